What follows belongs to an exercise in optimizing a design on an open flow for small area and a short achievable clock period; a production flow would make more cautious choices. At most, simulation tests tie the RTL to the original design; equivalence was not proved. The runs stand in the order in which they began. Some may have run side by side, so a run need not build on the results above it, and the first need not be the original design. The series may have gaps, and a smaller design here may also do less where the tests do not look. Function not checked in runs 2 and 3: the RTL went through the layout flow alone. Power and IR drop assume default switching activity.

<file path="design/flow/config.mk">
export PLATFORM = sky130hd
export DESIGN_NAME = processor
export DESIGN_NICKNAME = processor
export VERILOG_FILES = /design/flow/design.v
export SDC_FILE = /design/flow/constraint.sdc
export NUM_CORES = 4
export LEC_CHECK = 0
export CAP_MARGIN = 20
export CORE_MARGIN = 2
export CORE_UTILIZATION = 40
export SLEW_MARGIN = 20
</file>
<file path="design/flow/constraint.sdc">
create_clock -name core_clock -period 12.0 [get_ports {clk}]
set_input_delay 2.4000 -clock core_clock [delete_from_list [all_inputs] [get_ports {clk}]]
set_output_delay 2.4000 -clock core_clock [all_outputs]
set_load 0.01 [all_outputs]
</file>
<file path="design/flow/design.v">
module alu32(input [31:0] SrcA, SrcB, input [3:0] ALUControl, output reg [31:0] ALUResult, output zero);
	reg c;
	always @ (*) begin
		c = 0;
		ALUResult = 32'b0;
		case (ALUControl)
			4'b0010: ALUResult = SrcA + SrcB;
			4'b0110: ALUResult = SrcA - SrcB;
			4'b0000: ALUResult = SrcA & SrcB;
			4'b0001: ALUResult = SrcA | SrcB;
			4'b0011: ALUResult = SrcA ^ SrcB;
			4'b0111: ALUResult = (SrcA[31] != SrcB[31]) ? SrcA[31] : (SrcA < SrcB);
			4'b1010: ALUResult = SrcB << SrcA;
			4'b1011: ALUResult = SrcB >> SrcA;
			4'b1100: ALUResult = ($signed(SrcB) >>> (SrcA));
			4'b1000: begin
				ALUResult[7:0] = SrcA[7:0] + SrcB[7:0];
				ALUResult[15:8] = SrcA[15:8] + SrcB[15:8];
				ALUResult[23:16] = SrcA[23:16] + SrcB[23:16];
				ALUResult[31:24] = SrcA[31:24] + SrcB[31:24];
			end
			4'b1001: begin		
				c = 0;
				{c, ALUResult[7:0]} = SrcA[7:0] + SrcB[7:0];
				if(c == 1) ALUResult[7:0] = 8'b11111111;
				c = 0;
				{c, ALUResult[15:8]} = SrcA[15:8] + SrcB[15:8];
				if(c == 1) ALUResult[15:8] = 8'b11111111;
				c = 0;
				{c, ALUResult[23:16]} = SrcA[23:16] + SrcB[23:16];
				if(c == 1) ALUResult[23:16] = 8'b11111111;
				c = 0;
				{c, ALUResult[31:24]} = SrcA[31:24] + SrcB[31:24];
				if(c == 1) ALUResult[31:24] = 8'b11111111;
			end
		endcase
	end
		assign zero = ALUResult ? 0 : 1;
endmodule
module branchEnable(input zero, branch, output PCSrcBeq);
	assign PCSrcBeq = (zero && branch) ? 1 : 0;
endmodule
module controlUnit(input [5:0] Opcode, funct, input [4:0] shamt, 
				   output RegWrite, RegDst, ALUSrc, Branch, MemWrite, MemToReg, PCSrcJal, PCSrcJr, PCSrcJ, output [3:0] ALUControl);
	wire [1:0] tmp;
	mainDecoder mainDec(Opcode, RegWrite, RegDst, ALUSrc, Branch, MemWrite, MemToReg, PCSrcJal, PCSrcJr, PCSrcJ, tmp); 
	ALUOpDecoder aluDec(tmp, funct, shamt, ALUControl);
endmodule
module mainDecoder(input [5:0] Opcode, output reg RegWrite, RegDst, ALUSrc, Branch, MemWrite, MemToReg, PCSrcJal, PCSrcJr, PCSrcJ, output reg [1:0] ALUOp);
	always @ (*) begin
		{RegWrite, RegDst, ALUSrc, ALUOp, Branch, MemWrite, MemToReg, PCSrcJal, PCSrcJr, PCSrcJ} = 11'b0;
		case (Opcode)
			6'b000000: {RegWrite, RegDst, ALUSrc, ALUOp, Branch, MemWrite, MemToReg, PCSrcJal, PCSrcJr, PCSrcJ} = 11'b11010000000;
			6'b100011: {RegWrite, RegDst, ALUSrc, ALUOp, Branch, MemWrite, MemToReg, PCSrcJal, PCSrcJr, PCSrcJ} = 11'b10100001000;
			6'b101011: {RegWrite, RegDst, ALUSrc, ALUOp, Branch, MemWrite, MemToReg, PCSrcJal, PCSrcJr, PCSrcJ} = 11'b00100010000;
			6'b000100: {RegWrite, RegDst, ALUSrc, ALUOp, Branch, MemWrite, MemToReg, PCSrcJal, PCSrcJr, PCSrcJ} = 11'b00001100000;
			6'b001000: {RegWrite, RegDst, ALUSrc, ALUOp, Branch, MemWrite, MemToReg, PCSrcJal, PCSrcJr, PCSrcJ} = 11'b10100000000;
			6'b000011: {RegWrite, RegDst, ALUSrc, ALUOp, Branch, MemWrite, MemToReg, PCSrcJal, PCSrcJr, PCSrcJ} = 11'b10000000100;
			6'b000010: {RegWrite, RegDst, ALUSrc, ALUOp, Branch, MemWrite, MemToReg, PCSrcJal, PCSrcJr, PCSrcJ} = 11'b00000000001;
			6'b000111: {RegWrite, RegDst, ALUSrc, ALUOp, Branch, MemWrite, MemToReg, PCSrcJal, PCSrcJr, PCSrcJ} = 11'b00000000010;
			6'b011111: {RegWrite, RegDst, ALUSrc, ALUOp, Branch, MemWrite, MemToReg, PCSrcJal, PCSrcJr, PCSrcJ} = 11'b11011000000;
		endcase
	end
endmodule
module ALUOpDecoder(input [1:0] ALUOp, input [5:0] funct, input [4:0] shamt, output reg [3:0] ALUControl);
	always @ (*) begin
		ALUControl = 4'b0010;
		case (ALUOp)
			0: ALUControl = 4'b0010;
			1: ALUControl = 4'b0110;
			2: begin
				case (funct)
					6'b100000: ALUControl = 4'b0010;
					6'b100010: ALUControl = 4'b0110;
					6'b100100: ALUControl = 4'b0000;
					6'b100101: ALUControl = 4'b0001;
					6'b101010: ALUControl = 4'b0111;
					6'b000100: ALUControl = 4'b1010;
					6'b000110: if(shamt == 0) ALUControl = 4'b1011;
					6'b000111: if(shamt == 0) ALUControl = 4'b1100;
				endcase
			   end
			3: begin
				if(shamt == 5'b00000 && funct == 6'b010000)
					ALUControl = 4'b1000;
				if(shamt == 5'b00100 && funct == 6'b010000)
					ALUControl = 4'b1001;
			   end
		endcase
	end
endmodule
module expander16_32(input [15:0] a, output [31:0] b);
	assign b = { {16{a[15]}}, a };
endmodule
module multiply4(input [31:0] in, output [31:0] out);
	assign out = in * 4;	
endmodule
module mux_2_1_5 (input [4:0] d0, d1, input select, output reg [4:0] y);
	always@ (*) begin
		if(select) y = d1;
		else y = d0;
	end
endmodule
module mux_2_1 (input [31:0] d0, d1, input select, output reg [31:0] y);
	always@ (*) begin
		if(select) y = d1;
		else y = d0;
	end
endmodule
module programCounter(input [31:0] PC, beqValue, jalValue, jrValue, input reset, clk, beq, jal, jr, j, output reg [31:0] newPC);
	always @ (posedge clk) begin
		if(reset)
			newPC <= 0;
		else if(beq)
			newPC <= beqValue;
		else if(jal || j)
			newPC <= jalValue;
		else if(jr)
			newPC <= jrValue;
		else 
			newPC <= PC + 4;
	end
endmodule
module regFile(input [4:0] A1, A2, A3, input CLK, WE3, input [31:0] WD3, output reg [31:0] RD1, RD2);
	reg [31:0] rf[31:0];
	always @ (*) begin
		RD1 = (A1 == 5'd0) ? 32'b0 : rf[A1];
		RD2 = (A2 == 5'd0) ? 32'b0 : rf[A2];
	end
	always @ (posedge CLK) begin
		if(WE3) begin
			if(A3 != 0)
				rf[A3] <= WD3;
		end
	end
endmodule
module processor( input         clk, reset,
                  output [31:0] PC,
                  input  [31:0] instruction,
                  output        WE,
                  output [31:0] address_to_mem,
                  output [31:0] data_to_mem,
                  input  [31:0] data_from_mem
                );
    wire RegWrite, RegDst, ALUSrc, Branch, MemWrite, MemToReg, PCSrcJal, PCSrcJr, PCSrcJ, zero, BranchEQ;
	wire [3:0] ALUControl;
	wire [4:0] A3, writeReg, wire31;
	wire [31:0] AluOut, expandedInst, expInstMult4, RD1, RD2, PCBranch, SrcB, Result, WD3, nextPC;
	controlUnit controlUnit(instruction[31:26], instruction[5:0], instruction[10:6], RegWrite, RegDst, ALUSrc, Branch, MemWrite, MemToReg, PCSrcJal, PCSrcJr, PCSrcJ, ALUControl);
	programCounter pCounter(PC, PCBranch, {PC[31:28], instruction[25:0], 2'b00},	RD1, reset, clk, BranchEQ, PCSrcJal, PCSrcJr, PCSrcJ, PC);
	regFile regFile(instruction[25:21], instruction[20:16], A3, clk, RegWrite, WD3, RD1, RD2);
	expander16_32 expander16_32(instruction[15:0], expandedInst);
	mux_2_1_5 regDest(instruction[20:16], instruction[15:11], RegDst, writeReg);
	mux_2_1 aluSrc(RD2, expandedInst, ALUSrc, SrcB);
	mux_2_1 memToReg(AluOut, data_from_mem, MemToReg, Result);
	alu32 alu32(RD1, SrcB, ALUControl, AluOut, zero);
	assign data_to_mem = RD2;
	assign address_to_mem = AluOut;
	assign WE = MemWrite;
	assign PCBranch = PC + 4 + expInstMult4;
	assign wire31 = 31;
	assign nextPC = PC + 4;
	branchEnable branchEnable(zero, Branch, BranchEQ);
	multiply4 mult4(expandedInst, expInstMult4);
	mux_2_1_5 a3Mux(writeReg, wire31, PCSrcJal, A3);
	mux_2_1 wd3Mux(Result, nextPC, PCSrcJal, WD3);
endmodule
</file>
<file path="design/flow/run.sh">
#!/bin/bash
# synth_recipe.tcl (not shown) runs the flow's synth.tcl, then flattens the netlist and writes it again
# the make line also repeats each setting of config.mk as NAME=value (left out here)
make -C /OpenROAD-flow-scripts/flow DESIGN_CONFIG=/design/flow/config.mk WORK_HOME=/design/flow/orfs CLKGATE_MAP_FILE= SYNTH_SCRIPT=/design/flow/synth_recipe.tcl finish
</file>
==> results of run 1 <==
==> area by class of cell <==
cell class | instances | share of cell area, %
Multi-Input combinational cell | 3342 | 40.6
Clock inverter | 76 | 1.21
Antenna cell | 4 | 0.0138
Clock buffer | 129 | 3.91
Inverter | 130 | 0.671
Sequential cell | 1056 | 43.1
Timing Repair Buffer | 577 | 6.94
Tap cell | 2058 | 3.54
==> cell usage in the layout (no fill, tap or decap), types with 84 or more instances in the layout <==
cell type,n
a21oi_1,161
a22oi_1,222
buf_4,392
clkbuf_16,111
clkdlybuf4s50_1,151
edfxtp_1,1024
ha_1,128
inv_1,122
mux2_2,84
mux2i_1,306
mux4_2,349
nand2_1,295
nand3_1,116
nor2_1,238
o21ai_0,177
==> synth_stat cells, types with 50 or more instances <==
library cell	instances
a221oi_1	54
and3_1	54
inv_1	122
a21oi_1	179
nand2_1	298
o21ai_0	192
nor3_1	87
buf_2	95
edfxtp_1	1024
a22oi_1	222
mux2i_1	306
nand3_1	117
nor2_1	274
a31oi_1	50
xnor2_1	59
o211ai_1	54
a211oi_1	51
mux4_2	349
mux2_2	84
ha_1	128
clkbuf_1	164
==> registers in the layout (all words and copies together) (netlist names) <==
register and count:
pCounter.newPC 32, regFile.rf 1024
==> worst reg2reg max path: cells and delay by family (launching register included) <==
kind	cells	cell delay (ns)
flip-flops	1	0.38
AO/OA/AOI/OAI	10	2.65
multiplexers	3	1.05
adder cells (fa/ha/maj)	1	0.43
AND/OR/NAND/NOR	9	2.17
buffers and inverters	6	1.17
==> logic make-up after synthesis <==
| group | synth area share (%) |
|---|---|
| AOI/OAI and AO/OA | 13.9 |
| and+or+nand+nor | 8.76 |
| DFF | 50.0 |
| muxes | 19.2 |
| buffers and inverters | 4.13 |
| adders and majority gates | 2.74 |
| xor gates and xnor gates | 1.31 |
| other | 0.00597 |
==> how the worst min path moves through the flow <==
| stage | start | end | slack (ns) | cells after the start |
|---|---|---|---|---|
| 2_1_floorplan | pCounter.newPC[0] | pCounter.newPC[0] | 0.56 | 2 |
| 3_3_place_gp | pCounter.newPC[31] | pCounter.newPC[31] | 0.60 | 2 |
| 3_5_place_dp | pCounter.newPC[31] | pCounter.newPC[31] | 0.60 | 2 |
| 4_1_cts | pCounter.newPC[31] | pCounter.newPC[31] | 0.62 | 2 |
| 5_1_grt | pCounter.newPC[31] | pCounter.newPC[31] | 0.63 | 2 |
| 6_report | pCounter.newPC[31] | pCounter.newPC[31] | 0.62 | 2 |
==> per-stage QoR <==
step	util (%)	hold slack (ns)	area [µm²]	power [µW]	setup slack, ns
final	46.6	0.615	72800	11700	0.299
after global routing	46.6	0.634	72800	12000	0.0120
after CTS	46.6	0.618	72700	11600	0.0319
after detailed placement	44.2	0.604	68900	8110	0.0605
after global placement	44.1	0.604	68900	8120	0.0798
after floorplan	-	0.557	62900	6410	1.43
==> per-layer routing <==
layer	wire length, µm	up-vias	GRT usage [%]	share of wire (%)
met5	89	-	0	0.030
met4	24800	12	25.3	8.3
met3	32300	910	8.27	11
met2	134000	3642	56.3	45
met1	107000	25800	45.1	36
li1	-	20300	-	-
==> power by group through the flow <==
stage	Clock, µW	Combinational, µW	Sequential (µW)
after CTS	3600	3400	4640
after global placement	0	3400	4720
final	3580	3520	4640
after detailed placement	0	3390	4720
after floorplan	0	1670	4740
after global routing	3740	3640	4650
==> repair_timing <==
item,in CTS,in global routing
setup endpoints to repair,0,4
buffers inserted,0,3
resized for setup,0,7
==> impl_metrics.py, run 1 <==
metrics = {
    "routing": {
        "drtIter0Drc": 7456,
        "antenna_left": 0,
        "vias": 50700,
        "drt_first_pass_iters": 6,
        "finalWirelength_um": 298000,
        "drcViolationCount": 0,
        "post_drt_wl_per_cell_um": 40.5,
        "viasPerCell": 6.88,
    },
    "sta": {
        "max_freq_ghz": 0.0855,
        "final.setup_skew_ns": 0.0790,
        "slew_headroom_pct": 16.9,
        "fin_crit_ns": 11.70,
        "finalCritPeriodShare_pct": 97.5,
        "finalSetupViolCount": 0,
        "slew_violations": 0,
        "rsz0062_at_grt": "false",
        "setup-tns-final_ns": 0,
        "tightestPinTransition_ns": 1.25,
        "hold_violations": 0,
    },
    "setup_path": {
        "startpoint": "instruction[19]",
        "cp-start-kind": "input pin",
        "worstPathRequired_ns": 9.60,
        "crit_type": "input pin to output port",
        "end_kind": "output port",
        "crit_arrival_ns": 9.30,
        "slowest_delay_ns": 0.75,
        "worstSetupEndpoint": "address_to_mem[30]",
        "r2r_cells": 29,
        "reg2reg_from": "regFile.rf[15][2]",
        "worst-path-max-fanout": 17,
        "cp.depth": 24,
        "r2r-end": "pCounter.newPC[22]",
        "critPathTopFamily": "compound AO/OA/AOI/OAI gates",
        "r2r_slack_ns": 4.03,
        "crit_chain": "buf_2 > or3_2 > o221ai_1 > a211oi_1 > o31a_1 > inv_1 > ha_1 > inv_1 > fa_1 > nand2b_1 > a221oi_2 > o311ai_0 > buf_4 > a32oi_1 > o211ai_1 > a2111oi_1 > nor3_1 > nor4_1 > o31a_1 > o41ai_2 > o31ai_1 > xor2_1 > o221ai_1 > clkdlybuf4s50_1",
        "cp_slowest_cell": "or3_2",
        "path_buf_inv": 5,
    },
    "final_layout": {
        "fin_cells": 7372,
        "syn_to_final_growth_pct": 15.9,
        "fin_nets": 5418,
        "multi_input_area_um2": 29500,
        "regArea_um2": 31400,
        "nFillCells": 13900,
        "drive_gt1_share_pct": 23.0,
    },
    "cts": {
        "insertion_delay_ns": 0.77,
        "cts_made_buffers": 111,
        "htreeDepth": 3,
        "clockBufferDepth": 3,
        "path_clk_slew_ns": 0.06,
        "cts.sinks": 1056,
        "hold_buffers": 0,
        "cts_root_buffer": "clkbuf_16",
        "tritoncts": "yes",
    },
    "placed_design": {
        "io_buffers": 162,
        "dpl.hpwl_um": 209000,
        "gp_congestion": 1.05,
        "numPlacedInstances": 7159,
    },
    "run": {
        "maxCapViolCount": 0,
    },
    "global_route": {
        "grt_pass1_wl_um": 405000,
        "grt_start_max_net_pins": 83,
        "grt_pass1_vias": 48700,
        "grtUsageTotal_pct": 36.3,
        "overflow": 0,
        "grt_antenna_before_repair": 11,
    },
    "floorplanning": {
        "initial_core_util_pct": 40.2,
        "design.die.area_um2": 160000,
        "die_x_um": 400,
        "coreArea_um2": 156000,
        "ios": 163,
        "rows": 145,
        "die_h_um": 400,
    },
    "status": {
        "status": "complete, no violations",
    },
    "yosys": {
        "syn_avg_cell_area_um2": 12.9,
        "synth_cell_type_count": 114,
        "yosys.area.top_type_share_pct": 49.0,
        "ys_warn_count": 7,
        "netlist_area_um2": 62800,
        "synthCells": 4867,
        "synth_top_cells_by_area": "edfxtp_1 49%, mux4_2 13%, mux2i_1 4.9%",
        "ys_seq_elements": 1056,
        "async_reset_ff_share_pct": 0,
        "ys_seq_area_share_pct": 50.0,
        "yosys.area.top_type": "edfxtp_1",
        "synth_edf_count": 1024,
        "ys.flop_type": "edfxtp_1",
    },
    "power": {
        "p_comb_share_pct": 30.0,
        "power_switching_uw": 4010,
        "vdd_ir_drop_max_uv": 125,
        "p_leak_uw": 0.0253,
        "p_clk_share_pct": 30.5,
        "intPower_uw": 7740,
        "seq_power_share_pct": 39.5,
        "switching_share_pct": 34.1,
        "power_density_nw_per_um2": 161,
    },
    "hold_path": {
        "min_path_type": "flop to flop",
    },
}
==> inputs of run 2 (changes only) <==
==> design/flow/design.v (replaced) <==
module processor( input         clk, reset,
                  output [31:0] PC,
                  input  [31:0] instruction,
                  output        WE,
                  output [31:0] address_to_mem,
                  output [31:0] data_to_mem,
                  input  [31:0] data_from_mem
                );
    wire [5:0]  op  = instruction[31:26];
    wire [5:0]  fn  = instruction[5:0];
    wire [4:0]  rs  = instruction[25:21];
    wire [4:0]  rt  = instruction[20:16];
    wire [4:0]  rd  = instruction[15:11];
    wire [15:0] imm = instruction[15:0];
    wire [31:0] simm = {{16{imm[15]}}, imm};
    wire is_r    = (op == 6'b000000);
    wire is_sp3  = (op == 6'b011111);
    wire is_addi = (op == 6'b001000);
    wire is_lw   = (op == 6'b100011);
    wire is_sw   = (op == 6'b101011);
    wire is_beq  = (op == 6'b000100);
    wire is_j    = (op == 6'b000010);
    wire is_jal  = (op == 6'b000011);
    wire is_jr   = (op == 6'b000111);
    reg  [31:0] rf [1:31];
    reg  [31:0] A, B;
    integer r;
    always @(*) begin
        A = 32'd0; B = 32'd0;
        for (r = 1; r < 32; r = r + 1) begin
            A = A | ({32{rs == r}} & rf[r]);
            B = B | ({32{rt == r}} & rf[r]);
        end
    end
    reg [31:0] pc_q;
    assign PC = pc_q;
    wire [31:0] sum_imm = A + simm;
    assign address_to_mem = sum_imm;
    assign data_to_mem    = B;
    assign WE             = is_sw;
    wire        sub = fn[1];
    wire [31:0] addsub = sub ? (A - B) : (A + B);
    wire        slt = (A[31] != B[31]) ? A[31] : (A < B);
    wire        big = |A[31:5];
    wire [31:0] sll = big ? 32'd0 : (B << A[4:0]);
    wire [31:0] srl = big ? 32'd0 : (B >> A[4:0]);
    wire [31:0] sra5 = $signed(B) >>> A[4:0];
    wire [31:0] sra = big ? {32{B[31]}} : sra5;
    reg  [31:0] qb;
    reg  [8:0]  t;
    integer k;
    always @(*) begin
        for (k = 0; k < 4; k = k + 1) begin
            t = A[8*k +: 8] + B[8*k +: 8];
            qb[8*k +: 8] = (instruction[8] & t[8]) ? 8'hff : t[7:0];
        end
    end
    reg [31:0] rres;
    always @(*) begin
        if (fn[5]) begin
            if (fn[3])      rres = {31'd0, slt};
            else if (fn[2]) rres = fn[0] ? (A | B) : (A & B);
            else            rres = addsub;
        end else begin
            if (!fn[1])     rres = sll;
            else if (fn[0]) rres = sra;
            else            rres = srl;
        end
    end
    reg [31:0] wd;
    reg [4:0]  wa;
    reg        wen;
    wire [31:0] pc4 = pc_q + 32'd4;
    always @(*) begin
        wen = 1'b0; wa = rt; wd = rres;
        if (is_r)    begin wen = 1'b1; wa = rd; wd = rres; end
        if (is_sp3)  begin wen = 1'b1; wa = rd; wd = qb; end
        if (is_addi) begin wen = 1'b1; wa = rt; wd = sum_imm; end
        if (is_lw)   begin wen = 1'b1; wa = rt; wd = data_from_mem; end
        if (is_jal)  begin wen = 1'b1; wa = 5'd31; wd = pc4; end
    end
    always @(posedge clk)
        if (wen && wa != 5'd0) rf[wa] <= wd;
    wire [31:0] pcbr = pc4 + {simm[29:0], 2'b00};
    always @(posedge clk) begin
        if (reset)                     pc_q <= 32'd0;
        else if (is_beq && A == B)     pc_q <= pcbr;
        else if (is_j || is_jal)       pc_q <= {pc_q[31:28], instruction[25:0], 2'b00};
        else if (is_jr)                pc_q <= A;
        else                           pc_q <= pc4;
    end
endmodule
==> run 2 against run 1 <==
  * Now fails the layout checks on setup timing
  * Combinational power down 23%
  * Clock skew is 0.032 ns lower
  * Critical path depth is the same
  * Clock power decreased by 3%
  * Synthesized cell count grew 9.0%
  * Die area decreased by 7.3%
  * Sequential share of layout area is 1.8 points higher
  * Non-clock buffer count fell by 78
  * Total power is 13% lower
  * Setup slack lost 0.32 ns
  * Synthesized area decreased by 7.3%
  * Critical path type unchanged
  * Critical endpoint is now address_to_mem[31]
  * Fmax shrank 2.6%
==> impl_metrics.py, run 2 <==
metrics = {
    "yosys": {
        "synthCells": 5303,
        "ys_seq_area_share_pct": 52.3,
        "synth_top_cells_by_count": "992 x edfxtp_1, 601 x a22oi_1, 466 x and3_1",
        "netlist_area_um2": 58200,
        "synth_top_cells_by_area": "edfxtp_1 51%, a22oi_1 7.8%, and3_1 5.0%",
        "yosysMostFrequentCell": "edfxtp_1",
        "async_reset_ff_share_pct": 0,
        "synth_cell_type_count": 94,
        "yosys.area.top_type": "edfxtp_1",
        "yosys.area.top_type_share_pct": 51.2,
        "syn_avg_cell_area_um2": 11.0,
        "synth_edf_count": 992,
        "ys_seq_elements": 1024,
        "ys_warn_count": 1,
        "ys.flop_type": "edfxtp_1",
    },
    "global_route": {
        "grtUsageTotal_pct": 47.2,
        "grt_pass1_vias": 53500,
        "overflow": 0,
        "grt_antenna_before_repair": 39,
        "grt_start_max_net_pins": 57,
        "grt_pass1_wl_um": 474000,
    },
    "setup_path": {
        "crit_type": "input pin to output port",
        "slowest_delay_ns": 0.95,
        "cp-start-kind": "input pin",
        "critPathTopFamily": "compound AO/OA/AOI/OAI gates",
        "crit_arrival_ns": 9.62,
        "cp_slowest_cell": "nor2_2",
        "worstPathRequired_ns": 9.60,
        "cpMostUsedCell": "buf_4",
        "end_kind": "output port",
        "path_buf_inv": 6,
        "crit_chain": "clkdlybuf4s50_1 > buf_4 > nand2b_1 > nor2_2 > buf_4 > a22oi_1 > and3_1 > and4_2 > inv_2 > ha_1 > o21ai_0 > o21a_1 > o31ai_4 > buf_4 > a31oi_1 > a31oi_1 > nand2_1 > o21ai_1 > a41oi_1 > o31ai_1 > a221o_1 > a21o_1 > xnor2_1 > clkdlybuf4s50_1",
        "worst-path-max-fanout": 12,
    },
    "placed_design": {
        "dpl.hpwl_um": 237000,
        "place_ws_ns": -0.531,
        "io_buffers": 162,
        "place_area_um2": 64000,
        "gp_congestion": 1.06,
    },
    "final_layout": {
        "regMostFlops": "rf",
        "final_common_cell": "edfxtp_1",
        "fin_nets": 5725,
        "largest_reg_flops": 992,
        "reg_top3": "rf x992, pc_q x32",
        "syn_to_final_growth_pct": 16.3,
        "fin_area_um2": 67700,
        "layout_common_cells": "992 x edfxtp_1, 601 x a22oi_1, 466 x and3_1, 333 x buf_4, 305 x nand2_1",
        "multi_input_area_um2": 26600,
        "drive_gt1_share_pct": 13.0,
        "nFillCells": 13200,
        "regArea_um2": 30400,
    },
    "cts": {
        "postCtsSetupRepairBufs": 0,
        "cts_root_buffer": "clkbuf_16",
        "clockBufferDepth": 3,
        "tritoncts": "yes",
        "cts.sinks": 1024,
        "insertion_delay_ns": 0.78,
        "path_clk_slew_ns": 0.06,
        "cts_made_buffers": 108,
        "htreeDepth": 3,
    },
    "sta": {
        "slew_headroom_pct": 12.0,
        "final.setup_skew_ns": 0.0475,
        "setup_ws_ns": -0.0165,
        "slew_violations": 0,
        "setup-tns-final_ns": -0.0165,
        "rsz0062_at_grt": "false",
        "finalSetupViolCount": 1,
        "hold_ws_ns": 0.598,
        "tightestPinTransition_ns": 1.31,
        "finalCritPeriodShare_pct": 100,
        "max_freq_ghz": 0.0832,
        "hold_violations": 0,
        "fin_crit_ns": 12.02,
    },
    "floorplanning": {
        "initial_core_util_pct": 40.4,
        "die_x_um": 385,
        "die_h_um": 385,
        "coreArea_um2": 144000,
        "design.die.area_um2": 149000,
        "rows": 139,
        "ios": 163,
    },
    "power": {
        "p_clk_share_pct": 33.8,
        "power_density_nw_per_um2": 151,
        "power_switching_uw": 3450,
        "p_comb_share_pct": 26.5,
        "intPower_uw": 6780,
        "switching_share_pct": 33.7,
        "vdd_ir_drop_max_uv": 114,
        "seq_power_share_pct": 39.6,
        "p_leak_uw": 0.0251,
    },
    "routing": {
        "viasPerCell": 7.77,
        "finalWirelength_um": 362000,
        "post_drt_wl_per_cell_um": 48.1,
        "vias": 58500,
        "drt_first_pass_iters": 10,
        "antenna_left": 0,
        "drtIter0Drc": 13400,
        "drcViolationCount": 0,
    },
    "run": {
        "maxCapViolCount": 0,
    },
    "hold_path": {
        "min_path_type": "flop to flop",
    },
    "status": {
        "status": "failed layout checks",
        "so.violations": "setup timing",
    },
}
[run 2: kinds of logic after synthesis]
family	after synthesis	share of synthesized area, %
buf+inv	542	3.69
mux	188	3.27
compound gates	1559	19.4
xor+xnor	134	2.02
simple gates	1692	15.7
fa+ha+maj	164	3.60
flops	1024	52.3
[run 2: cell type report]
cell class / count / share of cell area, %
diodes: 35 / 0.129
clock buffers: 127 / 4.13
clock inverters: 77 / 1.14
inverters: 125 / 0.693
multi-input cells: 3737 / 39.3
flip-flops and latches: 1024 / 45.0
well taps: 1903 / 3.52
repair buffers: 499 / 6.09
[run 2: tightest hold or removal path: stages, from the launching register on]
cell and delay (ns):
dfxtp_1 0.35, inv_1 0.06, a21oi_1 0.05, o21a_1 0.09
[run 2: layer usage]
layer	vias to the layer above	routed length (µm)	GRT usage, %
li1	21600	-	-
met1	28300	122000	55.9
met2	6499	144000	65.7
met3	2086	58400	21.9
met4	20	37200	36.9
met5	-	172	0.260
[run 2: power by group through the flow]
stage	Sequential, µW	Combinational (µW)	Clock, µW
2_1_floorplan	4130	1350	0
3_3_place_gp	4130	2560	0
3_5_place_dp	4130	2550	0
4_1_cts	4060	2560	3450
5_1_grt	4050	2760	3580
6_report	4060	2710	3460
[run 2: path summary, 6_finish.rpt]
kind | startpoint | to | slack, ns | cells past startpoint
max | instruction[25] | address_to_mem[31] | -0.02 | 24
max reg2reg | rf[27][1] | rf[8][19] | 4.35 | 21
min | pc_q[29] | pc_q[29] | 0.60 | 3
min reg2reg | pc_q[29] | pc_q[29] | 0.60 | 3
[run 2: stage by stage]
stage / utilization, % / total power, µW / cells
floorplan: - / 5480 / 5303
finish: 47.0 / 10200 / 7527
detailed placement: 44.4 / 6680 / 7287
global placement: 44.4 / 6700 / 7287
CTS: 46.9 / 10100 / 7491
global route: 47.0 / 10400 / 7499
[run 2: what timing repair did]
item	in CTS	in global routing
gates resized for setup	3	5
endpoints found under the setup margin	6	6
hold buffers	0	0
==> inputs of run 3 (changes only) <==
--- a/design/flow/design.v
+++ b/design/flow/design.v
@@ -40,30 +40,36 @@
     assign WE             = is_sw;
+    wire        qbm = op[4];
     wire        sub = fn[1];
-    wire [31:0] addsub = sub ? (A - B) : (A + B);
-    wire        slt = (A[31] != B[31]) ? A[31] : (A < B);
-    wire        big = |A[31:5];
-    wire [31:0] sll = big ? 32'd0 : (B << A[4:0]);
-    wire [31:0] srl = big ? 32'd0 : (B >> A[4:0]);
-    wire [31:0] sra5 = $signed(B) >>> A[4:0];
-    wire [31:0] sra = big ? {32{B[31]}} : sra5;
-    reg  [31:0] qb;
-    reg  [8:0]  t;
+    wire [31:0] Bx  = sub ? ~B : B;
+    wire        p   = ~qbm;
+    wire [34:0] ax  = {A[31:24], p, A[23:16], p, A[15:8], p, A[7:0]};
+    wire [34:0] bx  = {Bx[31:24], 1'b0, Bx[23:16], 1'b0, Bx[15:8], 1'b0, Bx[7:0]};
+    wire [35:0] S   = ax + bx + {34'd0, sub};
+    wire [3:0]  co  = {S[35], S[26], S[17], S[8]};
+    wire [31:0] sum = {S[34:27], S[25:18], S[16:9], S[7:0]};
+    wire        sat = instruction[8];
+    wire [31:0] addres = sum | {{8{sat & co[3]}}, {8{sat & co[2]}}, {8{sat & co[1]}}, {8{sat & co[0]}}};
+    wire        slt = (A[31] != B[31]) ? A[31] : sum[31];
+    wire        left = ~fn[1];
+    wire        fill = fn[0] & B[31];
+    wire        big  = |A[31:5];
+    reg  [31:0] Brev, shr_rev;
     integer k;
+    wire [63:0] shin = {{32{fill}}, left ? Brev : B};
+    wire [63:0] shw  = shin >> A[4:0];
+    wire [31:0] shr  = big ? {32{fill}} : shw[31:0];
     always @(*) begin
-        for (k = 0; k < 4; k = k + 1) begin
-            t = A[8*k +: 8] + B[8*k +: 8];
-            qb[8*k +: 8] = (instruction[8] & t[8]) ? 8'hff : t[7:0];
+        for (k = 0; k < 32; k = k + 1) begin
+            Brev[k] = B[31-k];
+            shr_rev[k] = shr[31-k];
         end
     end
+    wire [31:0] shres = left ? shr_rev : shr;
     reg [31:0] rres;
     always @(*) begin
-        if (fn[5]) begin
+        if (qbm | (fn[5] & ~fn[3] & ~fn[2])) rres = addres;
+        else if (fn[5]) begin
             if (fn[3])      rres = {31'd0, slt};
-            else if (fn[2]) rres = fn[0] ? (A | B) : (A & B);
-            else            rres = addsub;
-        end else begin
-            if (!fn[1])     rres = sll;
-            else if (fn[0]) rres = sra;
-            else            rres = srl;
-        end
+            else            rres = fn[0] ? (A | B) : (A & B);
+        end else            rres = shres;
     end
@@ -76,3 +82,3 @@
         if (is_r)    begin wen = 1'b1; wa = rd; wd = rres; end
-        if (is_sp3)  begin wen = 1'b1; wa = rd; wd = qb; end
+        if (is_sp3)  begin wen = 1'b1; wa = rd; wd = rres; end
         if (is_addi) begin wen = 1'b1; wa = rt; wd = sum_imm; end
--- a/design/flow/config.mk
+++ b/design/flow/config.mk
@@ -9,3 +9,4 @@
 export CORE_MARGIN = 2
-export CORE_UTILIZATION = 40
+export CORE_UTILIZATION = 50
+export SETUP_SLACK_MARGIN = 3
 export SLEW_MARGIN = 20
==> run 3 against run 2 <==
  * Fails layout checks on capacitance limit, slew limit
  * Total power rose by 1.9%
  * Via count is 3.5% lower
  * Global-route usage increased by 9.5 points
  * Setup slack gained 2.2 ns
  * Clock power shrank 1%
  * Sequential cell count stayed put
  * Critical path depth is 2 lower
  * Critical path type unchanged
  * Highest routed layer unchanged
==> impl_metrics.py, run 3 <==
metrics = {
    "routing": {
        "viasPerCell": 8.26,
        "antenna_left": 0,
        "drt_first_pass_iters": 14,
        "post_drt_wl_per_cell_um": 48.5,
        "drcViolationCount": 0,
        "drtIter0Drc": 13400,
        "vias": 56500,
        "finalWirelength_um": 332000,
    },
    "yosys": {
        "syn_avg_cell_area_um2": 11.7,
        "synth_top_cells_by_area": "edfxtp_1 53%, a22oi_1 8.1%, and3_1 4.5%",
        "synth_edf_count": 992,
        "yosys.area.top_type": "edfxtp_1",
        "ys_seq_area_share_pct": 54.6,
        "async_reset_ff_share_pct": 0,
        "synthSimpleGateAreaFrac_pct": 14.9,
        "synthAdderAreaFrac_pct": 3.61,
        "yosys.area.top_type_share_pct": 53.4,
        "synth.mux.area_fraction_pct": 3.47,
        "yosys.area_share.xor_xnor_pct": 2.25,
        "synth_compound_area_share_pct": 17.6,
        "ys_seq_elements": 1024,
        "synth_cell_type_count": 95,
        "yosysMostFrequentCell": "edfxtp_1",
        "synthCells": 4768,
        "ys.flop_type": "edfxtp_1",
        "synth_top_family_by_area": "compound AO/OA/AOI/OAI gates",
        "netlist_area_um2": 55800,
        "synth_top_cells_by_count": "992 x edfxtp_1, 603 x a22oi_1, 400 x and3_1",
        "ys_warn_count": 1,
    },
    "floorplanning": {
        "rows": 122,
        "design.die.area_um2": 114000,
        "die_h_um": 338,
        "initial_core_util_pct": 50.4,
        "coreArea_um2": 111000,
        "die_x_um": 338,
        "ios": 163,
    },
    "setup_path": {
        "crit_arrival_ns": 7.41,
        "worstPathRequired_ns": 9.60,
        "cp-start-kind": "input pin",
        "critPathTopFamily": "compound AO/OA/AOI/OAI gates",
        "crit_chain": "buf_8 > buf_16 > and3b_2 > buf_12 > nand3_2 > nand4_1 > or4_1 > or2_4 > ha_4 > a211o_1 > a2111oi_4 > nor3_4 > o31ai_4 > a311oi_2 > o31ai_2 > o21a_1 > nor2_2 > o41ai_4 > o21bai_1 > a21oi_2 > xnor2_2 > buf_2",
        "crit_type": "input pin to output port",
        "end_kind": "output port",
        "worst-path-max-fanout": 8,
        "cp_slowest_cell": "or4_1",
        "path_buf_inv": 4,
        "slowest_delay_ns": 0.50,
    },
    "final_layout": {
        "drive_gt1_share_pct": 20.9,
        "largest_reg_flops": 992,
        "reg_top3": "rf x992, pc_q x32",
        "layout_common_cells": "992 x edfxtp_1, 595 x a22oi_1, 471 x buf_4, 395 x and3_1, 206 x nand3_1",
        "syn_to_final_growth_pct": 22.6,
        "post-route-util_pct": 61.8,
        "final_common_cell": "edfxtp_1",
        "fin_nets": 5462,
        "regMostFlops": "rf",
        "nFillCells": 8832,
    },
    "sta": {
        "slew_headroom_pct": -15.5,
        "setup-tns-final_ns": 0,
        "max_freq_ghz": 0.102,
        "finalCritPeriodShare_pct": 81.8,
        "tightestPinTransition_ns": 1.73,
        "slew_violations": 5,
        "fin_crit_ns": 9.81,
        "finalSetupViolCount": 0,
        "hold_violations": 0,
        "final.setup_skew_ns": 0.0785,
        "rsz0062_at_grt": "true",
    },
    "global_route": {
        "grt_pass1_wl_um": 435000,
        "grt_antenna_before_repair": 30,
        "grt_pass1_vias": 51300,
        "overflow": 0,
        "grt_start_max_net_pins": 43,
        "grtUsageTotal_pct": 56.7,
    },
    "power": {
        "power_density_nw_per_um2": 153,
        "p_leak_uw": 0.0252,
        "total_power_uw": 10400,
        "vdd_ir_drop_max_uv": 144,
    },
    "cts": {
        "clockBufferDepth": 3,
        "htreeDepth": 3,
        "insertion_delay_ns": 0.76,
        "path_clk_slew_ns": 0.06,
        "cts_root_buffer": "clkbuf_16",
        "cts.sinks": 1024,
        "cts_made_buffers": 106,
        "tritoncts": "yes",
    },
    "placed_design": {
        "dpl.hpwl_um": 209000,
        "gp_congestion": 1.07,
        "io_buffers": 162,
    },
    "status": {
        "status": "failed layout checks",
        "so.violations": "capacitance limit, slew limit",
    },
    "hold_path": {
        "min_path_type": "flop to flop",
    },
    "run": {
        "maxCapViolCount": 1,
    },
}
==> run 3: worst register-to-register path, delay by kind of cell (launching register included) <==
kind,cells,cell delay [ns]
AOI/OAI and AO/OA,5,2.48
and+or+nand+nor,8,2.67
buffers and inverters,2,0.51
DFF,1,0.43
==> run 3: power breakdown <==
group | internal (µW) | total, µW | switching, µW
clock | 1880 | 3410 | 1520
combinational | 889 | 2750 | 1870
sequential | 4260 | 4270 | 11.6
total | 7030 | 10400 | 3400
==> run 3: routing by layer <==
layer  up-vias  global-route usage, %  part of all wire, %
met5         -                   2.60                 0.15
met1     26600                   63.9                   31
met2      6961                   75.9                   38
li1      20300                      -                    -
met4        24                   52.5                   13
met3      2583                   30.3                   18
==> run 3: through the flow <==
step	instance area (µm²)	hold slack (ns)	std cells	setup slack, ns
after detailed placement	61500	0.541	6399	0.0809
after global placement	61500	0.531	6398	0.136
after CTS	67700	0.551	6782	2.39
after floorplan	56200	0.538	4768	2.67
final	68300	0.555	6841	2.19
after global routing	68300	0.605	6814	2.02
==> run 3: cell type report <==
type                            instances  area, µm²  share of cell area, %
Antenna cell                           29       72.6                  0.106
Clock buffer                          121       2730                   3.99
Clock inverter                         74        795                   1.16
Inverter                              119        447                  0.654
Multi-Input combinational cell       3266      25400                   37.1
Sequential cell                      1024      30400                   44.5
Tap cell                             1488       1860                   2.72
Timing Repair Buffer                  720       6640                   9.71
==> run 3: final timing paths <==
check	start	to	slack, ns	depth (start not counted)
min	pc_q[29]	pc_q[29]	0.55	2
min reg2reg	pc_q[29]	pc_q[29]	0.55	2
max reg2reg	rf[10][20]	rf[15][10]	5.62	15
max	instruction[22]	address_to_mem[31]	2.19	22
==> run 3: cell families after synthesis <==
kind of cell	after synthesis
compound gates	1314
xor+xnor	143
fa+ha+maj	159
buf+inv	481
flops	1024
mux	160
simple gates	1487
==> run 3: what timing repair did <==
item,CTS,global route
pin swaps,113,52
buffers inserted,177,29
hold buffers,0,0
setup endpoints to repair,802,370
resized for setup,311,76
gates cloned,11,1
## Run 4: large edit since run 3, in outline
design/flow/design.v: 98 -> 1036 lines; modules unchanged: 0
  processor: edited, 98 -> 104 lines
  rd_dec: new, 53 lines
  rd_port: new, 452 lines, shown in part
  rd_or: new, 34 lines
  addr_add: new, 357 lines, not shown
  g_inv: new, 3 lines
  g_nand2: new, 3 lines
  g_nand3: new, 3 lines
  g_nand4: new, 3 lines
  g_nor2: new, 3 lines
  g_or3: new, 3 lines
  g_nor4: new, 3 lines
  g_o31ai: new, 3 lines
  g_a222oi: new, 3 lines
  g_a21oi: new, 3 lines
  g_o21ai: new, 3 lines
  g_xor2: new, 3 lines
==> module processor, changes in run 4 <==
@@ -25,16 +25,22 @@
     reg  [31:0] rf [1:31];
-    reg  [31:0] A, B;
-    integer r;
-    always @(*) begin
-        A = 32'd0; B = 32'd0;
-        for (r = 1; r < 32; r = r + 1) begin
-            A = A | ({32{rs == r}} & rf[r]);
-            B = B | ({32{rt == r}} & rf[r]);
-        end
-    end
+    wire [31*32-1:0] rf_flat;
+    genvar gi;
+    generate for (gi = 1; gi < 32; gi = gi + 1) begin : fl
+        assign rf_flat[32*(gi-1) +: 32] = rf[gi];
+    end endgenerate
+    wire [31:1] sa, sb;
+    wire [31:0] ao1, ao2, ao3, bo1, bo2, bo3, A, B, Bm;
+    rd_dec  dec_a  (.s(rs), .sel(sa));
+    rd_dec  dec_b  (.s(rt), .sel(sb));
+    rd_port port_a (.q(rf_flat), .sel(sa), .o1(ao1), .o2(ao2), .o3(ao3));
+    rd_port port_b (.q(rf_flat), .sel(sb), .o1(bo1), .o2(bo2), .o3(bo3));
+    rd_or   or_a   (.o1(ao1), .o2(ao2), .o3(ao3), .y(A));
+    rd_or   or_b   (.o1(bo1), .o2(bo2), .o3(bo3), .y(B));
+    rd_or   or_bm  (.o1(bo1), .o2(bo2), .o3(bo3), .y(Bm));
     reg [31:0] pc_q;
     assign PC = pc_q;
-    wire [31:0] sum_imm = A + simm;
+    wire [31:0] sum_imm;
+    addr_add addr_add (.o1(ao1), .o2(ao2), .o3(ao3), .a(A), .imm(imm), .y(sum_imm));
     assign address_to_mem = sum_imm;
-    assign data_to_mem    = B;
+    assign data_to_mem    = Bm;
     assign WE             = is_sw;
==> module rd_dec as of run 4 <==
module rd_dec(input [4:0] s, output [31:1] sel);
    wire [4:0] sn;
    wire [3:0] lo_n;
    wire [7:0] hi_n;
    g_inv i0 (.a(s[0]), .y(sn[0]));
    g_inv i1 (.a(s[1]), .y(sn[1]));
    g_inv i2 (.a(s[2]), .y(sn[2]));
    g_inv i3 (.a(s[3]), .y(sn[3]));
    g_inv i4 (.a(s[4]), .y(sn[4]));
    g_nand2 l0 (.a(sn[0]), .b(sn[1]), .y(lo_n[0]));
    g_nand2 l1 (.a(s[0]), .b(sn[1]), .y(lo_n[1]));
    g_nand2 l2 (.a(sn[0]), .b(s[1]), .y(lo_n[2]));
    g_nand2 l3 (.a(s[0]), .b(s[1]), .y(lo_n[3]));
    g_nand3 h0 (.a(sn[2]), .b(sn[3]), .c(sn[4]), .y(hi_n[0]));
    g_nand3 h1 (.a(s[2]), .b(sn[3]), .c(sn[4]), .y(hi_n[1]));
    g_nand3 h2 (.a(sn[2]), .b(s[3]), .c(sn[4]), .y(hi_n[2]));
    g_nand3 h3 (.a(s[2]), .b(s[3]), .c(sn[4]), .y(hi_n[3]));
    g_nand3 h4 (.a(sn[2]), .b(sn[3]), .c(s[4]), .y(hi_n[4]));
    g_nand3 h5 (.a(s[2]), .b(sn[3]), .c(s[4]), .y(hi_n[5]));
    g_nand3 h6 (.a(sn[2]), .b(s[3]), .c(s[4]), .y(hi_n[6]));
    g_nand3 h7 (.a(s[2]), .b(s[3]), .c(s[4]), .y(hi_n[7]));
    g_nor2 s1 (.a(lo_n[1]), .b(hi_n[0]), .y(sel[1]));
    g_nor2 s2 (.a(lo_n[2]), .b(hi_n[0]), .y(sel[2]));
    g_nor2 s3 (.a(lo_n[3]), .b(hi_n[0]), .y(sel[3]));
    g_nor2 s4 (.a(lo_n[0]), .b(hi_n[1]), .y(sel[4]));
    g_nor2 s5 (.a(lo_n[1]), .b(hi_n[1]), .y(sel[5]));
    g_nor2 s6 (.a(lo_n[2]), .b(hi_n[1]), .y(sel[6]));
    g_nor2 s7 (.a(lo_n[3]), .b(hi_n[1]), .y(sel[7]));
    g_nor2 s8 (.a(lo_n[0]), .b(hi_n[2]), .y(sel[8]));
    g_nor2 s9 (.a(lo_n[1]), .b(hi_n[2]), .y(sel[9]));
    g_nor2 s10 (.a(lo_n[2]), .b(hi_n[2]), .y(sel[10]));
    g_nor2 s11 (.a(lo_n[3]), .b(hi_n[2]), .y(sel[11]));
    g_nor2 s12 (.a(lo_n[0]), .b(hi_n[3]), .y(sel[12]));
    g_nor2 s13 (.a(lo_n[1]), .b(hi_n[3]), .y(sel[13]));
    g_nor2 s14 (.a(lo_n[2]), .b(hi_n[3]), .y(sel[14]));
    g_nor2 s15 (.a(lo_n[3]), .b(hi_n[3]), .y(sel[15]));
    g_nor2 s16 (.a(lo_n[0]), .b(hi_n[4]), .y(sel[16]));
    g_nor2 s17 (.a(lo_n[1]), .b(hi_n[4]), .y(sel[17]));
    g_nor2 s18 (.a(lo_n[2]), .b(hi_n[4]), .y(sel[18]));
    g_nor2 s19 (.a(lo_n[3]), .b(hi_n[4]), .y(sel[19]));
    g_nor2 s20 (.a(lo_n[0]), .b(hi_n[5]), .y(sel[20]));
    g_nor2 s21 (.a(lo_n[1]), .b(hi_n[5]), .y(sel[21]));
    g_nor2 s22 (.a(lo_n[2]), .b(hi_n[5]), .y(sel[22]));
    g_nor2 s23 (.a(lo_n[3]), .b(hi_n[5]), .y(sel[23]));
    g_nor2 s24 (.a(lo_n[0]), .b(hi_n[6]), .y(sel[24]));
    g_nor2 s25 (.a(lo_n[1]), .b(hi_n[6]), .y(sel[25]));
    g_nor2 s26 (.a(lo_n[2]), .b(hi_n[6]), .y(sel[26]));
    g_nor2 s27 (.a(lo_n[3]), .b(hi_n[6]), .y(sel[27]));
    g_nor2 s28 (.a(lo_n[0]), .b(hi_n[7]), .y(sel[28]));
    g_nor2 s29 (.a(lo_n[1]), .b(hi_n[7]), .y(sel[29]));
    g_nor2 s30 (.a(lo_n[2]), .b(hi_n[7]), .y(sel[30]));
    g_nor2 s31 (.a(lo_n[3]), .b(hi_n[7]), .y(sel[31]));
endmodule
==> module rd_port as of run 4, first 19 of 452 lines <==
module rd_port(input [31*32-1:0] q, input [31:1] sel,
               output [31:0] o1, output [31:0] o2, output [31:0] o3);
    wire [10:0] n [0:31];
    g_a222oi a0_0 (.a1(sel[1]), .a2(q[0]), .b1(sel[2]), .b2(q[32]), .c1(sel[3]), .c2(q[64]), .y(n[0][0]));
    g_a222oi a0_1 (.a1(sel[4]), .a2(q[96]), .b1(sel[5]), .b2(q[128]), .c1(sel[6]), .c2(q[160]), .y(n[0][1]));
    g_a222oi a0_2 (.a1(sel[7]), .a2(q[192]), .b1(sel[8]), .b2(q[224]), .c1(sel[9]), .c2(q[256]), .y(n[0][2]));
    g_a222oi a0_3 (.a1(sel[10]), .a2(q[288]), .b1(sel[11]), .b2(q[320]), .c1(sel[12]), .c2(q[352]), .y(n[0][3]));
    g_a222oi a0_4 (.a1(sel[13]), .a2(q[384]), .b1(sel[14]), .b2(q[416]), .c1(sel[15]), .c2(q[448]), .y(n[0][4]));
    g_a222oi a0_5 (.a1(sel[16]), .a2(q[480]), .b1(sel[17]), .b2(q[512]), .c1(sel[18]), .c2(q[544]), .y(n[0][5]));
    g_a222oi a0_6 (.a1(sel[19]), .a2(q[576]), .b1(sel[20]), .b2(q[608]), .c1(sel[21]), .c2(q[640]), .y(n[0][6]));
    g_a222oi a0_7 (.a1(sel[22]), .a2(q[672]), .b1(sel[23]), .b2(q[704]), .c1(sel[24]), .c2(q[736]), .y(n[0][7]));
    g_a222oi a0_8 (.a1(sel[25]), .a2(q[768]), .b1(sel[26]), .b2(q[800]), .c1(sel[27]), .c2(q[832]), .y(n[0][8]));
    g_a222oi a0_9 (.a1(sel[28]), .a2(q[864]), .b1(sel[29]), .b2(q[896]), .c1(sel[30]), .c2(q[928]), .y(n[0][9]));
    g_nand2 a0_10 (.a(sel[31]), .b(q[960]), .y(n[0][10]));
    g_nand4 p0_1 (.a(n[0][0]), .b(n[0][1]), .c(n[0][2]), .d(n[0][3]), .y(o1[0]));
    g_nand4 p0_2 (.a(n[0][4]), .b(n[0][5]), .c(n[0][6]), .d(n[0][7]), .y(o2[0]));
    g_nand3 p0_3 (.a(n[0][8]), .b(n[0][9]), .c(n[0][10]), .y(o3[0]));
    g_a222oi a1_0 (.a1(sel[1]), .a2(q[1]), .b1(sel[2]), .b2(q[33]), .c1(sel[3]), .c2(q[65]), .y(n[1][0]));
    g_a222oi a1_1 (.a1(sel[4]), .a2(q[97]), .b1(sel[5]), .b2(q[129]), .c1(sel[6]), .c2(q[161]), .y(n[1][1]));
==> module rd_or as of run 4 <==
module rd_or(input [31:0] o1, input [31:0] o2, input [31:0] o3, output [31:0] y);
    g_or3 r0 (.a(o1[0]), .b(o2[0]), .c(o3[0]), .y(y[0]));
    g_or3 r1 (.a(o1[1]), .b(o2[1]), .c(o3[1]), .y(y[1]));
    g_or3 r2 (.a(o1[2]), .b(o2[2]), .c(o3[2]), .y(y[2]));
    g_or3 r3 (.a(o1[3]), .b(o2[3]), .c(o3[3]), .y(y[3]));
    g_or3 r4 (.a(o1[4]), .b(o2[4]), .c(o3[4]), .y(y[4]));
    g_or3 r5 (.a(o1[5]), .b(o2[5]), .c(o3[5]), .y(y[5]));
    g_or3 r6 (.a(o1[6]), .b(o2[6]), .c(o3[6]), .y(y[6]));
    g_or3 r7 (.a(o1[7]), .b(o2[7]), .c(o3[7]), .y(y[7]));
    g_or3 r8 (.a(o1[8]), .b(o2[8]), .c(o3[8]), .y(y[8]));
    g_or3 r9 (.a(o1[9]), .b(o2[9]), .c(o3[9]), .y(y[9]));
    g_or3 r10 (.a(o1[10]), .b(o2[10]), .c(o3[10]), .y(y[10]));
    g_or3 r11 (.a(o1[11]), .b(o2[11]), .c(o3[11]), .y(y[11]));
    g_or3 r12 (.a(o1[12]), .b(o2[12]), .c(o3[12]), .y(y[12]));
    g_or3 r13 (.a(o1[13]), .b(o2[13]), .c(o3[13]), .y(y[13]));
    g_or3 r14 (.a(o1[14]), .b(o2[14]), .c(o3[14]), .y(y[14]));
    g_or3 r15 (.a(o1[15]), .b(o2[15]), .c(o3[15]), .y(y[15]));
    g_or3 r16 (.a(o1[16]), .b(o2[16]), .c(o3[16]), .y(y[16]));
    g_or3 r17 (.a(o1[17]), .b(o2[17]), .c(o3[17]), .y(y[17]));
    g_or3 r18 (.a(o1[18]), .b(o2[18]), .c(o3[18]), .y(y[18]));
    g_or3 r19 (.a(o1[19]), .b(o2[19]), .c(o3[19]), .y(y[19]));
    g_or3 r20 (.a(o1[20]), .b(o2[20]), .c(o3[20]), .y(y[20]));
    g_or3 r21 (.a(o1[21]), .b(o2[21]), .c(o3[21]), .y(y[21]));
    g_or3 r22 (.a(o1[22]), .b(o2[22]), .c(o3[22]), .y(y[22]));
    g_or3 r23 (.a(o1[23]), .b(o2[23]), .c(o3[23]), .y(y[23]));
    g_or3 r24 (.a(o1[24]), .b(o2[24]), .c(o3[24]), .y(y[24]));
    g_or3 r25 (.a(o1[25]), .b(o2[25]), .c(o3[25]), .y(y[25]));
    g_or3 r26 (.a(o1[26]), .b(o2[26]), .c(o3[26]), .y(y[26]));
    g_or3 r27 (.a(o1[27]), .b(o2[27]), .c(o3[27]), .y(y[27]));
    g_or3 r28 (.a(o1[28]), .b(o2[28]), .c(o3[28]), .y(y[28]));
    g_or3 r29 (.a(o1[29]), .b(o2[29]), .c(o3[29]), .y(y[29]));
    g_or3 r30 (.a(o1[30]), .b(o2[30]), .c(o3[30]), .y(y[30]));
    g_or3 r31 (.a(o1[31]), .b(o2[31]), .c(o3[31]), .y(y[31]));
endmodule
==> module g_inv as of run 4 <==
module g_inv(input a, output y);
    assign y = ~a;
endmodule
==> module g_nand2 as of run 4 <==
module g_nand2(input a, b, output y);
    assign y = ~(a & b);
endmodule
==> module g_nand3 as of run 4 <==
module g_nand3(input a, b, c, output y);
    assign y = ~(a & b & c);
endmodule
==> module g_nand4 as of run 4 <==
module g_nand4(input a, b, c, d, output y);
    assign y = ~(a & b & c & d);
endmodule
==> module g_nor2 as of run 4 <==
module g_nor2(input a, b, output y);
    assign y = ~(a | b);
endmodule
==> module g_or3 as of run 4 <==
module g_or3(input a, b, c, output y);
    assign y = a | b | c;
endmodule
==> module g_nor4 as of run 4 <==
module g_nor4(input a, b, c, d, output y);
    assign y = ~(a | b | c | d);
endmodule
==> module g_o31ai as of run 4 <==
module g_o31ai(input a, b, c, d, output y);
    assign y = ~((a | b | c) & d);
endmodule
==> module g_a222oi as of run 4 <==
module g_a222oi(input a1, a2, b1, b2, c1, c2, output y);
    assign y = ~((a1 & a2) | (b1 & b2) | (c1 & c2));
endmodule
==> module g_a21oi as of run 4 <==
module g_a21oi(input a1, a2, b, output y);
    assign y = ~((a1 & a2) | b);
endmodule
==> module g_o21ai as of run 4 <==
module g_o21ai(input a1, a2, b, output y);
    assign y = ~((a1 | a2) & b);
endmodule
==> module g_xor2 as of run 4 <==
module g_xor2(input a, b, output y);
    assign y = a ^ b;
endmodule
--- a/design/flow/config.mk
+++ b/design/flow/config.mk
@@ -10,3 +10,5 @@
 export CORE_UTILIZATION = 50
-export SETUP_SLACK_MARGIN = 3
+export SETUP_SLACK_MARGIN = 4
 export SLEW_MARGIN = 20
+export SYNTH_HIERARCHICAL = 1
+export SYNTH_MINIMUM_KEEP_SIZE = 0
==> run 4 against run 3 <==
  * Fails layout checks on slew limit
  * Sequential share of layout area increased by 1.0 points
  * Routed wire length shrank 20%
  * Via count down 13%
  * Non-clock buffer count fell by 50
  * Critical endpoint is now address_to_mem[30]
  * Largest cell class unchanged
==> impl_metrics.py, run 4 <==
metrics = {
    "placed_design": {
        "dpl.hpwl_um": 174000,
        "gp_congestion": 1.08,
        "numPlacedInstances": 5720,
        "io_buffers": 162,
    },
    "sta": {
        "finalSetupViolCount": 0,
        "rsz0062_at_grt": "true",
        "slew_headroom_pct": -35.1,
        "setup-tns-final_ns": 0,
        "finalCritPeriodShare_pct": 70.1,
        "final.setup_skew_ns": 0.0496,
        "slew_violations": 2,
        "hold_violations": 0,
        "max_freq_ghz": 0.119,
        "tightestPinTransition_ns": 2.03,
        "fin_crit_ns": 8.41,
    },
    "yosys": {
        "synth_top_cells_by_count": "992 x edfxtp_1, 660 x a222oi_1, 266 x nor2_1",
        "synth_edf_count": 992,
        "netlist_area_um2": 53000,
        "synthCells": 4079,
        "ys_warn_count": 8,
        "synth_top_cells_by_area": "edfxtp_1 56%, a222oi_1 12%, ha_1 2.9%",
        "ys_seq_area_share_pct": 57.4,
        "syn_avg_cell_area_um2": 13.0,
        "yosys.area.top_type_share_pct": 56.2,
        "async_reset_ff_share_pct": 0,
        "ys_seq_elements": 1024,
        "yosys.area.top_type": "edfxtp_1",
        "yosysMostFrequentCell": "edfxtp_1",
        "synth_cell_type_count": 80,
        "ys.flop_type": "edfxtp_1",
    },
    "setup_path": {
        "worst-path-max-fanout": 6,
        "crit_type": "input pin to output port",
        "crit_chain": "buf_12 > clkinvlp_4 > nand3_4 > nor2_4 > buf_12 > a222oi_1 > nand4_1 > buf_6 > nor4_4 > buf_4 > o21ai_4 > a21oi_4 > o21ai_2 > a21oi_2 > o21ai_4 > xor2_2 > buf_2",
        "reg2reg_from": "rf[13][10]",
        "cp-start-kind": "input pin",
        "cp_slowest_cell": "a222oi_1",
        "slowest_delay_ns": 0.68,
        "startpoint": "instruction[23]",
        "worstPathRequired_ns": 9.60,
        "end_kind": "output port",
        "crit_arrival_ns": 6.01,
    },
    "cts": {
        "hold_buffers": 0,
        "cts_root_buffer": "clkbuf_16",
        "insertion_delay_ns": 0.75,
        "clockBufferDepth": 3,
        "htreeDepth": 3,
        "tritoncts": "yes",
        "cts.sinks": 1024,
        "cts_made_buffers": 106,
        "path_clk_slew_ns": 0.09,
    },
    "routing": {
        "met1_length_um": 88200,
        "wl_met3_um": 45500,
        "post_drt_wl_per_cell_um": 42.5,
        "vias": 49400,
        "drt_first_pass_iters": 15,
        "antenna_left": 0,
        "viasPerCell": 7.90,
        "finalWirelength_um": 266000,
        "drtIter0Drc": 12800,
        "wl_met2_um": 108000,
        "highest_layer": "met5",
        "drcViolationCount": 0,
    },
    "global_route": {
        "grt_antenna_before_repair": 15,
        "grt_start_max_net_pins": 48,
        "grt_pass1_wl_um": 357000,
        "grtUsageTotal_pct": 47.3,
        "grt_pass1_vias": 44900,
        "overflow": 0,
    },
    "floorplanning": {
        "coreArea_um2": 105000,
        "die_x_um": 330,
        "rows": 119,
        "design.die.area_um2": 109000,
        "ios": 163,
        "initial_core_util_pct": 50.4,
        "die_h_um": 330,
    },
    "power": {
        "vdd_ir_drop_max_uv": 125,
        "power_density_nw_per_um2": 159,
        "p_leak_uw": 0.0227,
    },
    "final_layout": {
        "nFillCells": 8060,
        "syn_to_final_growth_pct": 26.0,
        "fin_cells": 6253,
        "reg_top3": "rf x992, pc_q x32",
        "drive_gt1_share_pct": 26.8,
        "regMostFlops": "rf",
        "final_common_cell": "edfxtp_1",
        "fin_nets": 4965,
        "layout_common_cells": "992 x edfxtp_1, 660 x a222oi_1, 429 x buf_4, 243 x nand2_1, 145 x nand4_1",
        "largest_reg_flops": 992,
    },
    "hold_path": {
        "min_path_type": "flop to flop",
        "hp-start": "pc_q[1]",
    },
    "status": {
        "status": "failed layout checks",
        "so.violations": "slew limit",
    },
    "run": {
        "maxCapViolCount": 0,
    },
}
==> run 4: changes by cell type after synthesis, moves of 88 or more <==
cell	delta
a2111oi_0	-109
a222oi_1	+615
a22oi_1	-586
and3_1	-377
clkbuf_1	-164
nand3_1	-88
xor2_1	+99
==> run 4: worst max-delay path, delay by kind of cell <==
family,cells,cell delay (ns)
and+or+nand+nor,4,0.88
buffers and inverters,6,1.13
AOI/OAI and AO/OA,6,1.25
xor gates and xnor gates,1,0.29
==> run 4: kinds of logic after synthesis <==
group                    share of synthesized area, %
AO/OA/AOI/OAI                                    20.8
XOR/XNOR                                         2.89
adder cells (fa/ha/maj)                          3.02
buffers and inverters                            1.91
flip-flops                                       57.4
multiplexers                                     3.75
AND/OR/NAND/NOR                                  10.3
==> run 4: worst paths after layout <==
kind	depth (start not counted)	endpoint	slack, ns
worst min-delay path	2	pc_q[1]	0.63
worst min register to register	2	pc_q[1]	0.63
worst max-delay path	17	address_to_mem[30]	3.59
worst max register to register	14	rf[7][8]	6.21
==> run 4: timing repair <==
item                       in CTS  in global routing
cloned                         18                  4
setup buffers                 239                 74
resized for setup             454                205
pin swaps                     240                129
setup endpoints to repair    1086                962
==> run 4: layout make-up <==
class	instances	area (µm²)	area share [%]
tap	1391	1740	2.61
clock buffer	134	2760	4.13
sequential	1024	30400	45.5
inverter	146	581	0.869
multi-input combinational	2824	24700	37.0
clock inverter	60	594	0.890
antenna	4	10.0	0.0150
timing repair buffer	670	5990	8.97
==> run 4: stage by stage <==
step	instance area (µm²)	power, µW	utilization [%]	setup slack, ns	hold slack (ns)
global placement	58300	6950	55.4	1.18	0.570
finish	66800	10600	63.5	3.59	0.625
detailed placement	58300	6950	55.4	1.23	0.598
CTS	65300	10300	62.0	3.74	0.616
floorplan	53100	5690	-	4.01	0.557
global route	66800	10800	63.5	3.62	0.642
==> run 4: routing by layer <==
layer	vias up	track usage, %
li1	19300	-
met1	24100	59.8
met2	4991	66.5
met3	1000	18.3
met4	12	33.4
met5	-	0.565
==> run 4: Yosys stat by module, one instance, submodules excluded, excerpt <==
module | times used | flops+latches | cells | cell area, µm²
processor | 1 | 1024 | 2615 | 41700
g_nor4 | 30 | 0 | 1 | 12.5
g_o31ai | 31 | 0 | 1 | 12.5
g_a222oi | 640 | 0 | 1 | 10.0
g_a21oi | 52 | 0 | 1 | 8.76
g_or3 | 96 | 0 | 1 | 6.26
g_inv | 41 | 0 | 1 | 3.75
g_nor2 | 114 | 0 | 1 | 3.75
==> run 4: report_power, final <==
part / leakage [µW] / total [µW] / switching, µW / internal, µW
clock network: 0.00162 / 3240 / 1460 / 1780
registers: 0.00917 / 4270 / 8.69 / 4270
logic: 0.0119 / 3100 / 2140 / 956
--- run 5: outline of the changes from run 4 ---
design/flow/design.v: 1036 -> 2044 lines; modules unchanged: 13
  processor: edited, 104 -> 101 lines
  rd_dec: edited, 53 -> 84 lines
  rd_port2: new, 547 lines, shown in part
  rd_port1: new, 451 lines, not shown
  addr_add: edited, 357 -> 356 lines
  alu_add: new, 423 lines, not shown
  g_o311ai: new, 3 lines
  g_o41ai: new, 3 lines
  g_maj3: new, 3 lines
  g_maj3n: new, 3 lines
  removed: rd_port
==> module processor, changes in run 5 <==
@@ -30,11 +30,12 @@
     end endgenerate
-    wire [31:1] sa, sb;
-    wire [31:0] ao1, ao2, ao3, bo1, bo2, bo3, A, B, Bm;
-    rd_dec  dec_a  (.s(rs), .sel(sa));
-    rd_dec  dec_b  (.s(rt), .sel(sb));
-    rd_port port_a (.q(rf_flat), .sel(sa), .o1(ao1), .o2(ao2), .o3(ao3));
-    rd_port port_b (.q(rf_flat), .sel(sb), .o1(bo1), .o2(bo2), .o3(bo3));
-    rd_or   or_a   (.o1(ao1), .o2(ao2), .o3(ao3), .y(A));
-    rd_or   or_b   (.o1(bo1), .o2(bo2), .o3(bo3), .y(B));
-    rd_or   or_bm  (.o1(bo1), .o2(bo2), .o3(bo3), .y(Bm));
+    wire [31:1] sal, sah, sbl, sbh;
+    wire [31:0] ao1, ao2, ao3, ap1, ap2, ap3, bo1, bo2, bo3, A, B, Bm;
+    rd_dec   dec_a  (.s(rs), .sl(sal), .sh(sah));
+    rd_dec   dec_b  (.s(rt), .sl(sbl), .sh(sbh));
+    rd_port2 port_a (.q(rf_flat), .sl(sal), .sh(sah), .o0_1(ao1), .o0_2(ao2), .o0_3(ao3),
+                     .o1_1(ap1), .o1_2(ap2), .o1_3(ap3));
+    rd_port1 port_b (.q(rf_flat), .sl(sbl), .sh(sbh), .o0_1(bo1), .o0_2(bo2), .o0_3(bo3));
+    rd_or    or_a   (.o1(ap1), .o2(ap2), .o3(ap3), .y(A));
+    rd_or    or_b   (.o1(bo1), .o2(bo2), .o3(bo3), .y(B));
+    rd_or    or_bm  (.o1(bo1), .o2(bo2), .o3(bo3), .y(Bm));
     reg [31:0] pc_q;
@@ -48,9 +49,5 @@
     wire        sub = fn[1];
-    wire [31:0] Bx  = sub ? ~B : B;
-    wire        p   = ~qbm;
-    wire [34:0] ax  = {A[31:24], p, A[23:16], p, A[15:8], p, A[7:0]};
-    wire [34:0] bx  = {Bx[31:24], 1'b0, Bx[23:16], 1'b0, Bx[15:8], 1'b0, Bx[7:0]};
-    wire [35:0] S   = ax + bx + {34'd0, sub};
-    wire [3:0]  co  = {S[35], S[26], S[17], S[8]};
-    wire [31:0] sum = {S[34:27], S[25:18], S[16:9], S[7:0]};
+    wire [31:0] sum;
+    wire [3:0]  co;
+    alu_add alu_add (.o1(ap1), .o2(ap2), .o3(ap3), .a(A), .b(B), .sub(sub), .qbm(qbm), .y(sum), .co(co));
     wire        sat = instruction[8];
==> module rd_dec as of run 5 <==
module rd_dec(input [4:0] s, output [31:1] sl, output [31:1] sh);
    wire [4:0] sn;
    wire [3:0] lo_n;
    wire [7:0] hi_n;
    g_inv i0 (.a(s[0]), .y(sn[0]));
    g_inv i1 (.a(s[1]), .y(sn[1]));
    g_inv i2 (.a(s[2]), .y(sn[2]));
    g_inv i3 (.a(s[3]), .y(sn[3]));
    g_inv i4 (.a(s[4]), .y(sn[4]));
    g_nand2 l0 (.a(sn[0]), .b(sn[1]), .y(lo_n[0]));
    g_nand2 l1 (.a(s[0]), .b(sn[1]), .y(lo_n[1]));
    g_nand2 l2 (.a(sn[0]), .b(s[1]), .y(lo_n[2]));
    g_nand2 l3 (.a(s[0]), .b(s[1]), .y(lo_n[3]));
    g_nand3 h0 (.a(sn[2]), .b(sn[3]), .c(sn[4]), .y(hi_n[0]));
    g_nand3 h1 (.a(s[2]), .b(sn[3]), .c(sn[4]), .y(hi_n[1]));
    g_nand3 h2 (.a(sn[2]), .b(s[3]), .c(sn[4]), .y(hi_n[2]));
    g_nand3 h3 (.a(s[2]), .b(s[3]), .c(sn[4]), .y(hi_n[3]));
    g_nand3 h4 (.a(sn[2]), .b(sn[3]), .c(s[4]), .y(hi_n[4]));
    g_nand3 h5 (.a(s[2]), .b(sn[3]), .c(s[4]), .y(hi_n[5]));
    g_nand3 h6 (.a(sn[2]), .b(s[3]), .c(s[4]), .y(hi_n[6]));
    g_nand3 h7 (.a(s[2]), .b(s[3]), .c(s[4]), .y(hi_n[7]));
    g_nor2 sl1 (.a(lo_n[1]), .b(hi_n[0]), .y(sl[1]));
    g_nor2 sh1 (.a(lo_n[1]), .b(hi_n[0]), .y(sh[1]));
    g_nor2 sl2 (.a(lo_n[2]), .b(hi_n[0]), .y(sl[2]));
    g_nor2 sh2 (.a(lo_n[2]), .b(hi_n[0]), .y(sh[2]));
    g_nor2 sl3 (.a(lo_n[3]), .b(hi_n[0]), .y(sl[3]));
    g_nor2 sh3 (.a(lo_n[3]), .b(hi_n[0]), .y(sh[3]));
    g_nor2 sl4 (.a(lo_n[0]), .b(hi_n[1]), .y(sl[4]));
    g_nor2 sh4 (.a(lo_n[0]), .b(hi_n[1]), .y(sh[4]));
    g_nor2 sl5 (.a(lo_n[1]), .b(hi_n[1]), .y(sl[5]));
    g_nor2 sh5 (.a(lo_n[1]), .b(hi_n[1]), .y(sh[5]));
    g_nor2 sl6 (.a(lo_n[2]), .b(hi_n[1]), .y(sl[6]));
    g_nor2 sh6 (.a(lo_n[2]), .b(hi_n[1]), .y(sh[6]));
    g_nor2 sl7 (.a(lo_n[3]), .b(hi_n[1]), .y(sl[7]));
    g_nor2 sh7 (.a(lo_n[3]), .b(hi_n[1]), .y(sh[7]));
    g_nor2 sl8 (.a(lo_n[0]), .b(hi_n[2]), .y(sl[8]));
    g_nor2 sh8 (.a(lo_n[0]), .b(hi_n[2]), .y(sh[8]));
    g_nor2 sl9 (.a(lo_n[1]), .b(hi_n[2]), .y(sl[9]));
    g_nor2 sh9 (.a(lo_n[1]), .b(hi_n[2]), .y(sh[9]));
    g_nor2 sl10 (.a(lo_n[2]), .b(hi_n[2]), .y(sl[10]));
    g_nor2 sh10 (.a(lo_n[2]), .b(hi_n[2]), .y(sh[10]));
    g_nor2 sl11 (.a(lo_n[3]), .b(hi_n[2]), .y(sl[11]));
    g_nor2 sh11 (.a(lo_n[3]), .b(hi_n[2]), .y(sh[11]));
    g_nor2 sl12 (.a(lo_n[0]), .b(hi_n[3]), .y(sl[12]));
    g_nor2 sh12 (.a(lo_n[0]), .b(hi_n[3]), .y(sh[12]));
    g_nor2 sl13 (.a(lo_n[1]), .b(hi_n[3]), .y(sl[13]));
    g_nor2 sh13 (.a(lo_n[1]), .b(hi_n[3]), .y(sh[13]));
    g_nor2 sl14 (.a(lo_n[2]), .b(hi_n[3]), .y(sl[14]));
    g_nor2 sh14 (.a(lo_n[2]), .b(hi_n[3]), .y(sh[14]));
    g_nor2 sl15 (.a(lo_n[3]), .b(hi_n[3]), .y(sl[15]));
    g_nor2 sh15 (.a(lo_n[3]), .b(hi_n[3]), .y(sh[15]));
    g_nor2 sl16 (.a(lo_n[0]), .b(hi_n[4]), .y(sl[16]));
    g_nor2 sh16 (.a(lo_n[0]), .b(hi_n[4]), .y(sh[16]));
    g_nor2 sl17 (.a(lo_n[1]), .b(hi_n[4]), .y(sl[17]));
    g_nor2 sh17 (.a(lo_n[1]), .b(hi_n[4]), .y(sh[17]));
    g_nor2 sl18 (.a(lo_n[2]), .b(hi_n[4]), .y(sl[18]));
    g_nor2 sh18 (.a(lo_n[2]), .b(hi_n[4]), .y(sh[18]));
    g_nor2 sl19 (.a(lo_n[3]), .b(hi_n[4]), .y(sl[19]));
    g_nor2 sh19 (.a(lo_n[3]), .b(hi_n[4]), .y(sh[19]));
    g_nor2 sl20 (.a(lo_n[0]), .b(hi_n[5]), .y(sl[20]));
    g_nor2 sh20 (.a(lo_n[0]), .b(hi_n[5]), .y(sh[20]));
    g_nor2 sl21 (.a(lo_n[1]), .b(hi_n[5]), .y(sl[21]));
    g_nor2 sh21 (.a(lo_n[1]), .b(hi_n[5]), .y(sh[21]));
    g_nor2 sl22 (.a(lo_n[2]), .b(hi_n[5]), .y(sl[22]));
    g_nor2 sh22 (.a(lo_n[2]), .b(hi_n[5]), .y(sh[22]));
    g_nor2 sl23 (.a(lo_n[3]), .b(hi_n[5]), .y(sl[23]));
    g_nor2 sh23 (.a(lo_n[3]), .b(hi_n[5]), .y(sh[23]));
    g_nor2 sl24 (.a(lo_n[0]), .b(hi_n[6]), .y(sl[24]));
    g_nor2 sh24 (.a(lo_n[0]), .b(hi_n[6]), .y(sh[24]));
    g_nor2 sl25 (.a(lo_n[1]), .b(hi_n[6]), .y(sl[25]));
    g_nor2 sh25 (.a(lo_n[1]), .b(hi_n[6]), .y(sh[25]));
    g_nor2 sl26 (.a(lo_n[2]), .b(hi_n[6]), .y(sl[26]));
    g_nor2 sh26 (.a(lo_n[2]), .b(hi_n[6]), .y(sh[26]));
    g_nor2 sl27 (.a(lo_n[3]), .b(hi_n[6]), .y(sl[27]));
    g_nor2 sh27 (.a(lo_n[3]), .b(hi_n[6]), .y(sh[27]));
    g_nor2 sl28 (.a(lo_n[0]), .b(hi_n[7]), .y(sl[28]));
    g_nor2 sh28 (.a(lo_n[0]), .b(hi_n[7]), .y(sh[28]));
    g_nor2 sl29 (.a(lo_n[1]), .b(hi_n[7]), .y(sl[29]));
    g_nor2 sh29 (.a(lo_n[1]), .b(hi_n[7]), .y(sh[29]));
    g_nor2 sl30 (.a(lo_n[2]), .b(hi_n[7]), .y(sl[30]));
    g_nor2 sh30 (.a(lo_n[2]), .b(hi_n[7]), .y(sh[30]));
    g_nor2 sl31 (.a(lo_n[3]), .b(hi_n[7]), .y(sl[31]));
    g_nor2 sh31 (.a(lo_n[3]), .b(hi_n[7]), .y(sh[31]));
endmodule
==> module rd_port2 as of run 5, first 18 of 547 lines <==
module rd_port2(input [31*32-1:0] q, input [31:1] sl, input [31:1] sh, output [31:0] o0_1, output [31:0] o0_2, output [31:0] o0_3, output [31:0] o1_1, output [31:0] o1_2, output [31:0] o1_3);
    wire [10:0] n [0:31];
    g_a222oi a0_0 (.a1(sl[1]), .a2(q[0]), .b1(sl[2]), .b2(q[32]), .c1(sl[3]), .c2(q[64]), .y(n[0][0]));
    g_a222oi a0_1 (.a1(sl[4]), .a2(q[96]), .b1(sl[5]), .b2(q[128]), .c1(sl[6]), .c2(q[160]), .y(n[0][1]));
    g_a222oi a0_2 (.a1(sl[7]), .a2(q[192]), .b1(sl[8]), .b2(q[224]), .c1(sl[9]), .c2(q[256]), .y(n[0][2]));
    g_a222oi a0_3 (.a1(sl[10]), .a2(q[288]), .b1(sl[11]), .b2(q[320]), .c1(sl[12]), .c2(q[352]), .y(n[0][3]));
    g_a222oi a0_4 (.a1(sl[13]), .a2(q[384]), .b1(sl[14]), .b2(q[416]), .c1(sl[15]), .c2(q[448]), .y(n[0][4]));
    g_a222oi a0_5 (.a1(sl[16]), .a2(q[480]), .b1(sl[17]), .b2(q[512]), .c1(sl[18]), .c2(q[544]), .y(n[0][5]));
    g_a222oi a0_6 (.a1(sl[19]), .a2(q[576]), .b1(sl[20]), .b2(q[608]), .c1(sl[21]), .c2(q[640]), .y(n[0][6]));
    g_a222oi a0_7 (.a1(sl[22]), .a2(q[672]), .b1(sl[23]), .b2(q[704]), .c1(sl[24]), .c2(q[736]), .y(n[0][7]));
    g_a222oi a0_8 (.a1(sl[25]), .a2(q[768]), .b1(sl[26]), .b2(q[800]), .c1(sl[27]), .c2(q[832]), .y(n[0][8]));
    g_a222oi a0_9 (.a1(sl[28]), .a2(q[864]), .b1(sl[29]), .b2(q[896]), .c1(sl[30]), .c2(q[928]), .y(n[0][9]));
    g_nand2 a0_10 (.a(sl[31]), .b(q[960]), .y(n[0][10]));
    g_nand4 p0_0_1 (.a(n[0][0]), .b(n[0][1]), .c(n[0][2]), .d(n[0][3]), .y(o0_1[0]));
    g_nand4 p0_0_2 (.a(n[0][4]), .b(n[0][5]), .c(n[0][6]), .d(n[0][7]), .y(o0_2[0]));
    g_nand3 p0_0_3 (.a(n[0][8]), .b(n[0][9]), .c(n[0][10]), .y(o0_3[0]));
    g_nand4 p0_1_1 (.a(n[0][0]), .b(n[0][1]), .c(n[0][2]), .d(n[0][3]), .y(o1_1[0]));
    g_nand4 p0_1_2 (.a(n[0][4]), .b(n[0][5]), .c(n[0][6]), .d(n[0][7]), .y(o1_2[0]));
==> module addr_add, changes in run 5 <==
@@ -323,35 +323,34 @@
     g_o21ai G5_30 (.a1(P4[30]), .a2(G4[14]), .b(G4[30]), .y(G5[30]));
-    wire [31:0] c = {G5[30:0], 1'b0};
     assign y[0] = t[0];
-    g_xor2 s1 (.a(t[1]), .b(c[1]), .y(y[1]));
-    g_xor2 s2 (.a(t[2]), .b(c[2]), .y(y[2]));
-    g_xor2 s3 (.a(t[3]), .b(c[3]), .y(y[3]));
-    g_xor2 s4 (.a(t[4]), .b(c[4]), .y(y[4]));
-    g_xor2 s5 (.a(t[5]), .b(c[5]), .y(y[5]));
-    g_xor2 s6 (.a(t[6]), .b(c[6]), .y(y[6]));
-    g_xor2 s7 (.a(t[7]), .b(c[7]), .y(y[7]));
-    g_xor2 s8 (.a(t[8]), .b(c[8]), .y(y[8]));
-    g_xor2 s9 (.a(t[9]), .b(c[9]), .y(y[9]));
-    g_xor2 s10 (.a(t[10]), .b(c[10]), .y(y[10]));
-    g_xor2 s11 (.a(t[11]), .b(c[11]), .y(y[11]));
-    g_xor2 s12 (.a(t[12]), .b(c[12]), .y(y[12]));
-    g_xor2 s13 (.a(t[13]), .b(c[13]), .y(y[13]));
-    g_xor2 s14 (.a(t[14]), .b(c[14]), .y(y[14]));
-    g_xor2 s15 (.a(t[15]), .b(c[15]), .y(y[15]));
-    g_xor2 s16 (.a(t[16]), .b(c[16]), .y(y[16]));
-    g_xor2 s17 (.a(t[17]), .b(c[17]), .y(y[17]));
-    g_xor2 s18 (.a(t[18]), .b(c[18]), .y(y[18]));
-    g_xor2 s19 (.a(t[19]), .b(c[19]), .y(y[19]));
-    g_xor2 s20 (.a(t[20]), .b(c[20]), .y(y[20]));
-    g_xor2 s21 (.a(t[21]), .b(c[21]), .y(y[21]));
-    g_xor2 s22 (.a(t[22]), .b(c[22]), .y(y[22]));
-    g_xor2 s23 (.a(t[23]), .b(c[23]), .y(y[23]));
-    g_xor2 s24 (.a(t[24]), .b(c[24]), .y(y[24]));
-    g_xor2 s25 (.a(t[25]), .b(c[25]), .y(y[25]));
-    g_xor2 s26 (.a(t[26]), .b(c[26]), .y(y[26]));
-    g_xor2 s27 (.a(t[27]), .b(c[27]), .y(y[27]));
-    g_xor2 s28 (.a(t[28]), .b(c[28]), .y(y[28]));
-    g_xor2 s29 (.a(t[29]), .b(c[29]), .y(y[29]));
-    g_xor2 s30 (.a(t[30]), .b(c[30]), .y(y[30]));
-    g_xor2 s31 (.a(t[31]), .b(c[31]), .y(y[31]));
+    g_xor2 s1 (.a(t[1]), .b(G5[0]), .y(y[1]));
+    g_xor2 s2 (.a(t[2]), .b(G5[1]), .y(y[2]));
+    g_xor2 s3 (.a(t[3]), .b(G5[2]), .y(y[3]));
+    g_xor2 s4 (.a(t[4]), .b(G5[3]), .y(y[4]));
+    g_xor2 s5 (.a(t[5]), .b(G5[4]), .y(y[5]));
+    g_xor2 s6 (.a(t[6]), .b(G5[5]), .y(y[6]));
+    g_xor2 s7 (.a(t[7]), .b(G5[6]), .y(y[7]));
+    g_xor2 s8 (.a(t[8]), .b(G5[7]), .y(y[8]));
+    g_xor2 s9 (.a(t[9]), .b(G5[8]), .y(y[9]));
+    g_xor2 s10 (.a(t[10]), .b(G5[9]), .y(y[10]));
+    g_xor2 s11 (.a(t[11]), .b(G5[10]), .y(y[11]));
+    g_xor2 s12 (.a(t[12]), .b(G5[11]), .y(y[12]));
+    g_xor2 s13 (.a(t[13]), .b(G5[12]), .y(y[13]));
+    g_xor2 s14 (.a(t[14]), .b(G5[13]), .y(y[14]));
+    g_xor2 s15 (.a(t[15]), .b(G5[14]), .y(y[15]));
+    g_xor2 s16 (.a(t[16]), .b(G5[15]), .y(y[16]));
+    g_xor2 s17 (.a(t[17]), .b(G5[16]), .y(y[17]));
+    g_xor2 s18 (.a(t[18]), .b(G5[17]), .y(y[18]));
+    g_xor2 s19 (.a(t[19]), .b(G5[18]), .y(y[19]));
+    g_xor2 s20 (.a(t[20]), .b(G5[19]), .y(y[20]));
+    g_xor2 s21 (.a(t[21]), .b(G5[20]), .y(y[21]));
+    g_xor2 s22 (.a(t[22]), .b(G5[21]), .y(y[22]));
+    g_xor2 s23 (.a(t[23]), .b(G5[22]), .y(y[23]));
+    g_xor2 s24 (.a(t[24]), .b(G5[23]), .y(y[24]));
+    g_xor2 s25 (.a(t[25]), .b(G5[24]), .y(y[25]));
+    g_xor2 s26 (.a(t[26]), .b(G5[25]), .y(y[26]));
+    g_xor2 s27 (.a(t[27]), .b(G5[26]), .y(y[27]));
+    g_xor2 s28 (.a(t[28]), .b(G5[27]), .y(y[28]));
+    g_xor2 s29 (.a(t[29]), .b(G5[28]), .y(y[29]));
+    g_xor2 s30 (.a(t[30]), .b(G5[29]), .y(y[30]));
+    g_xor2 s31 (.a(t[31]), .b(G5[30]), .y(y[31]));
 endmodule
==> module g_o311ai as of run 5 <==
module g_o311ai(input a, b, c, d, e, output y);
    assign y = ~((a | b | c) & d & e);
endmodule
==> module g_o41ai as of run 5 <==
module g_o41ai(input a, b, c, d, e, output y);
    assign y = ~((a | b | c | d) & e);
endmodule
==> module g_maj3 as of run 5 <==
module g_maj3(input a, b, c, output y);
    assign y = (a & b) | (a & c) | (b & c);
endmodule
==> module g_maj3n as of run 5 <==
module g_maj3n(input a, b, c, output y);
    assign y = ~((a & b) | (a & c) | (b & c));
endmodule
--- a/design/flow/config.mk
+++ b/design/flow/config.mk
@@ -11,3 +11,3 @@
 export SETUP_SLACK_MARGIN = 4
-export SLEW_MARGIN = 20
+export SLEW_MARGIN = 40
 export SYNTH_HIERARCHICAL = 1
==> run 5 against run 4 <==
  * Clock power about the same
  * The run now finishes clean
  * Count of clock-buffer cells in the layout decreased by 2
  * Sequential share of layout area decreased by 1.1 points
  * Core utilization increased by 0.28 points
  * Non-clock buffer count increased by 118
  * Largest power group unchanged
  * Sequential power about the same
  * Combinational power increased by 2%
  * Synthesized area increased by 2.2%
  * Cell count increased by 5.2%
  * Largest cell class unchanged
  * Routed wire length decreased by 3.1%
  * Total power increased by 0.81%
  * Sequential cell count unchanged
==> impl_metrics.py, run 5 <==
metrics = {
    "routing": {
        "vias": 50800,
        "drcViolationCount": 0,
        "viasPerCell": 7.71,
        "drt_first_pass_iters": 14,
        "antenna_left": 0,
        "drtIter0Drc": 13000,
        "finalWirelength_um": 257000,
        "post_drt_wl_per_cell_um": 39.1,
    },
    "placed_design": {
        "place_ws_ns": 1.81,
        "numPlacedInstances": 5995,
        "io_buffers": 162,
        "dpl.hpwl_um": 180000,
        "gp_congestion": 1.09,
    },
    "setup_path": {
        "end_kind": "output port",
        "cp-start-kind": "input pin",
        "crit_type": "input pin to output port",
        "worstPathRequired_ns": 9.60,
        "crit_chain": "buf_12 > clkinvlp_4 > buf_6 > nand3_4 > nor2_1 > buf_6 > a222oi_1 > nand4_1 > o31ai_4 > buf_6 > inv_4 > a21oi_2 > o21ai_2 > a21oi_2 > buf_4 > o21ai_4 > xor2_2 > buf_2",
        "critPathTopFamily": "compound AO/OA/AOI/OAI gates",
        "worst-path-max-fanout": 16,
        "slowest_delay_ns": 0.53,
        "crit_arrival_ns": 5.91,
        "cpMostUsedCell": "buf_6",
        "path_buf_inv": 8,
        "cp_slowest_cell": "nand4_1",
    },
    "floorplanning": {
        "ios": 163,
        "die_x_um": 333,
        "die_h_um": 333,
        "rows": 120,
        "design.die.area_um2": 111000,
        "initial_core_util_pct": 50.5,
        "coreArea_um2": 107000,
    },
    "sta": {
        "hold_violations": 0,
        "tightestPinTransition_ns": 1.01,
        "slew_headroom_pct": 32.9,
        "finalSetupViolCount": 0,
        "fin_crit_ns": 8.31,
        "slew_violations": 0,
        "rsz0062_at_grt": "true",
        "setup_ws_ns": 3.69,
        "finalCritPeriodShare_pct": 69.3,
        "setup-tns-final_ns": 0,
        "final.setup_skew_ns": 0.0576,
        "max_freq_ghz": 0.120,
    },
    "yosys": {
        "synthCells": 4274,
        "ys_warn_count": 9,
        "netlist_area_um2": 54200,
        "syn_avg_cell_area_um2": 12.7,
    },
    "cts": {
        "cts_root_buffer": "clkbuf_16",
        "cts_made_buffers": 106,
        "insertion_delay_ns": 0.74,
        "hold_buffers": 0,
        "cts.sinks": 1024,
        "htreeDepth": 3,
        "clockBufferDepth": 3,
        "tritoncts": "yes",
        "path_clk_slew_ns": 0.06,
    },
    "global_route": {
        "grt_pass1_wl_um": 348000,
        "grt_start_max_net_pins": 46,
        "grt_antenna_before_repair": 6,
        "grtUsageTotal_pct": 44.3,
        "grt_pass1_vias": 46300,
        "overflow": 0,
    },
    "final_layout": {
        "nFillCells": 8299,
        "regMostFlops": "rf",
        "largest_reg_flops": 992,
        "multi_input_area_um2": 25500,
        "fin_nets": 5257,
        "regArea_um2": 30400,
        "drive_gt1_share_pct": 28.3,
        "syn_to_final_growth_pct": 26.2,
        "fin_cells": 6580,
        "reg_top3": "rf x992, pc_q x32",
        "layout_common_cells": "992 x edfxtp_1, 689 x a222oi_1, 519 x buf_4, 248 x nand2_1, 243 x nor2_1",
        "post-route-util_pct": 63.7,
        "final_common_cell": "edfxtp_1",
    },
    "power": {
        "p_comb_share_pct": 29.6,
        "p_clk_share_pct": 30.3,
        "power_density_nw_per_um2": 156,
        "power_switching_uw": 3640,
        "switching_share_pct": 34.0,
        "seq_power_share_pct": 40.1,
        "vdd_ir_drop_max_uv": 160,
        "p_leak_uw": 0.0238,
        "total_power_uw": 10700,
        "intPower_uw": 7060,
    },
    "status": {
        "status": "complete, no violations",
    },
    "run": {
        "maxCapViolCount": 0,
    },
    "hold_path": {
        "min_path_type": "flop to flop",
    },
}
-- run 5: cell count changes in the layout (fill, tap and decap cells not counted), moves of 38 or more --
cell / change
nand3_1: +38
o21ai_1: +75
nand4_1: +65
a21oi_2: +47
nor2_1: +101
xor2_1: +46
buf_4: +90
nor2_4: -46
-- run 5: layout make-up --
type                       count  area share [%]
clock buffer                 132            4.11
inverter                     172           0.991
antenna                        1         0.00366
sequential                  1024            44.5
tap                         1403            2.57
clock inverter                63           0.836
timing repair buffer         788            9.81
multi-input combinational   2997            37.2
-- run 5: path summary, 6_finish.rpt --
check | startpoint | to | slack [ns] | depth (start not counted)
worst max register to register | rf[13][24] | pc_q[18] | 6.17 | 14
worst max-delay path | instruction[23] | address_to_mem[31] | 3.69 | 18
worst min register to register | pc_q[30] | pc_q[30] | 0.62 | 2
worst min-delay path | pc_q[30] | pc_q[30] | 0.62 | 2
-- run 5: per-stage QoR --
| stage | hold WS (ns) | instance area (µm²) |
|---|---|---|
| final | 0.615 | 68400 |
| after global routing | 0.644 | 68400 |
| after CTS | 0.600 | 66800 |
| after detailed placement | 0.580 | 59600 |
| after global placement | 0.598 | 59400 |
| after floorplan | 0.599 | 54200 |
-- run 5: worst register-to-register path, stage by stage (launching register included) --
cell and delay (ns):
edfxtp_1 0.39, a222oi_1 0.54, buf_4 0.20, buf_4 0.09, nand4_1 0.37, or3_4 0.69, inv_1 0.10, ha_1 0.22
nor4_1 0.81, nand4_1 0.48, nor3_2 0.51, nor3_2 0.11, buf_4 0.22, a222oi_1 0.80, a21oi_1 0.15
-- run 5: per-layer routing --
layer	global-route usage [%]	part of all wire, %
met2	67.2	43
met1	55.3	34
met3	16.8	16
met4	22.6	7.1
met5	0.304	0.028
-- run 5: power groups by stage --
stage / sequential (µW) / clock [µW] / combinational [µW]
3_3_place_gp: 4360 / 0 / 2670
2_1_floorplan: 4370 / 0 / 1400
4_1_cts: 4280 / 3250 / 2880
6_report: 4290 / 3250 / 3170
5_1_grt: 4280 / 3410 / 3240
3_5_place_dp: 4360 / 0 / 2680
-- run 5: repair_timing --
item / CTS / global route
setup buffers: 282 / 95
resized for setup: 478 / 221
cloned: 6 / 6
setup endpoints to repair: 1086 / 968
pin swaps: 291 / 161
endpoints found under the hold margin: 0 / 0
==> inputs of run 6 (changes only) <==
--- a/design/flow/config.mk
+++ b/design/flow/config.mk
@@ -10,2 +10,4 @@
 export CORE_UTILIZATION = 50
+export CTS_CLUSTER_DIAMETER = 70
+export CTS_CLUSTER_SIZE = 20
 export SETUP_SLACK_MARGIN = 4
@@ -14 +16,2 @@
 export SYNTH_MINIMUM_KEEP_SIZE = 0
+export TNS_END_PERCENT = 10
==> run 6 against run 5 <==
  * Critical endpoint is now address_to_mem[22]
  * Largest power group unchanged
  * Routed wire length fell by 1.8%
  * Register-to-register slack worse by 0.32 ns
  * Sequential share of layout area increased by 2.0 points
  * Combinational power down 5%
  * Cell area fell by 4.3%
  * Sequential cell count is the same
  * Still clean on timing, DRC and antenna
  * Via count decreased by 2.4%
  * Synthesized area unchanged
  * Critical path depth unchanged
  * Sequential power about the same
  * Total power is 8.4% lower
  * Non-clock buffer count is 130 lower
==> impl_metrics.py, run 6 <==
metrics = {
    "status": {
        "status": "complete, no violations",
    },
    "final_layout": {
        "nFillCells": 8581,
        "post-route-util_pct": 61.0,
        "final_common_cell": "edfxtp_1",
        "layout_common_cells": "992 x edfxtp_1, 689 x a222oi_1, 437 x buf_4, 261 x nor2_1, 252 x nand2_1",
        "drive_gt1_share_pct": 24.5,
        "reg_top3": "rf x992, pc_q x32",
        "fin_nets": 5092,
        "largest_reg_flops": 992,
        "syn_to_final_growth_pct": 20.7,
        "regMostFlops": "rf",
    },
    "yosys": {
        "syn_avg_cell_area_um2": 12.7,
        "synthCells": 4274,
        "ys_warn_count": 9,
        "netlist_area_um2": 54200,
    },
    "cts": {
        "insertion_delay_ns": 0.70,
        "clockBufferDepth": 3,
        "cts.sinks": 1024,
        "htreeDepth": 3,
        "path_clk_slew_ns": 0.06,
        "tritoncts": "yes",
        "cts_root_buffer": "clkbuf_16",
        "cts_made_buffers": 71,
        "hold_buffers": 0,
    },
    "floorplanning": {
        "design.die.area_um2": 111000,
        "initial_core_util_pct": 50.5,
        "coreArea_um2": 107000,
        "die_h_um": 333,
        "ios": 163,
        "die_x_um": 333,
        "rows": 120,
    },
    "setup_path": {
        "slowest_delay_ns": 0.57,
        "cp_slowest_cell": "a222oi_1",
        "crit_arrival_ns": 5.97,
        "cpMostUsedCell": "buf_4",
        "reg2reg_from": "rf[22][9]",
        "crit_type": "input pin to output port",
        "crit_chain": "buf_12 > clkinvlp_4 > buf_4 > nand3_4 > buf_4 > buf_12 > nor2_4 > a222oi_1 > nand4_1 > buf_4 > nor4_4 > nor2_2 > a21oi_2 > o21ai_1 > a21oi_2 > o21ai_1 > xor2_1 > buf_2",
        "critPathTopFamily": "compound AO/OA/AOI/OAI gates",
        "path_buf_inv": 7,
        "end_kind": "output port",
        "worst-path-max-fanout": 7,
        "r2r_slack_ns": 5.85,
        "r2r_cells": 13,
        "worstPathRequired_ns": 9.60,
        "r2r-end": "rf[16][11]",
        "cp-start-kind": "input pin",
    },
    "routing": {
        "antenna_left": 0,
        "post_drt_wl_per_cell_um": 39.7,
        "drt_first_pass_iters": 17,
        "vias": 49500,
        "finalWirelength_um": 253000,
        "drtIter0Drc": 13000,
        "viasPerCell": 7.78,
        "drcViolationCount": 0,
    },
    "sta": {
        "rsz0062_at_grt": "true",
        "finalSetupViolCount": 0,
        "slew_violations": 0,
        "slew_headroom_pct": 33.3,
        "hold_violations": 0,
        "final.setup_skew_ns": 0.0614,
        "max_freq_ghz": 0.119,
        "fin_crit_ns": 8.37,
        "setup-tns-final_ns": 0,
        "tightestPinTransition_ns": 1.00,
        "finalCritPeriodShare_pct": 69.8,
    },
    "placed_design": {
        "io_buffers": 162,
        "gp_congestion": 1.09,
        "dpl.hpwl_um": 180000,
    },
    "run": {
        "maxCapViolCount": 0,
    },
    "hold_path": {
        "hold_end": "pc_q[30]",
        "min_path_type": "flop to flop",
        "hp-start": "pc_q[30]",
        "holdPathStages": 2,
    },
    "global_route": {
        "grt_start_max_net_pins": 46,
        "grt.met2_usage_pct": 66.9,
        "grt_pass1_wl_um": 345000,
        "grt_antenna_before_repair": 6,
        "use_met3_pct": 15.1,
        "grtUsageTotal_pct": 44.0,
        "overflow": 0,
        "grt_pass1_vias": 45400,
        "met1_usage_pct": 56.1,
        "top_usage_layer": "met2",
    },
    "power": {
        "vdd_ir_drop_max_uv": 163,
        "power_density_nw_per_um2": 150,
        "p_leak_uw": 0.0224,
    },
}
-- run 6: cell types whose count changed in the layout (fill, tap and decap cells not counted), moves of 18 or more --
| cell | previous run | this run |
|---|---|---|
| clkbuf_1 | 23 | 3 |
| clkinv_1 | 30 | 5 |
| buf_6 | 78 | 37 |
| clkbuf_16 | 109 | 75 |
| o21ai_1 | 98 | 121 |
| buf_4 | 519 | 437 |
| nor2_1 | 243 | 261 |
-- run 6: what timing repair did --
item | CTS | global route
buffers inserted | 212 | 34
endpoints found under the setup margin | 1086 | 1035
cloned | 11 | 1
resized for setup | 423 | 68
pin swaps | 258 | 60
-- run 6: metal layers --
| metal | share of wire [%] | up-vias | routed length, µm |
|---|---|---|---|
| li1 | - | 19800 | - |
| met3 | 16 | 853 | 40700 |
| met2 | 43 | 4621 | 109000 |
| met1 | 34 | 24200 | 86700 |
| met4 | 6.3 | 8 | 15900 |
| met5 | 0.059 | - | 148 |
-- run 6: worst reg2reg max path: cells and delay by family, from the launching register on --
kind	cells	cell delay (ns)
AOI/OAI and AO/OA	6	2.44
DFF	1	0.43
buffers and inverters	2	0.52
and+or+nand+nor	5	2.40
-- run 6: area by class of cell --
cell class	instances	area, µm²	share of cell area, %
diodes	4	10.0	0.0153
clock buffers	78	1890	2.88
clock inverters	30	328	0.501
inverters	172	662	1.01
multi-input cells	2997	24800	37.9
flip-flops and latches	1024	30400	46.5
well taps	1403	1760	2.68
repair buffers	658	5570	8.51
-- run 6: power by group --
group          internal [µW]  total, µW  switching (µW)
sequential              4270       4280            9.91
combinational            893       3020            2130
clock                   1220       2490            1280
total                   6380       9790            3410
-- run 6: worst max-delay path by stage --
stage,startpoint,end,cells past startpoint
finish,instruction[24],address_to_mem[22],18
global route,instruction[24],address_to_mem[22],18
CTS,instruction[24],address_to_mem[31],17
detailed placement,instruction[23],address_to_mem[17],15
global placement,instruction[21],rf[15][12],17
floorplan,instruction[22],rf[10][16],14
-- run 6: through the flow --
stage	total power, µW	setup slack (ns)	cells	instance area (µm²)	hold slack [ns]
final	9790	3.63	6366	65500	0.611
after global routing	10000	3.66	6362	65500	0.645
after CTS	9600	3.94	6326	64900	0.602
after detailed placement	7040	1.81	5995	59600	0.580
after global placement	7030	1.70	5984	59400	0.598
after floorplan	5770	4.16	4274	54200	0.599
==> inputs of run 7 (changes only) <==
==> design/flow/design.v: back to that of run 4 <==
==> run 7 against run 6 <==
  * Cell count fell by 3.6%
  * Non-clock buffer count fell by 13
  * Cell area fell by 0.32%
  * Total power rose by 0.68%
  * Sequential cell count did not move
  * Register-to-register slack improved by 0.24 ns
  * Worst hold slack improved by 0.020 ns
  * Critical endpoint is now address_to_mem[31]
  * Largest power group unchanged
==> impl_metrics.py, run 7 <==
metrics = {
    "routing": {
        "met1_length_um": 89700,
        "drtIter0Drc": 13100,
        "viasPerCell": 7.97,
        "drcViolationCount": 0,
        "antenna_left": 0,
        "finalWirelength_um": 258000,
        "drt_first_pass_iters": 13,
        "highest_layer": "met5",
        "vias": 48900,
        "post_drt_wl_per_cell_um": 42.1,
        "wl_met2_um": 105000,
        "wl_met3_um": 43000,
    },
    "placed_design": {
        "gp_congestion": 1.04,
        "dpl.hpwl_um": 174000,
        "io_buffers": 162,
        "numPlacedInstances": 5753,
        "place_ws_ns": 1.66,
    },
    "yosys": {
        "ys.flop_type": "edfxtp_1",
        "synth_edf_count": 992,
        "yosys.area.top_type_share_pct": 56.2,
        "yosysMostFrequentCell": "edfxtp_1",
        "ys_warn_count": 8,
        "ys_seq_elements": 1024,
        "yosys.area.top_type": "edfxtp_1",
        "ys_seq_area_share_pct": 57.4,
        "synth_top_cells_by_area": "edfxtp_1 56%, a222oi_1 12%, ha_1 2.9%",
        "synth_top_cells_by_count": "992 x edfxtp_1, 660 x a222oi_1, 266 x nor2_1",
        "async_reset_ff_share_pct": 0,
        "netlist_area_um2": 53000,
        "synth_cell_type_count": 80,
        "syn_avg_cell_area_um2": 13.0,
        "synthCells": 4079,
    },
    "sta": {
        "finalCritPeriodShare_pct": 68.9,
        "finalSetupViolCount": 0,
        "hold_ws_ns": 0.632,
        "setup_ws_ns": 3.73,
        "setup-tns-final_ns": 0,
        "slew_headroom_pct": 35.4,
        "final.setup_skew_ns": 0.0449,
        "slew_violations": 0,
        "tightestPinTransition_ns": 0.969,
        "hold_violations": 0,
        "rsz0062_at_grt": "true",
        "fin_crit_ns": 8.27,
        "max_freq_ghz": 0.121,
    },
    "setup_path": {
        "r2r-end": "rf[17][6]",
        "crit_chain": "buf_6 > inv_2 > nand3_4 > nor2_4 > buf_16 > buf_4 > a222oi_1 > nand4_1 > buf_4 > nor4_4 > buf_4 > nor2_1 > a21oi_2 > o21ai_2 > a21oi_2 > o21ai_2 > xor2_2 > buf_2",
        "worst-path-max-fanout": 6,
        "cp_slowest_cell": "a222oi_1",
        "critPathTopFamily": "compound AO/OA/AOI/OAI gates",
        "cpMostUsedCell": "buf_4",
        "startpoint": "instruction[24]",
        "crit_arrival_ns": 5.87,
        "r2r_slack_ns": 6.09,
        "cp-start-kind": "input pin",
        "worstPathRequired_ns": 9.60,
        "r2r_cells": 15,
        "crit_type": "input pin to output port",
        "path_buf_inv": 7,
        "slowest_delay_ns": 0.47,
        "reg2reg_from": "rf[16][17]",
        "end_kind": "output port",
    },
    "global_route": {
        "grt_pass1_wl_um": 347000,
        "grt_pass1_vias": 44500,
        "grtUsageTotal_pct": 45.8,
        "overflow": 0,
        "grt_start_max_net_pins": 64,
        "grt_antenna_before_repair": 12,
    },
    "cts": {
        "path_clk_slew_ns": 0.05,
        "cts_root_buffer": "clkbuf_16",
        "htreeDepth": 3,
        "hold_buffers": 0,
        "cts.sinks": 1024,
        "insertion_delay_ns": 0.71,
        "clockBufferDepth": 3,
        "cts_made_buffers": 74,
        "tritoncts": "yes",
    },
    "final_layout": {
        "drive_gt1_share_pct": 24.8,
        "regMostFlops": "rf",
        "fin_nets": 4900,
        "fin_cells": 6138,
        "syn_to_final_growth_pct": 23.1,
        "layout_common_cells": "992 x edfxtp_1, 660 x a222oi_1, 394 x buf_4, 250 x nand2_1, 150 x nor2_1",
        "final_common_cell": "edfxtp_1",
        "largest_reg_flops": 992,
        "reg_top3": "rf x992, pc_q x32",
    },
    "floorplanning": {
        "initial_core_util_pct": 50.4,
        "ios": 163,
        "design.die.area_um2": 109000,
        "rows": 119,
        "die_h_um": 330,
        "coreArea_um2": 105000,
        "die_x_um": 330,
    },
    "power": {
        "seq_power_share_pct": 43.3,
        "vdd_ir_drop_max_uv": 133,
        "p_comb_share_pct": 30.3,
        "power_switching_uw": 3440,
        "p_leak_uw": 0.0221,
        "intPower_uw": 6430,
        "power_density_nw_per_um2": 151,
        "switching_share_pct": 34.8,
        "p_clk_share_pct": 26.4,
    },
    "hold_path": {
        "holdPathStages": 2,
        "hold_end": "pc_q[1]",
        "hp-start": "pc_q[1]",
        "min_path_type": "flop to flop",
    },
    "run": {
        "maxCapViolCount": 0,
    },
    "status": {
        "status": "complete, no violations",
    },
}
## run 7: per-module statistics from Yosys (local to each module, per instance), a selection
module    flops+latches  cell area [µm²]  copies in the design  cells
g_o21ai               0             5.00                    72      1
g_nor2                0             3.75                   114      1
g_nand2               0             3.75                   114      1
g_xor2                0             8.76                    31      1
g_o31ai               0             12.5                    31      1
addr_add              0              319                     1     35
## run 7: layer usage
metal | global-route usage [%] | vias to the layer above
met5 | 0 | -
li1 | - | 19100
met2 | 64.2 | 4908
met1 | 61.8 | 24000
met3 | 14.4 | 869
met4 | 28.9 | 6
## run 7: power by group through the flow
| stage | Clock (µW) | Combinational (µW) | Sequential, µW |
|---|---|---|---|
| after floorplan | 0 | 1330 | 4360 |
| after global placement | 0 | 2600 | 4350 |
| after detailed placement | 0 | 2620 | 4350 |
| after CTS | 2600 | 2810 | 4270 |
| after global routing | 2730 | 3060 | 4270 |
| final | 2600 | 2990 | 4270 |
## run 7: worst reg2reg max path, cell delays in order (launching register included)
cell,delay [ns]
edfxtp_1,0.41
a222oi_1,0.47
nand4_1,0.16
buf_4,0.21
or3_1,0.74
nor4_1,0.54
nand3_1,0.38
nor3_1,0.24
buf_4,0.23
nand2_1,0.20
a211oi_1,0.30
a211oi_1,0.13
a211oi_1,0.60
o221ai_2,0.32
a31oi_2,0.24
buf_4,0.44
## run 7: per-stage QoR
step / power (µW) / instance area (µm²) / utilization [%]
3_5_place_dp: 6970 / 58800 / 55.8
2_1_floorplan: 5690 / 53100 / -
6_report: 9860 / 65300 / 62.0
3_3_place_gp: 6950 / 58400 / 55.5
4_1_cts: 9680 / 64600 / 61.3
5_1_grt: 10100 / 65300 / 62.0
## run 7: worst max path at each step
stage,endpoint,cells after the start
2_1_floorplan,rf[10][4],19
3_3_place_gp,rf[21][31],18
3_5_place_dp,rf[21][31],18
4_1_cts,data_to_mem[15],10
5_1_grt,address_to_mem[30],17
6_report,address_to_mem[31],18
## run 7: logic make-up (layout without fill, tap and decap cells)
logic type,Yosys count,count (layout),synth area share [%]
buf+inv,252,903,1.91
flops,1024,1024,57.4
fa+ha+maj,127,127,3.02
other cells,0,4,0
compound gates,1293,1293,20.8
simple gates,1072,1085,10.3
xor+xnor,175,175,2.89
mux,136,136,3.75
## run 7: what timing repair did
item,CTS,global route
pin swaps,210,85
cloned,10,4
resized for setup,414,83
setup buffers,219,35
setup endpoints to repair,1086,1026
## run 7: final cells by class
class,instances,area (µm²)
fill,8178,40000
sequential,1024,30400
multi-input combinational,2816,24200
timing repair buffer,645,5920
clock buffer,77,1880
tap,1391,1740
inverter,146,566
clock inverter,35,495
antenna,4,10.0
==> inputs of run 8 (changes only) <==
--- a/design/flow/design.v
+++ b/design/flow/design.v
@@ -60,35 +60,32 @@
     wire        fill = fn[0] & B[31];
-    wire        big  = |A[31:5];
-    reg  [31:0] Brev, shr_rev;
+    wire [31:0] shr;
+    shifter shifter (.b(B), .n(A[4:0]), .left(left), .fill(fill), .y(shr));
+    wire        big;
+    big_amt big_amt (.o1(ao1), .o2(ao2), .o3(ao3), .big(big));
+    wire        fa  = is_r & fn[5];
+    wire        s_add  = (fa & ~fn[3] & ~fn[2]) | is_sp3;
+    wire        s_and  = fa & fn[2] & ~fn[0];
+    wire        s_or   = fa & fn[2] & fn[0];
+    wire        s_slt  = fa & fn[3];
+    wire        s_sh   = is_r & ~fn[5];
+    wire        s_srl  = s_sh & ~left & ~big;
+    wire        s_sll  = s_sh & left & ~big;
+    wire        s_fill = s_sh & big & fill;
+    reg  [31:0] shl;
     integer k;
-    wire [63:0] shin = {{32{fill}}, left ? Brev : B};
-    wire [63:0] shw  = shin >> A[4:0];
-    wire [31:0] shr  = big ? {32{fill}} : shw[31:0];
-    always @(*) begin
-        for (k = 0; k < 32; k = k + 1) begin
-            Brev[k] = B[31-k];
-            shr_rev[k] = shr[31-k];
-        end
-    end
-    wire [31:0] shres = left ? shr_rev : shr;
-    reg [31:0] rres;
-    always @(*) begin
-        if (qbm | (fn[5] & ~fn[3] & ~fn[2])) rres = addres;
-        else if (fn[5]) begin
-            if (fn[3])      rres = {31'd0, slt};
-            else            rres = fn[0] ? (A | B) : (A & B);
-        end else            rres = shres;
-    end
-    reg [31:0] wd;
-    reg [4:0]  wa;
-    reg        wen;
+    always @(*)
+        for (k = 0; k < 32; k = k + 1) shl[k] = shr[31-k];
     wire [31:0] pc4 = pc_q + 32'd4;
-    always @(*) begin
-        wen = 1'b0; wa = rt; wd = rres;
-        if (is_r)    begin wen = 1'b1; wa = rd; wd = rres; end
-        if (is_sp3)  begin wen = 1'b1; wa = rd; wd = rres; end
-        if (is_addi) begin wen = 1'b1; wa = rt; wd = sum_imm; end
-        if (is_lw)   begin wen = 1'b1; wa = rt; wd = data_from_mem; end
-        if (is_jal)  begin wen = 1'b1; wa = 5'd31; wd = pc4; end
-    end
+    wire [31:0] wd = ({32{s_add}}   & addres)
+                   | ({32{s_and}}   & (A & B))
+                   | ({32{s_or}}    & (A | B))
+                   | ({32{s_slt}}   & {31'd0, slt})
+                   | ({32{s_srl}}   & shr)
+                   | ({32{s_sll}}   & shl)
+                   | {32{s_fill}}
+                   | ({32{is_addi}} & sum_imm)
+                   | ({32{is_lw}}   & data_from_mem)
+                   | ({32{is_jal}}  & pc4);
+    wire        wen = is_r | is_sp3 | is_addi | is_lw | is_jal;
+    wire [4:0]  wa  = is_jal ? 5'd31 : ((is_r | is_sp3) ? rd : rt);
     always @(posedge clk)
@@ -104,2 +101,13 @@
 endmodule
+module shifter(input [31:0] b, input [4:0] n, input left, input fill, output [31:0] y);
+    reg [31:0] x;
+    integer k;
+    always @(*)
+        for (k = 0; k < 32; k = k + 1) x[k] = left ? b[31-k] : b[k];
+    wire [63:0] w = {{32{fill}}, x} >> n;
+    assign y = w[31:0];
+endmodule
+module big_amt(input [31:0] o1, input [31:0] o2, input [31:0] o3, output big);
+    assign big = |{o1[31:5], o2[31:5], o3[31:5]};
+endmodule
 module rd_dec(input [4:0] s, output [31:1] sel);
==> run 8 against run 7 <==
  * Cell count fell by 0.73%
  * Setup slack worse by 0.061 ns
  * Routed wire length about the same
  * Critical path type unchanged
  * Largest cell class unchanged
  * Count of clock-buffer cells in the layout increased by 2
  * Total power is 11% lower
  * Synthesized area is 0.13% higher
  * Clock power is 7% lower
==> impl_metrics.py, run 8 <==
metrics = {
    "yosys": {
        "synthCells": 4096,
        "synth_top_family_by_area": "compound AO/OA/AOI/OAI gates",
        "synth_top_cells_by_area": "edfxtp_1 56%, a222oi_1 12%, ha_1 2.9%",
        "yosys.area.top_type_share_pct": 56.1,
        "async_reset_ff_share_pct": 0,
        "synth_edf_count": 992,
        "yosys.area.top_type": "edfxtp_1",
        "yosysMostFrequentCell": "edfxtp_1",
        "synthSimpleGateAreaFrac_pct": 10.3,
        "synth.mux.area_fraction_pct": 3.16,
        "ys.flop_type": "edfxtp_1",
        "synth_cell_type_count": 95,
        "synth_compound_area_share_pct": 21.6,
        "netlist_area_um2": 53100,
        "syn_avg_cell_area_um2": 13.0,
        "ys_seq_elements": 1024,
        "synth_top_cells_by_count": "992 x edfxtp_1, 662 x a222oi_1, 259 x nand2_1",
        "synthAdderAreaFrac_pct": 3.02,
        "ys_warn_count": 9,
        "yosys.area_share.xor_xnor_pct": 2.74,
        "ys_seq_area_share_pct": 57.3,
    },
    "placed_design": {
        "dpl.hpwl_um": 172000,
        "place_ws_ns": 1.74,
        "place_area_um2": 58300,
        "gp_congestion": 1.11,
        "io_buffers": 162,
    },
    "sta": {
        "slew_headroom_pct": 35.0,
        "final.setup_skew_ns": 0.0628,
        "setup-tns-final_ns": 0,
        "max_freq_ghz": 0.120,
        "rsz0062_at_grt": "true",
        "tightestPinTransition_ns": 0.973,
        "finalSetupViolCount": 0,
        "fin_crit_ns": 8.33,
        "hold_violations": 0,
        "finalCritPeriodShare_pct": 69.4,
        "setup_ws_ns": 3.67,
        "slew_violations": 0,
    },
    "final_layout": {
        "largest_reg_flops": 992,
        "layout_common_cells": "992 x edfxtp_1, 662 x a222oi_1, 348 x buf_4, 245 x nand2_1, 145 x nand4_1",
        "fin_area_um2": 64200,
        "multi_input_area_um2": 24100,
        "regMostFlops": "rf",
        "reg_top3": "rf x992, pc_q x32",
        "drive_gt1_share_pct": 22.6,
        "post-route-util_pct": 61.0,
        "fin_nets": 4854,
        "regArea_um2": 30400,
        "nFillCells": 8360,
        "syn_to_final_growth_pct": 20.9,
        "final_common_cell": "edfxtp_1",
    },
    "global_route": {
        "grt_pass1_vias": 44500,
        "grtUsageTotal_pct": 46.1,
        "overflow": 0,
        "grt_antenna_before_repair": 6,
        "grt_start_max_net_pins": 48,
        "grt_pass1_wl_um": 347000,
    },
    "floorplanning": {
        "coreArea_um2": 105000,
        "initial_core_util_pct": 50.5,
        "rows": 119,
        "design.die.area_um2": 109000,
        "ios": 163,
        "die_x_um": 330,
        "die_h_um": 330,
    },
    "cts": {
        "cts_root_buffer": "clkbuf_16",
        "cts.sinks": 1024,
        "clockBufferDepth": 3,
        "hold_buffers": 0,
        "path_clk_slew_ns": 0.05,
        "insertion_delay_ns": 0.71,
        "cts_made_buffers": 70,
        "htreeDepth": 3,
        "tritoncts": "yes",
    },
    "routing": {
        "antenna_left": 0,
        "finalWirelength_um": 258000,
        "vias": 47900,
        "viasPerCell": 7.86,
        "drt_first_pass_iters": 13,
        "drcViolationCount": 0,
        "drtIter0Drc": 11800,
        "post_drt_wl_per_cell_um": 42.4,
    },
    "power": {
        "p_leak_uw": 0.0221,
        "total_power_uw": 8750,
        "p_clk_share_pct": 27.8,
        "switching_share_pct": 32.8,
        "vdd_ir_drop_max_uv": 146,
        "p_comb_share_pct": 27.4,
        "intPower_uw": 5880,
        "power_density_nw_per_um2": 136,
        "seq_power_share_pct": 44.8,
        "power_switching_uw": 2870,
    },
    "setup_path": {
        "worst-path-max-fanout": 10,
        "crit_arrival_ns": 5.93,
        "crit_type": "input pin to output port",
        "r2r_slack_ns": 6.02,
        "reg2reg_from": "rf[16][2]",
        "end_kind": "output port",
        "worstPathRequired_ns": 9.60,
        "r2r_cells": 15,
        "startpoint": "instruction[24]",
        "cp-start-kind": "input pin",
        "r2r-end": "rf[28][25]",
        "worstSetupEndpoint": "address_to_mem[28]",
    },
    "hold_path": {
        "hp-start": "pc_q[1]",
        "min_path_type": "flop to flop",
    },
    "status": {
        "status": "complete, no violations",
    },
    "run": {
        "maxCapViolCount": 0,
    },
}
==> run 8: how the worst min path moves through the flow <==
stage,end,slack [ns],cells past startpoint
global placement,pc_q[1],0.52,2
floorplan,pc_q[1],0.56,2
detailed placement,pc_q[1],0.54,2
finish,pc_q[1],0.56,2
CTS,pc_q[1],0.56,2
global route,pc_q[1],0.59,2
==> run 8: logic make-up (layout without fill, tap and decap cells) <==
family	Yosys count	in the layout
other cells	0	7
simple gates	1065	1081
mux	137	137
fa+ha+maj	127	127
buf+inv	224	807
compound gates	1353	1353
flops	1024	1024
xor+xnor	166	166
==> run 8: layer usage <==
layer | GRT usage (%) | wire [µm] | up-vias
met2 | 66.0 | 106000 | 4325
met3 | 17.2 | 40600 | 929
met1 | 57.1 | 87300 | 23500
li1 | - | - | 19100
met4 | 33.6 | 24000 | 10
met5 | 0.478 | 80 | -
==> run 8: what timing repair did <==
action,in CTS,in global routing
setup endpoints to repair,1086,1015
cloned,14,3
pin swaps,227,21
buffers inserted,198,14
resized for setup,416,44
==> run 8: worst max-delay path: stages <==
cell and delay [ns]:
buf_12 0.11, clkinvlp_4 0.13, buf_4 0.18, nand3_4 0.15, nor2_4 0.09, buf_4 0.19
a222oi_1 0.55, nand4_1 0.18, buf_6 0.18, nor4_4 0.37, buf_4 0.18, nor2_2 0.05
a21oi_2 0.26, o21ai_2 0.12, a21oi_2 0.18, o21ai_2 0.10, xor2_2 0.29, buf_2 0.20
==> run 8: power groups by stage <==
stage	clock network, µW	registers [µW]	logic [µW]
after global routing	2560	3920	2450
final	2430	3920	2400
after global placement	0	4000	2090
after floorplan	0	4000	1170
after CTS	2440	3920	2250
after detailed placement	0	4000	2080
==> run 8: per-module statistics from Yosys (local to each module, per instance), excerpt <==
module     cells inside  times used  flip-flops and latches  cell area (µm²)
g_xor2                1          31                       0             8.76
g_a222oi              1         640                       0             10.0
g_o31ai               1          31                       0             12.5
g_nand4               1         128                       0             6.26
g_nand3               1          80                       0             5.00
g_a21oi               1          52                       0             8.76
shifter             359           1                       0             2820
big_amt              28           1                       0              178
g_nor4                1          30                       0             12.5
processor          2245           1                    1024            38700
g_or3                 1          96                       0             6.26
addr_add             35           1                       0              319
g_nor2                1         114                       0             3.75
g_nand2               1         114                       0             3.75
g_inv                 1          41                       0             3.75
g_o21ai               1          72                       0             5.00
==> run 8: cell type report <==
type                       count  share of cell area (%)
inverter                     127                   0.762
clock buffer                  79                    2.83
multi-input combinational   2864                    37.6
clock inverter                27                   0.544
timing repair buffer         574                    8.16
sequential                  1024                    47.4
tap                         1391                    2.71
antenna                        7                  0.0273
==> run 8: through the flow <==
stage,hold WS [ns],cells
after floorplan,0.556,4096
after global placement,0.524,5749
after detailed placement,0.543,5751
after CTS,0.558,6069
after global routing,0.587,6086
final,0.561,6093
==> inputs of run 9 (changes only) <==
--- a/design/flow/design.v
+++ b/design/flow/design.v
@@ -654,3 +654,35 @@
     wire [31:0] b = {{16{imm[15]}}, imm};
-    wire [31:0] t = a ^ b;
+    wire [31:0] ad, t = ad ^ b;
+    g_or3 ad0 (.a(o1[0]), .b(o2[0]), .c(o3[0]), .y(ad[0]));
+    g_or3 ad1 (.a(o1[1]), .b(o2[1]), .c(o3[1]), .y(ad[1]));
+    g_or3 ad2 (.a(o1[2]), .b(o2[2]), .c(o3[2]), .y(ad[2]));
+    g_or3 ad3 (.a(o1[3]), .b(o2[3]), .c(o3[3]), .y(ad[3]));
+    g_or3 ad4 (.a(o1[4]), .b(o2[4]), .c(o3[4]), .y(ad[4]));
+    g_or3 ad5 (.a(o1[5]), .b(o2[5]), .c(o3[5]), .y(ad[5]));
+    g_or3 ad6 (.a(o1[6]), .b(o2[6]), .c(o3[6]), .y(ad[6]));
+    g_or3 ad7 (.a(o1[7]), .b(o2[7]), .c(o3[7]), .y(ad[7]));
+    g_or3 ad8 (.a(o1[8]), .b(o2[8]), .c(o3[8]), .y(ad[8]));
+    g_or3 ad9 (.a(o1[9]), .b(o2[9]), .c(o3[9]), .y(ad[9]));
+    g_or3 ad10 (.a(o1[10]), .b(o2[10]), .c(o3[10]), .y(ad[10]));
+    g_or3 ad11 (.a(o1[11]), .b(o2[11]), .c(o3[11]), .y(ad[11]));
+    g_or3 ad12 (.a(o1[12]), .b(o2[12]), .c(o3[12]), .y(ad[12]));
+    g_or3 ad13 (.a(o1[13]), .b(o2[13]), .c(o3[13]), .y(ad[13]));
+    g_or3 ad14 (.a(o1[14]), .b(o2[14]), .c(o3[14]), .y(ad[14]));
+    g_or3 ad15 (.a(o1[15]), .b(o2[15]), .c(o3[15]), .y(ad[15]));
+    g_or3 ad16 (.a(o1[16]), .b(o2[16]), .c(o3[16]), .y(ad[16]));
+    g_or3 ad17 (.a(o1[17]), .b(o2[17]), .c(o3[17]), .y(ad[17]));
+    g_or3 ad18 (.a(o1[18]), .b(o2[18]), .c(o3[18]), .y(ad[18]));
+    g_or3 ad19 (.a(o1[19]), .b(o2[19]), .c(o3[19]), .y(ad[19]));
+    g_or3 ad20 (.a(o1[20]), .b(o2[20]), .c(o3[20]), .y(ad[20]));
+    g_or3 ad21 (.a(o1[21]), .b(o2[21]), .c(o3[21]), .y(ad[21]));
+    g_or3 ad22 (.a(o1[22]), .b(o2[22]), .c(o3[22]), .y(ad[22]));
+    g_or3 ad23 (.a(o1[23]), .b(o2[23]), .c(o3[23]), .y(ad[23]));
+    g_or3 ad24 (.a(o1[24]), .b(o2[24]), .c(o3[24]), .y(ad[24]));
+    g_or3 ad25 (.a(o1[25]), .b(o2[25]), .c(o3[25]), .y(ad[25]));
+    g_or3 ad26 (.a(o1[26]), .b(o2[26]), .c(o3[26]), .y(ad[26]));
+    g_or3 ad27 (.a(o1[27]), .b(o2[27]), .c(o3[27]), .y(ad[27]));
+    g_or3 ad28 (.a(o1[28]), .b(o2[28]), .c(o3[28]), .y(ad[28]));
+    g_or3 ad29 (.a(o1[29]), .b(o2[29]), .c(o3[29]), .y(ad[29]));
+    g_or3 ad30 (.a(o1[30]), .b(o2[30]), .c(o3[30]), .y(ad[30]));
+    g_or3 ad31 (.a(o1[31]), .b(o2[31]), .c(o3[31]), .y(ad[31]));
     wire [31:0] gn0, pn0;
==> run 9 against run 8 <==
  * Sequential cell count is the same
  * Global-route usage grew 0.91 points
  * Clock power is essentially flat
  * Setup slack gained 0.014 ns
  * Synthesized area grew 0.38%
  * First-iteration DRC count grew 3.3%
==> impl_metrics.py, run 9 <==
metrics = {
    "sta": {
        "hold_violations": 0,
        "hold_ws_ns": 0.571,
        "max_freq_ghz": 0.120,
        "setup_ws_ns": 3.68,
        "rsz0062_at_grt": "true",
        "setup-tns-final_ns": 0,
        "finalCritPeriodShare_pct": 69.3,
        "slew_headroom_pct": 33.3,
        "final.setup_skew_ns": 0.0406,
        "slew_violations": 0,
        "fin_crit_ns": 8.32,
        "tightestPinTransition_ns": 0.990,
        "finalSetupViolCount": 0,
    },
    "power": {
        "power_switching_uw": 2870,
        "seq_power_share_pct": 44.7,
        "p_clk_share_pct": 28.0,
        "switching_share_pct": 32.8,
        "intPower_uw": 5890,
        "total_power_uw": 8760,
        "vdd_ir_drop_max_uv": 145,
        "p_leak_uw": 0.0224,
        "p_comb_share_pct": 27.2,
        "power_density_nw_per_um2": 136,
    },
    "yosys": {
        "netlist_area_um2": 53300,
        "async_reset_ff_share_pct": 0,
        "yosysMostFrequentCell": "edfxtp_1",
        "yosys.area.top_type_share_pct": 55.9,
        "synth_top_cells_by_count": "992 x edfxtp_1, 662 x a222oi_1, 259 x nand2_1",
        "synth_edf_count": 992,
        "ys_warn_count": 9,
        "synthCells": 4128,
        "synth_cell_type_count": 95,
        "ys_seq_area_share_pct": 57.1,
        "synth_top_cells_by_area": "edfxtp_1 56%, a222oi_1 12%, ha_1 2.9%",
        "ys_seq_elements": 1024,
        "syn_avg_cell_area_um2": 12.9,
        "ys.flop_type": "edfxtp_1",
        "yosys.area.top_type": "edfxtp_1",
    },
    "setup_path": {
        "end_kind": "flop",
        "crit_arrival_ns": 8.75,
        "cp-start-kind": "input pin",
        "worstPathRequired_ns": 12.43,
        "worst-path-max-fanout": 31,
        "crit_type": "input pin to flop",
    },
    "routing": {
        "finalWirelength_um": 262000,
        "drt_first_pass_iters": 14,
        "vias": 48900,
        "drtIter0Drc": 12100,
        "viasPerCell": 7.94,
        "antenna_left": 0,
        "drcViolationCount": 0,
        "post_drt_wl_per_cell_um": 42.6,
    },
    "floorplanning": {
        "die_x_um": 331,
        "design.die.area_um2": 109000,
        "coreArea_um2": 106000,
        "initial_core_util_pct": 50.5,
        "rows": 119,
        "ios": 163,
        "die_h_um": 331,
    },
    "cts": {
        "cts_root_buffer": "clkbuf_16",
        "tritoncts": "yes",
        "clockBufferDepth": 3,
        "hold_buffers": 0,
        "insertion_delay_ns": 0.70,
        "htreeDepth": 3,
        "cts.sinks": 1024,
        "cts_made_buffers": 70,
        "path_clk_slew_ns": 0.07,
    },
    "final_layout": {
        "syn_to_final_growth_pct": 20.9,
        "fin_nets": 4914,
        "regMostFlops": "rf",
        "reg_top3": "rf x992, pc_q x32",
        "final_common_cell": "edfxtp_1",
        "multi_input_area_um2": 24200,
        "nFillCells": 8309,
        "layout_common_cells": "992 x edfxtp_1, 662 x a222oi_1, 385 x buf_4, 244 x nand2_1, 145 x nand4_1",
        "largest_reg_flops": 992,
        "regArea_um2": 30400,
        "drive_gt1_share_pct": 22.9,
    },
    "global_route": {
        "grt_pass1_wl_um": 354000,
        "grt_antenna_before_repair": 16,
        "grt_start_max_net_pins": 46,
        "grt_pass1_vias": 45100,
        "grtUsageTotal_pct": 47.0,
        "overflow": 0,
    },
    "run": {
        "maxCapViolCount": 0,
    },
    "placed_design": {
        "io_buffers": 162,
        "gp_congestion": 1.08,
        "place_ws_ns": 1.60,
        "dpl.hpwl_um": 180000,
    },
    "hold_path": {
        "min_path_type": "flop to flop",
    },
    "status": {
        "status": "complete, no violations",
    },
}
run 9: critical path: stages:
cell and delay, ns:
clkdlybuf4s15_2 0.35, inv_1 0.28, nand3_2 0.24, nor2_4 0.71, buf_4 0.44, a222oi_1 0.15
nand4_1 0.26, or3_2 0.49, mux2_2 0.26, o22ai_1 0.09, a221oi_1 0.64, o21ai_0 0.19
a222oi_1 0.42, mux2i_1 0.18, o21ai_0 0.81, a211oi_1 0.16, o221ai_2 0.13, buf_4 0.44
run 9: final cells by class:
type / instances / area share [%]
Clock inverter: 27 / 0.567
Clock buffer: 76 / 2.79
Multi-Input combinational cell: 2885 / 37.5
Tap cell: 1391 / 2.70
Sequential cell: 1024 / 47.2
Timing Repair Buffer: 613 / 8.42
Inverter: 127 / 0.757
Antenna cell: 14 / 0.0543
run 9: power groups by stage:
stage / sequential, µW / combinational [µW] / clock (µW)
after floorplan: 4000 / 1180 / 0
after global placement: 4000 / 2100 / 0
after detailed placement: 4000 / 2080 / 0
after CTS: 3920 / 2250 / 2470
after global routing: 3920 / 2450 / 2580
final: 3920 / 2390 / 2460
run 9: per-layer routing:
layer,track usage (%),routed length (µm),part of all wire (%)
met3,17.6,40700,16
met5,0,41,0.016
met2,67.5,109000,41
met4,35.8,25800,9.9
met1,57.4,87000,33
run 9: kinds of logic after synthesis:
kind of cell	Yosys count	synth area share, %
multiplexers	137	3.15
AND/OR/NAND/NOR	1097	10.7
XOR/XNOR	166	2.73
AO/OA/AOI/OAI	1353	21.5
flip-flops	1024	57.1
adder cells (fa/ha/maj)	127	3.01
buffers and inverters	224	1.83
run 9: stage by stage:
stage / cells / util (%) / cell area (µm²)
floorplan: 4128 / - / 53300
global route: 6143 / 61.0 / 64400
global placement: 5771 / 55.3 / 58300
finish: 6157 / 61.1 / 64500
CTS: 6124 / 60.8 / 64100
detailed placement: 5776 / 55.4 / 58500
run 9: per-module statistics from Yosys (local to each module, per instance), a selection:
module	times used	flops+latches	cells inside	cell area, µm²
addr_add	1	0	35	319
big_amt	1	0	28	178
g_a222oi	640	0	1	10.0
g_inv	41	0	1	3.75
g_nand2	114	0	1	3.75
g_nand3	80	0	1	5.00
g_nand4	128	0	1	6.26
g_nor4	30	0	1	12.5
g_o21ai	72	0	1	5.00
g_o31ai	31	0	1	12.5
g_or3	128	0	1	6.26
g_xor2	31	0	1	8.76
processor	1	1024	2245	38700
shifter	1	0	359	2820
run 9: path summary, 6_finish.rpt:
path	from	endpoint	slack, ns	depth (start not counted)
min	pc_q[1]	pc_q[1]	0.57	2
max	instruction[18]	rf[9][24]	3.68	18
max reg2reg	rf[4][1]	rf[9][24]	5.94	16
min reg2reg	pc_q[1]	pc_q[1]	0.57	2
run 9: repair_timing:
item / CTS / global route
endpoints found under the hold margin: 0 / 0
cloned: 5 / 1
setup buffers: 240 / 17
pin swaps: 222 / 24
resized for setup: 435 / 43
setup endpoints to repair: 1086 / 1074
==> inputs of run 10 (changes only) <==
--- a/design/flow/design.v
+++ b/design/flow/design.v
@@ -654,35 +654,3 @@
     wire [31:0] b = {{16{imm[15]}}, imm};
-    wire [31:0] ad, t = ad ^ b;
-    g_or3 ad0 (.a(o1[0]), .b(o2[0]), .c(o3[0]), .y(ad[0]));
-    g_or3 ad1 (.a(o1[1]), .b(o2[1]), .c(o3[1]), .y(ad[1]));
-    g_or3 ad2 (.a(o1[2]), .b(o2[2]), .c(o3[2]), .y(ad[2]));
-    g_or3 ad3 (.a(o1[3]), .b(o2[3]), .c(o3[3]), .y(ad[3]));
-    g_or3 ad4 (.a(o1[4]), .b(o2[4]), .c(o3[4]), .y(ad[4]));
-    g_or3 ad5 (.a(o1[5]), .b(o2[5]), .c(o3[5]), .y(ad[5]));
-    g_or3 ad6 (.a(o1[6]), .b(o2[6]), .c(o3[6]), .y(ad[6]));
-    g_or3 ad7 (.a(o1[7]), .b(o2[7]), .c(o3[7]), .y(ad[7]));
-    g_or3 ad8 (.a(o1[8]), .b(o2[8]), .c(o3[8]), .y(ad[8]));
-    g_or3 ad9 (.a(o1[9]), .b(o2[9]), .c(o3[9]), .y(ad[9]));
-    g_or3 ad10 (.a(o1[10]), .b(o2[10]), .c(o3[10]), .y(ad[10]));
-    g_or3 ad11 (.a(o1[11]), .b(o2[11]), .c(o3[11]), .y(ad[11]));
-    g_or3 ad12 (.a(o1[12]), .b(o2[12]), .c(o3[12]), .y(ad[12]));
-    g_or3 ad13 (.a(o1[13]), .b(o2[13]), .c(o3[13]), .y(ad[13]));
-    g_or3 ad14 (.a(o1[14]), .b(o2[14]), .c(o3[14]), .y(ad[14]));
-    g_or3 ad15 (.a(o1[15]), .b(o2[15]), .c(o3[15]), .y(ad[15]));
-    g_or3 ad16 (.a(o1[16]), .b(o2[16]), .c(o3[16]), .y(ad[16]));
-    g_or3 ad17 (.a(o1[17]), .b(o2[17]), .c(o3[17]), .y(ad[17]));
-    g_or3 ad18 (.a(o1[18]), .b(o2[18]), .c(o3[18]), .y(ad[18]));
-    g_or3 ad19 (.a(o1[19]), .b(o2[19]), .c(o3[19]), .y(ad[19]));
-    g_or3 ad20 (.a(o1[20]), .b(o2[20]), .c(o3[20]), .y(ad[20]));
-    g_or3 ad21 (.a(o1[21]), .b(o2[21]), .c(o3[21]), .y(ad[21]));
-    g_or3 ad22 (.a(o1[22]), .b(o2[22]), .c(o3[22]), .y(ad[22]));
-    g_or3 ad23 (.a(o1[23]), .b(o2[23]), .c(o3[23]), .y(ad[23]));
-    g_or3 ad24 (.a(o1[24]), .b(o2[24]), .c(o3[24]), .y(ad[24]));
-    g_or3 ad25 (.a(o1[25]), .b(o2[25]), .c(o3[25]), .y(ad[25]));
-    g_or3 ad26 (.a(o1[26]), .b(o2[26]), .c(o3[26]), .y(ad[26]));
-    g_or3 ad27 (.a(o1[27]), .b(o2[27]), .c(o3[27]), .y(ad[27]));
-    g_or3 ad28 (.a(o1[28]), .b(o2[28]), .c(o3[28]), .y(ad[28]));
-    g_or3 ad29 (.a(o1[29]), .b(o2[29]), .c(o3[29]), .y(ad[29]));
-    g_or3 ad30 (.a(o1[30]), .b(o2[30]), .c(o3[30]), .y(ad[30]));
-    g_or3 ad31 (.a(o1[31]), .b(o2[31]), .c(o3[31]), .y(ad[31]));
+    wire [31:0] t = a ^ b;
     wire [31:0] gn0, pn0;
==> design/flow/flow/run.sh (new file) <==
#!/bin/bash
bash standard.sh "BUFFER_PORTS_ARGS=-buffer_cell sky130_fd_sc_hd__buf_2" finish > standard.log 2>&1
==> design/flow/standard.sh (new file) <==
#!/bin/bash
# synth_recipe.tcl (not shown) runs the flow's synth.tcl, then flattens the netlist and writes it again
# the make line also repeats each setting of config.mk as NAME=value (left out here)
make -C /OpenROAD-flow-scripts/flow DESIGN_CONFIG=/design/flow/config.mk WORK_HOME=/design/flow/orfs CLKGATE_MAP_FILE= SYNTH_SCRIPT=/design/flow/synth_recipe.tcl "${@:-finish}"
removed: design/flow/run.sh
==> run 10 against run 9 <==
  * Highest routed layer unchanged
  * Largest power group unchanged
  * Core utilization down 0.43 points
  * Sequential cell count unchanged
  * Clock skew up 0.015 ns
==> impl_metrics.py, run 10 <==
metrics = {
    "global_route": {
        "overflow": 0,
        "grt_pass1_vias": 43100,
        "grt_pass1_wl_um": 333000,
        "grt_start_max_net_pins": 51,
        "grtUsageTotal_pct": 43.9,
        "grt_antenna_before_repair": 15,
    },
    "final_layout": {
        "syn_to_final_growth_pct": 20.2,
        "regMostFlops": "rf",
        "final_common_cell": "edfxtp_1",
        "layout_common_cells": "992 x edfxtp_1, 662 x a222oi_1, 251 x buf_4, 242 x nand2_1, 152 x buf_2",
        "drive_gt1_share_pct": 24.4,
        "reg_top3": "rf x992, pc_q x32",
        "fin_nets": 4788,
        "largest_reg_flops": 992,
        "post-route-util_pct": 60.6,
        "fin_cells": 6038,
    },
    "yosys": {
        "synth_edf_count": 992,
        "synthCells": 4096,
        "yosysMostFrequentCell": "edfxtp_1",
        "synth_cell_type_count": 95,
        "ys_warn_count": 9,
        "synth_top_cells_by_count": "992 x edfxtp_1, 662 x a222oi_1, 259 x nand2_1",
        "synth_top_cells_by_area": "edfxtp_1 56%, a222oi_1 12%, ha_1 2.9%",
        "async_reset_ff_share_pct": 0,
        "ys_seq_elements": 1024,
        "ys_seq_area_share_pct": 57.3,
        "yosys.area.top_type": "edfxtp_1",
        "syn_avg_cell_area_um2": 13.0,
        "yosys.area.top_type_share_pct": 56.1,
        "ys.flop_type": "edfxtp_1",
        "netlist_area_um2": 53100,
    },
    "cts": {
        "cts_made_buffers": 69,
        "cts.sinks": 1024,
        "tritoncts": "yes",
        "clockBufferDepth": 3,
        "insertion_delay_ns": 0.71,
        "htreeDepth": 3,
        "path_clk_slew_ns": 0.07,
        "cts_root_buffer": "clkbuf_16",
    },
    "setup_path": {
        "crit_arrival_ns": 8.56,
        "r2r_slack_ns": 6.13,
        "worstPathRequired_ns": 12.33,
        "cp-start-kind": "input pin",
        "crit_type": "input pin to flop",
        "end_kind": "flop",
        "worst-path-max-fanout": 32,
    },
    "power": {
        "power_density_nw_per_um2": 137,
        "p_comb_share_pct": 26.6,
        "p_clk_share_pct": 28.6,
        "switching_share_pct": 32.6,
        "power_switching_uw": 2850,
        "vdd_ir_drop_max_uv": 118,
        "intPower_uw": 5900,
        "seq_power_share_pct": 44.8,
        "p_leak_uw": 0.0221,
    },
    "sta": {
        "final.setup_skew_ns": 0.0559,
        "hold_ws_ns": 0.628,
        "rsz0062_at_grt": "true",
        "fin_crit_ns": 8.23,
        "finalSetupViolCount": 0,
        "slew_violations": 0,
        "tightestPinTransition_ns": 0.913,
        "max_freq_ghz": 0.121,
        "setup-tns-final_ns": 0,
        "slew_headroom_pct": 38.5,
        "finalCritPeriodShare_pct": 68.6,
        "hold_violations": 0,
    },
    "floorplanning": {
        "design.die.area_um2": 109000,
        "coreArea_um2": 105000,
        "rows": 119,
        "die_h_um": 330,
        "ios": 163,
        "die_x_um": 330,
        "initial_core_util_pct": 50.5,
    },
    "routing": {
        "drtIter0Drc": 10500,
        "antenna_left": 0,
        "viasPerCell": 7.78,
        "vias": 47000,
        "drt_first_pass_iters": 14,
        "drcViolationCount": 0,
        "post_drt_wl_per_cell_um": 40.9,
        "finalWirelength_um": 247000,
    },
    "placed_design": {
        "numPlacedInstances": 5728,
        "gp_congestion": 1.07,
        "dpl.hpwl_um": 165000,
        "io_buffers": 162,
    },
    "run": {
        "maxCapViolCount": 0,
    },
    "hold_path": {
        "min_path_type": "flop to flop",
    },
    "status": {
        "status": "complete, no violations",
    },
}
==> run 10: cell types whose count changed in the layout (fill, tap and decap cells not counted), sizes merged, moves of 5 or more <==
cell,change
clkdlybuf4s50,-119
buf,+36
or3,-32
dlygate4sd2,-6
clkdlybuf4s15,-5
diode,+5
==> run 10: metrics by stage <==
step / power [µW] / cell area, µm² / setup WS, ns
floorplan: 5170 / 53100 / 4.00
global placement: 5980 / 57100 / 2.20
detailed placement: 5970 / 57600 / 2.33
CTS: 8590 / 63000 / 3.90
global route: 8940 / 63800 / 3.79
finish: 8740 / 63800 / 3.77
==> run 10: per-module statistics from Yosys (local to each module, per instance), a selection <==
module     flops+latches  copies in the design  cells inside  cell area [µm²]
addr_add               0                     1            35              319
big_amt                0                     1            28              178
g_a21oi                0                    52             1             8.76
g_a222oi               0                   640             1             10.0
g_nand3                0                    80             1             5.00
g_nor2                 0                   114             1             3.75
g_nor4                 0                    30             1             12.5
g_o21ai                0                    72             1             5.00
g_or3                  0                    96             1             6.26
processor           1024                     1          2245            38700
shifter                0                     1           359             2820
==> run 10: critical path: stages <==
cell and delay, ns:
buf_2 0.27, inv_1 0.17, nand3_1 0.42, nor2_2 0.07, buf_4 0.29, a222oi_1 0.43
nand3_1 0.57, or3_1 0.52, buf_4 0.25, mux2_2 0.33, mux4_2 0.51, nor2_1 0.11
a21oi_1 0.11, a221oi_2 0.41, a221oi_1 0.16, mux2i_1 0.15, o21ai_0 0.33, a211oi_1 0.46
o211ai_1 0.15, buf_4 0.29
==> run 10: logic make-up (layout without fill, tap and decap cells) <==
kind of cell / after synthesis / in the layout / synth area share (%)
fa+ha+maj: 127 / 127 / 3.02
buf+inv: 224 / 755 / 1.84
compound gates: 1353 / 1353 / 21.6
simple gates: 1065 / 1066 / 10.3
mux: 137 / 137 / 3.16
flops: 1024 / 1024 / 57.3
other cells: 0 / 19 / 0
xor+xnor: 166 / 166 / 2.74
==> run 10: final timing paths <==
kind / depth (start not counted) / start / to
max: 20 / instruction[18] / rf[8][30]
min: 2 / pc_q[29] / pc_q[29]
max reg2reg: 15 / rf[25][0] / rf[28][16]
min reg2reg: 2 / pc_q[29] / pc_q[29]
==> run 10: area by class of cell <==
| class | count | area (µm²) |
|---|---|---|
| fillers | 8351 | 41400 |
| flip-flops and latches | 1024 | 30400 |
| multi-input cells | 2849 | 24000 |
| repair buffers | 524 | 4890 |
| clock buffers | 73 | 1780 |
| well taps | 1391 | 1740 |
| inverters | 127 | 487 |
| clock inverters | 31 | 434 |
| diodes | 19 | 47.5 |
==> run 10: layer usage <==
metal,part of all wire [%],GRT usage (%)
met2,42,63.8
met4,8.0,29.4
met1,34,56.0
met5,0.026,0
met3,15,14.3
==> run 10: what timing repair did <==
action | in CTS | in global routing
cloned | 9 | 6
pin swaps | 212 | 92
hold buffers | 0 | 0
setup endpoints to repair | 1026 | 1025
setup buffers | 147 | 25
gates resized for setup | 295 | 80
==> run 10: power groups by stage <==
stage | clock network [µW] | logic [µW] | registers [µW]
after global placement | 0 | 1980 | 4000
after global routing | 2630 | 2390 | 3920
after floorplan | 0 | 1170 | 4000
final | 2500 | 2320 | 3920
after CTS | 2500 | 2170 | 3920
after detailed placement | 0 | 1970 | 4000
==> inputs of run 11 (changes only) <==
--- a/design/flow/design.v
+++ b/design/flow/design.v
@@ -654,3 +654,35 @@
     wire [31:0] b = {{16{imm[15]}}, imm};
-    wire [31:0] t = a ^ b;
+    wire [31:0] ad, t = ad ^ b;
+    g_or3 ad0 (.a(o1[0]), .b(o2[0]), .c(o3[0]), .y(ad[0]));
+    g_or3 ad1 (.a(o1[1]), .b(o2[1]), .c(o3[1]), .y(ad[1]));
+    g_or3 ad2 (.a(o1[2]), .b(o2[2]), .c(o3[2]), .y(ad[2]));
+    g_or3 ad3 (.a(o1[3]), .b(o2[3]), .c(o3[3]), .y(ad[3]));
+    g_or3 ad4 (.a(o1[4]), .b(o2[4]), .c(o3[4]), .y(ad[4]));
+    g_or3 ad5 (.a(o1[5]), .b(o2[5]), .c(o3[5]), .y(ad[5]));
+    g_or3 ad6 (.a(o1[6]), .b(o2[6]), .c(o3[6]), .y(ad[6]));
+    g_or3 ad7 (.a(o1[7]), .b(o2[7]), .c(o3[7]), .y(ad[7]));
+    g_or3 ad8 (.a(o1[8]), .b(o2[8]), .c(o3[8]), .y(ad[8]));
+    g_or3 ad9 (.a(o1[9]), .b(o2[9]), .c(o3[9]), .y(ad[9]));
+    g_or3 ad10 (.a(o1[10]), .b(o2[10]), .c(o3[10]), .y(ad[10]));
+    g_or3 ad11 (.a(o1[11]), .b(o2[11]), .c(o3[11]), .y(ad[11]));
+    g_or3 ad12 (.a(o1[12]), .b(o2[12]), .c(o3[12]), .y(ad[12]));
+    g_or3 ad13 (.a(o1[13]), .b(o2[13]), .c(o3[13]), .y(ad[13]));
+    g_or3 ad14 (.a(o1[14]), .b(o2[14]), .c(o3[14]), .y(ad[14]));
+    g_or3 ad15 (.a(o1[15]), .b(o2[15]), .c(o3[15]), .y(ad[15]));
+    g_or3 ad16 (.a(o1[16]), .b(o2[16]), .c(o3[16]), .y(ad[16]));
+    g_or3 ad17 (.a(o1[17]), .b(o2[17]), .c(o3[17]), .y(ad[17]));
+    g_or3 ad18 (.a(o1[18]), .b(o2[18]), .c(o3[18]), .y(ad[18]));
+    g_or3 ad19 (.a(o1[19]), .b(o2[19]), .c(o3[19]), .y(ad[19]));
+    g_or3 ad20 (.a(o1[20]), .b(o2[20]), .c(o3[20]), .y(ad[20]));
+    g_or3 ad21 (.a(o1[21]), .b(o2[21]), .c(o3[21]), .y(ad[21]));
+    g_or3 ad22 (.a(o1[22]), .b(o2[22]), .c(o3[22]), .y(ad[22]));
+    g_or3 ad23 (.a(o1[23]), .b(o2[23]), .c(o3[23]), .y(ad[23]));
+    g_or3 ad24 (.a(o1[24]), .b(o2[24]), .c(o3[24]), .y(ad[24]));
+    g_or3 ad25 (.a(o1[25]), .b(o2[25]), .c(o3[25]), .y(ad[25]));
+    g_or3 ad26 (.a(o1[26]), .b(o2[26]), .c(o3[26]), .y(ad[26]));
+    g_or3 ad27 (.a(o1[27]), .b(o2[27]), .c(o3[27]), .y(ad[27]));
+    g_or3 ad28 (.a(o1[28]), .b(o2[28]), .c(o3[28]), .y(ad[28]));
+    g_or3 ad29 (.a(o1[29]), .b(o2[29]), .c(o3[29]), .y(ad[29]));
+    g_or3 ad30 (.a(o1[30]), .b(o2[30]), .c(o3[30]), .y(ad[30]));
+    g_or3 ad31 (.a(o1[31]), .b(o2[31]), .c(o3[31]), .y(ad[31]));
     wire [31:0] gn0, pn0;
--- a/design/flow/config.mk
+++ b/design/flow/config.mk
@@ -16,2 +16,2 @@
 export SYNTH_MINIMUM_KEEP_SIZE = 0
-export TNS_END_PERCENT = 10
+export TNS_END_PERCENT = 30
==> run 11 against run 10 <==
  * Routed wire length grew 3.6%
  * Core utilization shrank 1.0 points
  * Cell count up 0.30%
  * Critical endpoint is now rf[17][20]
==> impl_metrics.py, run 11 <==
metrics = {
    "status": {
        "status": "complete, no violations",
    },
    "setup_path": {
        "crit_type": "input pin to flop",
        "reg2reg_from": "rf[28][21]",
        "r2r_cells": 15,
        "cp-start-kind": "input pin",
        "r2r_slack_ns": 5.87,
        "end_kind": "flop",
        "worst-path-max-fanout": 32,
        "crit_arrival_ns": 8.81,
        "r2r-end": "rf[20][7]",
        "worstPathRequired_ns": 12.41,
    },
    "placed_design": {
        "io_buffers": 162,
        "gp_congestion": 1.03,
        "dpl.hpwl_um": 172000,
    },
    "final_layout": {
        "largest_reg_flops": 992,
        "reg_top3": "rf x992, pc_q x32",
        "fin_nets": 4816,
        "nFillCells": 8594,
        "post-route-util_pct": 59.6,
        "final_common_cell": "edfxtp_1",
        "drive_gt1_share_pct": 23.7,
        "regMostFlops": "rf",
        "syn_to_final_growth_pct": 18.1,
        "layout_common_cells": "992 x edfxtp_1, 662 x a222oi_1, 302 x buf_4, 241 x nand2_1, 153 x buf_2",
    },
    "yosys": {
        "yosys.area.top_type_share_pct": 55.9,
        "ys_warn_count": 9,
        "yosys.area.top_type": "edfxtp_1",
        "synth_compound_area_share_pct": 21.5,
        "synthAdderAreaFrac_pct": 3.01,
        "synth_top_family_by_area": "compound AO/OA/AOI/OAI gates",
        "syn_avg_cell_area_um2": 12.9,
        "synth_cell_type_count": 95,
        "yosysMostFrequentCell": "edfxtp_1",
        "netlist_area_um2": 53300,
        "ys_seq_elements": 1024,
        "synthSimpleGateAreaFrac_pct": 10.7,
        "ys.flop_type": "edfxtp_1",
        "yosys.area_share.xor_xnor_pct": 2.73,
        "synth_top_cells_by_area": "edfxtp_1 56%, a222oi_1 12%, ha_1 2.9%",
        "ys_seq_area_share_pct": 57.1,
        "synth.mux.area_fraction_pct": 3.15,
        "synthCells": 4128,
        "synth_top_cells_by_count": "992 x edfxtp_1, 662 x a222oi_1, 259 x nand2_1",
        "synth_edf_count": 992,
        "async_reset_ff_share_pct": 0,
    },
    "global_route": {
        "overflow": 0,
        "grt_start_max_net_pins": 50,
        "grt_pass1_vias": 43200,
        "grtUsageTotal_pct": 45.2,
        "grt_pass1_wl_um": 342000,
        "grt_antenna_before_repair": 20,
    },
    "sta": {
        "finalCritPeriodShare_pct": 69.9,
        "slew_headroom_pct": 36.3,
        "slew_violations": 0,
        "tightestPinTransition_ns": 0.947,
        "rsz0062_at_grt": "true",
        "final.setup_skew_ns": 0.0397,
        "max_freq_ghz": 0.119,
        "fin_crit_ns": 8.39,
        "hold_violations": 0,
        "finalSetupViolCount": 0,
        "setup-tns-final_ns": 0,
    },
    "routing": {
        "vias": 47800,
        "drt_first_pass_iters": 14,
        "post_drt_wl_per_cell_um": 42.2,
        "drtIter0Drc": 11800,
        "drcViolationCount": 0,
        "viasPerCell": 7.88,
        "finalWirelength_um": 256000,
        "antenna_left": 0,
    },
    "floorplanning": {
        "rows": 119,
        "coreArea_um2": 106000,
        "initial_core_util_pct": 50.5,
        "design.die.area_um2": 109000,
        "die_x_um": 331,
        "die_h_um": 331,
        "ios": 163,
    },
    "cts": {
        "cts_made_buffers": 70,
        "cts_root_buffer": "clkbuf_16",
        "clockBufferDepth": 3,
        "insertion_delay_ns": 0.70,
        "htreeDepth": 3,
        "path_clk_slew_ns": 0.07,
        "cts.sinks": 1024,
        "tritoncts": "yes",
    },
    "power": {
        "p_leak_uw": 0.0219,
        "power_density_nw_per_um2": 137,
        "vdd_ir_drop_max_uv": 138,
    },
    "run": {
        "maxCapViolCount": 0,
    },
    "hold_path": {
        "holdPathStages": 2,
        "hp-start": "pc_q[29]",
        "hold_end": "pc_q[29]",
        "min_path_type": "flop to flop",
    },
}
[run 11: cell count changes in the layout (fill, tap and decap cells not counted), moves of 11 or more]
cell	previous run	this run
or3_1	86	114
buf_4	251	302
buf_6	43	29
xor2_1	93	107
o31ai_4	20	9
buf_12	40	22
xor2_2	22	11
buf_16	22	0
o21ai_1	60	72
o31ai_2	15	26
nor2_1	125	137
[run 11: layer usage]
layer,track usage (%),wire length (µm),vias up,share of wire [%]
li1,-,-,19100,-
met1,57.7,87300,23700,34
met2,66.0,107000,4243,42
met3,14.1,39200,768,15
met4,30.5,21800,12,8.5
met5,0,84,-,0.033
[run 11: per-module statistics from Yosys (local to each module, per instance), excerpt]
| module | cell area [µm²] | copies in the design |
|---|---|---|
| addr_add | 319 | 1 |
| big_amt | 178 | 1 |
| g_a21oi | 8.76 | 52 |
| g_a222oi | 10.0 | 640 |
| g_nand2 | 3.75 | 114 |
| g_nand3 | 5.00 | 80 |
| g_nand4 | 6.26 | 128 |
| g_nor2 | 3.75 | 114 |
| g_nor4 | 12.5 | 30 |
| g_o21ai | 5.00 | 72 |
| g_o31ai | 12.5 | 31 |
| g_or3 | 6.26 | 128 |
| g_xor2 | 8.76 | 31 |
| processor | 38700 | 1 |
| shifter | 2820 | 1 |
[run 11: cells by family (layout without fill, tap and decap cells)]
kind of cell	Yosys count	after routing
AO/OA/AOI/OAI	1353	1353
XOR/XNOR	166	166
adder cells (fa/ha/maj)	127	127
buffers and inverters	224	747
flip-flops	1024	1024
multiplexers	137	137
other	0	9
AND/OR/NAND/NOR	1097	1102
[run 11: stage by stage]
step	cells	cell area (µm²)	total power, µW	worst slack [ns]	hold slack (ns)
detailed placement	5737	57300	5970	2.32	0.597
global placement	5737	57300	5990	2.18	0.597
finish	6056	62900	8640	3.61	0.625
global route	6047	62900	8830	3.78	0.675
floorplan	4128	53300	5180	4.00	0.556
CTS	6016	62300	8490	3.91	0.612
[run 11: cell type report]
class	instances	area, µm²	area share (%)
flip-flops and latches	1024	30400	48.3
multi-input cells	2885	24100	38.3
repair buffers	515	4020	6.39
clock buffers	71	1760	2.79
well taps	1391	1740	2.77
inverters	127	490	0.779
clock inverters	34	395	0.628
diodes	9	22.5	0.0358
[run 11: worst max-delay path by stage]
| stage | cells after the start | from | end | slack [ns] |
|---|---|---|---|---|
| floorplan | 16 | instruction[20] | rf[10][26] | 4.00 |
| global placement | 19 | instruction[22] | rf[19][3] | 2.18 |
| detailed placement | 19 | instruction[16] | rf[19][3] | 2.32 |
| CTS | 18 | instruction[20] | pc_q[30] | 3.91 |
| global route | 19 | instruction[18] | rf[15][20] | 3.78 |
| finish | 19 | instruction[16] | rf[17][20] | 3.61 |
[run 11: worst max-delay path: stages]
cell      delay, ns
buf_2          0.25
inv_1          0.14
nand2_2        0.34
nor2_4         0.04
buf_4          0.30
a222oi_1       0.77
nand4_1        0.43
or3_1          0.52
buf_4          0.22
xor2_1         0.18
ha_1           0.46
nand4b_1       0.27
nor2_1         0.28
a221oi_4       0.14
o311a_1        0.43
o31ai_2        0.39
mux2i_4        0.48
o21ai_0        0.23
nand2_4        0.43
[run 11: power breakdown]
group	internal (µW)	total, µW	switching (µW)
logic	751	2280	1530
registers	3910	3920	7.41
clock network	1160	2440	1280
[run 11: repair_timing]
| item | 4_1_cts | 5_1_grt |
|---|---|---|
| pin swaps | 163 | 59 |
| hold buffers | 0 | 0 |
| gates cloned | 6 | 4 |
| endpoints found under the setup margin | 1054 | 982 |
| resized for setup | 235 | 81 |
| setup buffers | 168 | 25 |

[static timing again, ports no longer ideal]
No port has a modelled driver above. Below, the same layouts with a new extraction and two added sets of constraints.
Step 1: set_driving_cell puts a clkbuf_16 on clk and a buf_2 on each other input, an assumption about the parent block.
Step 2, shift: input delay + t, output delay - t, t = (earliest + latest rising clock arrival at the registers) / 2. This alone moves slack from input paths to output paths.
Three values: ideal ports, drivers, drivers and shift; two values: the first two.
run | t, ns | slack for setup (ns) | worst setup path at the end
run 1 | 0.808 | 0.299 / 0.174 / 0.174 | input to output
run 2 | 0.836 | -0.017 / -0.079 / -0.079 | input to output
run 3 | 0.799 | 2.188 / 2.124 / 2.124 | input to output
run 4 | 0.794 | 3.587 / 3.516 / 3.121 | input to register
run 5 | 0.786 | 3.688 / 3.618 / 3.167 | input to register
run 6 | 0.748 | 3.626 / 3.549 / 2.930 | input to register
run 7 | 0.760 | 3.727 / 3.671 / 3.034 | input to register
run 8 | 0.754 | 3.666 / 3.598 / 2.989 | input to register
run 9 | 0.758 | 3.680 / 3.652 / 2.928 | input to register
run 10 | 0.762 | 3.765 / 3.736 / 3.045 | input to register
run 11 | 0.753 | 3.608 / 3.653 / 2.900 | input to register
For run 9, which loses most, drivers alone change the setup slack by -0.028 ns; drivers and shift together by -0.752 ns.
